From an optimization exercise on the open Yosys and OpenROAD flow, aimed at small area; shortcuts taken in it are not production practice. RTL that was checked went through simulation tests only; none was proved equivalent to the original. The runs stand in the order in which they began. Some may have run side by side, so a run need not build on the results above it, and the first need not be the original design. Some runs may be left out. An edit can pass the tests and still lose a function that they never use. Only the layout flow was run in run 3; the RTL was not checked for function there.

## flow/run.sh

```bash
#!/bin/bash
# synth_recipe.tcl (not shown) runs the flow's synth.tcl, then flattens the netlist and writes it again
# the make line also repeats each setting of config.mk as NAME=value (left out here)
make -C /OpenROAD-flow-scripts/flow DESIGN_CONFIG=/design/flow/config.mk WORK_HOME=/design/flow/orfs CLKGATE_MAP_FILE= SYNTH_SCRIPT=/design/flow/synth_recipe.tcl finish
```

## flow/constraint.sdc

```tcl
create_clock -name core_clock -period 9.0 [get_ports {CLK}]
set_input_delay 1.8000 -clock core_clock [delete_from_list [all_inputs] [get_ports {CLK}]]
set_output_delay 1.8000 -clock core_clock [all_outputs]
set_load 0.01 [all_outputs]
```

## flow/config.mk

```make
export PLATFORM = sky130hd
export DESIGN_NAME = mkMAC
export DESIGN_NICKNAME = mkMAC
export VERILOG_FILES = /design/flow/design.v
export SDC_FILE = /design/flow/constraint.sdc
export NUM_CORES = 8
export LEC_CHECK = 0
export CAP_MARGIN = 20
export CORE_MARGIN = 2
export CORE_UTILIZATION = 40
export SLEW_MARGIN = 20
```

## flow/design.v

```verilog
module mkMAC(CLK,
	     RST_N,
	     get_values_multiplicand1,
	     get_values_multiplicand2,
	     get_values_addend,
	     get_values_mode,
	     EN_get_values,
	     RDY_get_values,
	     mac_result,
	     RDY_mac_result);
  input  CLK;
  input  RST_N;
  input  [63 : 0] get_values_multiplicand1;
  input  [63 : 0] get_values_multiplicand2;
  input  [63 : 0] get_values_addend;
  input  [1 : 0] get_values_mode;
  input  EN_get_values;
  output RDY_get_values;
  output [127 : 0] mac_result;
  output RDY_mac_result;
  wire [127 : 0] mac_result;
  wire RDY_get_values, RDY_mac_result;
  reg [63 : 0] a;
  wire [63 : 0] a_D_IN;
  wire a_EN;
  reg [3 : 0] counter;
  wire [3 : 0] counter_D_IN;
  wire counter_EN;
  reg flag_0;
  wire flag_0_D_IN, flag_0_EN;
  reg flag_1;
  wire flag_1_D_IN, flag_1_EN;
  reg flag_2;
  wire flag_2_D_IN, flag_2_EN;
  reg flag_3;
  wire flag_3_D_IN, flag_3_EN;
  reg flag_4;
  wire flag_4_D_IN, flag_4_EN;
  reg inp_ready;
  wire inp_ready_D_IN, inp_ready_EN;
  reg [63 : 0] m1;
  wire [63 : 0] m1_D_IN;
  wire m1_EN;
  reg [63 : 0] m2;
  wire [63 : 0] m2_D_IN;
  wire m2_EN;
  reg [127 : 0] mac_output;
  reg [127 : 0] mac_output_D_IN;
  wire mac_output_EN;
  reg mac_ready;
  wire mac_ready_D_IN, mac_ready_EN;
  reg [31 : 0] partial_product_0;
  wire [31 : 0] partial_product_0_D_IN;
  wire partial_product_0_EN;
  reg [31 : 0] partial_product_1;
  wire [31 : 0] partial_product_1_D_IN;
  wire partial_product_1_EN;
  reg [31 : 0] partial_product_10;
  wire [31 : 0] partial_product_10_D_IN;
  wire partial_product_10_EN;
  reg [31 : 0] partial_product_11;
  wire [31 : 0] partial_product_11_D_IN;
  wire partial_product_11_EN;
  reg [31 : 0] partial_product_12;
  wire [31 : 0] partial_product_12_D_IN;
  wire partial_product_12_EN;
  reg [31 : 0] partial_product_13;
  wire [31 : 0] partial_product_13_D_IN;
  wire partial_product_13_EN;
  reg [31 : 0] partial_product_14;
  wire [31 : 0] partial_product_14_D_IN;
  wire partial_product_14_EN;
  reg [31 : 0] partial_product_15;
  wire [31 : 0] partial_product_15_D_IN;
  wire partial_product_15_EN;
  reg [31 : 0] partial_product_2;
  wire [31 : 0] partial_product_2_D_IN;
  wire partial_product_2_EN;
  reg [31 : 0] partial_product_3;
  wire [31 : 0] partial_product_3_D_IN;
  wire partial_product_3_EN;
  reg [31 : 0] partial_product_4;
  wire [31 : 0] partial_product_4_D_IN;
  wire partial_product_4_EN;
  reg [31 : 0] partial_product_5;
  wire [31 : 0] partial_product_5_D_IN;
  wire partial_product_5_EN;
  reg [31 : 0] partial_product_6;
  wire [31 : 0] partial_product_6_D_IN;
  wire partial_product_6_EN;
  reg [31 : 0] partial_product_7;
  wire [31 : 0] partial_product_7_D_IN;
  wire partial_product_7_EN;
  reg [31 : 0] partial_product_8;
  wire [31 : 0] partial_product_8_D_IN;
  wire partial_product_8_EN;
  reg [31 : 0] partial_product_9;
  wire [31 : 0] partial_product_9_D_IN;
  wire partial_product_9_EN;
  reg [127 : 0] partial_sum_0;
  wire [127 : 0] partial_sum_0_D_IN;
  wire partial_sum_0_EN;
  reg [127 : 0] partial_sum_1;
  wire [127 : 0] partial_sum_1_D_IN;
  wire partial_sum_1_EN;
  reg [127 : 0] partial_sum_2;
  wire [127 : 0] partial_sum_2_D_IN;
  wire partial_sum_2_EN;
  reg [127 : 0] partial_sum_3;
  wire [127 : 0] partial_sum_3_D_IN;
  wire partial_sum_3_EN;
  reg [127 : 0] partial_sum_4;
  wire [127 : 0] partial_sum_4_D_IN;
  wire partial_sum_4_EN;
  reg [127 : 0] partial_sum_5;
  wire [127 : 0] partial_sum_5_D_IN;
  wire partial_sum_5_EN;
  reg [127 : 0] partial_sum_6;
  wire [127 : 0] partial_sum_6_D_IN;
  wire partial_sum_6_EN;
  reg [1 : 0] reg_mode;
  wire [1 : 0] reg_mode_D_IN;
  wire reg_mode_EN;
  reg [15 : 0] x_0;
  wire [15 : 0] x_0_D_IN;
  wire x_0_EN;
  reg [15 : 0] x_1;
  reg [15 : 0] x_1_D_IN;
  wire x_1_EN;
  reg [15 : 0] x_10;
  reg [15 : 0] x_10_D_IN;
  wire x_10_EN;
  reg [15 : 0] x_11;
  reg [15 : 0] x_11_D_IN;
  wire x_11_EN;
  reg [15 : 0] x_12;
  reg [15 : 0] x_12_D_IN;
  wire x_12_EN;
  reg [15 : 0] x_13;
  reg [15 : 0] x_13_D_IN;
  wire x_13_EN;
  reg [15 : 0] x_14;
  reg [15 : 0] x_14_D_IN;
  wire x_14_EN;
  reg [15 : 0] x_15;
  wire [15 : 0] x_15_D_IN;
  wire x_15_EN;
  reg [15 : 0] x_2;
  reg [15 : 0] x_2_D_IN;
  wire x_2_EN;
  reg [15 : 0] x_3;
  reg [15 : 0] x_3_D_IN;
  wire x_3_EN;
  reg [15 : 0] x_4;
  reg [15 : 0] x_4_D_IN;
  wire x_4_EN;
  reg [15 : 0] x_5;
  reg [15 : 0] x_5_D_IN;
  wire x_5_EN;
  reg [15 : 0] x_6;
  reg [15 : 0] x_6_D_IN;
  wire x_6_EN;
  reg [15 : 0] x_7;
  reg [15 : 0] x_7_D_IN;
  wire x_7_EN;
  reg [15 : 0] x_8;
  reg [15 : 0] x_8_D_IN;
  wire x_8_EN;
  reg [15 : 0] x_9;
  reg [15 : 0] x_9_D_IN;
  wire x_9_EN;
  reg [15 : 0] y_0;
  wire [15 : 0] y_0_D_IN;
  wire y_0_EN;
  reg [15 : 0] y_1;
  wire [15 : 0] y_1_D_IN;
  wire y_1_EN;
  reg [15 : 0] y_10;
  reg [15 : 0] y_10_D_IN;
  wire y_10_EN;
  reg [15 : 0] y_11;
  reg [15 : 0] y_11_D_IN;
  wire y_11_EN;
  reg [15 : 0] y_12;
  reg [15 : 0] y_12_D_IN;
  wire y_12_EN;
  reg [15 : 0] y_13;
  reg [15 : 0] y_13_D_IN;
  wire y_13_EN;
  reg [15 : 0] y_14;
  wire [15 : 0] y_14_D_IN;
  wire y_14_EN;
  reg [15 : 0] y_15;
  wire [15 : 0] y_15_D_IN;
  wire y_15_EN;
  reg [15 : 0] y_2;
  reg [15 : 0] y_2_D_IN;
  wire y_2_EN;
  reg [15 : 0] y_3;
  reg [15 : 0] y_3_D_IN;
  wire y_3_EN;
  reg [15 : 0] y_4;
  reg [15 : 0] y_4_D_IN;
  wire y_4_EN;
  reg [15 : 0] y_5;
  reg [15 : 0] y_5_D_IN;
  wire y_5_EN;
  reg [15 : 0] y_6;
  reg [15 : 0] y_6_D_IN;
  wire y_6_EN;
  reg [15 : 0] y_7;
  reg [15 : 0] y_7_D_IN;
  wire y_7_EN;
  reg [15 : 0] y_8;
  reg [15 : 0] y_8_D_IN;
  wire y_8_EN;
  reg [15 : 0] y_9;
  reg [15 : 0] y_9_D_IN;
  wire y_9_EN;
  wire CAN_FIRE_RL_compute_MAC,
       CAN_FIRE_get_values,
       WILL_FIRE_RL_compute_MAC,
       WILL_FIRE_get_values;
  wire [127 : 0] x7294_PLUS_y7295__q1,
		 x7384_PLUS_y7385__q2,
		 x7564_PLUS_y7565__q3,
		 x7633_PLUS_y7634__q5,
		 x7700_PLUS_y7701__q4,
		 x__h17294,
		 x__h17384,
		 x__h17564,
		 x__h17633,
		 x__h17700,
		 x__h17702,
		 x__h17704,
		 x__h17920,
		 x__h18412,
		 x__h18601,
		 x__h18855,
		 x__h19064,
		 x__h19066,
		 x__h19068,
		 x__h19070,
		 x__h19072,
		 x__h19074,
		 x__h19076,
		 x__h19078,
		 x__h19080,
		 y__h17295,
		 y__h17385,
		 y__h17565,
		 y__h17634,
		 y__h17701,
		 y__h17703,
		 y__h17705,
		 y__h18890,
		 y__h19067,
		 y__h19069,
		 y__h19071,
		 y__h19073,
		 y__h19077;
  wire [95 : 0] partial_product_5_34_BITS_15_TO_0_71_PLUS_0_CO_ETC___d298;
  wire [63 : 0] _0_CONCAT_x_0_15_16_MUL_0_CONCAT_y_0_17_18___d119,
		_0_CONCAT_x_10_75_76_MUL_0_CONCAT_y_10_77_78___d179,
		_0_CONCAT_x_11_81_82_MUL_0_CONCAT_y_11_83_84___d185,
		_0_CONCAT_x_12_87_88_MUL_0_CONCAT_y_12_89_90___d191,
		_0_CONCAT_x_13_93_94_MUL_0_CONCAT_y_13_95_96___d197,
		_0_CONCAT_x_14_99_00_MUL_0_CONCAT_y_14_01_02___d203,
		_0_CONCAT_x_15_05_06_MUL_0_CONCAT_y_15_07_08___d209,
		_0_CONCAT_x_1_21_22_MUL_0_CONCAT_y_1_23_24___d125,
		_0_CONCAT_x_2_27_28_MUL_0_CONCAT_y_2_29_30___d131,
		_0_CONCAT_x_3_33_34_MUL_0_CONCAT_y_3_35_36___d137,
		_0_CONCAT_x_4_39_40_MUL_0_CONCAT_y_4_41_42___d143,
		_0_CONCAT_x_5_45_46_MUL_0_CONCAT_y_5_47_48___d149,
		_0_CONCAT_x_6_51_52_MUL_0_CONCAT_y_6_53_54___d155,
		_0_CONCAT_x_7_57_58_MUL_0_CONCAT_y_7_59_60___d161,
		_0_CONCAT_x_8_63_64_MUL_0_CONCAT_y_8_65_66___d167,
		_0_CONCAT_x_9_69_70_MUL_0_CONCAT_y_9_71_72___d173,
		partial_product_3_32_BITS_15_TO_0_79_PLUS_0_CO_ETC___d297,
		x__h18635,
		x__h18637,
		x__h18639,
		x__h18738,
		x__h18740,
		x__h18742,
		y__h18636,
		y__h18739;
  wire [31 : 0] x__h15829,
		x__h15916,
		x__h15981,
		x__h16046,
		x__h16111,
		x__h16176,
		x__h16241,
		x__h16306,
		x__h16371,
		x__h16436,
		x__h16501,
		x__h16566,
		x__h16631,
		x__h16696,
		x__h16761,
		x__h16826,
		y__h15830,
		y__h15917,
		y__h15982,
		y__h16047,
		y__h16112,
		y__h16177,
		y__h16242,
		y__h16307,
		y__h16372,
		y__h16437,
		y__h16502,
		y__h16567,
		y__h16632,
		y__h16697,
		y__h16762,
		y__h16827,
		y__h18447,
		y__h18484,
		y__h18516,
		y__h18548;
  wire [15 : 0] x__h5399,
		x__h5463,
		x__h5527,
		x__h5591,
		x__h5655,
		x__h5719,
		x__h5783,
		x__h5847,
		x__h6872,
		x__h6936,
		x__h7000,
		x__h7064,
		x__h7128,
		x__h7192,
		x__h7256,
		x__h7320,
		y__h17955,
		y__h18015,
		y__h18068,
		y__h18121,
		y__h18174,
		y__h18227,
		y__h18280,
		y__h18333;
  wire NOT_get_values_multiplicand1_EQ_m1_60_61_OR_NO_ETC___d367;
  assign RDY_get_values = 1'd1 ;
  assign CAN_FIRE_get_values = 1'd1 ;
  assign WILL_FIRE_get_values = EN_get_values ;
  assign mac_result = mac_output ;
  assign RDY_mac_result = mac_ready ;
  assign CAN_FIRE_RL_compute_MAC = 1'd1 ;
  assign WILL_FIRE_RL_compute_MAC = 1'd1 ;
  assign a_D_IN = get_values_addend ;
  assign a_EN =
	     EN_get_values &&
	     (NOT_get_values_multiplicand1_EQ_m1_60_61_OR_NO_ETC___d367 ||
	      get_values_mode != reg_mode) ;
  assign counter_D_IN = 4'h0 ;
  assign counter_EN = 1'b0 ;
  assign flag_0_D_IN = inp_ready ;
  assign flag_0_EN = 1'd1 ;
  assign flag_1_D_IN = flag_0 ;
  assign flag_1_EN = reg_mode != 2'd0 && reg_mode != 2'd1 || !flag_0 ;
  assign flag_2_D_IN = flag_1 ;
  assign flag_2_EN = 1'd1 ;
  assign flag_3_D_IN = flag_2 || flag_4 ;
  assign flag_3_EN = 1'd1 ;
  assign flag_4_D_IN = 1'd1 ;
  assign flag_4_EN = flag_0 && (reg_mode == 2'd0 || reg_mode == 2'd1) ;
  assign inp_ready_D_IN =
	     NOT_get_values_multiplicand1_EQ_m1_60_61_OR_NO_ETC___d367 ||
	     get_values_mode != reg_mode ;
  assign inp_ready_EN = EN_get_values ;
  assign m1_D_IN = get_values_multiplicand1 ;
  assign m1_EN =
	     EN_get_values &&
	     (NOT_get_values_multiplicand1_EQ_m1_60_61_OR_NO_ETC___d367 ||
	      get_values_mode != reg_mode) ;
  assign m2_D_IN = get_values_multiplicand2 ;
  assign m2_EN =
	     EN_get_values &&
	     (NOT_get_values_multiplicand1_EQ_m1_60_61_OR_NO_ETC___d367 ||
	      get_values_mode != reg_mode) ;
  always@(reg_mode or x__h18855 or x__h17920 or x__h18412 or x__h18601)
  begin
    case (reg_mode)
      2'd0: mac_output_D_IN = x__h17920;
      2'd1: mac_output_D_IN = x__h18412;
      2'd2: mac_output_D_IN = x__h18601;
      2'd3: mac_output_D_IN = x__h18855;
    endcase
  end
  assign mac_output_EN = flag_3_D_IN ;
  assign mac_ready_D_IN = 1'd1 ;
  assign mac_ready_EN = flag_3_D_IN ;
  assign partial_product_0_D_IN =
	     _0_CONCAT_x_0_15_16_MUL_0_CONCAT_y_0_17_18___d119[31:0] ;
  assign partial_product_0_EN = flag_0 ;
  assign partial_product_1_D_IN =
	     _0_CONCAT_x_1_21_22_MUL_0_CONCAT_y_1_23_24___d125[31:0] ;
  assign partial_product_1_EN = flag_0 ;
  assign partial_product_10_D_IN =
	     _0_CONCAT_x_10_75_76_MUL_0_CONCAT_y_10_77_78___d179[31:0] ;
  assign partial_product_10_EN = flag_0 ;
  assign partial_product_11_D_IN =
	     _0_CONCAT_x_11_81_82_MUL_0_CONCAT_y_11_83_84___d185[31:0] ;
  assign partial_product_11_EN = flag_0 ;
  assign partial_product_12_D_IN =
	     _0_CONCAT_x_12_87_88_MUL_0_CONCAT_y_12_89_90___d191[31:0] ;
  assign partial_product_12_EN = flag_0 ;
  assign partial_product_13_D_IN =
	     _0_CONCAT_x_13_93_94_MUL_0_CONCAT_y_13_95_96___d197[31:0] ;
  assign partial_product_13_EN = flag_0 ;
  assign partial_product_14_D_IN =
	     _0_CONCAT_x_14_99_00_MUL_0_CONCAT_y_14_01_02___d203[31:0] ;
  assign partial_product_14_EN = flag_0 ;
  assign partial_product_15_D_IN =
	     _0_CONCAT_x_15_05_06_MUL_0_CONCAT_y_15_07_08___d209[31:0] ;
  assign partial_product_15_EN = flag_0 ;
  assign partial_product_2_D_IN =
	     _0_CONCAT_x_2_27_28_MUL_0_CONCAT_y_2_29_30___d131[31:0] ;
  assign partial_product_2_EN = flag_0 ;
  assign partial_product_3_D_IN =
	     _0_CONCAT_x_3_33_34_MUL_0_CONCAT_y_3_35_36___d137[31:0] ;
  assign partial_product_3_EN = flag_0 ;
  assign partial_product_4_D_IN =
	     _0_CONCAT_x_4_39_40_MUL_0_CONCAT_y_4_41_42___d143[31:0] ;
  assign partial_product_4_EN = flag_0 ;
  assign partial_product_5_D_IN =
	     _0_CONCAT_x_5_45_46_MUL_0_CONCAT_y_5_47_48___d149[31:0] ;
  assign partial_product_5_EN = flag_0 ;
  assign partial_product_6_D_IN =
	     _0_CONCAT_x_6_51_52_MUL_0_CONCAT_y_6_53_54___d155[31:0] ;
  assign partial_product_6_EN = flag_0 ;
  assign partial_product_7_D_IN =
	     _0_CONCAT_x_7_57_58_MUL_0_CONCAT_y_7_59_60___d161[31:0] ;
  assign partial_product_7_EN = flag_0 ;
  assign partial_product_8_D_IN =
	     _0_CONCAT_x_8_63_64_MUL_0_CONCAT_y_8_65_66___d167[31:0] ;
  assign partial_product_8_EN = flag_0 ;
  assign partial_product_9_D_IN =
	     _0_CONCAT_x_9_69_70_MUL_0_CONCAT_y_9_71_72___d173[31:0] ;
  assign partial_product_9_EN = flag_0 ;
  assign partial_sum_0_D_IN = { x7294_PLUS_y7295__q1[111:0], 16'd0 } ;
  assign partial_sum_0_EN = flag_1 ;
  assign partial_sum_1_D_IN = { x7384_PLUS_y7385__q2[111:0], 16'd0 } ;
  assign partial_sum_1_EN = flag_1 ;
  assign partial_sum_2_D_IN = { 64'd0, partial_product_4, 32'd0 } ;
  assign partial_sum_2_EN = flag_1 ;
  assign partial_sum_3_D_IN = { 64'd0, partial_product_15, 32'd0 } ;
  assign partial_sum_3_EN = flag_1 ;
  assign partial_sum_4_D_IN = { x7564_PLUS_y7565__q3[111:0], 16'd0 } ;
  assign partial_sum_4_EN = flag_1 ;
  assign partial_sum_5_D_IN = { x7700_PLUS_y7701__q4[79:0], 48'd0 } ;
  assign partial_sum_5_EN = flag_1 ;
  assign partial_sum_6_D_IN = { x7633_PLUS_y7634__q5[111:0], 16'd0 } ;
  assign partial_sum_6_EN = flag_1 ;
  assign reg_mode_D_IN = get_values_mode ;
  assign reg_mode_EN =
	     EN_get_values &&
	     (NOT_get_values_multiplicand1_EQ_m1_60_61_OR_NO_ETC___d367 ||
	      get_values_mode != reg_mode) ;
  assign x_0_D_IN = (reg_mode == 2'd0) ? x__h5399 : m1[15:0] ;
  assign x_0_EN = inp_ready ;
  always@(reg_mode or m1 or x__h5463)
  begin
    case (reg_mode)
      2'd0: x_1_D_IN = x__h5463;
      2'd1: x_1_D_IN = m1[31:16];
      default: x_1_D_IN = m1[15:0];
    endcase
  end
  assign x_1_EN = inp_ready ;
  always@(reg_mode or m1 or x__h5527)
  begin
    case (reg_mode)
      2'd0: x_10_D_IN = x__h5527;
      2'd1, 2'd2: x_10_D_IN = m1[47:32];
      2'd3: x_10_D_IN = m1[31:16];
    endcase
  end
  assign x_10_EN = inp_ready ;
  always@(reg_mode or m1 or x__h5591)
  begin
    case (reg_mode)
      2'd0: x_11_D_IN = x__h5591;
      2'd1: x_11_D_IN = m1[63:48];
      default: x_11_D_IN = m1[47:32];
    endcase
  end
  assign x_11_EN = inp_ready ;
  always@(reg_mode or m1 or x__h5655)
  begin
    case (reg_mode)
      2'd0: x_12_D_IN = x__h5655;
      2'd1: x_12_D_IN = m1[15:0];
      default: x_12_D_IN = m1[63:48];
    endcase
  end
  assign x_12_EN = inp_ready ;
  always@(reg_mode or m1 or x__h5719)
  begin
    case (reg_mode)
      2'd0: x_13_D_IN = x__h5719;
      2'd1: x_13_D_IN = m1[31:16];
      default: x_13_D_IN = m1[47:32];
    endcase
  end
  assign x_13_EN = inp_ready ;
  always@(reg_mode or m1 or x__h5783)
  begin
    case (reg_mode)
      2'd0: x_14_D_IN = x__h5783;
      2'd1: x_14_D_IN = m1[47:32];
      default: x_14_D_IN = m1[63:48];
    endcase
  end
  assign x_14_EN = inp_ready ;
  assign x_15_D_IN = (reg_mode == 2'd0) ? x__h5847 : m1[63:48] ;
  assign x_15_EN = inp_ready ;
  always@(reg_mode or m1 or x__h5527)
  begin
    case (reg_mode)
      2'd0: x_2_D_IN = x__h5527;
      2'd1: x_2_D_IN = m1[47:32];
      default: x_2_D_IN = m1[31:16];
    endcase
  end
  assign x_2_EN = inp_ready ;
  always@(reg_mode or m1 or x__h5591)
  begin
    case (reg_mode)
      2'd0: x_3_D_IN = x__h5591;
      2'd1: x_3_D_IN = m1[63:48];
      default: x_3_D_IN = m1[15:0];
    endcase
  end
  assign x_3_EN = inp_ready ;
  always@(reg_mode or m1 or x__h5655)
  begin
    case (reg_mode)
      2'd0: x_4_D_IN = x__h5655;
      2'd1: x_4_D_IN = m1[15:0];
      default: x_4_D_IN = m1[31:16];
    endcase
  end
  assign x_4_EN = inp_ready ;
  always@(reg_mode or m1 or x__h5719)
  begin
    case (reg_mode)
      2'd0: x_5_D_IN = x__h5719;
      2'd1, 2'd2: x_5_D_IN = m1[31:16];
      2'd3: x_5_D_IN = m1[47:32];
    endcase
  end
  assign x_5_EN = inp_ready ;
  always@(reg_mode or m1 or x__h5783)
  begin
    case (reg_mode)
      2'd0: x_6_D_IN = x__h5783;
      2'd1: x_6_D_IN = m1[47:32];
      default: x_6_D_IN = m1[15:0];
    endcase
  end
  assign x_6_EN = inp_ready ;
  always@(reg_mode or m1 or x__h5847)
  begin
    case (reg_mode)
      2'd0: x_7_D_IN = x__h5847;
      2'd1: x_7_D_IN = m1[63:48];
      default: x_7_D_IN = m1[31:16];
    endcase
  end
  assign x_7_EN = inp_ready ;
  always@(reg_mode or m1 or x__h5399)
  begin
    case (reg_mode)
      2'd0: x_8_D_IN = x__h5399;
      2'd1: x_8_D_IN = m1[15:0];
      default: x_8_D_IN = m1[47:32];
    endcase
  end
  assign x_8_EN = inp_ready ;
  always@(reg_mode or m1 or x__h5463)
  begin
    case (reg_mode)
      2'd0: x_9_D_IN = x__h5463;
      2'd1: x_9_D_IN = m1[31:16];
      default: x_9_D_IN = m1[63:48];
    endcase
  end
  assign x_9_EN = inp_ready ;
  assign y_0_D_IN = (reg_mode == 2'd0) ? x__h6872 : m2[15:0] ;
  assign y_0_EN = inp_ready ;
  assign y_1_D_IN = (reg_mode == 2'd0) ? x__h6936 : m2[31:16] ;
  assign y_1_EN = inp_ready ;
  always@(reg_mode or m2 or x__h7000)
  begin
    case (reg_mode)
      2'd0: y_10_D_IN = x__h7000;
      2'd1: y_10_D_IN = m2[47:32];
      default: y_10_D_IN = m2[63:48];
    endcase
  end
  assign y_10_EN = inp_ready ;
  always@(reg_mode or m2 or x__h7064)
  begin
    case (reg_mode)
      2'd0: y_11_D_IN = x__h7064;
      2'd1: y_11_D_IN = m2[63:48];
      default: y_11_D_IN = m2[47:32];
    endcase
  end
  assign y_11_EN = inp_ready ;
  always@(reg_mode or m2 or x__h7128)
  begin
    case (reg_mode)
      2'd0: y_12_D_IN = x__h7128;
      2'd1: y_12_D_IN = m2[15:0];
      2'd2: y_12_D_IN = m2[47:32];
      2'd3: y_12_D_IN = m2[31:16];
    endcase
  end
  assign y_12_EN = inp_ready ;
  always@(reg_mode or m2 or x__h7192)
  begin
    case (reg_mode)
      2'd0: y_13_D_IN = x__h7192;
      2'd1: y_13_D_IN = m2[31:16];
      default: y_13_D_IN = m2[63:48];
    endcase
  end
  assign y_13_EN = inp_ready ;
  assign y_14_D_IN = (reg_mode == 2'd0) ? x__h7256 : m2[47:32] ;
  assign y_14_EN = inp_ready ;
  assign y_15_D_IN = (reg_mode == 2'd0) ? x__h7320 : m2[63:48] ;
  assign y_15_EN = inp_ready ;
  always@(reg_mode or m2 or x__h7000)
  begin
    case (reg_mode)
      2'd0: y_2_D_IN = x__h7000;
      2'd1: y_2_D_IN = m2[47:32];
      default: y_2_D_IN = m2[15:0];
    endcase
  end
  assign y_2_EN = inp_ready ;
  always@(reg_mode or m2 or x__h7064)
  begin
    case (reg_mode)
      2'd0: y_3_D_IN = x__h7064;
      2'd1: y_3_D_IN = m2[63:48];
      2'd2: y_3_D_IN = m2[31:16];
      2'd3: y_3_D_IN = m2[47:32];
    endcase
  end
  assign y_3_EN = inp_ready ;
  always@(reg_mode or m2 or x__h7128)
  begin
    case (reg_mode)
      2'd0: y_4_D_IN = x__h7128;
      2'd1: y_4_D_IN = m2[15:0];
      default: y_4_D_IN = m2[31:16];
    endcase
  end
  assign y_4_EN = inp_ready ;
  always@(reg_mode or m2 or x__h7192)
  begin
    case (reg_mode)
      2'd0: y_5_D_IN = x__h7192;
      2'd1: y_5_D_IN = m2[31:16];
      default: y_5_D_IN = m2[15:0];
    endcase
  end
  assign y_5_EN = inp_ready ;
  always@(reg_mode or m2 or x__h7256)
  begin
    case (reg_mode)
      2'd0: y_6_D_IN = x__h7256;
      2'd1: y_6_D_IN = m2[47:32];
      2'd2: y_6_D_IN = m2[15:0];
      2'd3: y_6_D_IN = m2[63:48];
    endcase
  end
  assign y_6_EN = inp_ready ;
  always@(reg_mode or m2 or x__h7320)
  begin
    case (reg_mode)
      2'd0: y_7_D_IN = x__h7320;
      2'd1: y_7_D_IN = m2[63:48];
      2'd2: y_7_D_IN = m2[31:16];
      2'd3: y_7_D_IN = m2[47:32];
    endcase
  end
  assign y_7_EN = inp_ready ;
  always@(reg_mode or m2 or x__h6872)
  begin
    case (reg_mode)
      2'd0: y_8_D_IN = x__h6872;
      2'd1: y_8_D_IN = m2[15:0];
      2'd2: y_8_D_IN = m2[47:32];
      2'd3: y_8_D_IN = m2[31:16];
    endcase
  end
  assign y_8_EN = inp_ready ;
  always@(reg_mode or m2 or x__h6936)
  begin
    case (reg_mode)
      2'd0: y_9_D_IN = x__h6936;
      2'd1: y_9_D_IN = m2[31:16];
      2'd2: y_9_D_IN = m2[63:48];
      2'd3: y_9_D_IN = m2[15:0];
    endcase
  end
  assign y_9_EN = inp_ready ;
  assign NOT_get_values_multiplicand1_EQ_m1_60_61_OR_NO_ETC___d367 =
	     get_values_multiplicand1 != m1 ||
	     get_values_multiplicand2 != m2 ||
	     get_values_addend != a ;
  assign _0_CONCAT_x_0_15_16_MUL_0_CONCAT_y_0_17_18___d119 =
	     x__h15829 * y__h15830 ;
  assign _0_CONCAT_x_10_75_76_MUL_0_CONCAT_y_10_77_78___d179 =
	     x__h16501 * y__h16502 ;
  assign _0_CONCAT_x_11_81_82_MUL_0_CONCAT_y_11_83_84___d185 =
	     x__h16566 * y__h16567 ;
  assign _0_CONCAT_x_12_87_88_MUL_0_CONCAT_y_12_89_90___d191 =
	     x__h16631 * y__h16632 ;
  assign _0_CONCAT_x_13_93_94_MUL_0_CONCAT_y_13_95_96___d197 =
	     x__h16696 * y__h16697 ;
  assign _0_CONCAT_x_14_99_00_MUL_0_CONCAT_y_14_01_02___d203 =
	     x__h16761 * y__h16762 ;
  assign _0_CONCAT_x_15_05_06_MUL_0_CONCAT_y_15_07_08___d209 =
	     x__h16826 * y__h16827 ;
  assign _0_CONCAT_x_1_21_22_MUL_0_CONCAT_y_1_23_24___d125 =
	     x__h15916 * y__h15917 ;
  assign _0_CONCAT_x_2_27_28_MUL_0_CONCAT_y_2_29_30___d131 =
	     x__h15981 * y__h15982 ;
  assign _0_CONCAT_x_3_33_34_MUL_0_CONCAT_y_3_35_36___d137 =
	     x__h16046 * y__h16047 ;
  assign _0_CONCAT_x_4_39_40_MUL_0_CONCAT_y_4_41_42___d143 =
	     x__h16111 * y__h16112 ;
  assign _0_CONCAT_x_5_45_46_MUL_0_CONCAT_y_5_47_48___d149 =
	     x__h16176 * y__h16177 ;
  assign _0_CONCAT_x_6_51_52_MUL_0_CONCAT_y_6_53_54___d155 =
	     x__h16241 * y__h16242 ;
  assign _0_CONCAT_x_7_57_58_MUL_0_CONCAT_y_7_59_60___d161 =
	     x__h16306 * y__h16307 ;
  assign _0_CONCAT_x_8_63_64_MUL_0_CONCAT_y_8_65_66___d167 =
	     x__h16371 * y__h16372 ;
  assign _0_CONCAT_x_9_69_70_MUL_0_CONCAT_y_9_71_72___d173 =
	     x__h16436 * y__h16437 ;
  assign partial_product_3_32_BITS_15_TO_0_79_PLUS_0_CO_ETC___d297 =
	     { partial_product_3[15:0] + y__h18174,
	       partial_product_2[15:0] + y__h18227,
	       partial_product_1[15:0] + y__h18280,
	       partial_product_0[15:0] + y__h18333 } ;
  assign partial_product_5_34_BITS_15_TO_0_71_PLUS_0_CO_ETC___d298 =
	     { partial_product_5[15:0] + y__h18068,
	       partial_product_4[15:0] + y__h18121,
	       partial_product_3_32_BITS_15_TO_0_79_PLUS_0_CO_ETC___d297 } ;
  assign x7294_PLUS_y7295__q1 = x__h17294 + y__h17295 ;
  assign x7384_PLUS_y7385__q2 = x__h17384 + y__h17385 ;
  assign x7564_PLUS_y7565__q3 = x__h17564 + y__h17565 ;
  assign x7633_PLUS_y7634__q5 = x__h17633 + y__h17634 ;
  assign x7700_PLUS_y7701__q4 = x__h17700 + y__h17701 ;
  assign x__h15829 = { 16'd0, x_0 } ;
  assign x__h15916 = { 16'd0, x_1 } ;
  assign x__h15981 = { 16'd0, x_2 } ;
  assign x__h16046 = { 16'd0, x_3 } ;
  assign x__h16111 = { 16'd0, x_4 } ;
  assign x__h16176 = { 16'd0, x_5 } ;
  assign x__h16241 = { 16'd0, x_6 } ;
  assign x__h16306 = { 16'd0, x_7 } ;
  assign x__h16371 = { 16'd0, x_8 } ;
  assign x__h16436 = { 16'd0, x_9 } ;
  assign x__h16501 = { 16'd0, x_10 } ;
  assign x__h16566 = { 16'd0, x_11 } ;
  assign x__h16631 = { 16'd0, x_12 } ;
  assign x__h16696 = { 16'd0, x_13 } ;
  assign x__h16761 = { 16'd0, x_14 } ;
  assign x__h16826 = { 16'd0, x_15 } ;
  assign x__h17294 = { 96'd0, partial_product_1 } ;
  assign x__h17384 = { 96'd0, partial_product_13 } ;
  assign x__h17564 = { 96'd0, partial_product_3 } ;
  assign x__h17633 = { 96'd0, partial_product_10 } ;
  assign x__h17700 = x__h17702 + y__h17703 ;
  assign x__h17702 = x__h17704 + y__h17705 ;
  assign x__h17704 = { 96'd0, partial_product_6 } ;
  assign x__h17920 =
	     { partial_product_7[15:0] + y__h17955,
	       partial_product_6[15:0] + y__h18015,
	       partial_product_5_34_BITS_15_TO_0_71_PLUS_0_CO_ETC___d298 } ;
  assign x__h18412 =
	     { partial_product_3 + y__h18447,
	       partial_product_2 + y__h18484,
	       partial_product_1 + y__h18516,
	       partial_product_0 + y__h18548 } ;
  assign x__h18601 = { x__h18635 + y__h18636, x__h18738 + y__h18739 } ;
  assign x__h18635 = x__h18637 + partial_sum_3[63:0] ;
  assign x__h18637 = x__h18639 + partial_sum_1[63:0] ;
  assign x__h18639 = { 32'd0, partial_product_8 } ;
  assign x__h18738 = x__h18740 + partial_sum_2[63:0] ;
  assign x__h18740 = x__h18742 + partial_sum_0[63:0] ;
  assign x__h18742 = { 32'd0, partial_product_0 } ;
  assign x__h18855 = x__h19064 + y__h18890 ;
  assign x__h19064 = x__h19066 + y__h19067 ;
  assign x__h19066 = x__h19068 + y__h19069 ;
  assign x__h19068 = x__h19070 + y__h19071 ;
  assign x__h19070 = x__h19072 + y__h19073 ;
  assign x__h19072 = x__h19074 + partial_sum_5 ;
  assign x__h19074 = x__h19076 + y__h19077 ;
  assign x__h19076 = x__h19078 + partial_sum_2 ;
  assign x__h19078 = x__h19080 + partial_sum_0 ;
  assign x__h19080 = { 96'd0, partial_product_0 } ;
  assign x__h5399 = { 8'd0, m1[7:0] } ;
  assign x__h5463 = { 8'd0, m1[15:8] } ;
  assign x__h5527 = { 8'd0, m1[23:16] } ;
  assign x__h5591 = { 8'd0, m1[31:24] } ;
  assign x__h5655 = { 8'd0, m1[39:32] } ;
  assign x__h5719 = { 8'd0, m1[47:40] } ;
  assign x__h5783 = { 8'd0, m1[55:48] } ;
  assign x__h5847 = { 8'd0, m1[63:56] } ;
  assign x__h6872 = { 8'd0, m2[7:0] } ;
  assign x__h6936 = { 8'd0, m2[15:8] } ;
  assign x__h7000 = { 8'd0, m2[23:16] } ;
  assign x__h7064 = { 8'd0, m2[31:24] } ;
  assign x__h7128 = { 8'd0, m2[39:32] } ;
  assign x__h7192 = { 8'd0, m2[47:40] } ;
  assign x__h7256 = { 8'd0, m2[55:48] } ;
  assign x__h7320 = { 8'd0, m2[63:56] } ;
  assign y__h15830 = { 16'd0, y_0 } ;
  assign y__h15917 = { 16'd0, y_1 } ;
  assign y__h15982 = { 16'd0, y_2 } ;
  assign y__h16047 = { 16'd0, y_3 } ;
  assign y__h16112 = { 16'd0, y_4 } ;
  assign y__h16177 = { 16'd0, y_5 } ;
  assign y__h16242 = { 16'd0, y_6 } ;
  assign y__h16307 = { 16'd0, y_7 } ;
  assign y__h16372 = { 16'd0, y_8 } ;
  assign y__h16437 = { 16'd0, y_9 } ;
  assign y__h16502 = { 16'd0, y_10 } ;
  assign y__h16567 = { 16'd0, y_11 } ;
  assign y__h16632 = { 16'd0, y_12 } ;
  assign y__h16697 = { 16'd0, y_13 } ;
  assign y__h16762 = { 16'd0, y_14 } ;
  assign y__h16827 = { 16'd0, y_15 } ;
  assign y__h17295 = { 96'd0, partial_product_2 } ;
  assign y__h17385 = { 96'd0, partial_product_14 } ;
  assign y__h17565 = { 96'd0, partial_product_5 } ;
  assign y__h17634 = { 96'd0, partial_product_12 } ;
  assign y__h17701 = { 96'd0, partial_product_9 } ;
  assign y__h17703 = { 96'd0, partial_product_8 } ;
  assign y__h17705 = { 96'd0, partial_product_7 } ;
  assign y__h17955 = { 8'd0, a[63:56] } ;
  assign y__h18015 = { 8'd0, a[55:48] } ;
  assign y__h18068 = { 8'd0, a[47:40] } ;
  assign y__h18121 = { 8'd0, a[39:32] } ;
  assign y__h18174 = { 8'd0, a[31:24] } ;
  assign y__h18227 = { 8'd0, a[23:16] } ;
  assign y__h18280 = { 8'd0, a[15:8] } ;
  assign y__h18333 = { 8'd0, a[7:0] } ;
  assign y__h18447 = { 16'd0, a[63:48] } ;
  assign y__h18484 = { 16'd0, a[47:32] } ;
  assign y__h18516 = { 16'd0, a[31:16] } ;
  assign y__h18548 = { 16'd0, a[15:0] } ;
  assign y__h18636 = { 32'd0, a[63:32] } ;
  assign y__h18739 = { 32'd0, a[31:0] } ;
  assign y__h18890 = { 64'd0, a } ;
  assign y__h19067 = { partial_sum_3[63:0], 64'd0 } ;
  assign y__h19069 = { partial_sum_1[63:0], 64'd0 } ;
  assign y__h19071 = { partial_sum_6[79:0], 48'd0 } ;
  assign y__h19073 = { 32'd0, partial_product_11, 64'd0 } ;
  assign y__h19077 = { partial_sum_4[111:0], 16'd0 } ;
  always@(posedge CLK)
  begin
    if (RST_N == 1'b0)
      begin
        a <=  64'd0;
	counter <=  4'd0;
	flag_0 <=  1'd0;
	flag_1 <=  1'd0;
	flag_2 <=  1'd0;
	flag_3 <=  1'd0;
	flag_4 <=  1'd0;
	inp_ready <=  1'd0;
	m1 <=  64'd0;
	m2 <=  64'd0;
	mac_output <=  128'd0;
	mac_ready <=  1'd0;
	partial_product_0 <=  32'd0;
	partial_product_1 <=  32'd0;
	partial_product_10 <=  32'd0;
	partial_product_11 <=  32'd0;
	partial_product_12 <=  32'd0;
	partial_product_13 <=  32'd0;
	partial_product_14 <=  32'd0;
	partial_product_15 <=  32'd0;
	partial_product_2 <=  32'd0;
	partial_product_3 <=  32'd0;
	partial_product_4 <=  32'd0;
	partial_product_5 <=  32'd0;
	partial_product_6 <=  32'd0;
	partial_product_7 <=  32'd0;
	partial_product_8 <=  32'd0;
	partial_product_9 <=  32'd0;
	partial_sum_0 <=  128'd0;
	partial_sum_1 <=  128'd0;
	partial_sum_2 <=  128'd0;
	partial_sum_3 <=  128'd0;
	partial_sum_4 <=  128'd0;
	partial_sum_5 <=  128'd0;
	partial_sum_6 <=  128'd0;
	reg_mode <=  2'd0;
	x_0 <=  16'd0;
	x_1 <=  16'd0;
	x_10 <=  16'd0;
	x_11 <=  16'd0;
	x_12 <=  16'd0;
	x_13 <=  16'd0;
	x_14 <=  16'd0;
	x_15 <=  16'd0;
	x_2 <=  16'd0;
	x_3 <=  16'd0;
	x_4 <=  16'd0;
	x_5 <=  16'd0;
	x_6 <=  16'd0;
	x_7 <=  16'd0;
	x_8 <=  16'd0;
	x_9 <=  16'd0;
	y_0 <=  16'd0;
	y_1 <=  16'd0;
	y_10 <=  16'd0;
	y_11 <=  16'd0;
	y_12 <=  16'd0;
	y_13 <=  16'd0;
	y_14 <=  16'd0;
	y_15 <=  16'd0;
	y_2 <=  16'd0;
	y_3 <=  16'd0;
	y_4 <=  16'd0;
	y_5 <=  16'd0;
	y_6 <=  16'd0;
	y_7 <=  16'd0;
	y_8 <=  16'd0;
	y_9 <=  16'd0;
      end
    else
      begin
        if (a_EN) a <=  a_D_IN;
	if (counter_EN) counter <=  counter_D_IN;
	if (flag_0_EN) flag_0 <=  flag_0_D_IN;
	if (flag_1_EN) flag_1 <=  flag_1_D_IN;
	if (flag_2_EN) flag_2 <=  flag_2_D_IN;
	if (flag_3_EN) flag_3 <=  flag_3_D_IN;
	if (flag_4_EN) flag_4 <=  flag_4_D_IN;
	if (inp_ready_EN) inp_ready <=  inp_ready_D_IN;
	if (m1_EN) m1 <=  m1_D_IN;
	if (m2_EN) m2 <=  m2_D_IN;
	if (mac_output_EN)
	  mac_output <=  mac_output_D_IN;
	if (mac_ready_EN) mac_ready <=  mac_ready_D_IN;
	if (partial_product_0_EN)
	  partial_product_0 <=  partial_product_0_D_IN;
	if (partial_product_1_EN)
	  partial_product_1 <=  partial_product_1_D_IN;
	if (partial_product_10_EN)
	  partial_product_10 <=  partial_product_10_D_IN;
	if (partial_product_11_EN)
	  partial_product_11 <=  partial_product_11_D_IN;
	if (partial_product_12_EN)
	  partial_product_12 <=  partial_product_12_D_IN;
	if (partial_product_13_EN)
	  partial_product_13 <=  partial_product_13_D_IN;
	if (partial_product_14_EN)
	  partial_product_14 <=  partial_product_14_D_IN;
	if (partial_product_15_EN)
	  partial_product_15 <=  partial_product_15_D_IN;
	if (partial_product_2_EN)
	  partial_product_2 <=  partial_product_2_D_IN;
	if (partial_product_3_EN)
	  partial_product_3 <=  partial_product_3_D_IN;
	if (partial_product_4_EN)
	  partial_product_4 <=  partial_product_4_D_IN;
	if (partial_product_5_EN)
	  partial_product_5 <=  partial_product_5_D_IN;
	if (partial_product_6_EN)
	  partial_product_6 <=  partial_product_6_D_IN;
	if (partial_product_7_EN)
	  partial_product_7 <=  partial_product_7_D_IN;
	if (partial_product_8_EN)
	  partial_product_8 <=  partial_product_8_D_IN;
	if (partial_product_9_EN)
	  partial_product_9 <=  partial_product_9_D_IN;
	if (partial_sum_0_EN)
	  partial_sum_0 <=  partial_sum_0_D_IN;
	if (partial_sum_1_EN)
	  partial_sum_1 <=  partial_sum_1_D_IN;
	if (partial_sum_2_EN)
	  partial_sum_2 <=  partial_sum_2_D_IN;
	if (partial_sum_3_EN)
	  partial_sum_3 <=  partial_sum_3_D_IN;
	if (partial_sum_4_EN)
	  partial_sum_4 <=  partial_sum_4_D_IN;
	if (partial_sum_5_EN)
	  partial_sum_5 <=  partial_sum_5_D_IN;
	if (partial_sum_6_EN)
	  partial_sum_6 <=  partial_sum_6_D_IN;
	if (reg_mode_EN) reg_mode <=  reg_mode_D_IN;
	if (x_0_EN) x_0 <=  x_0_D_IN;
	if (x_1_EN) x_1 <=  x_1_D_IN;
	if (x_10_EN) x_10 <=  x_10_D_IN;
	if (x_11_EN) x_11 <=  x_11_D_IN;
	if (x_12_EN) x_12 <=  x_12_D_IN;
	if (x_13_EN) x_13 <=  x_13_D_IN;
	if (x_14_EN) x_14 <=  x_14_D_IN;
	if (x_15_EN) x_15 <=  x_15_D_IN;
	if (x_2_EN) x_2 <=  x_2_D_IN;
	if (x_3_EN) x_3 <=  x_3_D_IN;
	if (x_4_EN) x_4 <=  x_4_D_IN;
	if (x_5_EN) x_5 <=  x_5_D_IN;
	if (x_6_EN) x_6 <=  x_6_D_IN;
	if (x_7_EN) x_7 <=  x_7_D_IN;
	if (x_8_EN) x_8 <=  x_8_D_IN;
	if (x_9_EN) x_9 <=  x_9_D_IN;
	if (y_0_EN) y_0 <=  y_0_D_IN;
	if (y_1_EN) y_1 <=  y_1_D_IN;
	if (y_10_EN) y_10 <=  y_10_D_IN;
	if (y_11_EN) y_11 <=  y_11_D_IN;
	if (y_12_EN) y_12 <=  y_12_D_IN;
	if (y_13_EN) y_13 <=  y_13_D_IN;
	if (y_14_EN) y_14 <=  y_14_D_IN;
	if (y_15_EN) y_15 <=  y_15_D_IN;
	if (y_2_EN) y_2 <=  y_2_D_IN;
	if (y_3_EN) y_3 <=  y_3_D_IN;
	if (y_4_EN) y_4 <=  y_4_D_IN;
	if (y_5_EN) y_5 <=  y_5_D_IN;
	if (y_6_EN) y_6 <=  y_6_D_IN;
	if (y_7_EN) y_7 <=  y_7_D_IN;
	if (y_8_EN) y_8 <=  y_8_D_IN;
	if (y_9_EN) y_9 <=  y_9_D_IN;
      end
  end
endmodule   
```

==> flow_summary.ini, run 1 <==
[run_status]
status = finished clean

[worst_setup_path]
crit_type = reg -> reg
arrival_ps = 8790
reg2reg_depth = 24
critPathRequiredTime_ps = 9860
start_kind = flip-flop
endpoint_kind = flip-flop
worstPathMaxFanout = 10

[yosys]
yosys.area_share.adder = 0.4162
synth_area_sq_um = 231700
synthDistinctLibCells = 99
synth_compound_area_frac = 0.1180
synth-edff-count = 0
synthXorXnorAreaFrac = 0.04457
synth_top_family_by_area = adder cells
ys_seq_area_frac = 0.1353
syn_inst = 27320
synthSimpleGateAreaFrac = 0.1630
async_flop_share = 0
synth-main-ff-cell = dfxtp_1
yosysWarningCount = 1
synth_seq_cells = 1566
synthMuxAreaShare = 0.02974
syn_area_per_cell_sq_um = 8.481

[grt]
grt_pass1_vias = 195200
antenna_found_initial = 180
grt_first_pass_wirelength_um = 1507000
grt_overflow_total = 0
grt.total_usage = 0.3632
grt_start_max_net_pins = 144

[timing]
setup-tns-final_ps = 0
fin_crit_sh = 0.8813
maxSlewViolCount = 0
setup_viol_count_final = 0
worstMarginPinSlew_ps = 1359
finalCriticalPeriod_ps = 7932
slew_headroom = 0.08741
hold_viol_final = 0
rsz0062_at_grt = no
clock_skew_ps = 85.50
fmax_ghz = 0.1261

[hold_path]
worstHoldPathCells = 1
hold_path_class = reg -> reg

[cts]
root_buffer = clkbuf_16
postCtsHoldBufs = 0
post-cts-setup-buffer-count = 0
cts_tree = done
cts_resized = 0
numCtsBuffers = 201
clock_sinks = 1566
clock_path_buffers = 4
clk_latency_ps = 1030
htree_levels = 4
path_clk_slew_ps = 60

[routing]
drtIter0Drc = 22940
ant_nets = 0
wl_um = 1085000
drt_pass1_iterations = 9
route.detailed.drc = 0
vias_per_cell = 5.789
num_vias = 203300
wire_per_inst_um = 30.88

[die]
die_w_um = 765.1
fp.coreArea_sq_um = 577000
die-area_sq_um = 585400
die_h_um = 765.1
start_util = 0.4015
rows = 279
ios = 327

[final_layout]
fin_nets = 32980
syn_to_final_growth_pct = 8.739
drive_gt1_frac = 0.04187

[flow_run]
drv_cap = 0

[placed_design]
port_buffers = 325
dp_hpwl_um = 873200
place_congestion = 1.062
-- kinds of logic (layout without fill, tap and decap cells) --
| logic type | after synthesis | in the layout |
|---|---|---|
| buffers and inverters | 5740 | 5643 |
| muxes | 688 | 688 |
| and+or+nand+nor | 8053 | 8053 |
| DFF | 1566 | 1566 |
| xor gates and xnor gates | 1179 | 1179 |
| other | 1 | 169 |
| adders and majority gates | 5717 | 5717 |
| AOI/OAI and AO/OA | 4377 | 4377 |
-- synth_stat cells, drive strengths merged (21+ instances only) --
cell     count  area [sq um]
nand2     3201         12020
dfxtp     1566         31350
a22oi      121         913.4
nor2      1681          6310
nand4      194          1214
clkbuf    1272          4775
o21bai     168          1261
nand3b      27         202.7
inv       4376         16430
or3         76         475.5
and4        25         219.0
o21a       134          1006
and3       149         932.1
o31ai       59         500.5
xor2       434          3801
a21boi      41         307.8
nand3      272          1361
and2      1931         12080
xnor2      745          6525
buf         88         367.9
o211ai      71         533.0
a41oi       26         235.2
a211oi     123         923.4
o221ai      66         578.1
a222oi      38         380.4
a2111oi     21         198.9
a211o       24         210.2
a21oi     1505          7555
a221o       32         320.3
a22o        21         183.9
mux2i      684          6847
nand2b     109         681.9
ha        2400         30030
o21ai      995          5002
or2         29         181.4
nor2b       95         601.8
nor4        47         294.0
a221oi      93         814.5
a311oi      25         225.2
nor3       182         910.9
fa        3317         66400
o22ai       25         162.6
a31oi      196          1241
o31a        23         201.4
a21o       408          3063
-- state kept, by name (all words and copies together), names as in the netlist, 33 cells and up --
register / count
a: 64
m1: 64
m2: 64
mac_output: 128
partial_sum_0: 33
partial_sum_1: 33
partial_sum_4: 33
partial_sum_5: 34
partial_sum_6: 33
-- area by class of cell --
class	instances	area, sq um
Multi-Input combinational cell	20020	179200
Fill cell	57610	325100
Inverter	4380	16460
Sequential cell	1566	31430
Timing Repair Buffer	899	7841
Antenna cell	168	420.4
Tap cell	7727	9668
Clock inverter	112	1418
Clock buffer	252	5523
-- routing by layer --
metal  global-route usage  part of all wire
met5              0.01218            0.0015
met4               0.2249             0.075
met3               0.1278              0.11
met2               0.5125              0.40
met1               0.4722              0.40
-- critical path: stages (launching register included) --
cell and delay, ps:
dfxtp_1 900, buf_4 280, nand2_1 90, fa_1 520, inv_1 70, fa_1 480
fa_1 480, fa_1 440, fa_1 510, inv_1 50, fa_1 510, inv_1 50
ha_1 400, a21o_1 210, a21o_1 170, a21oi_1 260, o21a_1 210, nor4bb_2 610
o41ai_1 230, a211oi_1 310, nor2_1 130, or4_1 420, a31oi_1 210, xnor2_1 140
o21ai_0 90
-- stage by stage --
stage / hold WS (ps) / cells / area [sq um] / setup slack [ps] / util
after CTS: 458.7 / 34950 / 251400 / 1219 / 0.4357
after global placement: 439.0 / 34580 / 244400 / 1115 / 0.4235
after floorplan: 424.8 / 27320 / 231700 / 2302 / -
final: 459.9 / 35120 / 252000 / 1068 / 0.4366
after global routing: 468.9 / 34980 / 251600 / 883.5 / 0.4360
after detailed placement: 443.0 / 34580 / 244500 / 1225 / 0.4237
-- path summary, 6_finish.rpt --
| kind | start | endpoint | slack (ps) |
|---|---|---|---|
| worst min-delay path | mac_output[77] | mac_output[77] | 460 |
| worst max-delay path | x_7[7] | partial_product_7[31] | 1070 |
| worst max register to register | x_7[7] | partial_product_7[31] | 1070 |
| worst min register to register | mac_output[77] | mac_output[77] | 460 |
-- placed cells by master (no fill, tap or decap), types with 123 or more instances in the layout --
| master | count |
|---|---|
| a211oi_1 | 123 |
| a21o_1 | 408 |
| a21oi_1 | 1482 |
| a31oi_1 | 195 |
| and2_1 | 1931 |
| and3_1 | 149 |
| buf_4 | 552 |
| clkbuf_16 | 202 |
| clkdlybuf4s50_1 | 324 |
| dfxtp_1 | 1508 |
| diode_2 | 168 |
| fa_1 | 3317 |
| ha_1 | 2396 |
| inv_1 | 4372 |
| mux2i_1 | 684 |
| nand2_1 | 3196 |
| nand3_1 | 272 |
| nand4_1 | 194 |
| nor2_1 | 1672 |
| nor3_1 | 181 |
| o21a_1 | 134 |
| o21ai_0 | 972 |
| o21bai_1 | 168 |
| xnor2_1 | 734 |
| xor2_1 | 429 |
Power of run 1 is not shown: the default activity estimate is doubtful for this run.
==> run 2: changes to the inputs <==
==> flow/design.v (replaced) <==
module mkMAC(CLK,
	     RST_N,
	     get_values_multiplicand1,
	     get_values_multiplicand2,
	     get_values_addend,
	     get_values_mode,
	     EN_get_values,
	     RDY_get_values,
	     mac_result,
	     RDY_mac_result);
  input  CLK;
  input  RST_N;
  input  [63 : 0] get_values_multiplicand1;
  input  [63 : 0] get_values_multiplicand2;
  input  [63 : 0] get_values_addend;
  input  [1 : 0] get_values_mode;
  input  EN_get_values;
  output RDY_get_values;
  output [127 : 0] mac_result;
  output RDY_mac_result;
  reg [63:0] m1, m2, a;
  reg [1:0] md;
  reg valid;
  reg [2:0] st;           
  reg [64:0] hi;
  reg [51:0] lo;
  wire differ = (get_values_multiplicand1 != m1) ||
                (get_values_multiplicand2 != m2) ||
                (get_values_addend != a) || (get_values_mode != md);
  wire start = EN_get_values && (differ || !valid);
  reg [127:0] A;
  integer k;
  always @(*) begin
    A = 128'd0;
    case (md)
      2'd0: for (k = 0; k < 8; k = k + 1) A[16*k +: 8] = a[8*k +: 8];
      2'd1: for (k = 0; k < 4; k = k + 1) A[32*k +: 16] = a[16*k +: 16];
      2'd2: for (k = 0; k < 2; k = k + 1) A[64*k +: 32] = a[32*k +: 32];
      default: A[63:0] = a;
    endcase
  end
  reg [12:0] c;
  reg [12:0] X;
  reg [64:0] hin;
  always @(*) begin
    case (st)
      3'd0: begin c = m2[12:0];  X = A[77:65];  hin = A[64:0]; end
      3'd1: begin c = m2[25:13]; X = A[90:78];  hin = hi; end
      3'd2: begin c = m2[38:26]; X = A[103:91]; hin = hi; end
      3'd3: begin c = m2[51:39]; X = A[116:104]; hin = hi; end
      default: begin c = {1'b0, m2[63:52]}; X = {2'b0, A[127:117]}; hin = hi; end
    endcase
  end
  reg [63:0] row [0:12];
  integer jj, i;
  reg [6:0] j;
  always @(*) begin
    for (jj = 0; jj < 13; jj = jj + 1) begin
      j = st * 13 + jj;
      for (i = 0; i < 64; i = i + 1)
        row[jj][i] = m1[i] & c[jj] & ((i >> (3 + md)) == (j >> (3 + md)));
    end
  end
  reg [77:0] S;
  always @(*) begin
    S = {65'd0, hin} + {X, 65'd0};
    for (jj = 0; jj < 13; jj = jj + 1)
      S = S + ({14'd0, row[jj]} << jj);
  end
  always @(posedge CLK) begin
    if (!RST_N) begin
      valid <= 1'b0;
      st <= 3'd4;
    end else if (start) begin
      valid <= 1'b1;
      st <= 3'd0;
    end else if (st != 3'd4)
      st <= st + 3'd1;
  end
  always @(posedge CLK) begin
    if (start) begin
      m1 <= get_values_multiplicand1;
      m2 <= get_values_multiplicand2;
      a <= get_values_addend;
      md <= get_values_mode;
    end
  end
  always @(posedge CLK) begin
    if (st != 3'd4 && !start) begin
      hi <= S[77:13];
      case (st)
        3'd0: lo[12:0] <= S[12:0];
        3'd1: lo[25:13] <= S[12:0];
        3'd2: lo[38:26] <= S[12:0];
        default: lo[51:39] <= S[12:0];
      endcase
    end
  end
  assign RDY_get_values = 1'b1;
  assign mac_result = {S[75:0], lo};
  assign RDY_mac_result = valid && st == 3'd4;
endmodule
==> run 2 against run 1 <==
Synthesized cell count decreased by 82%. Hold slack improved by 140 ps. Maximum frequency decreased by 33%. Area after synthesis shrank 80%. Global-route usage shrank 1.9 points. Register-to-register slack worse by 1900 ps. Sequential cell count down 1251. Die area shrank 80%. Count of clock-buffer cells in the layout shrank 199. Utilization is 15 points higher. Highest routed layer unchanged. Largest cell class unchanged. Now fails the layout checks on setup timing.
==> flow_summary.ini, run 2 <==
[routing]
wl_met3_um = 17070
drt_pass1_iterations = 9
drtIter0Drc = 4360
wire_per_inst_um = 25.90
wl_met1_um = 79340
route.detailed.drc = 0
wl_um = 204600
wl_met2_um = 96810
vias_per_cell = 5.419
highest_layer = met5
num_vias = 42810
ant_nets = 0

[grt]
grt_start_max_net_pins = 65
grt.total_usage = 0.3438
grt_pass1_vias = 43600
grt_first_pass_wirelength_um = 292000
grt_overflow_total = 0
antenna_found_initial = 3

[die]
start_util = 0.4023
die-area_sq_um = 117600
ios = 327
die_h_um = 342.9
rows = 124
die_w_um = 342.9
fp.coreArea_sq_um = 114200

[cts]
clock_path_buffers = 3
postCtsHoldBufs = 0
path_clk_slew_ps = 60
cts_tree = done
root_buffer = clkbuf_16
htree_levels = 2
clk_latency_ps = 690
clock_sinks = 315
numCtsBuffers = 45

[hold_path]
hold_path_class = reg -> reg

[yosys]
synthDistinctLibCells = 104
syn_inst = 4873
synth-main-ff-cell = edfxtp_1
synth-edff-count = 311
synth_area_leaders = fa_1, edfxtp_1, inv_1
async_flop_share = 0
syn_area_per_cell_sq_um = 9.426
synth_top_area_frac = 0.3304
synth_top_area_cell = fa_1
ys_seq_area_frac = 0.2051
synth_area_sq_um = 45930
synth_seq_cells = 315
synthTopCellsByCount = inv_1, fa_1, nand2_1
yosysWarningCount = 10
yosysMostFrequentCell = inv_1

[final_layout]
fillCellCount = 9915
largest_reg_flops = 65
syn_to_final_growth_pct = 45.49
n_antenna_cell = 0
top_register = hi
final_cell_mix = buf_4, inv_1, fa_1
fin_nets = 7468
final_util = 0.5852
drive_gt1_frac = 0.3447
final_common_cell = buf_4

[placed_design]
place_congestion = 1.010
dp_hpwl_um = 172700
port_buffers = 325

[timing]
maxSlewViolCount = 0
hold_viol_final = 0
timing.hold.ws_ps = 595.3
fin_crit_sh = 1.324
setup_ws_ps = -2920
setup_viol_count_final = 107
worstMarginPinSlew_ps = 1036
finalCriticalPeriod_ps = 11920
fmax_ghz = 0.08389
rsz0062_at_grt = yes
setup-tns-final_ps = -164440
slew_headroom = 0.3068
clock_skew_ps = 80.39

[run_status]
status = complete, but fails checks
violations = setup timing

[flow_run]
drv_cap = 0

[worst_setup_path]
cp_top_family = adder cells
arrival_ps = 10120
worstPathMaxFanout = 8
cp_common_cell = fa_1
worst-path-buf-inv = 15
start_kind = flip-flop
critPathMaxStageDelay_ps = 590
critPathRequiredTime_ps = 7200
crit_type = reg -> out
cpMaxStageDelayCell = fa_1
endpoint_kind = output pin
-- run 2: cell count changes after synthesis, moves of 1562 or more --
cell	delta
and2_1	-1786
dfxtp_1	-1562
fa_1	-2559
ha_1	-2239
inv_1	-3582
nand2_1	-2497
-- run 2: worst paths after layout --
path	from	to	slack [ps]	depth (start not counted)
worst max-delay path	st[1]	mac_result[124]	-2920	43
worst min register to register	valid	valid	600	1
worst min-delay path	valid	valid	600	1
worst max register to register	st[1]	hi[64]	-820	42
-- run 2: final cells by class --
cell class,instances,area [sq um],area share
inverters,797,3013,0.04508
clock inverters,30,434.2,0.006497
repair buffers,1717,14710,0.2200
flip-flops and latches,315,9425,0.1410
clock buffers,53,1176,0.01760
multi-input cells,3476,36180,0.5414
well taps,1512,1892,0.02831
-- run 2: cell families after synthesis --
family,after synthesis,synth area share
other cells,1,0.00008164
simple gates,1537,0.1572
buf+inv,1082,0.09637
flops,315,0.2051
mux,19,0.004794
fa+ha+maj,919,0.3742
xor+xnor,323,0.06290
compound gates,677,0.09942
-- run 2: timing repair --
| action | 4_1_cts | 5_1_grt |
|---|---|---|
| pin swaps | 173 | 260 |
| endpoints found under the setup margin | 120 | 121 |
| setup buffers | 102 | 80 |
| resized for setup | 756 | 313 |
-- run 2: metal layers --
metal  GRT usage  up-vias
met5           0        -
met1      0.4482    21660
met2      0.5626     2032
met3     0.05757      433
met4      0.1550        4
li1            -    18680
-- run 2: worst reg2reg max path, delay by kind of cell (launching register included) --
family / cells / cell delay [ps]
AND/OR/NAND/NOR: 5 / 900
XOR/XNOR: 3 / 300
buffers and inverters: 13 / 1430
AO/OA/AOI/OAI: 10 / 2100
flip-flops: 1 / 380
adder cells (fa/ha/maj): 11 / 4430
-- run 2: per-stage QoR --
| step | cells | setup WS [ps] | instance area (sq um) |
|---|---|---|---|
| finish | 7900 | -2920 | 66830 |
| global route | 7900 | -3205 | 66830 |
| CTS | 7832 | -2924 | 65020 |
| detailed placement | 7653 | -3186 | 60400 |
| global placement | 7653 | -3065 | 60400 |
| floorplan | 4873 | -1651 | 47030 |
Power of run 2 is not shown: the default activity estimate is doubtful for this run.
==> run 3: too many edits to list; what changed since run 2 <==
flow/design.v: 102 -> 3885 lines; modules unchanged: 0
  mkMAC: edited, 102 -> 3873 lines, shown in part
  fa: new, 6 lines
  han: new, 6 lines
==> module mkMAC, changes in run 3, first 33 of 3814 lines <==
@@ -41,2 +41,4 @@
   end
+  wire s0 = st == 3'd0, s1 = st == 3'd1, s2 = st == 3'd2, s3 = st == 3'd3, s4 = st == 3'd4;
+  wire mo0 = md == 2'd0, mo1 = md == 2'd1, mo2 = md == 2'd2, mo3 = md == 2'd3;
   reg [12:0] c;
@@ -53,18 +55,3787 @@
   end
-  reg [63:0] row [0:12];
-  integer jj, i;
-  reg [6:0] j;
-  always @(*) begin
-    for (jj = 0; jj < 13; jj = jj + 1) begin
-      j = st * 13 + jj;
-      for (i = 0; i < 64; i = i + 1)
-        row[jj][i] = m1[i] & c[jj] & ((i >> (3 + md)) == (j >> (3 + md)));
-    end
-  end
-  reg [77:0] S;
-  always @(*) begin
-    S = {65'd0, hin} + {X, 65'd0};
-    for (jj = 0; jj < 13; jj = jj + 1)
-      S = S + ({14'd0, row[jj]} << jj);
-  end
+  wire [103:0] cm;
+  assign cm[0] = c[0] & (s0 | (s1 & (mo1 | mo2 | mo3)) | (s2 & (mo2 | mo3)) | (s3 & (mo3)) | (s4 & (mo3)));
+  assign cm[1] = c[0] & ((s0 & (mo1 | mo2 | mo3)) | s1 | (s2 & (mo2 | mo3)) | (s3 & (mo3)) | (s4 & (mo3)));
+  assign cm[2] = c[0] & ((s0 & (mo2 | mo3)) | (s1 & (mo2 | mo3)) | (s2 & (mo1 | mo2 | mo3)) | (s3 & (mo3)) | (s4 & (mo3)));
+  assign cm[3] = c[0] & ((s0 & (mo2 | mo3)) | (s1 & (mo2 | mo3)) | s2 | (s3 & (mo3)) | (s4 & (mo3)));
+  assign cm[4] = c[0] & ((s0 & (mo3)) | (s1 & (mo3)) | (s2 & (mo3)) | s3 | (s4 & (mo2 | mo3)));
+  assign cm[5] = c[0] & ((s0 & (mo3)) | (s1 & (mo3)) | (s2 & (mo3)) | (s3 & (mo1 | mo2 | mo3)) | (s4 & (mo2 | mo3)));
+  assign cm[6] = c[0] & ((s0 & (mo3)) | (s1 & (mo3)) | (s2 & (mo3)) | (s3 & (mo2 | mo3)) | s4);
+  assign cm[7] = c[0] & ((s0 & (mo3)) | (s1 & (mo3)) | (s2 & (mo3)) | (s3 & (mo2 | mo3)) | (s4 & (mo1 | mo2 | mo3)));
+  assign cm[8] = c[1] & (s0 | (s1 & (mo1 | mo2 | mo3)) | (s2 & (mo2 | mo3)) | (s3 & (mo3)) | (s4 & (mo3)));
==> module fa as of run 3 <==
module fa(a, b, c, s, co);
  input a, b, c;
  output s, co;
  assign s = a ^ b ^ c;
  assign co = (a & b) | (a & c) | (b & c);
endmodule
==> module han as of run 3 <==
module han(a, b, s, co);
  input a, b;
  output s, co;
  assign s = ~(a ^ b);
  assign co = a | b;
endmodule
==> run 3 against run 2 <==
Still fails the layout checks on setup timing. Cell area is 18% lower. Via count fell by 21%. Wire length shrank 18%. Critical path type unchanged.
==> flow_summary.ini, run 3 <==
[timing]
worstMarginPinSlew_ps = 1007
rsz0062_at_grt = yes
setup_viol_count_final = 60
setup_ws_ps = -1558
hold_viol_final = 0
timing.hold.ws_ps = 500.4
finalCriticalPeriod_ps = 10560
slew_headroom = 0.3110
fmax_ghz = 0.09472
maxSlewViolCount = 0
clock_skew_ps = 51.98
fin_crit_sh = 1.173

[cts]
postCtsHoldBufs = 0
cts_tree = done
clock_sinks = 315
numCtsBuffers = 43
htree_levels = 2
clk_latency_ps = 660
clock_path_buffers = 3
root_buffer = clkbuf_16
path_clk_slew_ps = 60

[hold_path]
worstHoldPathCells = 1
hold_path_class = reg -> reg
hold_end = valid
min_from = valid

[yosys]
synthMuxAreaShare = 0.001690
synth-edff-count = 311
yosysMostFrequentCell = inv_1
synthXorXnorAreaFrac = 0.02767
async_flop_share = 0
synth_area_leaders = fa_1, edfxtp_1, and2_1
synth_compound_area_frac = 0.06122
synth_seq_cells = 315
synth_top_area_frac = 0.3833
syn_inst = 4044
synthTopCellsByCount = inv_1, fa_1, and2_1
synthDistinctLibCells = 68
syn_area_per_cell_sq_um = 10.25
synth-main-ff-cell = edfxtp_1
yosysWarningCount = 1
synth_top_area_cell = fa_1
synth_top_family_by_area = adder cells
synthSimpleGateAreaFrac = 0.1669
ys_seq_area_frac = 0.2271
synth_area_sq_um = 41470
yosys.area_share.adder = 0.4129

[run_status]
violations = setup timing
status = complete, but fails checks

[worst_setup_path]
crit_path_start = st[1]
start_kind = flip-flop
cp_top_family = adder cells
arrival_ps = 8760
worstPathMaxFanout = 8
critPathMaxStageDelay_ps = 570
critPathRequiredTime_ps = 7200
reg2reg_from = st[1]
reg2reg_depth = 33
rrSetupSlack_ps = 430
cp_common_cell = fa_2
worst-path-buf-inv = 10
r2r_end = hi[64]
endpoint_kind = output pin
cp.depth = 33
crit_type = reg -> out
cpMaxStageDelayCell = fa_1

[die]
start_util = 0.4018
fp.coreArea_sq_um = 103200
rows = 118
die_w_um = 326.0
die-area_sq_um = 106300
die_h_um = 326.0
ios = 327

[routing]
ant_nets = 0
num_vias = 33770
wire_per_inst_um = 26.13
route.detailed.drc = 0
drtIter0Drc = 3247
drt_pass1_iterations = 7
wl_um = 167100
vias_per_cell = 5.281

[grt]
grt_start_max_net_pins = 84
antenna_found_initial = 4
grt.total_usage = 0.3171
grt_pass1_vias = 35520
grt_first_pass_wirelength_um = 241900
grt_overflow_total = 0

[flow_run]
drv_cap = 0

[placed_design]
port_buffers = 325
place_congestion = 1.012
dp.cells = 6229
dpl-instance-area_sq_um = 51230
dp_hpwl_um = 141000

[final_layout]
syn_to_final_growth_pct = 32.28
final_cell_mix = inv_1, fa_1, buf_4
final_common_cell = inv_1
fin_nets = 6070
stdcell_count = 6395
fillCellCount = 9344
largest_reg_flops = 65
post-route-cell-area_sq_um = 54860
top_register = hi
drive_gt1_frac = 0.2487
## run 3: cell types whose count changed after synthesis, moves of 49 or more
| cell | before | now |
|---|---|---|
| nand2_1 | 704 | 178 |
| nor2_1 | 248 | 158 |
| ha_1 | 161 | 98 |
| and2_1 | 145 | 576 |
| xor2_1 | 117 | 59 |
| xnor2_1 | 201 | 72 |
| a21oi_1 | 204 | 77 |
| and3_1 | 51 | 2 |
## run 3: area by class of cell
cell class / instances / area (sq um) / share of cell area
inverters: 832 / 3149 / 0.05741
flip-flops and latches: 315 / 9427 / 0.1718
multi-input cells: 2674 / 29540 / 0.5385
repair buffers: 1115 / 9648 / 0.1759
diodes: 1 / 2.502 / 0.00004562
clock inverters: 25 / 229.0 / 0.004174
clock buffers: 53 / 1135 / 0.02069
well taps: 1380 / 1727 / 0.03148
## run 3: cells by family (layout without fill, tap and decap cells)
logic type	Yosys count	count (layout)
xor gates and xnor gates	131	131
and+or+nand+nor	1279	1279
adders and majority gates	892	892
other	1	2
DFF	315	315
muxes	7	7
buffers and inverters	1055	2025
AOI/OAI and AO/OA	364	364
## run 3: worst reg2reg max path, delay by kind of cell, from the launching register on
family          cells  cell delay, ps
compound gates      7            1840
xor+xnor            1             180
fa+ha+maj           9            3850
buf+inv            10            1290
flops               1             400
simple gates        6             760
## run 3: through the flow
stage | util | setup WS, ps | setup TNS [ps]
finish | 0.5315 | -1558 | -77630
global route | 0.5315 | -1744 | -88420
CTS | 0.5230 | -1624 | -79470
detailed placement | 0.4964 | -1717 | -76360
global placement | 0.4964 | -1691 | -75310
floorplan | - | -149.1 | -407.7
## run 3: what timing repair did
action,in CTS,in global routing
endpoints found under the setup margin,67,68
cloned,0,0
gates resized for setup,497,179
pin swaps,121,146
setup buffers,61,37
hold endpoints to repair,0,0
## run 3: worst max path at each step
stage                            to  slack, ps
floorplan           mac_result[126]       -150
global placement    mac_result[115]      -1690
detailed placement  mac_result[121]      -1720
CTS                 mac_result[126]      -1620
global route        mac_result[126]      -1740
finish              mac_result[127]      -1560
## run 3: routing by layer
metal	wire [um]	global-route usage
met1	66150	0.4236
met2	75360	0.4937
met3	15930	0.06753
met4	9609	0.1501
met5	25	0
Power of run 3 is left out: the tool's default activity adds up to more than one toggle a clock period on the data nets, which glitch-free logic cannot reach.
==> run 4: too many edits to list; what changed since run 3 <==
flow/design.v: 3885 -> 4062 lines; modules unchanged: 2
  mkMAC: edited, 3873 -> 4044 lines, shown in part
  ha: new, 6 lines
==> module mkMAC, changes in run 4, first 43 of 2531 lines <==
@@ -23,5 +23,5 @@
   reg valid;
-  reg [2:0] st;           
-  reg [64:0] hi;
-  reg [51:0] lo;
+  reg [4:0] st;           
+  reg [64:0] hi;          
+  reg [64:0] lo;          
   wire differ = (get_values_multiplicand1 != m1) ||
@@ -30,27 +30,29 @@
   wire start = EN_get_values && (differ || !valid);
-  reg [127:0] A;
+  wire s0 = st[0], s1 = st[1], s2 = st[2], s3 = st[3], s4 = st[4];
+  wire [63:0] M = s0 ? get_values_multiplicand1 : m1;
+  wire [1:0] mde = s0 ? get_values_mode : md;
+  wire mo0 = mde == 2'd0, mo1 = mde == 2'd1, mo2 = mde == 2'd2, mo3 = mde == 2'd3;
+  reg [127:0] Ap, Ar;
   integer k;
   always @(*) begin
-    A = 128'd0;
-    case (md)
-      2'd0: for (k = 0; k < 8; k = k + 1) A[16*k +: 8] = a[8*k +: 8];
-      2'd1: for (k = 0; k < 4; k = k + 1) A[32*k +: 16] = a[16*k +: 16];
-      2'd2: for (k = 0; k < 2; k = k + 1) A[64*k +: 32] = a[32*k +: 32];
-      default: A[63:0] = a;
+    Ap = 128'd0;
+    case (get_values_mode)
+      2'd0: for (k = 0; k < 8; k = k + 1) Ap[16*k +: 8] = get_values_addend[8*k +: 8];
+      2'd1: for (k = 0; k < 4; k = k + 1) Ap[32*k +: 16] = get_values_addend[16*k +: 16];
+      2'd2: for (k = 0; k < 2; k = k + 1) Ap[64*k +: 32] = get_values_addend[32*k +: 32];
+      default: Ap[63:0] = get_values_addend;
     endcase
-  end
-  wire s0 = st == 3'd0, s1 = st == 3'd1, s2 = st == 3'd2, s3 = st == 3'd3, s4 = st == 3'd4;
-  wire mo0 = md == 2'd0, mo1 = md == 2'd1, mo2 = md == 2'd2, mo3 = md == 2'd3;
-  reg [12:0] c;
-  reg [12:0] X;
-  reg [64:0] hin;
-  always @(*) begin
-    case (st)
-      3'd0: begin c = m2[12:0];  X = A[77:65];  hin = A[64:0]; end
-      3'd1: begin c = m2[25:13]; X = A[90:78];  hin = hi; end
-      3'd2: begin c = m2[38:26]; X = A[103:91]; hin = hi; end
==> module ha as of run 4 <==
module ha(a, b, s, co);
  input a, b;
  output s, co;
  assign s = a ^ b;
  assign co = a & b;
endmodule
removed: flow/run.sh
==> flow/flow/run.sh (new file) <==
#!/bin/bash
# Layout flow: the standard ORFS flow, with the port buffers made from
# sky130_fd_sc_hd__buf_1 instead of the cell buffer_ports picks by default.
set -euo pipefail
bash standard.sh 'BUFFER_PORTS_ARGS=-buffer_cell sky130_fd_sc_hd__buf_1' finish > standard_flow.log 2>&1
==> flow/standard.sh (new file) <==
#!/bin/bash
# synth_recipe.tcl (not shown) runs the flow's synth.tcl, then flattens the netlist and writes it again
# the make line also repeats each setting of config.mk as NAME=value (left out here)
make -C /OpenROAD-flow-scripts/flow DESIGN_CONFIG=/design/flow/config.mk WORK_HOME=/design/flow/orfs CLKGATE_MAP_FILE= SYNTH_SCRIPT=/design/flow/synth_recipe.tcl "${@:-finish}"
--- a/flow/config.mk
+++ b/flow/config.mk
@@ -10,2 +10,6 @@
 export CORE_UTILIZATION = 40
+export CTS_BUF_LIST = sky130_fd_sc_hd__clkbuf_4 sky130_fd_sc_hd__clkbuf_8
+export GPL_TIMING_DRIVEN = 0
 export SLEW_MARGIN = 20
+export SYNTH_HIERARCHICAL = 1
+export SYNTH_MINIMUM_KEEP_SIZE = 0
==> run 4 against run 3 <==
The run now finishes clean. Die area shrank 8.1%. Utilization shrank 7.1 points. Synthesized cell count shrank 14%. Sequential share of layout area grew 5.4 points. Cell count shrank 18%. Via count shrank 9.0%. Global-route usage is essentially flat. Cell area shrank 20%. Area after synthesis shrank 8.2%. Wire length shrank 7.1%. Critical path type is now in -> reg. Critical endpoint is now hi[41].
==> flow_summary.ini, run 4 <==
[final_layout]
post-route-cell-area_sq_um = 43630
final_util = 0.4606
stdcell_count = 5243
final_common_cell = nand2_1
drive_gt1_frac = 0.1099
fin_nets = 4952
reg.largest.list = hi x65, lo x65
fillCellCount = 9074
final_cell_mix = nand2_1, fa_1, buf_1
syn_to_final_growth_pct = 14.57

[die]
fp.coreArea_sq_um = 94730
die_h_um = 312.6
die_w_um = 312.6
ios = 327
die-area_sq_um = 97690
start_util = 0.4020
rows = 113

[grt]
grt_overflow_total = 0
grt_start_max_net_pins = 43
grt_pass1_vias = 31280
antenna_found_initial = 60
grt_first_pass_wirelength_um = 219400
grt.total_usage = 0.3170

[yosys]
synthSimpleGateAreaFrac = 0.1326
synthTopCellsByCount = nand2_1, fa_1, edfxtp_1
synthMuxAreaShare = 0.01534
syn_area_per_cell_sq_um = 10.96
yosysMostFrequentCell = nand2_1
synthXorXnorAreaFrac = 0.03611
synth_top_area_cell = fa_1
synth_top_area_frac = 0.4006
yosysWarningCount = 7
synth-edff-count = 324
synth_area_leaders = fa_1, edfxtp_1, nand2_1
syn_inst = 3474
synth-main-ff-cell = edfxtp_1
async_flop_share = 0
synth_seq_cells = 330
ys_seq_area_frac = 0.2586
synth_compound_area_frac = 0.08089
synthDistinctLibCells = 64
yosys.area_share.adder = 0.4318
synth_area_sq_um = 38080
synth_top_family_by_area = adder cells

[routing]
drt_pass1_iterations = 9
num_vias = 30740
wl_um = 155200
highest_layer = met5
wire_per_inst_um = 29.60
wl_met3_um = 17630
ant_nets = 0
vias_per_cell = 5.864
wl_met1_um = 57250
route.detailed.drc = 0
drtIter0Drc = 3794
wl_met2_um = 70600

[timing]
setup-tns-final_ps = 0
slew_headroom = 0.2021
clock_skew_ps = 82.50
worstMarginPinSlew_ps = 1186
fmax_ghz = 0.1132
hold_viol_final = 0
setup_viol_count_final = 0
rsz0062_at_grt = no
maxSlewViolCount = 0
fin_crit_sh = 0.9815
finalCriticalPeriod_ps = 8834

[cts]
clock_sinks = 330
clk_latency_ps = 750
clock_path_buffers = 3
htree_levels = 3
root_buffer = clkbuf_8
numCtsBuffers = 67
postCtsHoldBufs = 0
cts_tree = done
path_clk_slew_ps = 60

[hold_path]
hold_path_class = reg -> reg
min_from = valid

[placed_design]
place_congestion = 1.041
dp_hpwl_um = 129500
dpl-instance-area_sq_um = 41450
port_buffers = 325
dp.cells = 5084

[worst_setup_path]
rrSetupSlack_ps = 220
start_kind = input port
critPathRequiredTime_ps = 9420
arrival_ps = 9260
crit_path_start = get_values_mode[1]
worstPathMaxFanout = 10
reg2reg_from = st[0]
crit_type = in -> reg
endpoint_kind = flip-flop

[run_status]
status = finished clean

[flow_run]
drv_cap = 0
-- run 4: cell count changes in the layout (fill, tap and decap cells not counted), sizes merged, moves of 43 or more --
cell	delta
nand2	+740
inv	-631
and2	-561
buf	-413
clkdlybuf4s50	-257
nor3	-170
clkbuf	+145
mux2	+43
-- run 4: Yosys stat by module (local to each module, per instance) --
module	flip-flops and latches	copies in the design	area, sq um	cells
mkMAC	330	1	22610	2654
han	0	13	27.53	5
fa	0	755	20.02	1
-- run 4: cell type report --
| class | count | area, sq um | share of cell area |
|---|---|---|---|
| multi-input combinational | 2756 | 27300 | 0.6257 |
| sequential | 330 | 9857 | 0.2259 |
| timing repair buffer | 362 | 1715 | 0.03932 |
| tap | 1265 | 1583 | 0.03628 |
| clock buffer | 94 | 1137 | 0.02607 |
| buffer | 182 | 1016 | 0.02329 |
| inverter | 199 | 747.0 | 0.01712 |
| clock inverter | 27 | 203.9 | 0.004675 |
| antenna | 28 | 70.07 | 0.001606 |
-- run 4: stage by stage --
step	hold slack, ps	worst slack [ps]
global placement	473.4	-7421
floorplan	448.2	426.8
detailed placement	487.2	-2764
global route	525.9	9.365
CTS	504.5	10.89
finish	516.1	166.3
-- run 4: worst max-delay path, cell delays in order --
cell and delay (ps):
clkbuf_4 220, nand2_1 140, a21boi_4 210, nand2_8 160
buf_6 220, a21oi_4 80, buf_12 150, nor2_4 170
nand2_1 170, fa_1 630, fa_1 480, fa_1 500
fa_1 430, fa_1 550, fa_1 450, ha_1 340
a21oi_2 240, o21a_1 180, o211ai_1 200, a221o_2 560
o21a_2 290, a31o_1 280, a221o_1 350, a21o_1 220
a21oi_2 150, xor2_1 70
-- run 4: worst paths after layout --
check,endpoint,cells past startpoint
max,hi[41],26
min,valid,1
max reg2reg,hi[41],23
min reg2reg,valid,1
-- run 4: cells by family (layout without fill, tap and decap cells) --
logic type               Yosys count  in the layout
AND/OR/NAND/NOR                 1249           1249
adder cells (fa/ha/maj)          857            857
AO/OA/AOI/OAI                    439            439
buffers and inverters            388            864
flip-flops                       330            330
XOR/XNOR                         157            157
multiplexers                      53             53
other                              1             29
-- run 4: repair_timing --
item	4_1_cts	5_1_grt
setup buffers	6	11
setup endpoints to repair	55	31
gates resized for setup	111	148
pin swaps	4	12
-- run 4: metal layers --
| metal | GRT usage | vias to the layer above |
|---|---|---|
| met5 | 0 | - |
| met4 | 0.1663 | 70 |
| met3 | 0.09522 | 442 |
| met2 | 0.4881 | 1903 |
| met1 | 0.4047 | 15870 |
| li1 | - | 12460 |
Power of run 4 is not shown: the default activity estimate is doubtful for this run.
==> run 5: changes to the inputs <==
--- a/flow/config.mk
+++ b/flow/config.mk
@@ -11,3 +11,6 @@
 export CTS_BUF_LIST = sky130_fd_sc_hd__clkbuf_4 sky130_fd_sc_hd__clkbuf_8
+export CTS_CLUSTER_DIAMETER = 60
+export CTS_CLUSTER_SIZE = 18
 export GPL_TIMING_DRIVEN = 0
+export SETUP_SLACK_MARGIN = 0.1
 export SLEW_MARGIN = 20
==> run 5 against run 4 <==
Sequential cell count is the same. Largest cell class unchanged. Worst setup slack better by 94 ps. Register-to-register slack gained 40 ps.
==> flow_summary.ini, run 5 <==
[grt]
grt_start_max_net_pins = 43
grt.total_usage = 0.3143
grt_overflow_total = 0
grt_pass1_vias = 30950
antenna_found_initial = 62
grt_first_pass_wirelength_um = 218000

[yosys]
syn_inst = 3474
yosysMostFrequentCell = nand2_1
synth-edff-count = 324
synth_top_area_frac = 0.4006
synth_area_sq_um = 38080
synthDistinctLibCells = 64
synth-main-ff-cell = edfxtp_1
yosysWarningCount = 7
syn_area_per_cell_sq_um = 10.96
synth_top_area_cell = fa_1
synth_area_leaders = fa_1, edfxtp_1, nand2_1
synth_seq_cells = 330
async_flop_share = 0
ys_seq_area_frac = 0.2586
synthTopCellsByCount = nand2_1, fa_1, edfxtp_1

[final_layout]
final_cell_mix = nand2_1, fa_1, buf_1
post-route-cell-area_sq_um = 43290
final_common_cell = nand2_1
fillCellCount = 9102
reg.largest.list = hi x65, lo x65
syn_to_final_growth_pct = 13.66
drive_gt1_frac = 0.1041
fin_nets = 4934

[cts]
path_clk_slew_ps = 90
cts_tree = done
htree_levels = 2
clock_sinks = 330
clock_path_buffers = 3
clk_latency_ps = 740
root_buffer = clkbuf_8
numCtsBuffers = 43

[worst_setup_path]
start_kind = input port
worstPathMaxFanout = 8
reg2reg_depth = 23
critPathRequiredTime_ps = 9450
r2r_end = hi[41]
crit_type = in -> reg
rrSetupSlack_ps = 260
endpoint_kind = flip-flop
reg2reg_from = st[0]
arrival_ps = 9190

[timing]
fmax_ghz = 0.1144
setup_viol_count_final = 0
timing.hold.ws_ps = 515.5
hold_viol_final = 0
setup-tns-final_ps = 0
worstMarginPinSlew_ps = 1176
fin_crit_sh = 0.9711
maxSlewViolCount = 0
slew_headroom = 0.2087
clock_skew_ps = 49.62
finalCriticalPeriod_ps = 8740
rsz0062_at_grt = no

[placed_design]
place_congestion = 1.041
dp_hpwl_um = 129500
dpl-instance-area_sq_um = 41450
port_buffers = 325

[routing]
wl_um = 153900
num_vias = 30270
ant_nets = 0
drt_pass1_iterations = 7
route.detailed.drc = 0
wire_per_inst_um = 29.57
drtIter0Drc = 3778
vias_per_cell = 5.815

[die]
start_util = 0.4020
die_h_um = 312.6
fp.coreArea_sq_um = 94730
die_w_um = 312.6
rows = 113
die-area_sq_um = 97690
ios = 327

[hold_path]
hold_end = valid
hold_path_class = reg -> reg
min_from = valid
worstHoldPathCells = 1

[flow_run]
drv_cap = 0

[run_status]
status = finished clean
## run 5: changes by cell type in the layout (fill, tap and decap cells not counted), moves of 4 or more
cell	before	now
clkbuf_1	61	65
clkbuf_8	69	43
clkinv_1	12	3
buf_4	79	83
clkbuf_4	32	6
inv_8	2	11
## run 5: final cells by class
| class | count | area (sq um) | area share |
|---|---|---|---|
| antenna | 29 | 72.57 | 0.001677 |
| timing repair buffer | 365 | 1738 | 0.04015 |
| sequential | 330 | 9857 | 0.2277 |
| buffer | 185 | 1022 | 0.02362 |
| multi-input combinational | 2756 | 27340 | 0.6316 |
| clock buffer | 44 | 599.3 | 0.01385 |
| clock inverter | 32 | 327.8 | 0.007573 |
| tap | 1265 | 1583 | 0.03657 |
| inverter | 199 | 747.0 | 0.01726 |
## run 5: cell families (layout without fill, tap and decap cells)
kind of cell | count (synthesis) | count (layout) | synth area share
AO/OA/AOI/OAI | 439 | 439 | 0.08089
buffers and inverters | 388 | 825 | 0.04455
other | 1 | 30 | 0.00009847
multiplexers | 53 | 53 | 0.01534
flip-flops | 330 | 330 | 0.2586
XOR/XNOR | 157 | 157 | 0.03611
adder cells (fa/ha/maj) | 857 | 857 | 0.4318
AND/OR/NAND/NOR | 1249 | 1249 | 0.1326
## run 5: what timing repair did
action | CTS | global route
buffers inserted | 7 | 13
resized for setup | 133 | 125
hold buffers | 0 | 0
endpoints found under the setup margin | 56 | 35
pin swaps | 5 | 17
## run 5: metal layers
layer | GRT usage | up-vias | part of all wire
met5 | 0 | - | 0.0027
met4 | 0.1703 | 64 | 0.062
met3 | 0.09005 | 412 | 0.11
met2 | 0.4809 | 1854 | 0.45
met1 | 0.4048 | 15530 | 0.37
li1 | - | 12400 | -
## run 5: worst max-delay path, cell delays in order
cell and delay (ps):
clkbuf_4 200, nand2_1 150, a21boi_4 320, buf_4 170
a21oi_2 50, nor2_2 450, nor2_4 150, nand2_1 130
fa_1 470, fa_1 480, fa_1 470, fa_1 470
fa_1 520, fa_1 550, ha_2 310, a21oi_4 170
o21a_1 180, o211ai_1 210, a221o_2 560, o21a_2 290
a31o_1 290, a221o_1 350, a21o_1 220, a21oi_2 150
xor2_1 70
## run 5: Yosys stat by module, one instance, submodules excluded
module / cells / area [sq um] / copies in the design
fa: 1 / 20.02 / 755
mkMAC: 2654 / 22610 / 1
han: 5 / 27.53 / 13
## run 5: through the flow
stage,utilization,worst slack (ps),instances
6_report,0.4569,260.3,5205
5_1_grt,0.4565,76.19,5188
4_1_cts,0.4520,102.5,5167
3_5_place_dp,0.4376,-2764,5084
3_3_place_gp,0.4316,-7421,5064
2_1_floorplan,-,426.8,3474
## run 5: worst max-delay path by stage
stage | from | end | slack, ps | cells after the start
finish | get_values_mode[1] | hi[41] | 260 | 25
global route | st[0] | hi[64] | 80 | 25
CTS | get_values_mode[1] | hi[64] | 100 | 26
detailed placement | get_values_mode[1] | hi[49] | -2760 | 25
global placement | EN_get_values | hi[24] | -7420 | 3
floorplan | get_values_mode[0] | hi[41] | 430 | 24
Power of run 5 is not shown: the default activity estimate is doubtful for this run.
==> run 6: changes to the inputs <==
--- a/flow/design.v
+++ b/flow/design.v
@@ -32,4 +32,5 @@
   wire [63:0] M = s0 ? get_values_multiplicand1 : m1;
-  wire [1:0] mde = s0 ? get_values_mode : md;
-  wire mo0 = mde == 2'd0, mo1 = mde == 2'd1, mo2 = mde == 2'd2, mo3 = mde == 2'd3;
+  wire pm0 = get_values_mode == 2'd0, pm1 = get_values_mode == 2'd1,
+       pm2 = get_values_mode == 2'd2, pm3 = get_values_mode == 2'd3;
+  wire rm0 = md == 2'd0, rm1 = md == 2'd1, rm2 = md == 2'd2, rm3 = md == 2'd3;
   reg [127:0] Ap, Ar;
@@ -58,106 +59,106 @@
   wire [103:0] cm;
-  assign cm[0] = c[0] & (s0 | (s1 & (mo1 | mo2 | mo3)) | (s2 & (mo2 | mo3)) | (s3 & (mo3)) | (s4 & (mo3)));
-  assign cm[1] = c[0] & ((s0 & (mo1 | mo2 | mo3)) | s1 | (s2 & (mo2 | mo3)) | (s3 & (mo3)) | (s4 & (mo3)));
-  assign cm[2] = c[0] & ((s0 & (mo2 | mo3)) | (s1 & (mo2 | mo3)) | (s2 & (mo1 | mo2 | mo3)) | (s3 & (mo3)) | (s4 & (mo3)));
-  assign cm[3] = c[0] & ((s0 & (mo2 | mo3)) | (s1 & (mo2 | mo3)) | s2 | (s3 & (mo3)) | (s4 & (mo3)));
-  assign cm[4] = c[0] & ((s0 & (mo3)) | (s1 & (mo3)) | (s2 & (mo3)) | s3 | (s4 & (mo2 | mo3)));
-  assign cm[5] = c[0] & ((s0 & (mo3)) | (s1 & (mo3)) | (s2 & (mo3)) | (s3 & (mo1 | mo2 | mo3)) | (s4 & (mo2 | mo3)));
-  assign cm[6] = c[0] & ((s0 & (mo3)) | (s1 & (mo3)) | (s2 & (mo3)) | (s3 & (mo2 | mo3)) | s4);
-  assign cm[7] = c[0] & ((s0 & (mo3)) | (s1 & (mo3)) | (s2 & (mo3)) | (s3 & (mo2 | mo3)) | (s4 & (mo1 | mo2 | mo3)));
-  assign cm[8] = c[1] & (s0 | (s1 & (mo1 | mo2 | mo3)) | (s2 & (mo2 | mo3)) | (s3 & (mo3)) | (s4 & (mo3)));
-  assign cm[9] = c[1] & ((s0 & (mo1 | mo2 | mo3)) | s1 | (s2 & (mo2 | mo3)) | (s3 & (mo3)) | (s4 & (mo3)));
-  assign cm[10] = c[1] & ((s0 & (mo2 | mo3)) | (s1 & (mo2 | mo3)) | (s2 & (mo1 | mo2 | mo3)) | (s3 & (mo3)) | (s4 & (mo3)));
-  assign cm[11] = c[1] & ((s0 & (mo2 | mo3)) | (s1 & (mo2 | mo3)) | s2 | (s3 & (mo3)) | (s4 & (mo3)));
-  assign cm[12] = c[1] & ((s0 & (mo3)) | (s1 & (mo3)) | (s2 & (mo3)) | (s3 & (mo1 | mo2 | mo3)) | (s4 & (mo2 | mo3)));
-  assign cm[13] = c[1] & ((s0 & (mo3)) | (s1 & (mo3)) | (s2 & (mo3)) | s3 | (s4 & (mo2 | mo3)));
-  assign cm[14] = c[1] & ((s0 & (mo3)) | (s1 & (mo3)) | (s2 & (mo3)) | (s3 & (mo2 | mo3)) | s4);
-  assign cm[15] = c[1] & ((s0 & (mo3)) | (s1 & (mo3)) | (s2 & (mo3)) | (s3 & (mo2 | mo3)) | (s4 & (mo1 | mo2 | mo3)));
-  assign cm[16] = c[2] & (s0 | (s1 & (mo1 | mo2 | mo3)) | (s2 & (mo2 | mo3)) | (s3 & (mo3)) | (s4 & (mo3)));
-  assign cm[17] = c[2] & ((s0 & (mo1 | mo2 | mo3)) | s1 | (s2 & (mo2 | mo3)) | (s3 & (mo3)) | (s4 & (mo3)));
-  assign cm[18] = c[2] & ((s0 & (mo2 | mo3)) | (s1 & (mo2 | mo3)) | (s2 & (mo1 | mo2 | mo3)) | (s3 & (mo3)) | (s4 & (mo3)));
-  assign cm[19] = c[2] & ((s0 & (mo2 | mo3)) | (s1 & (mo2 | mo3)) | s2 | (s3 & (mo3)) | (s4 & (mo3)));
-  assign cm[20] = c[2] & ((s0 & (mo3)) | (s1 & (mo3)) | (s2 & (mo3)) | (s3 & (mo1 | mo2 | mo3)) | (s4 & (mo2 | mo3)));
-  assign cm[21] = c[2] & ((s0 & (mo3)) | (s1 & (mo3)) | (s2 & (mo3)) | s3 | (s4 & (mo2 | mo3)));
-  assign cm[22] = c[2] & ((s0 & (mo3)) | (s1 & (mo3)) | (s2 & (mo3)) | (s3 & (mo2 | mo3)) | s4);
-  assign cm[23] = c[2] & ((s0 & (mo3)) | (s1 & (mo3)) | (s2 & (mo3)) | (s3 & (mo2 | mo3)) | (s4 & (mo1 | mo2 | mo3)));
-  assign cm[24] = c[3] & (s0 | (s1 & (mo2 | mo3)) | (s2 & (mo2 | mo3)) | (s3 & (mo3)) | (s4 & (mo3)));
-  assign cm[25] = c[3] & ((s0 & (mo1 | mo2 | mo3)) | (s1 & (mo2 | mo3)) | (s2 & (mo2 | mo3)) | (s3 & (mo3)) | (s4 & (mo3)));
-  assign cm[26] = c[3] & ((s0 & (mo2 | mo3)) | s1 | (s2 & (mo1 | mo2 | mo3)) | (s3 & (mo3)) | (s4 & (mo3)));
-  assign cm[27] = c[3] & ((s0 & (mo2 | mo3)) | (s1 & (mo1 | mo2 | mo3)) | s2 | (s3 & (mo3)) | (s4 & (mo3)));
-  assign cm[28] = c[3] & ((s0 & (mo3)) | (s1 & (mo3)) | (s2 & (mo3)) | (s3 & (mo1 | mo2 | mo3)) | (s4 & (mo2 | mo3)));
-  assign cm[29] = c[3] & ((s0 & (mo3)) | (s1 & (mo3)) | (s2 & (mo3)) | s3 | (s4 & (mo2 | mo3)));
-  assign cm[30] = c[3] & ((s0 & (mo3)) | (s1 & (mo3)) | (s2 & (mo3)) | (s3 & (mo2 | mo3)) | s4);
-  assign cm[31] = c[3] & ((s0 & (mo3)) | (s1 & (mo3)) | (s2 & (mo3)) | (s3 & (mo2 | mo3)) | (s4 & (mo1 | mo2 | mo3)));
-  assign cm[32] = c[4] & (s0 | (s1 & (mo2 | mo3)) | (s2 & (mo2 | mo3)) | (s3 & (mo3)) | (s4 & (mo3)));
-  assign cm[33] = c[4] & ((s0 & (mo1 | mo2 | mo3)) | (s1 & (mo2 | mo3)) | (s2 & (mo2 | mo3)) | (s3 & (mo3)) | (s4 & (mo3)));
-  assign cm[34] = c[4] & ((s0 & (mo2 | mo3)) | s1 | (s2 & (mo1 | mo2 | mo3)) | (s3 & (mo3)) | (s4 & (mo3)));
-  assign cm[35] = c[4] & ((s0 & (mo2 | mo3)) | (s1 & (mo1 | mo2 | mo3)) | s2 | (s3 & (mo3)) | (s4 & (mo3)));
-  assign cm[36] = c[4] & ((s0 & (mo3)) | (s1 & (mo3)) | (s2 & (mo3)) | (s3 & (mo1 | mo2 | mo3)) | (s4 & (mo2 | mo3)));
-  assign cm[37] = c[4] & ((s0 & (mo3)) | (s1 & (mo3)) | (s2 & (mo3)) | s3 | (s4 & (mo2 | mo3)));
-  assign cm[38] = c[4] & ((s0 & (mo3)) | (s1 & (mo3)) | (s2 & (mo3)) | (s3 & (mo2 | mo3)) | (s4 & (mo1 | mo2 | mo3)));
-  assign cm[39] = c[4] & ((s0 & (mo3)) | (s1 & (mo3)) | (s2 & (mo3)) | (s3 & (mo2 | mo3)) | s4);
-  assign cm[40] = c[5] & (s0 | (s1 & (mo2 | mo3)) | (s2 & (mo2 | mo3)) | (s3 & (mo3)) | (s4 & (mo3)));
-  assign cm[41] = c[5] & ((s0 & (mo1 | mo2 | mo3)) | (s1 & (mo2 | mo3)) | (s2 & (mo2 | mo3)) | (s3 & (mo3)) | (s4 & (mo3)));
-  assign cm[42] = c[5] & ((s0 & (mo2 | mo3)) | s1 | (s2 & (mo1 | mo2 | mo3)) | (s3 & (mo3)) | (s4 & (mo3)));
-  assign cm[43] = c[5] & ((s0 & (mo2 | mo3)) | (s1 & (mo1 | mo2 | mo3)) | s2 | (s3 & (mo3)) | (s4 & (mo3)));
-  assign cm[44] = c[5] & ((s0 & (mo3)) | (s1 & (mo3)) | (s2 & (mo3)) | (s3 & (mo1 | mo2 | mo3)) | (s4 & (mo2 | mo3)));
-  assign cm[45] = c[5] & ((s0 & (mo3)) | (s1 & (mo3)) | (s2 & (mo3)) | s3 | (s4 & (mo2 | mo3)));
-  assign cm[46] = c[5] & ((s0 & (mo3)) | (s1 & (mo3)) | (s2 & (mo3)) | (s3 & (mo2 | mo3)) | (s4 & (mo1 | mo2 | mo3)));
-  assign cm[47] = c[5] & ((s0 & (mo3)) | (s1 & (mo3)) | (s2 & (mo3)) | (s3 & (mo2 | mo3)) | s4);
-  assign cm[48] = c[6] & (s0 | (s1 & (mo2 | mo3)) | (s2 & (mo3)) | (s3 & (mo3)) | (s4 & (mo3)));
-  assign cm[49] = c[6] & ((s0 & (mo1 | mo2 | mo3)) | (s1 & (mo2 | mo3)) | (s2 & (mo3)) | (s3 & (mo3)) | (s4 & (mo3)));
-  assign cm[50] = c[6] & ((s0 & (mo2 | mo3)) | s1 | (s2 & (mo3)) | (s3 & (mo3)) | (s4 & (mo3)));
-  assign cm[51] = c[6] & ((s0 & (mo2 | mo3)) | (s1 & (mo1 | mo2 | mo3)) | (s2 & (mo3)) | (s3 & (mo3)) | (s4 & (mo3)));
-  assign cm[52] = c[6] & ((s0 & (mo3)) | (s1 & (mo3)) | s2 | (s3 & (mo1 | mo2 | mo3)) | (s4 & (mo2 | mo3)));
-  assign cm[53] = c[6] & ((s0 & (mo3)) | (s1 & (mo3)) | (s2 & (mo1 | mo2 | mo3)) | s3 | (s4 & (mo2 | mo3)));
-  assign cm[54] = c[6] & ((s0 & (mo3)) | (s1 & (mo3)) | (s2 & (mo2 | mo3)) | (s3 & (mo2 | mo3)) | (s4 & (mo1 | mo2 | mo3)));
-  assign cm[55] = c[6] & ((s0 & (mo3)) | (s1 & (mo3)) | (s2 & (mo2 | mo3)) | (s3 & (mo2 | mo3)) | s4);
-  assign cm[56] = c[7] & (s0 | (s1 & (mo2 | mo3)) | (s2 & (mo3)) | (s3 & (mo3)) | (s4 & (mo3)));
-  assign cm[57] = c[7] & ((s0 & (mo1 | mo2 | mo3)) | (s1 & (mo2 | mo3)) | (s2 & (mo3)) | (s3 & (mo3)) | (s4 & (mo3)));
-  assign cm[58] = c[7] & ((s0 & (mo2 | mo3)) | s1 | (s2 & (mo3)) | (s3 & (mo3)) | (s4 & (mo3)));
-  assign cm[59] = c[7] & ((s0 & (mo2 | mo3)) | (s1 & (mo1 | mo2 | mo3)) | (s2 & (mo3)) | (s3 & (mo3)) | (s4 & (mo3)));
-  assign cm[60] = c[7] & ((s0 & (mo3)) | (s1 & (mo3)) | s2 | (s3 & (mo1 | mo2 | mo3)) | (s4 & (mo2 | mo3)));
-  assign cm[61] = c[7] & ((s0 & (mo3)) | (s1 & (mo3)) | (s2 & (mo1 | mo2 | mo3)) | s3 | (s4 & (mo2 | mo3)));
-  assign cm[62] = c[7] & ((s0 & (mo3)) | (s1 & (mo3)) | (s2 & (mo2 | mo3)) | (s3 & (mo2 | mo3)) | (s4 & (mo1 | mo2 | mo3)));
-  assign cm[63] = c[7] & ((s0 & (mo3)) | (s1 & (mo3)) | (s2 & (mo2 | mo3)) | (s3 & (mo2 | mo3)) | s4);
-  assign cm[64] = c[8] & ((s0 & (mo1 | mo2 | mo3)) | (s1 & (mo2 | mo3)) | (s2 & (mo3)) | (s3 & (mo3)) | (s4 & (mo3)));
-  assign cm[65] = c[8] & (s0 | (s1 & (mo2 | mo3)) | (s2 & (mo3)) | (s3 & (mo3)) | (s4 & (mo3)));
-  assign cm[66] = c[8] & ((s0 & (mo2 | mo3)) | s1 | (s2 & (mo3)) | (s3 & (mo3)) | (s4 & (mo3)));
-  assign cm[67] = c[8] & ((s0 & (mo2 | mo3)) | (s1 & (mo1 | mo2 | mo3)) | (s2 & (mo3)) | (s3 & (mo3)) | (s4 & (mo3)));
-  assign cm[68] = c[8] & ((s0 & (mo3)) | (s1 & (mo3)) | s2 | (s3 & (mo1 | mo2 | mo3)) | (s4 & (mo2 | mo3)));
-  assign cm[69] = c[8] & ((s0 & (mo3)) | (s1 & (mo3)) | (s2 & (mo1 | mo2 | mo3)) | s3 | (s4 & (mo2 | mo3)));
-  assign cm[70] = c[8] & ((s0 & (mo3)) | (s1 & (mo3)) | (s2 & (mo2 | mo3)) | (s3 & (mo2 | mo3)) | (s4 & (mo1 | mo2 | mo3)));
-  assign cm[71] = c[8] & ((s0 & (mo3)) | (s1 & (mo3)) | (s2 & (mo2 | mo3)) | (s3 & (mo2 | mo3)) | s4);
-  assign cm[72] = c[9] & ((s0 & (mo1 | mo2 | mo3)) | (s1 & (mo2 | mo3)) | (s2 & (mo3)) | (s3 & (mo3)) | (s4 & (mo3)));
-  assign cm[73] = c[9] & (s0 | (s1 & (mo2 | mo3)) | (s2 & (mo3)) | (s3 & (mo3)) | (s4 & (mo3)));
-  assign cm[74] = c[9] & ((s0 & (mo2 | mo3)) | s1 | (s2 & (mo3)) | (s3 & (mo3)) | (s4 & (mo3)));
-  assign cm[75] = c[9] & ((s0 & (mo2 | mo3)) | (s1 & (mo1 | mo2 | mo3)) | (s2 & (mo3)) | (s3 & (mo3)) | (s4 & (mo3)));
-  assign cm[76] = c[9] & ((s0 & (mo3)) | (s1 & (mo3)) | s2 | (s3 & (mo2 | mo3)) | (s4 & (mo2 | mo3)));
-  assign cm[77] = c[9] & ((s0 & (mo3)) | (s1 & (mo3)) | (s2 & (mo1 | mo2 | mo3)) | (s3 & (mo2 | mo3)) | (s4 & (mo2 | mo3)));
-  assign cm[78] = c[9] & ((s0 & (mo3)) | (s1 & (mo3)) | (s2 & (mo2 | mo3)) | s3 | (s4 & (mo1 | mo2 | mo3)));
-  assign cm[79] = c[9] & ((s0 & (mo3)) | (s1 & (mo3)) | (s2 & (mo2 | mo3)) | (s3 & (mo1 | mo2 | mo3)) | s4);
-  assign cm[80] = c[10] & ((s0 & (mo1 | mo2 | mo3)) | (s1 & (mo2 | mo3)) | (s2 & (mo3)) | (s3 & (mo3)) | (s4 & (mo3)));
-  assign cm[81] = c[10] & (s0 | (s1 & (mo2 | mo3)) | (s2 & (mo3)) | (s3 & (mo3)) | (s4 & (mo3)));
-  assign cm[82] = c[10] & ((s0 & (mo2 | mo3)) | s1 | (s2 & (mo3)) | (s3 & (mo3)) | (s4 & (mo3)));
-  assign cm[83] = c[10] & ((s0 & (mo2 | mo3)) | (s1 & (mo1 | mo2 | mo3)) | (s2 & (mo3)) | (s3 & (mo3)) | (s4 & (mo3)));
-  assign cm[84] = c[10] & ((s0 & (mo3)) | (s1 & (mo3)) | s2 | (s3 & (mo2 | mo3)) | (s4 & (mo2 | mo3)));
-  assign cm[85] = c[10] & ((s0 & (mo3)) | (s1 & (mo3)) | (s2 & (mo1 | mo2 | mo3)) | (s3 & (mo2 | mo3)) | (s4 & (mo2 | mo3)));
-  assign cm[86] = c[10] & ((s0 & (mo3)) | (s1 & (mo3)) | (s2 & (mo2 | mo3)) | s3 | (s4 & (mo1 | mo2 | mo3)));
-  assign cm[87] = c[10] & ((s0 & (mo3)) | (s1 & (mo3)) | (s2 & (mo2 | mo3)) | (s3 & (mo1 | mo2 | mo3)) | s4);
-  assign cm[88] = c[11] & ((s0 & (mo1 | mo2 | mo3)) | (s1 & (mo2 | mo3)) | (s2 & (mo3)) | (s3 & (mo3)) | (s4 & (mo3)));
-  assign cm[89] = c[11] & (s0 | (s1 & (mo2 | mo3)) | (s2 & (mo3)) | (s3 & (mo3)) | (s4 & (mo3)));
-  assign cm[90] = c[11] & ((s0 & (mo2 | mo3)) | (s1 & (mo1 | mo2 | mo3)) | (s2 & (mo3)) | (s3 & (mo3)) | (s4 & (mo3)));
-  assign cm[91] = c[11] & ((s0 & (mo2 | mo3)) | s1 | (s2 & (mo3)) | (s3 & (mo3)) | (s4 & (mo3)));
-  assign cm[92] = c[11] & ((s0 & (mo3)) | (s1 & (mo3)) | s2 | (s3 & (mo2 | mo3)) | (s4 & (mo2 | mo3)));
-  assign cm[93] = c[11] & ((s0 & (mo3)) | (s1 & (mo3)) | (s2 & (mo1 | mo2 | mo3)) | (s3 & (mo2 | mo3)) | (s4 & (mo2 | mo3)));
-  assign cm[94] = c[11] & ((s0 & (mo3)) | (s1 & (mo3)) | (s2 & (mo2 | mo3)) | s3 | (s4 & (mo1 | mo2 | mo3)));
-  assign cm[95] = c[11] & ((s0 & (mo3)) | (s1 & (mo3)) | (s2 & (mo2 | mo3)) | (s3 & (mo1 | mo2 | mo3)) | s4);
-  assign cm[96] = c[12] & ((s0 & (mo1 | mo2 | mo3)) | (s1 & (mo2 | mo3)) | (s2 & (mo3)) | (s3 & (mo3)));
-  assign cm[97] = c[12] & (s0 | (s1 & (mo2 | mo3)) | (s2 & (mo3)) | (s3 & (mo3)));
-  assign cm[98] = c[12] & ((s0 & (mo2 | mo3)) | (s1 & (mo1 | mo2 | mo3)) | (s2 & (mo3)) | (s3 & (mo3)));
-  assign cm[99] = c[12] & ((s0 & (mo2 | mo3)) | s1 | (s2 & (mo3)) | (s3 & (mo3)));
-  assign cm[100] = c[12] & ((s0 & (mo3)) | (s1 & (mo3)) | s2 | (s3 & (mo2 | mo3)));
-  assign cm[101] = c[12] & ((s0 & (mo3)) | (s1 & (mo3)) | (s2 & (mo1 | mo2 | mo3)) | (s3 & (mo2 | mo3)));
-  assign cm[102] = c[12] & ((s0 & (mo3)) | (s1 & (mo3)) | (s2 & (mo2 | mo3)) | s3);
-  assign cm[103] = c[12] & ((s0 & (mo3)) | (s1 & (mo3)) | (s2 & (mo2 | mo3)) | (s3 & (mo1 | mo2 | mo3)));
+  assign cm[0] = c[0] & (s0 | (s1 & (rm1 | rm2 | rm3)) | (s2 & (rm2 | rm3)) | (s3 & (rm3)) | (s4 & (rm3)));
+  assign cm[1] = c[0] & ((s0 & (pm1 | pm2 | pm3)) | s1 | (s2 & (rm2 | rm3)) | (s3 & (rm3)) | (s4 & (rm3)));
+  assign cm[2] = c[0] & ((s0 & (pm2 | pm3)) | (s1 & (rm2 | rm3)) | (s2 & (rm1 | rm2 | rm3)) | (s3 & (rm3)) | (s4 & (rm3)));
+  assign cm[3] = c[0] & ((s0 & (pm2 | pm3)) | (s1 & (rm2 | rm3)) | s2 | (s3 & (rm3)) | (s4 & (rm3)));
+  assign cm[4] = c[0] & ((s0 & (pm3)) | (s1 & (rm3)) | (s2 & (rm3)) | s3 | (s4 & (rm2 | rm3)));
+  assign cm[5] = c[0] & ((s0 & (pm3)) | (s1 & (rm3)) | (s2 & (rm3)) | (s3 & (rm1 | rm2 | rm3)) | (s4 & (rm2 | rm3)));
+  assign cm[6] = c[0] & ((s0 & (pm3)) | (s1 & (rm3)) | (s2 & (rm3)) | (s3 & (rm2 | rm3)) | s4);
+  assign cm[7] = c[0] & ((s0 & (pm3)) | (s1 & (rm3)) | (s2 & (rm3)) | (s3 & (rm2 | rm3)) | (s4 & (rm1 | rm2 | rm3)));
+  assign cm[8] = c[1] & (s0 | (s1 & (rm1 | rm2 | rm3)) | (s2 & (rm2 | rm3)) | (s3 & (rm3)) | (s4 & (rm3)));
+  assign cm[9] = c[1] & ((s0 & (pm1 | pm2 | pm3)) | s1 | (s2 & (rm2 | rm3)) | (s3 & (rm3)) | (s4 & (rm3)));
+  assign cm[10] = c[1] & ((s0 & (pm2 | pm3)) | (s1 & (rm2 | rm3)) | (s2 & (rm1 | rm2 | rm3)) | (s3 & (rm3)) | (s4 & (rm3)));
+  assign cm[11] = c[1] & ((s0 & (pm2 | pm3)) | (s1 & (rm2 | rm3)) | s2 | (s3 & (rm3)) | (s4 & (rm3)));
+  assign cm[12] = c[1] & ((s0 & (pm3)) | (s1 & (rm3)) | (s2 & (rm3)) | (s3 & (rm1 | rm2 | rm3)) | (s4 & (rm2 | rm3)));
+  assign cm[13] = c[1] & ((s0 & (pm3)) | (s1 & (rm3)) | (s2 & (rm3)) | s3 | (s4 & (rm2 | rm3)));
+  assign cm[14] = c[1] & ((s0 & (pm3)) | (s1 & (rm3)) | (s2 & (rm3)) | (s3 & (rm2 | rm3)) | s4);
+  assign cm[15] = c[1] & ((s0 & (pm3)) | (s1 & (rm3)) | (s2 & (rm3)) | (s3 & (rm2 | rm3)) | (s4 & (rm1 | rm2 | rm3)));
+  assign cm[16] = c[2] & (s0 | (s1 & (rm1 | rm2 | rm3)) | (s2 & (rm2 | rm3)) | (s3 & (rm3)) | (s4 & (rm3)));
+  assign cm[17] = c[2] & ((s0 & (pm1 | pm2 | pm3)) | s1 | (s2 & (rm2 | rm3)) | (s3 & (rm3)) | (s4 & (rm3)));
+  assign cm[18] = c[2] & ((s0 & (pm2 | pm3)) | (s1 & (rm2 | rm3)) | (s2 & (rm1 | rm2 | rm3)) | (s3 & (rm3)) | (s4 & (rm3)));
+  assign cm[19] = c[2] & ((s0 & (pm2 | pm3)) | (s1 & (rm2 | rm3)) | s2 | (s3 & (rm3)) | (s4 & (rm3)));
+  assign cm[20] = c[2] & ((s0 & (pm3)) | (s1 & (rm3)) | (s2 & (rm3)) | (s3 & (rm1 | rm2 | rm3)) | (s4 & (rm2 | rm3)));
+  assign cm[21] = c[2] & ((s0 & (pm3)) | (s1 & (rm3)) | (s2 & (rm3)) | s3 | (s4 & (rm2 | rm3)));
+  assign cm[22] = c[2] & ((s0 & (pm3)) | (s1 & (rm3)) | (s2 & (rm3)) | (s3 & (rm2 | rm3)) | s4);
+  assign cm[23] = c[2] & ((s0 & (pm3)) | (s1 & (rm3)) | (s2 & (rm3)) | (s3 & (rm2 | rm3)) | (s4 & (rm1 | rm2 | rm3)));
+  assign cm[24] = c[3] & (s0 | (s1 & (rm2 | rm3)) | (s2 & (rm2 | rm3)) | (s3 & (rm3)) | (s4 & (rm3)));
+  assign cm[25] = c[3] & ((s0 & (pm1 | pm2 | pm3)) | (s1 & (rm2 | rm3)) | (s2 & (rm2 | rm3)) | (s3 & (rm3)) | (s4 & (rm3)));
+  assign cm[26] = c[3] & ((s0 & (pm2 | pm3)) | s1 | (s2 & (rm1 | rm2 | rm3)) | (s3 & (rm3)) | (s4 & (rm3)));
+  assign cm[27] = c[3] & ((s0 & (pm2 | pm3)) | (s1 & (rm1 | rm2 | rm3)) | s2 | (s3 & (rm3)) | (s4 & (rm3)));
+  assign cm[28] = c[3] & ((s0 & (pm3)) | (s1 & (rm3)) | (s2 & (rm3)) | (s3 & (rm1 | rm2 | rm3)) | (s4 & (rm2 | rm3)));
+  assign cm[29] = c[3] & ((s0 & (pm3)) | (s1 & (rm3)) | (s2 & (rm3)) | s3 | (s4 & (rm2 | rm3)));
+  assign cm[30] = c[3] & ((s0 & (pm3)) | (s1 & (rm3)) | (s2 & (rm3)) | (s3 & (rm2 | rm3)) | s4);
+  assign cm[31] = c[3] & ((s0 & (pm3)) | (s1 & (rm3)) | (s2 & (rm3)) | (s3 & (rm2 | rm3)) | (s4 & (rm1 | rm2 | rm3)));
+  assign cm[32] = c[4] & (s0 | (s1 & (rm2 | rm3)) | (s2 & (rm2 | rm3)) | (s3 & (rm3)) | (s4 & (rm3)));
+  assign cm[33] = c[4] & ((s0 & (pm1 | pm2 | pm3)) | (s1 & (rm2 | rm3)) | (s2 & (rm2 | rm3)) | (s3 & (rm3)) | (s4 & (rm3)));
+  assign cm[34] = c[4] & ((s0 & (pm2 | pm3)) | s1 | (s2 & (rm1 | rm2 | rm3)) | (s3 & (rm3)) | (s4 & (rm3)));
+  assign cm[35] = c[4] & ((s0 & (pm2 | pm3)) | (s1 & (rm1 | rm2 | rm3)) | s2 | (s3 & (rm3)) | (s4 & (rm3)));
+  assign cm[36] = c[4] & ((s0 & (pm3)) | (s1 & (rm3)) | (s2 & (rm3)) | (s3 & (rm1 | rm2 | rm3)) | (s4 & (rm2 | rm3)));
+  assign cm[37] = c[4] & ((s0 & (pm3)) | (s1 & (rm3)) | (s2 & (rm3)) | s3 | (s4 & (rm2 | rm3)));
+  assign cm[38] = c[4] & ((s0 & (pm3)) | (s1 & (rm3)) | (s2 & (rm3)) | (s3 & (rm2 | rm3)) | (s4 & (rm1 | rm2 | rm3)));
+  assign cm[39] = c[4] & ((s0 & (pm3)) | (s1 & (rm3)) | (s2 & (rm3)) | (s3 & (rm2 | rm3)) | s4);
+  assign cm[40] = c[5] & (s0 | (s1 & (rm2 | rm3)) | (s2 & (rm2 | rm3)) | (s3 & (rm3)) | (s4 & (rm3)));
+  assign cm[41] = c[5] & ((s0 & (pm1 | pm2 | pm3)) | (s1 & (rm2 | rm3)) | (s2 & (rm2 | rm3)) | (s3 & (rm3)) | (s4 & (rm3)));
+  assign cm[42] = c[5] & ((s0 & (pm2 | pm3)) | s1 | (s2 & (rm1 | rm2 | rm3)) | (s3 & (rm3)) | (s4 & (rm3)));
+  assign cm[43] = c[5] & ((s0 & (pm2 | pm3)) | (s1 & (rm1 | rm2 | rm3)) | s2 | (s3 & (rm3)) | (s4 & (rm3)));
+  assign cm[44] = c[5] & ((s0 & (pm3)) | (s1 & (rm3)) | (s2 & (rm3)) | (s3 & (rm1 | rm2 | rm3)) | (s4 & (rm2 | rm3)));
+  assign cm[45] = c[5] & ((s0 & (pm3)) | (s1 & (rm3)) | (s2 & (rm3)) | s3 | (s4 & (rm2 | rm3)));
+  assign cm[46] = c[5] & ((s0 & (pm3)) | (s1 & (rm3)) | (s2 & (rm3)) | (s3 & (rm2 | rm3)) | (s4 & (rm1 | rm2 | rm3)));
+  assign cm[47] = c[5] & ((s0 & (pm3)) | (s1 & (rm3)) | (s2 & (rm3)) | (s3 & (rm2 | rm3)) | s4);
+  assign cm[48] = c[6] & (s0 | (s1 & (rm2 | rm3)) | (s2 & (rm3)) | (s3 & (rm3)) | (s4 & (rm3)));
+  assign cm[49] = c[6] & ((s0 & (pm1 | pm2 | pm3)) | (s1 & (rm2 | rm3)) | (s2 & (rm3)) | (s3 & (rm3)) | (s4 & (rm3)));
+  assign cm[50] = c[6] & ((s0 & (pm2 | pm3)) | s1 | (s2 & (rm3)) | (s3 & (rm3)) | (s4 & (rm3)));
+  assign cm[51] = c[6] & ((s0 & (pm2 | pm3)) | (s1 & (rm1 | rm2 | rm3)) | (s2 & (rm3)) | (s3 & (rm3)) | (s4 & (rm3)));
+  assign cm[52] = c[6] & ((s0 & (pm3)) | (s1 & (rm3)) | s2 | (s3 & (rm1 | rm2 | rm3)) | (s4 & (rm2 | rm3)));
+  assign cm[53] = c[6] & ((s0 & (pm3)) | (s1 & (rm3)) | (s2 & (rm1 | rm2 | rm3)) | s3 | (s4 & (rm2 | rm3)));
+  assign cm[54] = c[6] & ((s0 & (pm3)) | (s1 & (rm3)) | (s2 & (rm2 | rm3)) | (s3 & (rm2 | rm3)) | (s4 & (rm1 | rm2 | rm3)));
+  assign cm[55] = c[6] & ((s0 & (pm3)) | (s1 & (rm3)) | (s2 & (rm2 | rm3)) | (s3 & (rm2 | rm3)) | s4);
+  assign cm[56] = c[7] & (s0 | (s1 & (rm2 | rm3)) | (s2 & (rm3)) | (s3 & (rm3)) | (s4 & (rm3)));
+  assign cm[57] = c[7] & ((s0 & (pm1 | pm2 | pm3)) | (s1 & (rm2 | rm3)) | (s2 & (rm3)) | (s3 & (rm3)) | (s4 & (rm3)));
+  assign cm[58] = c[7] & ((s0 & (pm2 | pm3)) | s1 | (s2 & (rm3)) | (s3 & (rm3)) | (s4 & (rm3)));
+  assign cm[59] = c[7] & ((s0 & (pm2 | pm3)) | (s1 & (rm1 | rm2 | rm3)) | (s2 & (rm3)) | (s3 & (rm3)) | (s4 & (rm3)));
+  assign cm[60] = c[7] & ((s0 & (pm3)) | (s1 & (rm3)) | s2 | (s3 & (rm1 | rm2 | rm3)) | (s4 & (rm2 | rm3)));
+  assign cm[61] = c[7] & ((s0 & (pm3)) | (s1 & (rm3)) | (s2 & (rm1 | rm2 | rm3)) | s3 | (s4 & (rm2 | rm3)));
+  assign cm[62] = c[7] & ((s0 & (pm3)) | (s1 & (rm3)) | (s2 & (rm2 | rm3)) | (s3 & (rm2 | rm3)) | (s4 & (rm1 | rm2 | rm3)));
+  assign cm[63] = c[7] & ((s0 & (pm3)) | (s1 & (rm3)) | (s2 & (rm2 | rm3)) | (s3 & (rm2 | rm3)) | s4);
+  assign cm[64] = c[8] & ((s0 & (pm1 | pm2 | pm3)) | (s1 & (rm2 | rm3)) | (s2 & (rm3)) | (s3 & (rm3)) | (s4 & (rm3)));
+  assign cm[65] = c[8] & (s0 | (s1 & (rm2 | rm3)) | (s2 & (rm3)) | (s3 & (rm3)) | (s4 & (rm3)));
+  assign cm[66] = c[8] & ((s0 & (pm2 | pm3)) | s1 | (s2 & (rm3)) | (s3 & (rm3)) | (s4 & (rm3)));
+  assign cm[67] = c[8] & ((s0 & (pm2 | pm3)) | (s1 & (rm1 | rm2 | rm3)) | (s2 & (rm3)) | (s3 & (rm3)) | (s4 & (rm3)));
+  assign cm[68] = c[8] & ((s0 & (pm3)) | (s1 & (rm3)) | s2 | (s3 & (rm1 | rm2 | rm3)) | (s4 & (rm2 | rm3)));
+  assign cm[69] = c[8] & ((s0 & (pm3)) | (s1 & (rm3)) | (s2 & (rm1 | rm2 | rm3)) | s3 | (s4 & (rm2 | rm3)));
+  assign cm[70] = c[8] & ((s0 & (pm3)) | (s1 & (rm3)) | (s2 & (rm2 | rm3)) | (s3 & (rm2 | rm3)) | (s4 & (rm1 | rm2 | rm3)));
+  assign cm[71] = c[8] & ((s0 & (pm3)) | (s1 & (rm3)) | (s2 & (rm2 | rm3)) | (s3 & (rm2 | rm3)) | s4);
+  assign cm[72] = c[9] & ((s0 & (pm1 | pm2 | pm3)) | (s1 & (rm2 | rm3)) | (s2 & (rm3)) | (s3 & (rm3)) | (s4 & (rm3)));
+  assign cm[73] = c[9] & (s0 | (s1 & (rm2 | rm3)) | (s2 & (rm3)) | (s3 & (rm3)) | (s4 & (rm3)));
+  assign cm[74] = c[9] & ((s0 & (pm2 | pm3)) | s1 | (s2 & (rm3)) | (s3 & (rm3)) | (s4 & (rm3)));
+  assign cm[75] = c[9] & ((s0 & (pm2 | pm3)) | (s1 & (rm1 | rm2 | rm3)) | (s2 & (rm3)) | (s3 & (rm3)) | (s4 & (rm3)));
+  assign cm[76] = c[9] & ((s0 & (pm3)) | (s1 & (rm3)) | s2 | (s3 & (rm2 | rm3)) | (s4 & (rm2 | rm3)));
+  assign cm[77] = c[9] & ((s0 & (pm3)) | (s1 & (rm3)) | (s2 & (rm1 | rm2 | rm3)) | (s3 & (rm2 | rm3)) | (s4 & (rm2 | rm3)));
+  assign cm[78] = c[9] & ((s0 & (pm3)) | (s1 & (rm3)) | (s2 & (rm2 | rm3)) | s3 | (s4 & (rm1 | rm2 | rm3)));
+  assign cm[79] = c[9] & ((s0 & (pm3)) | (s1 & (rm3)) | (s2 & (rm2 | rm3)) | (s3 & (rm1 | rm2 | rm3)) | s4);
+  assign cm[80] = c[10] & ((s0 & (pm1 | pm2 | pm3)) | (s1 & (rm2 | rm3)) | (s2 & (rm3)) | (s3 & (rm3)) | (s4 & (rm3)));
+  assign cm[81] = c[10] & (s0 | (s1 & (rm2 | rm3)) | (s2 & (rm3)) | (s3 & (rm3)) | (s4 & (rm3)));
+  assign cm[82] = c[10] & ((s0 & (pm2 | pm3)) | s1 | (s2 & (rm3)) | (s3 & (rm3)) | (s4 & (rm3)));
+  assign cm[83] = c[10] & ((s0 & (pm2 | pm3)) | (s1 & (rm1 | rm2 | rm3)) | (s2 & (rm3)) | (s3 & (rm3)) | (s4 & (rm3)));
+  assign cm[84] = c[10] & ((s0 & (pm3)) | (s1 & (rm3)) | s2 | (s3 & (rm2 | rm3)) | (s4 & (rm2 | rm3)));
+  assign cm[85] = c[10] & ((s0 & (pm3)) | (s1 & (rm3)) | (s2 & (rm1 | rm2 | rm3)) | (s3 & (rm2 | rm3)) | (s4 & (rm2 | rm3)));
+  assign cm[86] = c[10] & ((s0 & (pm3)) | (s1 & (rm3)) | (s2 & (rm2 | rm3)) | s3 | (s4 & (rm1 | rm2 | rm3)));
+  assign cm[87] = c[10] & ((s0 & (pm3)) | (s1 & (rm3)) | (s2 & (rm2 | rm3)) | (s3 & (rm1 | rm2 | rm3)) | s4);
+  assign cm[88] = c[11] & ((s0 & (pm1 | pm2 | pm3)) | (s1 & (rm2 | rm3)) | (s2 & (rm3)) | (s3 & (rm3)) | (s4 & (rm3)));
+  assign cm[89] = c[11] & (s0 | (s1 & (rm2 | rm3)) | (s2 & (rm3)) | (s3 & (rm3)) | (s4 & (rm3)));
+  assign cm[90] = c[11] & ((s0 & (pm2 | pm3)) | (s1 & (rm1 | rm2 | rm3)) | (s2 & (rm3)) | (s3 & (rm3)) | (s4 & (rm3)));
+  assign cm[91] = c[11] & ((s0 & (pm2 | pm3)) | s1 | (s2 & (rm3)) | (s3 & (rm3)) | (s4 & (rm3)));
+  assign cm[92] = c[11] & ((s0 & (pm3)) | (s1 & (rm3)) | s2 | (s3 & (rm2 | rm3)) | (s4 & (rm2 | rm3)));
+  assign cm[93] = c[11] & ((s0 & (pm3)) | (s1 & (rm3)) | (s2 & (rm1 | rm2 | rm3)) | (s3 & (rm2 | rm3)) | (s4 & (rm2 | rm3)));
+  assign cm[94] = c[11] & ((s0 & (pm3)) | (s1 & (rm3)) | (s2 & (rm2 | rm3)) | s3 | (s4 & (rm1 | rm2 | rm3)));
+  assign cm[95] = c[11] & ((s0 & (pm3)) | (s1 & (rm3)) | (s2 & (rm2 | rm3)) | (s3 & (rm1 | rm2 | rm3)) | s4);
+  assign cm[96] = c[12] & ((s0 & (pm1 | pm2 | pm3)) | (s1 & (rm2 | rm3)) | (s2 & (rm3)) | (s3 & (rm3)));
+  assign cm[97] = c[12] & (s0 | (s1 & (rm2 | rm3)) | (s2 & (rm3)) | (s3 & (rm3)));
+  assign cm[98] = c[12] & ((s0 & (pm2 | pm3)) | (s1 & (rm1 | rm2 | rm3)) | (s2 & (rm3)) | (s3 & (rm3)));
+  assign cm[99] = c[12] & ((s0 & (pm2 | pm3)) | s1 | (s2 & (rm3)) | (s3 & (rm3)));
+  assign cm[100] = c[12] & ((s0 & (pm3)) | (s1 & (rm3)) | s2 | (s3 & (rm2 | rm3)));
+  assign cm[101] = c[12] & ((s0 & (pm3)) | (s1 & (rm3)) | (s2 & (rm1 | rm2 | rm3)) | (s3 & (rm2 | rm3)));
+  assign cm[102] = c[12] & ((s0 & (pm3)) | (s1 & (rm3)) | (s2 & (rm2 | rm3)) | s3);
+  assign cm[103] = c[12] & ((s0 & (pm3)) | (s1 & (rm3)) | (s2 & (rm2 | rm3)) | (s3 & (rm1 | rm2 | rm3)));
   wire [64:0] hn = ~hin;
@@ -4053,4 +4054,14 @@
   output s, co;
-  assign s = ~(a ^ b);
-  assign co = a | b;
+  xnr ux (.a(a), .b(b), .y(s));
+  orr uo (.a(a), .b(b), .y(co));
+endmodule
+module xnr(a, b, y);
+  input a, b;
+  output y;
+  assign y = ~(a ^ b);
+endmodule
+module orr(a, b, y);
+  input a, b;
+  output y;
+  assign y = a | b;
 endmodule
==> run 6 against run 5 <==
Count of clock-buffer cells in the layout did not move. Critical path type unchanged. Register-to-register slack improved by 80 ps. Still clean. Clock skew rose by 18 ps. Maximum frequency rose by 0.35%. Synthesized cell count rose by 0.35%. Critical endpoint is now hi[64]. Non-clock buffer count fell by 14.
==> flow_summary.ini, run 6 <==
[run_status]
status = finished clean

[grt]
grt.total_usage = 0.3142
grt_first_pass_wirelength_um = 218200
grt_overflow_total = 0
grt_pass1_vias = 30760
grt_start_max_net_pins = 39
antenna_found_initial = 69

[yosys]
synthDistinctLibCells = 69
synth_top_area_frac = 0.3999
synth_area_leaders = fa_1, edfxtp_1, nand2_1
yosysWarningCount = 7
synth_seq_cells = 330
synth_top_area_cell = fa_1
async_flop_share = 0
yosysMostFrequentCell = nand2_1
synthTopCellsByCount = nand2_1, fa_1, edfxtp_1
synth-main-ff-cell = edfxtp_1
synth-edff-count = 324
syn_inst = 3486
ys_seq_area_frac = 0.2582
synth_area_sq_um = 38150
syn_area_per_cell_sq_um = 10.94

[final_layout]
fin_nets = 4923
drive_gt1_frac = 0.08278
syn_to_final_growth_pct = 12.62
final_cell_mix = nand2_1, fa_1, buf_1
final_common_cell = nand2_1
reg.largest.list = hi x65, lo x65

[die]
die_h_um = 312.8
die-area_sq_um = 97850
start_util = 0.4027
die_w_um = 312.8
fp.coreArea_sq_um = 94730
rows = 113
ios = 327

[routing]
route.detailed.drc = 0
wire_per_inst_um = 29.62
ant_nets = 0
num_vias = 30320
drt_pass1_iterations = 8
vias_per_cell = 5.827
drtIter0Drc = 3413
wl_um = 154100

[worst_setup_path]
cpMaxStageDelayCell = fa_1
r2r_end = hi[49]
arrival_ps = 9210
cp_common_cell = fa_1
critPathRequiredTime_ps = 9500
reg2reg_depth = 24
start_kind = input port
worstPathMaxFanout = 8
endpoint_kind = flip-flop
cp_cell_sequence = buf_1, ha_4, a22oi_1, nand2_1, a211oi_4, nor2_1, nand2_1, fa_1, fa_1, fa_1, fa_1, fa_1, fa_1, ha_1, nand4_1, nor3_1, nand2_1, a31oi_4, o21ai_0, o211ai_4, a211oi_2, o21bai_1, xnor2_1
reg2reg_from = st[4]
worst-path-buf-inv = 1
crit_type = in -> reg
rrSetupSlack_ps = 340
critPathMaxStageDelay_ps = 550
cp_top_family = adder cells

[placed_design]
post-place-ws_ps = -1312
port_buffers = 325
place_congestion = 1.029
dp_hpwl_um = 129900

[timing]
rsz0062_at_grt = yes
hold_viol_final = 0
finalCriticalPeriod_ps = 8709
maxSlewViolCount = 0
clock_skew_ps = 67.54
fin_crit_sh = 0.9677
setup_ws_ps = 290.6
slew_headroom = 0.2035
timing.hold.ws_ps = 530.2
fmax_ghz = 0.1148
worstMarginPinSlew_ps = 1184
setup_viol_count_final = 0

[cts]
numCtsBuffers = 43
postCtsHoldBufs = 0
clock_path_buffers = 3
clock_sinks = 330
root_buffer = clkbuf_8
path_clk_slew_ps = 90
clk_latency_ps = 770
htree_levels = 2
cts_tree = done

[hold_path]
hold_path_class = reg -> reg
min_from = valid
hold_end = valid
worstHoldPathCells = 1

[flow_run]
drv_cap = 0
==> run 6: cell type report <==
class,instances,area [sq um]
Inverter,161,604.3
Clock buffer,44,599.3
Multi-Input combinational cell,2808,27190
Antenna cell,24,60.06
Clock inverter,35,464.2
Sequential cell,330,9857
Fill cell,9196,51770
Tap cell,1265,1583
Timing Repair Buffer,351,1627
Buffer,185,973.4
==> run 6: Yosys stat by module (local to each module, per instance), excerpt <==
module	copies in the design	flip-flops and latches	area, sq um
mkMAC	1	330	22840
orr	13	0	6.256
fa	755	0	20.02
xnr	13	0	8.758
==> run 6: worst reg2reg max path: cells and delay by family, from the launching register on <==
kind            cells  cell delay, ps
compound gates     10            2800
fa+ha+maj           7            3270
buf+inv             4            1170
flops               1             460
simple gates        3             700
==> run 6: stage by stage <==
step	TNS (ps)	std cells	cell area, sq um	util
after floorplan	0	3486	38150	-
after global placement	-1001780	5076	40950	0.4323
after detailed placement	-39830	5097	41520	0.4383
after CTS	0	5177	42720	0.4510
after global routing	0	5190	42930	0.4532
final	0	5203	42960	0.4535
==> run 6: worst max-delay path by stage <==
stage                                 from  endpoint  slack (ps)  cells past startpoint
2_1_floorplan  get_values_multiplicand2[1]    hi[49]         820                     21
3_3_place_gp                 EN_get_values    hi[27]       -6960                      3
3_5_place_dp            get_values_mode[1]    hi[52]       -1310                     24
4_1_cts                 get_values_mode[0]    hi[64]         110                     25
5_1_grt                 get_values_mode[1]    hi[52]          70                     23
6_report                get_values_mode[1]    hi[64]         290                     23
==> run 6: logic make-up (layout without fill, tap and decap cells) <==
| group | count (synthesis) | after routing | share of synthesized area |
|---|---|---|---|
| other | 1 | 25 | 0.00009830 |
| muxes | 50 | 50 | 0.01443 |
| AOI/OAI and AO/OA | 429 | 429 | 0.07862 |
| and+or+nand+nor | 1310 | 1310 | 0.1411 |
| DFF | 330 | 330 | 0.2582 |
| adders and majority gates | 846 | 846 | 0.4274 |
| xor gates and xnor gates | 172 | 172 | 0.03949 |
| buffers and inverters | 348 | 776 | 0.04057 |
==> run 6: repair_timing <==
| action | 4_1_cts | 5_1_grt |
|---|---|---|
| pin swaps | 1 | 5 |
| setup endpoints to repair | 59 | 29 |
| cloned | 0 | 0 |
| buffers inserted | 2 | 3 |
| resized for setup | 50 | 50 |
==> run 6: metal layers <==
metal  vias to the layer above  share of wire  routed length (um)  global-route usage
met2                      1855           0.44               68010              0.4720
li1                      12430              -                   -                   -
met3                       437           0.12               18560              0.1108
met5                         -         0.0037                 577                   0
met1                     15510           0.38               58140              0.4051
met4                        90          0.057                8847              0.1533
Power of run 6 is not shown: the default activity estimate is doubtful for this run.
==> run 7: changes to the inputs <==
==> flow/flow/run.sh (replaced) <==
#!/bin/bash
# Layout flow: the standard ORFS flow, with the port buffers made from
# sky130_fd_sc_hd__buf_1 and the synthesis buffers removed before placement
# (the resizer rebuffers where needed).
set -euo pipefail
bash standard.sh 'BUFFER_PORTS_ARGS=-buffer_cell sky130_fd_sc_hd__buf_1' REMOVE_ABC_BUFFERS=1 finish > standard_flow.log 2>&1
==> run 7 against run 6 <==
Critical path depth fell by 3. Via count fell by 3.3%. Largest cell class unchanged. Critical endpoint is now hi[52]. Utilization fell by 0.59 points. Still clean on timing, DRC and antenna. Global-route usage fell by 2.1 points. Hold slack improved by 81 ps.
==> flow_summary.ini, run 7 <==
[timing]
fmax_ghz = 0.1149
setup_viol_count_final = 0
finalCriticalPeriod_ps = 8703
hold_viol_final = 0
maxSlewViolCount = 0
clock_skew_ps = 104.2
worstMarginPinSlew_ps = 1083
slew_headroom = 0.2747
rsz0062_at_grt = yes
fin_crit_sh = 0.9670

[final_layout]
seq_area_sq_um = 9866
post-route-cell-area_sq_um = 42400
reg.largest.list = hi x65, lo x65
final_common_cell = nand2_1
fillCellCount = 9012
stdcell_count = 5039
final_cell_mix = nand2_1, fa_1, edfxtp_1
drive_gt1_frac = 0.07141
multi_input_comb_area_sq_um = 27280
syn_to_final_growth_pct = 11.16
fin_nets = 4762

[placed_design]
dp.cells = 4929
dp_hpwl_um = 119300
port_buffers = 325
dpl-instance-area_sq_um = 41010
place_congestion = 0.9888

[yosys]
synth_compound_area_frac = 0.07862
async_flop_share = 0
synth_top_family_by_area = adder cells
synthMuxAreaShare = 0.01443
syn_inst = 3486
syn_area_per_cell_sq_um = 10.94
synthDistinctLibCells = 69
synth_area_leaders = fa_1, edfxtp_1, nand2_1
yosysWarningCount = 7
synth_top_area_cell = fa_1
synthTopCellsByCount = nand2_1, fa_1, edfxtp_1
synth_top_area_frac = 0.3999
yosysMostFrequentCell = nand2_1
yosys.area_share.adder = 0.4274
synth_seq_cells = 330
synthSimpleGateAreaFrac = 0.1411
synth_area_sq_um = 38150
synth-main-ff-cell = edfxtp_1
synthXorXnorAreaFrac = 0.03949
ys_seq_area_frac = 0.2582
synth-edff-count = 324

[die]
start_util = 0.4027
rows = 113
ios = 327
die_h_um = 312.8
die-area_sq_um = 97850
die_w_um = 312.8
fp.coreArea_sq_um = 94730

[worst_setup_path]
critPathRequiredTime_ps = 9450
crit_end = hi[52]
cp_common_cell = fa_1
crit_path_start = get_values_mode[1]
reg2reg_from = st[0]
cpMaxStageDelayCell = ha_1
start_kind = input port
cp_cell_sequence = clkbuf_2, inv_1, ha_1, nor2_1, o311ai_0, o21ai_0, fa_1, fa_1, fa_1, fa_1, ha_1, nand4_1, nor3_4, nand3_1, nor2_4, o211ai_4, a21oi_1, inv_1, fa_1, xor2_1
reg2reg_depth = 25
cp_top_family = adder cells
crit_type = in -> reg
arrival_ps = 9150
cp.depth = 20
rrSetupSlack_ps = 650
worst-path-buf-inv = 3
worstPathMaxFanout = 17
endpoint_kind = flip-flop
critPathMaxStageDelay_ps = 830
r2r_end = hi[52]

[cts]
cts_tree = done
clock_sinks = 330
numCtsBuffers = 44
clock_path_buffers = 3
clk_latency_ps = 750
root_buffer = clkbuf_8
htree_levels = 2
path_clk_slew_ps = 100

[flow_run]
drv_cap = 0

[routing]
drt_pass1_iterations = 9
highest_layer = met5
drtIter0Drc = 3366
wl_met1_um = 53810
wl_met2_um = 63850
vias_per_cell = 5.820
wl_um = 143300
wl_met3_um = 18440
wire_per_inst_um = 28.44
ant_nets = 0
route.detailed.drc = 0
num_vias = 29330

[grt]
grt_pass1_vias = 29850
grt_first_pass_wirelength_um = 206700
grt.total_usage = 0.2931
grt_start_max_net_pins = 67
antenna_found_initial = 50
grt_overflow_total = 0

[hold_path]
hold_path_class = reg -> reg

[run_status]
status = finished clean
## run 7: logic make-up (layout without fill, tap and decap cells)
kind of cell,after synthesis,count (layout)
AND/OR/NAND/NOR,1310,1310
adder cells (fa/ha/maj),846,846
AO/OA/AOI/OAI,429,429
buffers and inverters,348,615
flip-flops,330,330
XOR/XNOR,172,172
multiplexers,50,50
other,1,22
## run 7: timing repair
action / 4_1_cts / 5_1_grt
gates resized for setup: 15 / 36
setup endpoints to repair: 40 / 34
setup buffers: 4 / 5
pin swaps: 5 / 4
hold buffers: 0 / 0
## run 7: cell type report
class	count	area share
Inverter	161	0.01431
Timing Repair Buffer	374	0.04639
Tap cell	1265	0.03733
Antenna cell	21	0.001239
Clock inverter	30	0.009206
Sequential cell	330	0.2327
Multi-Input combinational cell	2808	0.6434
Clock buffer	50	0.01549
## run 7: per-module statistics from Yosys (local to each module, per instance), excerpt
module  cells inside  area (sq um)
mkMAC           2705         22840
orr                1         6.256
xnr                1         8.758
fa                 1         20.02
## run 7: metal layers
layer  track usage  vias up
met3        0.1128      344
met1        0.3768    15150
li1              -    12110
met5             0        -
met2        0.4459     1661
met4        0.1181       66
## run 7: how the worst min path moves through the flow
stage               startpoint    end  slack [ps]  cells after the start
finish                   valid  valid         610                      1
global route             valid  valid         640                      1
CTS                      valid  valid         630                      1
detailed placement       valid  valid         610                      1
global placement         valid  valid         600                      1
floorplan                valid  valid         450                      1
## run 7: worst reg2reg max path, cell delays in order, from the launching register on
cell and delay (ps):
dfxtp_4 370, buf_16 190, buf_16 240, buf_16 260, a222oi_1 300, inv_1 130
a221oi_4 520, buf_6 260, nor2_2 120, nand2_1 140, fa_1 420, fa_1 580
fa_1 480, fa_1 430, fa_1 540, fa_1 420, ha_1 350, a21oi_1 90
o21ai_0 600, a22oi_2 220, a31oi_4 370, nor3_1 100, a21oi_1 310, inv_1 90
fa_1 380, xor2_1 170
## run 7: stage by stage
step / hold slack, ps / setup slack (ps) / TNS, ps / util
after floorplan: 454.2 / -1639 / -82650 / -
after global placement: 604.8 / -7957 / -1562510 / 0.4223
after detailed placement: 614.4 / -1530 / -48630 / 0.4329
after CTS: 628.0 / 86.76 / 0 / 0.4451
after global routing: 638.1 / 73.89 / 0 / 0.4472
final: 610.9 / 296.6 / 0 / 0.4476
Power of run 7 is not shown: the default activity estimate is doubtful for this run.
==> run 8: changes to the inputs <==
==> flow/flow/run.sh (replaced) <==
#!/bin/bash
# Layout flow: the standard ORFS flow, with the port buffers made from
# sky130_fd_sc_hd__buf_1 and the synthesis buffers removed before placement
# (the resizer rebuffers where needed), and cells on paths with slack sized
# down after global routing.
set -euo pipefail
bash standard.sh 'BUFFER_PORTS_ARGS=-buffer_cell sky130_fd_sc_hd__buf_1' REMOVE_ABC_BUFFERS=1 RECOVER_POWER=100 finish > standard_flow.log 2>&1
--- a/flow/config.mk
+++ b/flow/config.mk
@@ -14,3 +14,3 @@
 export GPL_TIMING_DRIVEN = 0
-export SETUP_SLACK_MARGIN = 0.1
+export SETUP_SLACK_MARGIN = 0.2
 export SLEW_MARGIN = 20
==> run 8 against run 7 <==
The layout now fails its checks (capacitance limit, slew limit). Hold slack lost 11 ps. Utilization shrank 0.19 points. Synthesized cell count is the same. First-iteration DRC count shrank 2.0%. Worst setup slack gained 77 ps. Non-clock buffer count grew 1. Cell area shrank 0.42%. Critical path type unchanged. Critical endpoint is now hi[64].
==> flow_summary.ini, run 8 <==
[final_layout]
seq_area_sq_um = 9861
fillCellCount = 9028
stdcell_count = 5039
drive_gt1_frac = 0.06793
reg.largest.list = hi x65, lo x65
syn_to_final_growth_pct = 10.70
final_common_cell = nand2_1
multi_input_comb_area_sq_um = 27250
final_cell_mix = nand2_1, fa_1, edfxtp_1
fin_nets = 4763

[routing]
drt_pass1_iterations = 6
ant_nets = 0
drtIter0Drc = 3299
route.detailed.drc = 0
wire_per_inst_um = 28.42
vias_per_cell = 5.822
num_vias = 29340
wl_um = 143200

[grt]
grt_start_max_net_pins = 67
grt_first_pass_wirelength_um = 206900
grt_overflow_total = 0
grt.total_usage = 0.2933
grt_pass1_vias = 29820
antenna_found_initial = 52

[worst_setup_path]
worstPathMaxFanout = 25
crit_type = in -> reg
critPathRequiredTime_ps = 9440
start_kind = input port
endpoint_kind = flip-flop
arrival_ps = 9070

[timing]
setup-tns-final_ps = 0
setup_viol_count_final = 0
rsz0062_at_grt = yes
finalCriticalPeriod_ps = 8626
worstMarginPinSlew_ps = 2371
maxSlewViolCount = 216
fmax_ghz = 0.1159
hold_viol_final = 0
clock_skew_ps = 98.03
slew_headroom = -0.5806
fin_crit_sh = 0.9584

[yosys]
synth_top_area_cell = fa_1
ys_seq_area_frac = 0.2582
synthDistinctLibCells = 69
synthTopCellsByCount = nand2_1, fa_1, edfxtp_1
yosysWarningCount = 7
syn_inst = 3486
synth_area_leaders = fa_1, edfxtp_1, nand2_1
yosys.area_share.adder = 0.4274
yosysMostFrequentCell = nand2_1
synth_area_sq_um = 38150
synth-edff-count = 324
synth-main-ff-cell = edfxtp_1
async_flop_share = 0
synth_top_family_by_area = adder cells
synthXorXnorAreaFrac = 0.03949
synth_top_area_frac = 0.3999
synth_compound_area_frac = 0.07862
synthMuxAreaShare = 0.01443
synthSimpleGateAreaFrac = 0.1411
syn_area_per_cell_sq_um = 10.94
synth_seq_cells = 330

[die]
die_w_um = 312.8
rows = 113
start_util = 0.4027
die-area_sq_um = 97850
ios = 327
fp.coreArea_sq_um = 94730
die_h_um = 312.8

[cts]
numCtsBuffers = 44
clk_latency_ps = 740
clock_sinks = 330
clock_path_buffers = 3
path_clk_slew_ps = 100
htree_levels = 2
root_buffer = clkbuf_8
cts_tree = done
postCtsHoldBufs = 0

[placed_design]
dp.cells = 4929
port_buffers = 325
place_congestion = 0.9888
dp_hpwl_um = 119300

[hold_path]
hold_path_class = reg -> reg

[flow_run]
drv_cap = 7

[run_status]
violations = capacitance limit, slew limit
status = complete, but fails checks
run 8: cell counts after synthesis:
No cell type changed its count.
run 8: layout make-up:
| type | instances | area share |
|---|---|---|
| clock inverters | 30 | 0.009245 |
| flip-flops and latches | 330 | 0.2335 |
| inverters | 161 | 0.01437 |
| multi-input cells | 2808 | 0.6454 |
| well taps | 1265 | 0.03748 |
| repair buffers | 375 | 0.04329 |
| clock buffers | 50 | 0.01556 |
| diodes | 20 | 0.001185 |
run 8: through the flow:
step	hold WS (ps)	area, sq um	setup WS (ps)	utilization
CTS	628.0	42220	208.1	0.4457
global placement	604.8	40010	-7957	0.4223
finish	599.9	42230	374.0	0.4458
floorplan	454.2	37200	-1639	-
global route	638.1	42190	94.16	0.4454
detailed placement	614.4	41010	-1530	0.4329
run 8: path summary, 6_finish.rpt:
path	start	to	slack (ps)	cells past startpoint
worst max-delay path	get_values_mode[0]	hi[64]	370	25
worst min-delay path	valid	valid	600	1
worst max register to register	st[1]	hi[64]	500	21
worst min register to register	valid	valid	600	1
run 8: logic make-up (layout without fill, tap and decap cells):
kind of cell / count (synthesis) / count (layout)
and+or+nand+nor: 1310 / 1310
adders and majority gates: 846 / 846
AOI/OAI and AO/OA: 429 / 429
buffers and inverters: 348 / 616
DFF: 330 / 330
xor gates and xnor gates: 172 / 172
muxes: 50 / 50
other: 1 / 21
run 8: per-module statistics from Yosys (local to each module, per instance), excerpt:
module | cells | flops+latches
orr | 1 | 0
mkMAC | 2705 | 330
fa | 1 | 0
xnr | 1 | 0
run 8: timing repair:
| item | CTS | global route |
|---|---|---|
| endpoints found under the setup margin | 43 | 34 |
| pin swaps | 5 | 4 |
| resized for setup | 24 | 34 |
| setup buffers | 6 | 4 |
run 8: routing by layer:
metal  GRT usage  part of all wire  up-vias
li1            -                 -    12110
met5    0.005319            0.0030        -
met1      0.3781              0.38    15110
met3      0.1107              0.13      343
met2      0.4491              0.45     1708
met4      0.1121             0.045       66
run 8: critical path, stage by stage:
cell      delay, ps
clkbuf_2        150
inv_1           160
ha_4            320
buf_16          200
nor2_2           80
nor3_2          280
nor2_2           70
buf_4           180
nand2_1          80
fa_1            440
fa_1            520
fa_1            460
fa_1            450
fa_1            570
fa_1            420
ha_1            370
a21oi_2         200
o21ai_0         140
a21oi_2         360
o21ai_2         200
o211ai_4        480
o211ai_2        260
a211oi_1        540
o21bai_1        140
xnor2_1         140
Power of run 8 is not shown: the default activity estimate is doubtful for this run.
==> run 9: changes to the inputs <==
==> flow/flow/run.sh (replaced) <==
#!/bin/bash
# Layout flow: the standard ORFS flow, with the port buffers made from
# sky130_fd_sc_hd__buf_1 and the synthesis buffers removed before placement
# (the resizer rebuffers where needed).
set -euo pipefail
bash standard.sh 'BUFFER_PORTS_ARGS=-buffer_cell sky130_fd_sc_hd__buf_1' REMOVE_ABC_BUFFERS=1 finish > standard_flow.log 2>&1
--- a/flow/config.mk
+++ b/flow/config.mk
@@ -10,7 +10,7 @@
 export CORE_UTILIZATION = 40
-export CTS_BUF_LIST = sky130_fd_sc_hd__clkbuf_4 sky130_fd_sc_hd__clkbuf_8
-export CTS_CLUSTER_DIAMETER = 60
-export CTS_CLUSTER_SIZE = 18
+export CTS_BUF_LIST = sky130_fd_sc_hd__clkbuf_16
+export CTS_CLUSTER_DIAMETER = 80
+export CTS_CLUSTER_SIZE = 30
 export GPL_TIMING_DRIVEN = 0
-export SETUP_SLACK_MARGIN = 0.2
+export SETUP_SLACK_MARGIN = 0.1
 export SLEW_MARGIN = 20
==> run 9 against run 8 <==
The run now finishes clean. Worst setup slack got worse by 100 ps. Via count is 0.22% higher. Hold slack improved by 8.4 ps. Cell area grew 0.40%. Wire length decreased by 0.16%. First-iteration DRC count grew 5.3%. Clock skew fell by 40 ps. Largest cell class unchanged. Highest routed layer unchanged.
==> flow_summary.ini, run 9 <==
[run_status]
status = finished clean

[grt]
grt_use_met1 = 0.3762
grt_first_pass_wirelength_um = 206200
grt_overflow_total = 0
grt_start_max_net_pins = 67
busiest_layer = met2
grt.total_usage = 0.2916
antenna_found_initial = 48
grtUsageMet2 = 0.4488
grt_pass1_vias = 29620
met3_usage = 0.1105

[yosys]
synth_top_area_frac = 0.3999
ys_seq_area_frac = 0.2582
yosysMostFrequentCell = nand2_1
syn_area_per_cell_sq_um = 10.94
async_flop_share = 0
syn_inst = 3486
synth_area_leaders = fa_1, edfxtp_1, nand2_1
synth_area_sq_um = 38150
synthTopCellsByCount = nand2_1, fa_1, edfxtp_1
synth-edff-count = 324
synth-main-ff-cell = edfxtp_1
synth_seq_cells = 330
synthDistinctLibCells = 69
yosysWarningCount = 7
synth_top_area_cell = fa_1

[cts]
cts_tree = done
path_clk_slew_ps = 100
clock_path_buffers = 3
clk_latency_ps = 680
htree_levels = 1
numCtsBuffers = 27
root_buffer = clkbuf_16
clock_sinks = 330

[worst_setup_path]
arrival_ps = 9130
crit_end = hi[52]
critPathRequiredTime_ps = 9400
crit_path_start = get_values_mode[1]
start_kind = input port
worstPathMaxFanout = 18
reg2reg_from = st[0]
reg2reg_depth = 25
r2r_end = hi[52]
endpoint_kind = flip-flop
rrSetupSlack_ps = 390
crit_type = in -> reg

[timing]
fmax_ghz = 0.1146
worstMarginPinSlew_ps = 1093
slew_headroom = 0.2679
finalCriticalPeriod_ps = 8730
clock_skew_ps = 57.68
setup_ws_ps = 270.2
timing.hold.ws_ps = 608.2
setup_viol_count_final = 0
rsz0062_at_grt = yes
fin_crit_sh = 0.9700
hold_viol_final = 0
maxSlewViolCount = 0

[hold_path]
hold_path_class = reg -> reg

[placed_design]
dp_hpwl_um = 119300
dp.cells = 4929
port_buffers = 325
place_congestion = 0.9888
post-place-ws_ps = -1530

[routing]
route.detailed.drc = 0
ant_nets = 0
drtIter0Drc = 3474
vias_per_cell = 5.873
wl_um = 143000
wire_per_inst_um = 28.56
num_vias = 29400
drt_pass1_iterations = 6

[final_layout]
stdcell_count = 5006
syn_to_final_growth_pct = 11.14
multi_input_comb_area_sq_um = 27280
reg.largest.list = hi x65, lo x65
seq_area_sq_um = 9866
drive_gt1_frac = 0.06527
final_common_cell = nand2_1
fillCellCount = 9004
final_cell_mix = nand2_1, fa_1, edfxtp_1
fin_nets = 4745

[die]
rows = 113
die_w_um = 312.8
die-area_sq_um = 97850
die_h_um = 312.8
ios = 327
fp.coreArea_sq_um = 94730
start_util = 0.4027

[flow_run]
drv_cap = 0
## run 9: changes by cell type in the layout (fill, tap and decap cells not counted), sizes merged
cell,change
buf,+78
clkbuf,-102
diode,-2
bufinv,-4
clkinv,-7
inv,+4
## run 9: metrics by stage
| step | util | instance area [sq um] | TNS (ps) |
|---|---|---|---|
| 3_5_place_dp | 0.4329 | 41010 | -48630 |
| 2_1_floorplan | - | 37200 | -82650 |
| 6_report | 0.4476 | 42400 | 0 |
| 5_1_grt | 0.4472 | 42360 | 0 |
| 3_3_place_gp | 0.4223 | 40010 | -1562510 |
| 4_1_cts | 0.4458 | 42230 | 0 |
## run 9: worst max-delay path: stages
cell	delay, ps
clkbuf_2	170
ha_4	290
a22oi_2	270
o21ai_0	280
nor2_2	400
nor2_4	130
nand2_1	130
fa_1	450
fa_1	620
fa_1	470
fa_1	430
fa_1	540
fa_1	420
ha_1	330
nand2_1	80
o21ai_0	610
a22oi_2	230
a31oi_4	390
nor3_1	90
a21oi_1	310
inv_1	90
fa_1	380
xor2_1	170
## run 9: timing repair
item                                    in CTS  in global routing
hold buffers                                 0                  0
endpoints found under the setup margin      40                 31
resized for setup                           23                 30
pin swaps                                    6                  4
hold endpoints to repair                     0                  0
buffers inserted                             7                  2
## run 9: cells by family after synthesis
logic type / Yosys count / synth area share
simple gates: 1310 / 0.1411
compound gates: 429 / 0.07862
buf+inv: 348 / 0.04057
flops: 330 / 0.2582
fa+ha+maj: 846 / 0.4274
other cells: 1 / 0.00009830
xor+xnor: 172 / 0.03949
mux: 50 / 0.01443
## run 9: Yosys stat by module, one instance, submodules excluded, excerpt
module	flops+latches	cell area, sq um
mkMAC	330	22840
fa	0	20.02
xnr	0	8.758
orr	0	6.256
## run 9: how the worst min path moves through the flow
stage,startpoint,end,slack [ps],depth (start not counted)
global route,valid,valid,640,1
detailed placement,valid,valid,610,1
global placement,valid,valid,600,1
floorplan,valid,valid,450,1
CTS,valid,valid,630,1
finish,valid,valid,610,1
## run 9: layout make-up
| class | instances | area share |
|---|---|---|
| Antenna cell | 18 | 0.001062 |
| Clock buffer | 27 | 0.01594 |
| Clock inverter | 23 | 0.008794 |
| Inverter | 161 | 0.01431 |
| Multi-Input combinational cell | 2808 | 0.6435 |
| Sequential cell | 330 | 0.2327 |
| Tap cell | 1265 | 0.03733 |
| Timing Repair Buffer | 374 | 0.04639 |
## run 9: per-layer routing
metal	wire length [um]	vias up	part of all wire
li1	-	12050	-
met1	53760	15290	0.38
met2	64410	1683	0.45
met3	18020	311	0.13
met4	6430	60	0.045
met5	375	-	0.0026
Power of run 9 is not shown: the default activity estimate is doubtful for this run.
==> run 10: changes to the inputs <==
--- a/flow/design.v
+++ b/flow/design.v
@@ -31,3 +31,5 @@
   wire s0 = st[0], s1 = st[1], s2 = st[2], s3 = st[3], s4 = st[4];
-  wire [63:0] M = s0 ? get_values_multiplicand1 : m1;
+  wire [63:0] M = (get_values_multiplicand1 & {64{EN_get_values}}) | (m1 & {64{~EN_get_values}});
+  wire [63:0] AE = (get_values_addend & {64{EN_get_values}}) | (a & {64{~EN_get_values}});
+  wire [1:0] ME = (get_values_mode & {2{EN_get_values}}) | (md & {2{~EN_get_values}});
   wire pm0 = get_values_mode == 2'd0, pm1 = get_values_mode == 2'd1,
@@ -35,18 +37,11 @@
   wire rm0 = md == 2'd0, rm1 = md == 2'd1, rm2 = md == 2'd2, rm3 = md == 2'd3;
-  reg [127:0] Ap, Ar;
+  reg [127:0] A;
   integer k;
   always @(*) begin
-    Ap = 128'd0;
-    case (get_values_mode)
-      2'd0: for (k = 0; k < 8; k = k + 1) Ap[16*k +: 8] = get_values_addend[8*k +: 8];
-      2'd1: for (k = 0; k < 4; k = k + 1) Ap[32*k +: 16] = get_values_addend[16*k +: 16];
-      2'd2: for (k = 0; k < 2; k = k + 1) Ap[64*k +: 32] = get_values_addend[32*k +: 32];
-      default: Ap[63:0] = get_values_addend;
-    endcase
-    Ar = 128'd0;
-    case (md)
-      2'd0: for (k = 0; k < 8; k = k + 1) Ar[16*k +: 8] = a[8*k +: 8];
-      2'd1: for (k = 0; k < 4; k = k + 1) Ar[32*k +: 16] = a[16*k +: 16];
-      2'd2: for (k = 0; k < 2; k = k + 1) Ar[64*k +: 32] = a[32*k +: 32];
-      default: Ar[63:0] = a;
+    A = 128'd0;
+    case (ME)
+      2'd0: for (k = 0; k < 8; k = k + 1) A[16*k +: 8] = AE[8*k +: 8];
+      2'd1: for (k = 0; k < 4; k = k + 1) A[32*k +: 16] = AE[16*k +: 16];
+      2'd2: for (k = 0; k < 2; k = k + 1) A[64*k +: 32] = AE[32*k +: 32];
+      default: A[63:0] = AE;
     endcase
@@ -55,5 +50,5 @@
                   ({13{s2}} & m2[38:26]) | ({13{s3}} & m2[51:39]) | ({13{s4}} & {1'b0, m2[63:52]});
-  wire [12:0] X = ({13{s0}} & Ap[77:65]) | ({13{s1}} & Ar[90:78]) | ({13{s2}} & Ar[103:91]) |
-                  ({13{s3}} & Ar[116:104]) | ({13{s4}} & {2'b0, Ar[127:117]});
-  wire [64:0] hin = s0 ? Ap[64:0] : hi;
+  wire [12:0] X = ({13{s0}} & A[77:65]) | ({13{s1}} & A[90:78]) | ({13{s2}} & A[103:91]) |
+                  ({13{s3}} & A[116:104]) | ({13{s4}} & {2'b0, A[127:117]});
+  wire [64:0] hin = s0 ? A[64:0] : hi;
   wire [103:0] cm;
@@ -4026,8 +4021,7 @@
   always @(posedge CLK) begin
-    if (EN_get_values) begin
-      m1 <= get_values_multiplicand1;
+    m1 <= M;
+    a <= AE;
+    md <= ME;
+    if (EN_get_values)
       m2 <= get_values_multiplicand2;
-      a <= get_values_addend;
-      md <= get_values_mode;
-    end
   end
--- a/flow/config.mk
+++ b/flow/config.mk
@@ -10,5 +10,5 @@
 export CORE_UTILIZATION = 40
-export CTS_BUF_LIST = sky130_fd_sc_hd__clkbuf_16
-export CTS_CLUSTER_DIAMETER = 80
-export CTS_CLUSTER_SIZE = 30
+export CTS_BUF_LIST = sky130_fd_sc_hd__clkbuf_4 sky130_fd_sc_hd__clkbuf_8
+export CTS_CLUSTER_DIAMETER = 60
+export CTS_CLUSTER_SIZE = 18
 export GPL_TIMING_DRIVEN = 0
==> run 10 against run 9 <==
Still clean on timing, DRC and antenna. First-iteration DRC count down 3.3%. Count of clock-buffer cells in the layout up 20. Non-clock buffer count rose by 18. Critical path type is now reg -> reg.
==> flow_summary.ini, run 10 <==
[run_status]
status = finished clean

[worst_setup_path]
critPathMaxStageDelay_ps = 1120
start_kind = flip-flop
reg2reg_from = md[1]
crit_type = reg -> reg
critPathRequiredTime_ps = 9440
cp_top_family = adder cells
rrSetupSlack_ps = 190
arrival_ps = 9250
cp_cell_sequence = o21ai_0, nand2_1, nor2_1, nor2_2, nand2_1, fa_1, fa_1, fa_1, fa_1, fa_1, fa_1, ha_4, nand4_1, or4b_4, o22ai_4, o2bb2ai_4, o211ai_1, buf_4, a211oi_4, o31ai_2, a21oi_2, a21oi_2, xnor2_1
worstPathMaxFanout = 23
cp_common_cell = fa_1
cpMaxStageDelayCell = dfxtp_1
reg2reg_depth = 23
worst-path-buf-inv = 1
endpoint_kind = flip-flop
r2r_end = hi[64]

[cts]
postCtsHoldBufs = 0
root_buffer = clkbuf_8
clock_path_buffers = 3
clk_latency_ps = 750
clock_sinks = 330
numCtsBuffers = 43
htree_levels = 2
path_clk_slew_ps = 90
cts_tree = done

[timing]
setup_ws_ps = 189.2
fin_crit_sh = 0.9790
rsz0062_at_grt = no
slew_headroom = 0.1731
finalCriticalPeriod_ps = 8811
clock_skew_ps = 82.24
fmax_ghz = 0.1135
worstMarginPinSlew_ps = 1229
maxSlewViolCount = 0
hold_viol_final = 0
setup_viol_count_final = 0

[die]
die-area_sq_um = 95540
die_w_um = 309.1
start_util = 0.4050
ios = 327
die_h_um = 309.1
rows = 111
fp.coreArea_sq_um = 91940

[grt]
grtUsageMet2 = 0.4611
antenna_found_initial = 37
grt_use_met1 = 0.3861
grt_pass1_vias = 29750
grt_start_max_net_pins = 64
grt_first_pass_wirelength_um = 206700
busiest_layer = met2
met3_usage = 0.1023
grt_overflow_total = 0
grt.total_usage = 0.3032

[yosys]
synth-main-ff-cell = edfxtp_1
ys_seq_area_frac = 0.2296
synth-edff-count = 194
async_flop_share = 0
synthTopCellsByCount = nand2_1, fa_1, edfxtp_1
yosysMostFrequentCell = nand2_1
syn_inst = 3490
synth_seq_cells = 330
synthDistinctLibCells = 76
yosysWarningCount = 7
synth_area_leaders = fa_1, edfxtp_1, nand2_1
syn_area_per_cell_sq_um = 10.67
synth_top_area_cell = fa_1
synth_area_sq_um = 37230
synth_top_area_frac = 0.4097

[final_layout]
syn_to_final_growth_pct = 12.31
fin_nets = 4777
reg.largest.list = hi x65, lo x65
fillCellCount = 8777
final_cell_mix = nand2_1, fa_1, buf_1
seq_area_sq_um = 8567
multi_input_comb_area_sq_um = 27760
drive_gt1_frac = 0.08667
final_common_cell = nand2_1

[placed_design]
post-place-ws_ps = -1971
dp_hpwl_um = 119400
port_buffers = 325
place_congestion = 1.010

[routing]
wire_per_inst_um = 28.92
route.detailed.drc = 0
vias_per_cell = 5.863
drt_pass1_iterations = 8
wl_um = 145700
drtIter0Drc = 3359
num_vias = 29540
ant_nets = 0

[hold_path]
worstHoldPathCells = 2
hold_end = m1[57]
min_from = m1[57]
hold_path_class = reg -> reg

[flow_run]
drv_cap = 0
==> run 10: per-module statistics from Yosys, one instance, submodules excluded, excerpt <==
| module | cell area (sq um) | copies in the design |
|---|---|---|
| fa | 20.02 | 755 |
| orr | 6.256 | 13 |
| mkMAC | 21920 | 1 |
| xnr | 8.758 | 13 |
==> run 10: worst max-delay path by stage <==
stage | from | to | slack [ps] | depth (start not counted)
finish | md[1] | hi[64] | 190 | 23
global route | md[1] | hi[64] | 100 | 23
CTS | get_values_mode[1] | hi[51] | 100 | 22
detailed placement | EN_get_values | hi[51] | -1970 | 25
global placement | EN_get_values | hi[51] | -14510 | 18
floorplan | get_values_multiplicand2[1] | hi[51] | 550 | 20
==> run 10: worst min-delay path, stage by stage, from the launching register on <==
cell and delay, ps:
dfxtp_1 300, inv_1 90, o21ai_2 80
==> run 10: layer usage <==
| metal | wire length [um] | part of all wire | vias up |
|---|---|---|---|
| li1 | - | - | 12090 |
| met1 | 54250 | 0.37 | 15160 |
| met2 | 64810 | 0.44 | 1866 |
| met3 | 17720 | 0.12 | 393 |
| met4 | 8719 | 0.060 | 32 |
| met5 | 214 | 0.0015 | - |
==> run 10: cells by family after synthesis <==
logic type,count (synthesis),synth area share
AO/OA/AOI/OAI,449,0.08777
XOR/XNOR,168,0.03952
adder cells (fa/ha/maj),842,0.4366
buffers and inverters,357,0.04244
flip-flops,330,0.2296
multiplexers,91,0.02661
other,1,0.0001007
AND/OR/NAND/NOR,1252,0.1374
==> run 10: cell type report <==
type                            instances  share of cell area
Multi-Input combinational cell       2803              0.6638
Sequential cell                       330              0.2049
Clock inverter                         33            0.009664
Antenna cell                           23            0.001376
Timing Repair Buffer                  392             0.05290
Inverter                              168             0.01514
Tap cell                             1243             0.03719
Clock buffer                           47             0.01502
==> run 10: timing repair <==
action	4_1_cts	5_1_grt
cloned	2	3
pin swaps	7	8
buffers inserted	7	15
resized for setup	46	42
setup endpoints to repair	52	34
==> run 10: per-stage QoR <==
step / utilization / hold slack, ps / std cells / area, sq um / setup TNS [ps]
2_1_floorplan: - / 448.2 / 3301 / 36280 / 0
3_3_place_gp: 0.4248 / 501.0 / 4869 / 39060 / -2915280
3_5_place_dp: 0.4352 / 498.2 / 4909 / 40010 / -76610
4_1_cts: 0.4501 / 510.3 / 4998 / 41380 / 0
5_1_grt: 0.4544 / 530.5 / 5024 / 41780 / 0
6_report: 0.4548 / 519.9 / 5039 / 41820 / 0
Power of run 10 is not shown: the default activity estimate is doubtful for this run.
==> run 11: changes to the inputs <==
--- a/flow/config.mk
+++ b/flow/config.mk
@@ -9,6 +9,6 @@
 export CORE_MARGIN = 2
-export CORE_UTILIZATION = 40
+export CORE_UTILIZATION = 50
 export CTS_BUF_LIST = sky130_fd_sc_hd__clkbuf_4 sky130_fd_sc_hd__clkbuf_8
-export CTS_CLUSTER_DIAMETER = 60
-export CTS_CLUSTER_SIZE = 18
+export CTS_CLUSTER_DIAMETER = 50
+export CTS_CLUSTER_SIZE = 16
 export GPL_TIMING_DRIVEN = 0
==> run 11 against run 10 <==
Non-clock buffer count is 28 lower. Maximum frequency is 0.44% higher. First-iteration DRC count is 4.4% lower. Sequential cell count stayed put. Cell area is 2.3% lower. Area after synthesis stayed put. Clock skew is 25 ps higher. Sequential share of layout area is 0.48 points higher. Synthesized cell count stayed put. Cell count is 6.0% lower. Via count is 2.3% lower. Largest cell class unchanged.
==> flow_summary.ini, run 11 <==
[run_status]
status = finished clean

[timing]
setup_viol_count_final = 0
finalCriticalPeriod_ps = 8772
slew_headroom = 0.2689
clock_skew_ps = 107.1
setup-tns-final_ps = 0
fmax_ghz = 0.1140
fin_crit_sh = 0.9747
setup_ws_ps = 227.7
worstMarginPinSlew_ps = 1085
hold_viol_final = 0
rsz0062_at_grt = yes
maxSlewViolCount = 0

[grt]
grt_first_pass_wirelength_um = 199100
grt_pass1_vias = 29580
antenna_found_initial = 15
grt_overflow_total = 0
grt_start_max_net_pins = 64
grt.total_usage = 0.3586

[cts]
path_clk_slew_ps = 100
htree_levels = 2
root_buffer = clkbuf_8
clock_path_buffers = 3
numCtsBuffers = 50
clk_latency_ps = 780
postCtsHoldBufs = 0
cts_tree = done
clock_sinks = 330

[yosys]
yosysMostFrequentCell = nand2_1
async_flop_share = 0
yosysWarningCount = 7
syn_area_per_cell_sq_um = 10.67
synth_top_area_cell = fa_1
synth_area_sq_um = 37230
ys_seq_area_frac = 0.2296
synth_area_leaders = fa_1, edfxtp_1, nand2_1
synthDistinctLibCells = 76
synth-edff-count = 194
syn_inst = 3490
synth-main-ff-cell = edfxtp_1
synth_top_area_frac = 0.4097
synthTopCellsByCount = nand2_1, fa_1, edfxtp_1
synth_seq_cells = 330

[die]
rows = 100
ios = 327
die_h_um = 276.9
die_w_um = 276.9
die-area_sq_um = 76670
fp.coreArea_sq_um = 74070
start_util = 0.5027

[worst_setup_path]
critPathMaxStageDelay_ps = 620
reg2reg_depth = 22
cp_cell_sequence = buf_1, o21ai_1, nand2_1, nor2_2, nor2_4, nand2_1, fa_1, fa_1, fa_1, fa_1, fa_1, fa_1, ha_1, nand4_1, or4b_1, o22ai_4, o2bb2ai_2, nor2_2, o41ai_4, buf_4, a21o_2, a41oi_1, xor2_1
critPathRequiredTime_ps = 9430
rrSetupSlack_ps = 340
cpMaxStageDelayCell = or4b_1
cp_common_cell = fa_1
r2r_end = hi[42]
worstPathMaxFanout = 8
arrival_ps = 9200
reg2reg_from = md[1]
endpoint_kind = flip-flop
crit_type = in -> reg
start_kind = input port

[final_layout]
reg.largest.list = hi x65, lo x65
syn_to_final_growth_pct = 9.748
final_common_cell = nand2_1
fin_nets = 4756
drive_gt1_frac = 0.07850
post-route-cell-area_sq_um = 40860
final_cell_mix = nand2_1, fa_1, buf_1

[placed_design]
post-place-ws_ps = -1191
dpl-instance-area_sq_um = 39570
place_congestion = 0.9804
dp_hpwl_um = 112500
port_buffers = 325

[hold_path]
min_from = m1[21]
hold_path_class = reg -> reg
worstHoldPathCells = 2
hold_end = m1[21]

[routing]
vias_per_cell = 6.095
drtIter0Drc = 3210
ant_nets = 0
drt_pass1_iterations = 7
num_vias = 28860
wl_um = 136700
wire_per_inst_um = 28.86
route.detailed.drc = 0

[flow_run]
drv_cap = 0
run 11: area by class of cell:
cell class	count	area (sq um)
multi-input combinational	2803	27570
clock buffer	52	709.4
inverter	168	633.1
fill	6621	33210
antenna	8	20.02
tap	969	1212
clock inverter	41	372.9
sequential	330	8567
timing repair buffer	364	1783
run 11: worst max-delay path, delay by kind of cell:
kind | cells | cell delay (ps)
adders and majority gates | 7 | 3300
and+or+nand+nor | 7 | 1760
AOI/OAI and AO/OA | 6 | 1690
buffers and inverters | 2 | 420
xor gates and xnor gates | 1 | 170
run 11: per-layer routing:
layer  up-vias  GRT usage  wire [um]
li1      12040          -          -
met1     14770     0.4675      51320
met2      1716     0.5524      61990
met3       326     0.1096      15720
met4        14     0.1644       7549
met5         -          0         85
run 11: kinds of logic after synthesis:
group / after synthesis / synth area share
flops: 330 / 0.2296
compound gates: 449 / 0.08777
mux: 91 / 0.02661
fa+ha+maj: 842 / 0.4366
other cells: 1 / 0.0001007
xor+xnor: 168 / 0.03952
buf+inv: 357 / 0.04244
simple gates: 1252 / 0.1374
run 11: what timing repair did:
item	4_1_cts	5_1_grt
pin swaps	1	2
resized for setup	14	27
setup buffers	3	2
setup endpoints to repair	25	26
run 11: stage by stage:
stage,utilization,hold slack [ps],cells
finish,0.5517,504.4,4735
global route,0.5517,548.2,4734
detailed placement,0.5342,493.1,4629
global placement,0.5227,506.1,4595
floorplan,-,448.2,3301
CTS,0.5497,506.3,4725
run 11: worst max path at each step:
| stage | from | endpoint | slack [ps] | depth (start not counted) |
|---|---|---|---|---|
| 5_1_grt | get_values_multiplicand2[2] | hi[64] | 30 | 25 |
| 3_3_place_gp | EN_get_values | hi[51] | -14130 | 18 |
| 4_1_cts | EN_get_values | hi[64] | 90 | 23 |
| 3_5_place_dp | get_values_mode[1] | hi[64] | -1190 | 23 |
| 6_report | get_values_mode[1] | hi[42] | 230 | 23 |
| 2_1_floorplan | get_values_multiplicand2[1] | hi[51] | 550 | 20 |
run 11: modules after synthesis (local to each module, per instance), a selection:
| module | cells | flops+latches |
|---|---|---|
| orr | 1 | 0 |
| xnr | 1 | 0 |
| fa | 1 | 0 |
| mkMAC | 2709 | 330 |
Power of run 11 is not shown: the default activity estimate is doubtful for this run.
==> run 12: changes to the inputs <==
--- a/flow/config.mk
+++ b/flow/config.mk
@@ -9,5 +9,5 @@
 export CORE_MARGIN = 2
-export CORE_UTILIZATION = 50
+export CORE_UTILIZATION = 60
 export CTS_BUF_LIST = sky130_fd_sc_hd__clkbuf_4 sky130_fd_sc_hd__clkbuf_8
-export CTS_CLUSTER_DIAMETER = 50
+export CTS_CLUSTER_DIAMETER = 45
 export CTS_CLUSTER_SIZE = 16
==> run 12 against run 11 <==
Via count up 4.3%. Register-to-register slack better by 160 ps. Wire length up 0.90%. Critical endpoint is now hi[52]. Sequential cell count unchanged.
==> flow_summary.ini, run 12 <==
[routing]
ant_nets = 0
num_vias = 30110
wl_um = 137900
route.detailed.drc = 0
vias_per_cell = 6.569
wire_per_inst_um = 30.09
drtIter0Drc = 3485
drt_pass1_iterations = 8

[die]
start_util = 0.6056
die-area_sq_um = 64070
die_h_um = 253.1
rows = 91
die_w_um = 253.1
ios = 327
fp.coreArea_sq_um = 61480

[yosys]
yosysMostFrequentCell = nand2_1
synth-edff-count = 194
synth_seq_cells = 330
synthMuxAreaShare = 0.02661
synth_top_family_by_area = adder cells
synth-main-ff-cell = edfxtp_1
yosys.area_share.adder = 0.4366
syn_area_per_cell_sq_um = 10.67
async_flop_share = 0
synthXorXnorAreaFrac = 0.03952
synthDistinctLibCells = 76
synthSimpleGateAreaFrac = 0.1374
synth_area_leaders = fa_1, edfxtp_1, nand2_1
synth_area_sq_um = 37230
syn_inst = 3490
synth_compound_area_frac = 0.08777
synth_top_area_cell = fa_1
synthTopCellsByCount = nand2_1, fa_1, edfxtp_1
synth_top_area_frac = 0.4097
ys_seq_area_frac = 0.2296
yosysWarningCount = 7

[final_layout]
reg.largest.list = hi x65, lo x65
final_cell_mix = nand2_1, fa_1, buf_1
multi_input_comb_area_sq_um = 27640
final_common_cell = nand2_1
syn_to_final_growth_pct = 10.09
seq_area_sq_um = 8562
fillCellCount = 4849
fin_nets = 4767
drive_gt1_frac = 0.08347

[cts]
path_clk_slew_ps = 70
cts_tree = done
root_buffer = clkbuf_8
clk_latency_ps = 740
clock_path_buffers = 3
postCtsHoldBufs = 0
clock_sinks = 330
numCtsBuffers = 54
htree_levels = 2

[grt]
grt_first_pass_wirelength_um = 199900
antenna_found_initial = 29
grt_start_max_net_pins = 64
grt.total_usage = 0.4373
grt_pass1_vias = 31320
grt_overflow_total = 0

[placed_design]
port_buffers = 325
place_congestion = 1.036
dp_hpwl_um = 112700

[flow_run]
drv_cap = 0

[worst_setup_path]
cp_common_cell = fa_1
cp_top_family = adder cells
cp_cell_sequence = buf_1, a222oi_1, inv_1, a221oi_4, nor2_2, nand2_1, fa_1, fa_1, fa_1, fa_1, fa_1, fa_1, ha_1, nand4_1, or4b_1, o22ai_4, buf_12, o2bb2ai_4, o211ai_1, buf_4, nand2_2, a31oi_2, fa_1, xor2_1
worstPathMaxFanout = 8
start_kind = input port
arrival_ps = 9240
critPathMaxStageDelay_ps = 640
endpoint_kind = flip-flop
crit_type = in -> reg
worst-path-buf-inv = 4
critPathRequiredTime_ps = 9450
cpMaxStageDelayCell = or4b_1
rrSetupSlack_ps = 500

[timing]
rsz0062_at_grt = yes
slew_headroom = 0.2096
finalCriticalPeriod_ps = 8789
clock_skew_ps = 35.50
maxSlewViolCount = 0
worstMarginPinSlew_ps = 1173
setup_viol_count_final = 0
setup-tns-final_ps = 0
fmax_ghz = 0.1138
hold_viol_final = 0
fin_crit_sh = 0.9766

[hold_path]
hold_path_class = reg -> reg

[run_status]
status = finished clean
## run 12: metrics by stage
step / instance area [sq um] / hold slack [ps] / setup WS, ps / std cells / util
3_3_place_gp: 38490 / 505.3 / -13770 / 4416 / 0.6261
4_1_cts: 40760 / 519.7 / 111.4 / 4561 / 0.6629
5_1_grt: 40970 / 541.4 / 91.27 / 4573 / 0.6663
6_report: 40990 / 522.8 / 210.8 / 4583 / 0.6667
3_5_place_dp: 39380 / 510.6 / -1631 / 4452 / 0.6405
2_1_floorplan: 36280 / 448.2 / 545.1 / 3301 / -
## run 12: worst paths after layout
path / start / endpoint / cells past startpoint
worst max-delay path: get_values_multiplicand2[0] / hi[52] / 24
worst min-delay path: m1[59] / m1[59] / 2
worst max register to register: st[4] / hi[52] / 26
worst min register to register: m1[59] / m1[59] / 2
## run 12: logic make-up after synthesis
family          after synthesis
simple gates               1252
fa+ha+maj                   842
compound gates              449
buf+inv                     357
flops                       330
xor+xnor                    168
mux                          91
other cells                   1
## run 12: modules after synthesis, one instance, submodules excluded, a selection
module  copies in the design  flip-flops and latches  cells  cell area [sq um]
xnr                       13                       0      1              8.758
fa                       755                       0      1              20.02
mkMAC                      1                     330   2709              21920
orr                       13                       0      1              6.256
## run 12: metal layers
layer	up-vias	global-route usage	part of all wire
li1	12090	-	-
met3	493	0.1407	0.12
met2	2174	0.6793	0.46
met4	28	0.2544	0.073
met1	15330	0.5401	0.35
met5	-	0	0.0019
## run 12: area by class of cell
type,instances,share of cell area
antenna,19,0.001160
clock buffer,57,0.01883
clock inverter,45,0.01074
inverter,168,0.01544
multi-input combinational,2803,0.6742
sequential,330,0.2089
tap,790,0.02411
timing repair buffer,371,0.04661
## run 12: repair_timing
item,CTS,global route
buffers inserted,7,2
gates cloned,0,1
resized for setup,19,30
pin swaps,5,4
setup endpoints to repair,38,29
## run 12: worst register-to-register path, stage by stage (launching register included)
cell and delay (ps):
dfxtp_2 670, buf_12 280, nor2_1 140, nor2b_1 190, o21ai_0 130, nand2_1 150, nor2_1 100, nor2_2 360
nand2_1 150, fa_1 590, fa_1 470, fa_1 500, fa_1 440, fa_1 460, fa_1 550, ha_1 380
nand4_1 210, or4b_1 640, o22ai_4 180, buf_12 160, o2bb2ai_4 220, o211ai_1 160, buf_4 200, nand2_2 180
a31oi_2 150, fa_1 390, xor2_1 190
Power of run 12 is not shown: the default activity estimate is doubtful for this run.
==> run 13: changes to the inputs <==
--- a/flow/config.mk
+++ b/flow/config.mk
@@ -9,8 +9,8 @@
 export CORE_MARGIN = 2
-export CORE_UTILIZATION = 60
+export CORE_UTILIZATION = 50
 export CTS_BUF_LIST = sky130_fd_sc_hd__clkbuf_4 sky130_fd_sc_hd__clkbuf_8
-export CTS_CLUSTER_DIAMETER = 45
+export CTS_CLUSTER_DIAMETER = 50
 export CTS_CLUSTER_SIZE = 16
 export GPL_TIMING_DRIVEN = 0
-export SETUP_SLACK_MARGIN = 0.1
+export SETUP_SLACK_MARGIN = 0.05
 export SLEW_MARGIN = 20
==> run 13 against run 12 <==
Wire length decreased by 0.97%. Utilization decreased by 12 points. Synthesized cell count unchanged. Count of clock-buffer cells in the layout decreased by 5. Global-route usage decreased by 7.9 points. Via count decreased by 3.9%. Critical endpoint is now hi[51]. Largest cell class unchanged. Highest routed layer unchanged.
==> flow_summary.ini, run 13 <==
[timing]
rsz0062_at_grt = yes
maxSlewViolCount = 0
fin_crit_sh = 0.9806
slew_headroom = 0.2589
hold_viol_final = 0
setup_viol_count_final = 0
clock_skew_ps = 110.4
worstMarginPinSlew_ps = 1100
finalCriticalPeriod_ps = 8825
fmax_ghz = 0.1133

[yosys]
synth-main-ff-cell = edfxtp_1
synth_top_area_frac = 0.4097
syn_area_per_cell_sq_um = 10.67
synthDistinctLibCells = 76
synth_area_leaders = fa_1, edfxtp_1, nand2_1
syn_inst = 3490
ys_seq_area_frac = 0.2296
synth-edff-count = 194
yosysWarningCount = 7
async_flop_share = 0
synth_top_area_cell = fa_1
synth_area_sq_um = 37230
synthTopCellsByCount = nand2_1, fa_1, edfxtp_1
synth_seq_cells = 330
yosysMostFrequentCell = nand2_1

[cts]
path_clk_slew_ps = 100
clock_sinks = 330
numCtsBuffers = 50
cts_tree = done
clk_latency_ps = 790
htree_levels = 2
clock_path_buffers = 3
root_buffer = clkbuf_8

[worst_setup_path]
worstPathMaxFanout = 35
cp_top_family = adder cells
cp.depth = 24
start_kind = input port
endpoint_kind = flip-flop
cp_cell_sequence = buf_2, buf_12, buf_12, mux2i_1, inv_1, ha_1, nor2_2, nor2_1, a221o_1, o21ai_0, fa_1, fa_1, fa_1, fa_1, ha_1, and4_1, nand3_1, o22ai_1, or3_4, a2111oi_4, buf_4, nand2_2, a31oi_2, fa_1
crit_type = in -> reg
critPathRequiredTime_ps = 9440
reg2reg_depth = 22
cp_common_cell = fa_1
critPathMaxStageDelay_ps = 550
cpMaxStageDelayCell = fa_1
reg2reg_from = md[1]
worst-path-buf-inv = 5
arrival_ps = 9260
rrSetupSlack_ps = 380
r2r_end = hi[42]

[hold_path]
hold_path_class = reg -> reg
hold_end = m1[21]
min_from = m1[21]
worstHoldPathCells = 2

[routing]
wire_per_inst_um = 28.85
wl_um = 136600
drtIter0Drc = 3137
num_vias = 28940
vias_per_cell = 6.114
drt_pass1_iterations = 8
route.detailed.drc = 0
ant_nets = 0

[grt]
grt_first_pass_wirelength_um = 199100
grt_pass1_vias = 29570
grt_overflow_total = 0
grt_start_max_net_pins = 64
antenna_found_initial = 15
grt.total_usage = 0.3586

[placed_design]
place_congestion = 0.9804
port_buffers = 325
dp_hpwl_um = 112500
dp.cells = 4629

[die]
rows = 100
fp.coreArea_sq_um = 74070
die_w_um = 276.9
die-area_sq_um = 76670
die_h_um = 276.9
ios = 327
start_util = 0.5027

[final_layout]
final_common_cell = nand2_1
drive_gt1_frac = 0.07770
syn_to_final_growth_pct = 9.661
reg.largest.list = hi x65, lo x65
final_cell_mix = nand2_1, fa_1, buf_1
fin_nets = 4756
stdcell_count = 4734

[flow_run]
drv_cap = 0

[run_status]
status = finished clean
run 13: cell counts after synthesis:
No cell type changed its count.
run 13: kinds of logic (layout without fill, tap and decap cells):
logic type / Yosys count / count (layout) / synth area share
buffers and inverters: 357 / 625 / 0.04244
and+or+nand+nor: 1252 / 1252 / 0.1374
xor gates and xnor gates: 168 / 168 / 0.03952
other: 1 / 8 / 0.0001007
AOI/OAI and AO/OA: 449 / 449 / 0.08777
muxes: 91 / 91 / 0.02661
DFF: 330 / 330 / 0.2296
adders and majority gates: 842 / 842 / 0.4366
run 13: routing by layer:
layer	GRT usage	up-vias	part of all wire
li1	-	12030	-
met3	0.1098	331	0.11
met1	0.4687	14840	0.38
met2	0.5517	1731	0.45
met5	0	-	0.00068
met4	0.1625	16	0.055
run 13: layout make-up:
cell class / instances / area (sq um)
inverter: 168 / 633.1
clock inverter: 41 / 372.9
multi-input combinational: 2803 / 27540
tap: 969 / 1212
fill: 6622 / 33240
clock buffer: 52 / 709.4
timing repair buffer: 364 / 1783
antenna: 7 / 17.52
sequential: 330 / 8567
run 13: metrics by stage:
stage,setup slack (ps),hold slack [ps],util,cell area (sq um),TNS [ps]
global route,35.29,548.2,0.5513,40830,0
CTS,34.54,506.3,0.5495,40700,0
detailed placement,-1191,493.1,0.5342,39570,-30360
global placement,-14130,506.1,0.5227,38720,-2756640
finish,174.6,504.3,0.5513,40830,0
floorplan,545.1,448.2,-,36280,0
run 13: worst min-delay path, delay by kind of cell, from the launching register on:
family | cells | cell delay [ps]
flip-flops | 1 | 320
buffers and inverters | 1 | 80
AO/OA/AOI/OAI | 1 | 70
run 13: modules after synthesis (local to each module, per instance), excerpt:
module  area (sq um)  copies in the design  flip-flops and latches
mkMAC          21920                     1                     330
orr            6.256                    13                       0
fa             20.02                   755                       0
xnr            8.758                    13                       0
run 13: what timing repair did:
action                                  CTS  global route
buffers inserted                          2             3
hold buffers                              0             0
endpoints found under the setup margin   24            24
hold endpoints to repair                  0             0
gates resized for setup                  10            25
pin swaps                                 1             2
run 13: worst max-delay path by stage:
stage	from	to	slack, ps
2_1_floorplan	get_values_multiplicand2[1]	hi[51]	550
3_3_place_gp	EN_get_values	hi[51]	-14130
3_5_place_dp	get_values_mode[1]	hi[64]	-1190
4_1_cts	get_values_mode[1]	hi[51]	30
5_1_grt	get_values_multiplicand2[2]	hi[64]	40
6_report	EN_get_values	hi[51]	170
Power of run 13 is not shown: the default activity estimate is doubtful for this run.
==> run 14: changes to the inputs <==
--- a/flow/config.mk
+++ b/flow/config.mk
@@ -9,3 +9,3 @@
 export CORE_MARGIN = 2
-export CORE_UTILIZATION = 50
+export CORE_UTILIZATION = 45
 export CTS_BUF_LIST = sky130_fd_sc_hd__clkbuf_4 sky130_fd_sc_hd__clkbuf_8
@@ -14,3 +14,3 @@
 export GPL_TIMING_DRIVEN = 0
-export SETUP_SLACK_MARGIN = 0.05
+export SETUP_SLACK_MARGIN = 0.1
 export SLEW_MARGIN = 20
==> run 14 against run 13 <==
Non-clock buffer count is 20 higher. Die area is 11% higher. Critical endpoint is now hi[64]. Largest cell class unchanged. Highest routed layer unchanged. Critical path type unchanged. Maximum frequency is 0.81% higher. Clock skew is 65 ps lower. Still clean.
==> flow_summary.ini, run 14 <==
[run_status]
status = finished clean

[cts]
clock_sinks = 330
path_clk_slew_ps = 80
clock_path_buffers = 3
numCtsBuffers = 51
clk_latency_ps = 740
postCtsHoldBufs = 0
cts_tree = done
htree_levels = 2
root_buffer = clkbuf_8

[flow_run]
drv_cap = 0

[die]
rows = 105
die_w_um = 291.7
die_h_um = 291.7
ios = 327
die-area_sq_um = 85060
fp.coreArea_sq_um = 81980
start_util = 0.4542

[yosys]
syn_inst = 3490
ys_seq_area_frac = 0.2296
synth-main-ff-cell = edfxtp_1
yosysWarningCount = 7
synth_top_area_frac = 0.4097
synth-edff-count = 194
syn_area_per_cell_sq_um = 10.67
synth_area_sq_um = 37230
synth_top_area_cell = fa_1
yosysMostFrequentCell = nand2_1
synth_area_leaders = fa_1, edfxtp_1, nand2_1
synthTopCellsByCount = nand2_1, fa_1, edfxtp_1
synth_seq_cells = 330
async_flop_share = 0
synthDistinctLibCells = 76

[routing]
wire_per_inst_um = 29.62
vias_per_cell = 6.047
drtIter0Drc = 2955
drt_pass1_iterations = 6
wl_um = 144000
num_vias = 29400
ant_nets = 0
route.detailed.drc = 0

[grt]
grt_pass1_vias = 30010
grt.total_usage = 0.3379
grt_first_pass_wirelength_um = 207200
antenna_found_initial = 23
grt_start_max_net_pins = 64
grt_overflow_total = 0

[placed_design]
port_buffers = 325
dp.cells = 4728
dp_hpwl_um = 117900
place_congestion = 0.9962

[timing]
rsz0062_at_grt = no
maxSlewViolCount = 0
fmax_ghz = 0.1142
fin_crit_sh = 0.9727
worstMarginPinSlew_ps = 1299
hold_viol_final = 0
slew_headroom = 0.1251
setup_viol_count_final = 0
finalCriticalPeriod_ps = 8755
clock_skew_ps = 45.64

[final_layout]
syn_to_final_growth_pct = 11.99
final_common_cell = nand2_1
fin_nets = 4778
reg.largest.list = hi x65, lo x65
stdcell_count = 4862
drive_gt1_frac = 0.08622
final_cell_mix = nand2_1, fa_1, buf_1

[worst_setup_path]
reg2reg_from = st[3]
reg2reg_depth = 27
arrival_ps = 9220
endpoint_kind = flip-flop
worstPathMaxFanout = 8
crit_type = in -> reg
r2r_end = hi[64]
start_kind = input port
critPathRequiredTime_ps = 9470
rrSetupSlack_ps = 530

[hold_path]
worstHoldPathCells = 2
hold_end = m1[21]
min_from = m1[21]
hold_path_class = reg -> reg
## run 14: cell counts after synthesis
No cell type changed its count.
## run 14: worst max path at each step
stage / from / end / slack [ps]
after floorplan: get_values_multiplicand2[1] / hi[51] / 550
after global placement: EN_get_values / hi[51] / -14320
after detailed placement: EN_get_values / hi[64] / -1970
after CTS: get_values_multiplicand2[1] / hi[64] / 100
after global routing: EN_get_values / hi[58] / 100
final: get_values_multiplicand2[0] / hi[64] / 250
## run 14: logic make-up after synthesis
family | share of synthesized area
simple gates | 0.1374
fa+ha+maj | 0.4366
xor+xnor | 0.03952
buf+inv | 0.04244
compound gates | 0.08777
flops | 0.2296
other cells | 0.0001007
mux | 0.02661
## run 14: metrics by stage
| step | utilization | area, sq um | hold WS, ps | setup TNS (ps) | setup WS (ps) |
|---|---|---|---|---|---|
| after CTS | 0.5034 | 41270 | 512.3 | 0 | 104.2 |
| after detailed placement | 0.4839 | 39670 | 500.5 | -75240 | -1973 |
| final | 0.5086 | 41700 | 520.9 | 0 | 245.3 |
| after floorplan | - | 36280 | 448.2 | 0 | 545.1 |
| after global routing | 0.5084 | 41680 | 519.3 | 0 | 102.7 |
| after global placement | 0.4738 | 38840 | 504.1 | -2807660 | -14320 |
## run 14: area by class of cell
cell class	instances	area [sq um]
Antenna cell	11	27.53
Clock buffer	58	767.0
Clock inverter	37	465.4
Fill cell	7619	40280
Inverter	168	633.1
Multi-Input combinational cell	2804	27740
Sequential cell	330	8568
Tap cell	1070	1339
Timing Repair Buffer	384	2161
## run 14: critical path, cell delays in order
cell       delay [ps]
buf_1             110
a222oi_1          270
inv_1             190
a221oi_4          540
buf_6             240
nor2_2            110
nand2_1           130
fa_1              410
fa_1              580
fa_1              470
fa_1              430
fa_1              570
fa_1              450
ha_1              350
nand4_1           150
or4b_4            580
o22ai_4           170
buf_12            150
o2bb2ai_4         210
o211ai_1          150
buf_4             200
a211oi_4          360
o31ai_4           110
a21oi_2           230
a21oi_2           100
xnor2_1           120
## run 14: Yosys stat by module (local to each module, per instance), a selection
module	cells inside	flops+latches	area, sq um	copies in the design
orr	1	0	6.256	13
mkMAC	2709	330	21920	1
fa	1	0	20.02	755
xnr	1	0	8.758	13
## run 14: metal layers
| layer | vias to the layer above | share of wire | global-route usage |
|---|---|---|---|
| met5 | - | 0.0012 | 0 |
| met2 | 1751 | 0.45 | 0.5227 |
| li1 | 12110 | - | - |
| met3 | 365 | 0.11 | 0.08814 |
| met4 | 26 | 0.063 | 0.1754 |
| met1 | 15150 | 0.37 | 0.4389 |
## run 14: repair_timing
item	CTS	global route
hold endpoints to repair	0	0
pin swaps	8	5
gates cloned	3	4
buffers inserted	5	16
resized for setup	44	35
endpoints found under the setup margin	54	30
Power of run 14 is not shown: the default activity estimate is doubtful for this run.
==> run 15: changes to the inputs <==
--- a/flow/config.mk
+++ b/flow/config.mk
@@ -9,6 +9,6 @@
 export CORE_MARGIN = 2
-export CORE_UTILIZATION = 45
-export CTS_BUF_LIST = sky130_fd_sc_hd__clkbuf_4 sky130_fd_sc_hd__clkbuf_8
-export CTS_CLUSTER_DIAMETER = 50
-export CTS_CLUSTER_SIZE = 16
+export CORE_UTILIZATION = 50
+export CTS_BUF_LIST = sky130_fd_sc_hd__clkbuf_2 sky130_fd_sc_hd__clkbuf_4 sky130_fd_sc_hd__clkbuf_8
+export CTS_CLUSTER_DIAMETER = 40
+export CTS_CLUSTER_SIZE = 12
 export GPL_TIMING_DRIVEN = 0
==> run 15 against run 14 <==
Synthesized cell count unchanged. Wire length decreased by 4.8%. Sequential share of layout area increased by 0.13 points. Clock skew increased by 3.5 ps. Sequential cell count unchanged. Area after synthesis unchanged. Global-route usage increased by 2.2 points. Utilization increased by 5.1 points. Register-to-register slack got worse by 40 ps.
==> flow_summary.ini, run 15 <==
[placed_design]
dp_hpwl_um = 112500
place_congestion = 0.9804
dp.cells = 4629
port_buffers = 325
dpl-instance-area_sq_um = 39570

[routing]
route.detailed.drc = 0
vias_per_cell = 6.096
drtIter0Drc = 3038
ant_nets = 0
drt_pass1_iterations = 8
wire_per_inst_um = 28.72
wl_um = 137100
num_vias = 29100

[cts]
postCtsHoldBufs = 0
cts_tree = done
root_buffer = clkbuf_8
numCtsBuffers = 71
clock_sinks = 330
path_clk_slew_ps = 70
clk_latency_ps = 700
htree_levels = 3
clock_path_buffers = 3

[worst_setup_path]
worst-path-buf-inv = 6
start_kind = input port
cp_top_family = adder cells
cp_common_cell = fa_1
critPathMaxStageDelay_ps = 570
cpMaxStageDelayCell = fa_1
worstPathMaxFanout = 35
cp_cell_sequence = buf_2, buf_12, buf_16, buf_12, buf_16, mux2_4, nand2_1, fa_1, fa_1, fa_1, fa_1, fa_1, fa_1, ha_1, a21o_1, a31oi_2, o22ai_1, or3_4, a2111oi_4, buf_4, nand2_2, a31oi_2, fa_1
endpoint_kind = flip-flop
arrival_ps = 9060
crit_type = in -> reg
critPathRequiredTime_ps = 9400

[final_layout]
post-route-cell-area_sq_um = 41430
stdcell_count = 4774
final_common_cell = nand2_1
final_util = 0.5593
drive_gt1_frac = 0.08849
fin_nets = 4777
reg.largest.list = hi x65, lo x65
syn_to_final_growth_pct = 11.27
final_cell_mix = nand2_1, fa_1, buf_1

[yosys]
yosysMostFrequentCell = nand2_1
yosysWarningCount = 7
synth_seq_cells = 330
syn_inst = 3490
synth_area_sq_um = 37230
async_flop_share = 0
synthDistinctLibCells = 76
synth_top_area_frac = 0.4097
synth_area_leaders = fa_1, edfxtp_1, nand2_1
synthTopCellsByCount = nand2_1, fa_1, edfxtp_1
synth-main-ff-cell = edfxtp_1
synth_top_area_cell = fa_1
ys_seq_area_frac = 0.2296
syn_area_per_cell_sq_um = 10.67
synth-edff-count = 194

[timing]
clock_skew_ps = 49.18
maxSlewViolCount = 0
rsz0062_at_grt = no
setup_viol_count_final = 0
slew_headroom = 0.2184
fin_crit_sh = 0.9622
worstMarginPinSlew_ps = 1160
finalCriticalPeriod_ps = 8660
hold_viol_final = 0
fmax_ghz = 0.1155
timing.hold.ws_ps = 501.8

[run_status]
status = finished clean

[grt]
grt_start_max_net_pins = 64
grt_overflow_total = 0
grt.total_usage = 0.3602
antenna_found_initial = 13
grt_pass1_vias = 29770
grt_first_pass_wirelength_um = 199400

[die]
die_w_um = 276.9
die_h_um = 276.9
start_util = 0.5027
fp.coreArea_sq_um = 74070
rows = 100
die-area_sq_um = 76670
ios = 327

[flow_run]
drv_cap = 0

[hold_path]
hold_path_class = reg -> reg
run 15: kinds of logic (layout without fill, tap and decap cells):
group	after synthesis	after routing	share of synthesized area
fa+ha+maj	842	842	0.4366
simple gates	1252	1252	0.1374
buf+inv	357	664	0.04244
other cells	1	9	0.0001007
mux	91	91	0.02661
flops	330	330	0.2296
xor+xnor	168	168	0.03952
compound gates	449	449	0.08777
run 15: area by class of cell:
type | count | area, sq um
multi-input combinational | 2803 | 27610
timing repair buffer | 364 | 1790
tap | 969 | 1212
clock inverter | 41 | 424.2
inverter | 168 | 633.1
clock buffer | 91 | 1177
antenna | 8 | 20.02
fill | 6577 | 32640
sequential | 330 | 8567
run 15: stage by stage:
| step | TNS (ps) | setup slack [ps] |
|---|---|---|
| 6_report | 0 | 339.9 |
| 3_5_place_dp | -30360 | -1191 |
| 2_1_floorplan | 0 | 545.1 |
| 3_3_place_gp | -2756640 | -14130 |
| 5_1_grt | 0 | 110.0 |
| 4_1_cts | 0 | 95.10 |
run 15: path summary, 6_finish.rpt:
| check | start | depth (start not counted) | slack [ps] | to |
|---|---|---|---|---|
| worst max register to register | md[1] | 22 | 490 | hi[42] |
| worst max-delay path | EN_get_values | 23 | 340 | hi[51] |
| worst min register to register | m1[21] | 2 | 500 | m1[21] |
| worst min-delay path | m1[21] | 2 | 500 | m1[21] |
run 15: worst min-delay path, delay by kind of cell, from the launching register on:
family          cells  cell delay, ps
flops               1             310
buf+inv             1              80
compound gates      1              70
run 15: repair_timing:
| item | 4_1_cts | 5_1_grt |
|---|---|---|
| buffers inserted | 4 | 1 |
| endpoints found under the setup margin | 26 | 23 |
| gates resized for setup | 18 | 30 |
| pin swaps | 2 | 1 |
run 15: per-module statistics from Yosys, one instance, submodules excluded, excerpt:
module / area [sq um] / cells
orr: 6.256 / 1
fa: 20.02 / 1
xnr: 8.758 / 1
mkMAC: 21920 / 2709
run 15: metal layers:
metal / wire length, um / GRT usage
met2: 62160 / 0.5552
met4: 7533 / 0.1619
met1: 51740 / 0.4679
met5: 74 / 0
met3: 15610 / 0.1143
Power of run 15 is not shown: the default activity estimate is doubtful for this run.
==> run 16: changes to the inputs <==
--- a/flow/config.mk
+++ b/flow/config.mk
@@ -10,5 +10,5 @@
 export CORE_UTILIZATION = 50
-export CTS_BUF_LIST = sky130_fd_sc_hd__clkbuf_2 sky130_fd_sc_hd__clkbuf_4 sky130_fd_sc_hd__clkbuf_8
+export CTS_BUF_LIST = sky130_fd_sc_hd__clkbuf_4 sky130_fd_sc_hd__clkbuf_8
 export CTS_CLUSTER_DIAMETER = 40
-export CTS_CLUSTER_SIZE = 12
+export CTS_CLUSTER_SIZE = 10
 export GPL_TIMING_DRIVEN = 0
==> run 16 against run 15 <==
Critical path depth grew 1. First-iteration DRC count shrank 0.69%. Utilization is essentially flat. Die area is the same. Worst setup slack lost 120 ps. Maximum frequency shrank 1.3%. Count of clock-buffer cells in the layout grew 3. Wire length shrank 0.24%. Global-route usage is essentially flat. Critical endpoint is now hi[46]. Largest cell class unchanged.
==> flow_summary.ini, run 16 <==
[grt]
grt_first_pass_wirelength_um = 199500
grt_pass1_vias = 29800
antenna_found_initial = 14
grt.total_usage = 0.3601
grt_start_max_net_pins = 64
grt_overflow_total = 0

[yosys]
synth-edff-count = 194
synth_seq_cells = 330
synth_top_area_cell = fa_1
yosysMostFrequentCell = nand2_1
synthDistinctLibCells = 76
async_flop_share = 0
synth_area_sq_um = 37230
syn_area_per_cell_sq_um = 10.67
synthTopCellsByCount = nand2_1, fa_1, edfxtp_1
yosysWarningCount = 7
synth_area_leaders = fa_1, edfxtp_1, nand2_1
syn_inst = 3490
synth_top_area_frac = 0.4097
ys_seq_area_frac = 0.2296
synth-main-ff-cell = edfxtp_1

[routing]
drt_pass1_iterations = 6
ant_nets = 0
wl_um = 136800
vias_per_cell = 6.094
drtIter0Drc = 3017
wire_per_inst_um = 28.65
num_vias = 29100
route.detailed.drc = 0

[timing]
slew_headroom = 0.2555
setup_viol_count_final = 0
maxSlewViolCount = 0
fin_crit_sh = 0.9753
hold_viol_final = 0
worstMarginPinSlew_ps = 1105
finalCriticalPeriod_ps = 8778
clock_skew_ps = 45.07
rsz0062_at_grt = yes
timing.hold.ws_ps = 501.7
fmax_ghz = 0.1139

[worst_setup_path]
reg2reg_depth = 23
arrival_ps = 9190
r2r_end = hi[46]
worstPathMaxFanout = 8
critPathRequiredTime_ps = 9410
rrSetupSlack_ps = 330
crit_type = in -> reg
reg2reg_from = md[1]
endpoint_kind = flip-flop
start_kind = input port

[cts]
clk_latency_ps = 700
path_clk_slew_ps = 70
postCtsHoldBufs = 0
root_buffer = clkbuf_8
clock_path_buffers = 3
cts_tree = done
htree_levels = 3
numCtsBuffers = 72
clock_sinks = 330

[hold_path]
hold_end = m1[21]
hold_path_class = reg -> reg
worstHoldPathCells = 2
min_from = m1[21]

[placed_design]
port_buffers = 325
dpl-instance-area_sq_um = 39570
dp_hpwl_um = 112500
place_congestion = 0.9804
dp.cells = 4629

[die]
die-area_sq_um = 76670
rows = 100
start_util = 0.5027
ios = 327
die_h_um = 276.9
fp.coreArea_sq_um = 74070
die_w_um = 276.9

[final_layout]
fin_nets = 4778
final_common_cell = nand2_1
final_util = 0.5596
reg.largest.list = hi x65, lo x65
stdcell_count = 4775
post-route-cell-area_sq_um = 41450
syn_to_final_growth_pct = 11.32
seq_area_sq_um = 8567
fillCellCount = 6573
drive_gt1_frac = 0.08871
multi_input_comb_area_sq_um = 27580
final_cell_mix = nand2_1, fa_1, buf_1

[run_status]
status = finished clean

[flow_run]
drv_cap = 0
==> run 16: how the worst max path moves through the flow <==
stage	startpoint	endpoint	slack [ps]
after floorplan	get_values_multiplicand2[1]	hi[51]	550
after global placement	EN_get_values	hi[51]	-14130
after detailed placement	get_values_mode[1]	hi[64]	-1190
after CTS	EN_get_values	hi[51]	100
after global routing	get_values_multiplicand2[2]	hi[64]	7
final	get_values_mode[1]	hi[46]	220
==> run 16: final cells by class <==
cell class,instances,share of cell area
Inverter,168,0.01527
Clock inverter,40,0.01035
Multi-Input combinational cell,2803,0.6654
Clock buffer,94,0.02940
Timing Repair Buffer,364,0.04320
Tap cell,969,0.02925
Antenna cell,7,0.0004226
Sequential cell,330,0.2067
==> run 16: kinds of logic (layout without fill, tap and decap cells) <==
group	Yosys count	in the layout	synth area share
AOI/OAI and AO/OA	449	449	0.08777
other	1	8	0.0001007
and+or+nand+nor	1252	1252	0.1374
DFF	330	330	0.2296
xor gates and xnor gates	168	168	0.03952
buffers and inverters	357	666	0.04244
adders and majority gates	842	842	0.4366
muxes	91	91	0.02661
==> run 16: modules after synthesis (local to each module, per instance), a selection <==
module  times used  flip-flops and latches  cells  cell area, sq um
xnr             13                       0      1             8.758
mkMAC            1                     330   2709             21920
orr             13                       0      1             6.256
fa             755                       0      1             20.02
==> run 16: per-stage QoR <==
stage	setup WS (ps)	TNS [ps]
floorplan	545.1	0
global placement	-14130	-2756640
detailed placement	-1191	-30360
CTS	103.2	0
global route	6.900	0
finish	222.4	0
==> run 16: layer usage <==
layer / up-vias / track usage / share of wire / routed length (um)
met2: 1716 / 0.5484 / 0.45 / 61660
li1: 12090 / - / - / -
met5: - / 0 / 0.00063 / 86
met3: 341 / 0.1135 / 0.11 / 15310
met1: 14940 / 0.4678 / 0.38 / 51540
met4: 14 / 0.1771 / 0.060 / 8195
==> run 16: critical path, cell delays in order <==
cell	delay (ps)
buf_1	380
o21ai_1	240
nand2_1	160
nor2_2	110
nor2_4	260
nand2_1	120
fa_1	530
fa_1	460
fa_1	500
fa_1	570
fa_1	430
fa_1	510
ha_1	370
nand4_1	210
or4b_1	620
o22ai_4	270
o2bb2ai_2	320
nor2_2	210
o41ai_4	370
buf_4	200
a21oi_2	100
o21bai_2	170
a21oi_1	100
xor2_1	140
==> run 16: what timing repair did <==
item                                   CTS  global route
buffers inserted                         3             2
setup endpoints to repair               27            24
endpoints found under the hold margin    0             0
resized for setup                       20            25
pin swaps                                1             2
Power of run 16 is not shown: the default activity estimate is doubtful for this run.

separate check: timing with driven ports:
How much do the figures lean on ideal ports? The routed layouts below were timed once more, with nothing changed but the port constraints.
Step 1 assumes that a clkbuf_16 drives the clock port and a buf_2 every other input.
Step 2 moves the port delays by t, midway between the first and last clock arrival at a register: inputs arrive t later, outputs are due t later. That takes back most of the time a late clock gives input paths.
Three values: no drivers, after step 1, after step 2; two values: the first two.
run	t, ns	slack for setup (ns)	latest minus earliest clock arrival (ns)
run 1	1.121	1.068 / 1.068 / 1.068	0.085 / 0.086
run 2	0.719	-2.920 / -2.989 / -2.270	0.081 / 0.080
run 3	0.704	-1.558 / -1.629 / -0.925	0.052 / 0.052
run 4	0.784	0.166 / 0.083 / -0.701	0.083 / 0.082
run 5	0.788	0.260 / 0.250 / -0.538	0.050 / 0.049
run 6	0.796	0.291 / 0.266 / -0.530	0.068 / 0.068
run 7	0.765	0.297 / 0.267 / -0.498	0.104 / 0.104
run 8	0.756	0.374 / 0.361 / -0.395	0.098 / 0.098
run 9	0.723	0.270 / 0.238 / -0.485	0.058 / 0.058
run 10	0.772	0.189 / 0.189 / -0.492	0.083 / 0.082
run 11	0.793	0.228 / 0.221 / -0.572	0.108 / 0.108
run 12	0.790	0.211 / 0.251 / -0.539	0.036 / 0.036
run 13	0.794	0.175 / 0.219 / -0.575	0.110 / 0.110
run 14	0.790	0.245 / 0.284 / -0.506	0.046 / 0.046
run 15	0.745	0.340 / 0.324 / -0.421	0.050 / 0.050
run 16	0.744	0.222 / 0.191 / -0.553	0.045 / 0.045
The setup slack of run 4, which loses most, moves by -0.083 ns with the drivers and by -0.867 ns with both steps.
